Source: an optimization exercise on an open RTL-to-GDS flow (aim: small area and a short achievable clock period). Production flows keep margins and buffers that such runs may drop. Only simulation tests tie the RTL to the original design; equivalence was not proved. The runs stand in the order in which they began. Some may have run side by side, so a run need not build on the results above it, and the first need not be the original design. Not every run is shown, and edits may drop behaviour that the tests do not exercise. Power figures rest on the tool's default switching activity, not on a simulated workload.

[design/flow/config.mk]
export PLATFORM = sky130hd
export DESIGN_NAME = dsp
export DESIGN_NICKNAME = dsp
export VERILOG_FILES = /design/flow/design.v
export SDC_FILE = /design/flow/constraint.sdc
export NUM_CORES = 4
export LEC_CHECK = 0
export CAP_MARGIN = 20
export CORE_MARGIN = 2
export CORE_UTILIZATION = 40
export SLEW_MARGIN = 20
[design/flow/design.v]
module two_multipliers_one_adder(
A0,
A1,
B0,
B1,
clk,
reset,
mode_0,
mode_1,
P
);
input [17:0] A0;
input [17:0] A1;
input [17:0] B0;
input [17:0] B1;
input clk;
input reset;
input mode_0;
input mode_1;
output [71:0] P;
reg [17:0] A0_registered;
reg [17:0] B0_registered;
reg [17:0] A1_registered;
reg [17:0] B1_registered;
wire [35:0] A0xB0;
wire [35:0] A1xB1;
wire [36:0] tempsum;
reg [71:0] moutput;
always @(posedge clk)
if (reset) begin
    A0_registered <= 18'b0;
    A1_registered <= 18'b0;
    B0_registered <= 18'b0;
    B1_registered <= 18'b0;
	moutput <= 72'b0;
    end else begin
    A0_registered <= A0;
    A1_registered <= A1;
    B0_registered <= B0;
    B1_registered <= B1;
	if (mode_0 == 1'b0 && mode_1 ==1'b0) begin
	moutput <= {35'd0, tempsum};
	end else if (mode_0 == 1'b1 && mode_1 ==1'b0) begin
	moutput <= {A0xB0, A1xB1};
	end else begin
	moutput <= {36'd0, A0xB0};
	end
end
assign A0xB0 = A0_registered * B0_registered;
assign A1xB1 = A1_registered * B1_registered;
assign P = moutput;
assign tempsum = A0xB0 + A1xB1;
endmodule
module accumulate(
A0,
B0,
C0,
clk,
add_previous,
reset,
mode_0,
S
);
input [71:0] A0;
input [71:0] B0;
input [43:0] C0;
input clk;
input reset;
input add_previous;
input mode_0;
output [143:0] S;
wire [37:0] A0pB0;
wire [43:0] accumulated;
reg [37:0] A0pB0_reg;
reg [143:0] S_temp;
always @(posedge clk)
if (reset) begin
    A0pB0_reg <= 38'b0;
	S_temp <= 144'b0;
    end else begin
    A0pB0_reg <= A0pB0;
	if (mode_0) begin
	S_temp <= {A0[71:0],B0[71:0]};
	end else if (add_previous) begin
    S_temp <= { accumulated , 100'd0};
    end else begin
    S_temp <= {A0pB0_reg, 100'd0};
    end
end
assign A0pB0 = A0[35:0] + B0[35:0];
assign accumulated = A0pB0_reg + C0;
assign S = S_temp;
endmodule
module half_dsp (
A0,
A1,
B0,
B1,
C0,
C1,
D0,
D1,
mode_0,
mode_1,
from_previous,
add_previous,
clk,
reset,
result
);
input [17:0] A0;
input [17:0] A1;
input [17:0] B0;
input [17:0] B1;
input [17:0] C0;
input [17:0] C1;
input [17:0] D0;
input [17:0] D1;
input [43:0] from_previous;
input clk;
input reset;
input mode_0;
input mode_1;
input add_previous;
output [143:0] result;
wire [71:0] partial_0;
wire [71:0] partial_1;
wire [143:0] the_output;
two_multipliers_one_adder m0(
.A0 (A0),
.A1 (A1),
.B0 (B0),
.B1 (B1),
.clk (clk),
.mode_0 (mode_0),
.mode_1 (mode_1),
.reset (reset),
.P (partial_0)
);
two_multipliers_one_adder m1(
.A0 (C0),
.A1 (C1),
.B0 (D0),
.B1 (D1),
.clk (clk),
.mode_0 (mode_0),
.mode_1 (mode_1),
.reset (reset),
.P (partial_1)
);
accumulate m2(
.A0 (partial_0),
.B0 (partial_1),
.C0 (from_previous),
.add_previous (add_previous),
.S (the_output),
.clk (clk),
.mode_0 (mode_0),
.reset (reset)
);
assign result = the_output;
endmodule
module dsp (
A0,
A1,
B0,
B1,
C0,
C1,
D0,
D1,
E0,
E1,
F0,
F1,
G0,
G1,
H0,
H1,
from_previous,
add_previous,
clk,
mode_0,
mode_1,
reset,
result0,
result1
);
input [17:0] A0;
input [17:0] A1;
input [17:0] B0;
input [17:0] B1;
input [17:0] C0;
input [17:0] C1;
input [17:0] D0;
input [17:0] D1;
input [17:0] E0;
input [17:0] E1;
input [17:0] F0;
input [17:0] F1;
input [17:0] G0;
input [17:0] G1;
input [17:0] H0;
input [17:0] H1;
input [43:0] from_previous;
input clk;
input reset;
input mode_0;
input mode_1;
input add_previous;
output [143:0] result0;
output [143:0] result1;
wire [143:0] the_output0;
wire [143:0] the_output1;
half_dsp m0(
.A0 (A0),
.A1 (A1),
.B0 (B0),
.B1 (B1),
.C0 (C0),
.C1 (C1),
.D0 (D0),
.D1 (D1),
.mode_0 (mode_0),
.mode_1 (mode_1),
.from_previous (from_previous),
.add_previous (add_previous),
.clk (clk),
.reset (reset),
.result (the_output0)
);
half_dsp m1(
.A0 (E0),
.A1 (E1),
.B0 (F0),
.B1 (F1),
.C0 (G0),
.C1 (G1),
.D0 (H0),
.D1 (H1),
.mode_0 (mode_0),
.mode_1 (mode_1),
.from_previous (the_output0[71:28]),
.add_previous (add_previous),
.clk (clk),
.reset (reset),
.result (the_output1)
);
assign result0 = the_output0;
assign result1 = the_output1;
endmodule
[design/flow/constraint.sdc]
create_clock -name core_clock -period 8.5 [get_ports {clk}]
set_input_delay 1.7000 -clock core_clock [delete_from_list [all_inputs] [get_ports {clk}]]
set_output_delay 1.7000 -clock core_clock [all_outputs]
set_load 0.01 [all_outputs]
[design/flow/run.sh]
#!/bin/bash
# synth_recipe.tcl (not shown) runs the flow's synth.tcl, then flattens the netlist and writes it again
# the make line also repeats each setting of config.mk as NAME=value (left out here)
make -C /OpenROAD-flow-scripts/flow DESIGN_CONFIG=/design/flow/config.mk WORK_HOME=/design/flow/orfs CLKGATE_MAP_FILE= SYNTH_SCRIPT=/design/flow/synth_recipe.tcl finish
==> flow_metrics.env, run 1 <==
export IMPL_status="finished clean"
export IMPL_yosys_warnings=2
export IMPL_fp_row_count=206
export IMPL_relSlewSlack=0.148
export IMPL_critPathMostFrequentCell="fa_1"
export IMPL_max_cap_violations=0
export IMPL_grt_antenna_before_repair=52
export IMPL_async_flop_share=0
export IMPL_start_util=0.403
export IMPL_dr_max_layer_used="met5"
export IMPL_grt_max_degree=215
export IMPL_final_hold_viol_count=0
export IMPL_antenna_violating_nets_post_route=0
export IMPL_finalWirelength_um=422000
export IMPL_gr_total_overflow=0
export IMPL_fin_util=0.472
export IMPL_grt_usage=0.261
export IMPL_hold_slack_ns=0.450
export IMPL_via_count=102000
export IMPL_met2_length_um=183000
export IMPL_ys_flop_type="dfxtp_1"
export IMPL_ff_latch_area_mm2=0.0190
export IMPL_cp_start_kind="flop"
export IMPL_cts_buffers=122
export IMPL_routedWlPerCell_um=21.3
export IMPL_syn_num_nets=18100
export IMPL_report_final_slew_viol_count=0
export IMPL_synth_area_mm2=0.127
export IMPL_cp_buffers_inverters=7
export IMPL_htree_levels=3
export IMPL_rsz0062_at_grt="true"
export IMPL_io_buffers=624
export IMPL_synth_cells=14500
export IMPL_criticalPathCategory="reg2reg"
export IMPL_area_growth_pct=17.2
export IMPL_clock_root_buffer="clkbuf_16"
export IMPL_place_hpwl_um=355000
export IMPL_cellPowerDensity_mw_per_mm2=229
export IMPL_die_area_mm2=0.322
export IMPL_min_period_ns=8.31
export IMPL_tightest_slew_ns=1.28
export IMPL_power_leakage_nw=73.9
export IMPL_ctsHoldBuffers=0
export IMPL_via_per_inst=5.12
export IMPL_final_cell_mix="inv_1, fa_1, nand2_1, and2_1, ha_1"
export IMPL_setup_viol=0
export IMPL_ys_seq_area_frac=0.148
export IMPL_crit_path_max_fanout=4
export IMPL_reg_largest_list="m0.m2.S_temp x144, m1.m2.S_temp x144"
export IMPL_ys_ff_latch=938
export IMPL_clock_skew_ns=0.105
export IMPL_fp_coreArea_mm2=0.315
export IMPL_worstSkewPairLatency_ns=0.95
export IMPL_n_fill_cell=30700
export IMPL_crit_family="adder cells"
export IMPL_multi_input_area_mm2=0.0964
export IMPL_route_met3_wl_um=33900
export IMPL_drc=0
export IMPL_ir_drop_mv=0.276
export IMPL_die_w_um=568
export IMPL_final_common_cell="inv_1"
export IMPL_clock_sinks=938
export IMPL_drtPass1Iterations=6
export IMPL_ys_types=112
export IMPL_max_freq_mhz=120
export IMPL_drive_gt1_frac=0.0968
export IMPL_critPathArrivalTime_ns=9.03
export IMPL_required_ns=9.22
export IMPL_ios=625
export IMPL_synth_edf_count=0
export IMPL_clkTransAtPathRegs_ns=0.06
export IMPL_cts_tree="yes"
export IMPL_clockBufferDepth=4
export IMPL_cp_slowest_stage_delay_ns=0.59
export IMPL_worst_path_max_delay_cell="fa_1"
export IMPL_post_route_period_util=0.978
export IMPL_drt_initial_drc_count=7805
export IMPL_die_h_um=568
export IMPL_gp_congestion=0.958
export IMPL_endpoint_kind="flop"
export IMPL_m1WireLength_um=182000
export IMPL_grt_pass1_vias=103000
export IMPL_grt_pass1_wl_um=641000
export IMPL_holdCritPathClass="reg2reg"
export IMPL_fin_nets=19100
export IMPL_syn_avg_cell_area_um2=8.74
## stage by stage
stage	total power [mW]	setup TNS, ns	instances	area [µm²]	worst slack [ns]
floorplan	19.0	0	14500	127000	0.141
global placement	27.1	-0.0472	19600	143000	-0.0472
detailed placement	27.1	-0.287	19600	143000	-0.0761
CTS	33.1	0	19800	147000	0.000560
global route	36.7	-0.612	19800	149000	-0.122
finish	34.2	0	19800	149000	0.189
## final cells by class
class / instances / share of cell area
multi-input cells: 10200 / 0.647
flip-flops and latches: 938 / 0.128
repair buffers: 1507 / 0.0888
inverters: 2837 / 0.0716
well taps: 4160 / 0.0350
clock buffers: 142 / 0.0220
clock inverters: 81 / 0.00720
diodes: 22 / 0.000370
## cells in the mapped netlist, drive strengths merged, types with 10 or more instances
cell	n	area, µm²
inv	2835	10600
fa	2056	41200
nand2	1742	6540
and2	1214	7600
ha	1164	14600
dfxtp	938	18800
nor2	576	2170
clkbuf	574	2150
a21oi	563	2830
nor2b	349	2180
o21ai	318	1600
xnor2	275	2470
and3	253	1580
a21o	246	1850
a211oi	202	1540
xor2	177	1570
nand3	94	470
nor3	81	405
nand2b	74	463
o21a	66	495
o21bai	60	450
nand4	54	338
a31oi	53	359
mux2i	46	460
a221oi	43	408
o211ai	41	313
buf	36	161
or3	35	219
o31ai	27	236
o22ai	25	156
or2	20	125
a21boi	19	143
o211a	18	180
a211o	17	150
a2111oi	15	213
a311oi	13	126
a31o	13	114
a41oi	13	121
nor4	13	81.3
o31a	13	114
a22oi	12	95.1
and4	11	96.3
nor3b	11	82.6
nand3b	10	75.1
## cell families after synthesis
family / after synthesis / synth area share
xor+xnor: 453 / 0.0319
mux: 52 / 0.00415
compound gates: 1858 / 0.0966
fa+ha+maj: 3228 / 0.439
simple gates: 4564 / 0.178
buf+inv: 3447 / 0.102
flops: 938 / 0.148
## metal layers
metal | global-route usage | vias up
met5 | 0 | -
met3 | 0.0496 | 578
met4 | 0.125 | 6
li1 | - | 47100
met1 | 0.357 | 50600
met2 | 0.397 | 3372
## timing repair
item / in CTS / in global routing
buffers inserted: 1 / 38
pin swaps: 2 / 143
gates resized for setup: 39 / 373
endpoints found under the setup margin: 14 / 41
## where the power goes
part           internal, mW  total (mW)  switching (mW)
clock                  3.33        5.72            2.39
combinational          9.99        22.7            12.7
sequential             4.96        5.74           0.775
## worst paths after layout
kind | from | to | slack, ns | cells after the start
max reg2reg | m1.m1.A0_registered[7] | m1.m1.moutput[34] | 0.19 | 36
min reg2reg | m1.m1.moutput[36] | m1.m2.S_temp[36] | 0.45 | 1
min | m1.m1.moutput[36] | m1.m2.S_temp[36] | 0.45 | 1
max | m1.m1.A0_registered[7] | m1.m1.moutput[34] | 0.19 | 36
==> run 2, diff against run 1 <==
==> design/flow/design.v (replaced) <==
module two_multipliers_one_adder(
A0,
A1,
B0,
B1,
clk,
sel_sum,
sel_pair,
sel_x,
P
);
input [17:0] A0;
input [17:0] A1;
input [17:0] B0;
input [17:0] B1;
input clk;
input sel_sum;
input sel_pair;
input sel_x;
output [71:0] P;
reg [17:0] A0_registered;
reg [17:0] B0_registered;
reg [17:0] A1_registered;
reg [17:0] B1_registered;
wire [35:0] xs_w, xc_w, ys_w, yc_w;
reg [35:0] xs, xc, ys, yc;
mul18cs mx(.a(A0_registered), .b(B0_registered), .s(xs_w), .c(xc_w));
mul18cs my(.a(A1_registered), .b(B1_registered), .s(ys_w), .c(yc_w));
always @(posedge clk) begin
    A0_registered <= A0;
    A1_registered <= A1;
    B0_registered <= B0;
    B1_registered <= B1;
    xs <= xs_w;
    xc <= xc_w;
    ys <= ys_w;
    yc <= yc_w;
end
wire [35:0] A0xB0 = xs + xc;
wire [35:0] A1xB1 = ys + yc;
wire [36:0] tempsum = A0xB0 + A1xB1;
assign P[71:37] = {35{sel_pair}} & A0xB0[35:1];
assign P[36]    = (sel_pair & A0xB0[0]) | (sel_sum & tempsum[36]);
assign P[35:0]  = ({36{sel_pair}} & A1xB1) | ({36{sel_sum}} & tempsum[35:0])
                | ({36{sel_x}} & A0xB0);
endmodule
module mul18cs(a, b, s, c);
  input [17:0] a;
  input [17:0] b;
  output [35:0] s;
  output [35:0] c;
  wire pp0_0 = a[0] & b[0];
  wire pp0_1 = a[0] & b[1];
  wire pp0_2 = a[0] & b[2];
  wire pp0_3 = a[0] & b[3];
  wire pp0_4 = a[0] & b[4];
  wire pp0_5 = a[0] & b[5];
  wire pp0_6 = a[0] & b[6];
  wire pp0_7 = a[0] & b[7];
  wire pp0_8 = a[0] & b[8];
  wire pp0_9 = a[0] & b[9];
  wire pp0_10 = a[0] & b[10];
  wire pp0_11 = a[0] & b[11];
  wire pp0_12 = a[0] & b[12];
  wire pp0_13 = a[0] & b[13];
  wire pp0_14 = a[0] & b[14];
  wire pp0_15 = a[0] & b[15];
  wire pp0_16 = a[0] & b[16];
  wire pp0_17 = a[0] & b[17];
  wire pp1_0 = a[1] & b[0];
  wire pp1_1 = a[1] & b[1];
  wire pp1_2 = a[1] & b[2];
  wire pp1_3 = a[1] & b[3];
  wire pp1_4 = a[1] & b[4];
  wire pp1_5 = a[1] & b[5];
  wire pp1_6 = a[1] & b[6];
  wire pp1_7 = a[1] & b[7];
  wire pp1_8 = a[1] & b[8];
  wire pp1_9 = a[1] & b[9];
  wire pp1_10 = a[1] & b[10];
  wire pp1_11 = a[1] & b[11];
  wire pp1_12 = a[1] & b[12];
  wire pp1_13 = a[1] & b[13];
  wire pp1_14 = a[1] & b[14];
  wire pp1_15 = a[1] & b[15];
  wire pp1_16 = a[1] & b[16];
  wire pp1_17 = a[1] & b[17];
  wire pp2_0 = a[2] & b[0];
  wire pp2_1 = a[2] & b[1];
  wire pp2_2 = a[2] & b[2];
  wire pp2_3 = a[2] & b[3];
  wire pp2_4 = a[2] & b[4];
  wire pp2_5 = a[2] & b[5];
  wire pp2_6 = a[2] & b[6];
  wire pp2_7 = a[2] & b[7];
  wire pp2_8 = a[2] & b[8];
  wire pp2_9 = a[2] & b[9];
  wire pp2_10 = a[2] & b[10];
  wire pp2_11 = a[2] & b[11];
  wire pp2_12 = a[2] & b[12];
  wire pp2_13 = a[2] & b[13];
  wire pp2_14 = a[2] & b[14];
  wire pp2_15 = a[2] & b[15];
  wire pp2_16 = a[2] & b[16];
  wire pp2_17 = a[2] & b[17];
  wire pp3_0 = a[3] & b[0];
  wire pp3_1 = a[3] & b[1];
  wire pp3_2 = a[3] & b[2];
  wire pp3_3 = a[3] & b[3];
  wire pp3_4 = a[3] & b[4];
  wire pp3_5 = a[3] & b[5];
  wire pp3_6 = a[3] & b[6];
  wire pp3_7 = a[3] & b[7];
  wire pp3_8 = a[3] & b[8];
  wire pp3_9 = a[3] & b[9];
  wire pp3_10 = a[3] & b[10];
  wire pp3_11 = a[3] & b[11];
  wire pp3_12 = a[3] & b[12];
  wire pp3_13 = a[3] & b[13];
  wire pp3_14 = a[3] & b[14];
  wire pp3_15 = a[3] & b[15];
  wire pp3_16 = a[3] & b[16];
  wire pp3_17 = a[3] & b[17];
  wire pp4_0 = a[4] & b[0];
  wire pp4_1 = a[4] & b[1];
  wire pp4_2 = a[4] & b[2];
  wire pp4_3 = a[4] & b[3];
  wire pp4_4 = a[4] & b[4];
  wire pp4_5 = a[4] & b[5];
  wire pp4_6 = a[4] & b[6];
  wire pp4_7 = a[4] & b[7];
  wire pp4_8 = a[4] & b[8];
  wire pp4_9 = a[4] & b[9];
  wire pp4_10 = a[4] & b[10];
  wire pp4_11 = a[4] & b[11];
  wire pp4_12 = a[4] & b[12];
  wire pp4_13 = a[4] & b[13];
  wire pp4_14 = a[4] & b[14];
  wire pp4_15 = a[4] & b[15];
  wire pp4_16 = a[4] & b[16];
  wire pp4_17 = a[4] & b[17];
  wire pp5_0 = a[5] & b[0];
  wire pp5_1 = a[5] & b[1];
  wire pp5_2 = a[5] & b[2];
  wire pp5_3 = a[5] & b[3];
  wire pp5_4 = a[5] & b[4];
  wire pp5_5 = a[5] & b[5];
  wire pp5_6 = a[5] & b[6];
  wire pp5_7 = a[5] & b[7];
  wire pp5_8 = a[5] & b[8];
  wire pp5_9 = a[5] & b[9];
  wire pp5_10 = a[5] & b[10];
  wire pp5_11 = a[5] & b[11];
  wire pp5_12 = a[5] & b[12];
  wire pp5_13 = a[5] & b[13];
  wire pp5_14 = a[5] & b[14];
  wire pp5_15 = a[5] & b[15];
  wire pp5_16 = a[5] & b[16];
  wire pp5_17 = a[5] & b[17];
  wire pp6_0 = a[6] & b[0];
  wire pp6_1 = a[6] & b[1];
  wire pp6_2 = a[6] & b[2];
  wire pp6_3 = a[6] & b[3];
  wire pp6_4 = a[6] & b[4];
  wire pp6_5 = a[6] & b[5];
  wire pp6_6 = a[6] & b[6];
  wire pp6_7 = a[6] & b[7];
  wire pp6_8 = a[6] & b[8];
  wire pp6_9 = a[6] & b[9];
  wire pp6_10 = a[6] & b[10];
  wire pp6_11 = a[6] & b[11];
  wire pp6_12 = a[6] & b[12];
  wire pp6_13 = a[6] & b[13];
  wire pp6_14 = a[6] & b[14];
  wire pp6_15 = a[6] & b[15];
  wire pp6_16 = a[6] & b[16];
  wire pp6_17 = a[6] & b[17];
  wire pp7_0 = a[7] & b[0];
  wire pp7_1 = a[7] & b[1];
  wire pp7_2 = a[7] & b[2];
  wire pp7_3 = a[7] & b[3];
  wire pp7_4 = a[7] & b[4];
  wire pp7_5 = a[7] & b[5];
  wire pp7_6 = a[7] & b[6];
  wire pp7_7 = a[7] & b[7];
  wire pp7_8 = a[7] & b[8];
  wire pp7_9 = a[7] & b[9];
  wire pp7_10 = a[7] & b[10];
  wire pp7_11 = a[7] & b[11];
  wire pp7_12 = a[7] & b[12];
  wire pp7_13 = a[7] & b[13];
  wire pp7_14 = a[7] & b[14];
  wire pp7_15 = a[7] & b[15];
  wire pp7_16 = a[7] & b[16];
  wire pp7_17 = a[7] & b[17];
  wire pp8_0 = a[8] & b[0];
  wire pp8_1 = a[8] & b[1];
  wire pp8_2 = a[8] & b[2];
  wire pp8_3 = a[8] & b[3];
  wire pp8_4 = a[8] & b[4];
  wire pp8_5 = a[8] & b[5];
  wire pp8_6 = a[8] & b[6];
  wire pp8_7 = a[8] & b[7];
  wire pp8_8 = a[8] & b[8];
  wire pp8_9 = a[8] & b[9];
  wire pp8_10 = a[8] & b[10];
  wire pp8_11 = a[8] & b[11];
  wire pp8_12 = a[8] & b[12];
  wire pp8_13 = a[8] & b[13];
  wire pp8_14 = a[8] & b[14];
  wire pp8_15 = a[8] & b[15];
  wire pp8_16 = a[8] & b[16];
  wire pp8_17 = a[8] & b[17];
  wire pp9_0 = a[9] & b[0];
  wire pp9_1 = a[9] & b[1];
  wire pp9_2 = a[9] & b[2];
  wire pp9_3 = a[9] & b[3];
  wire pp9_4 = a[9] & b[4];
  wire pp9_5 = a[9] & b[5];
  wire pp9_6 = a[9] & b[6];
  wire pp9_7 = a[9] & b[7];
  wire pp9_8 = a[9] & b[8];
  wire pp9_9 = a[9] & b[9];
  wire pp9_10 = a[9] & b[10];
  wire pp9_11 = a[9] & b[11];
  wire pp9_12 = a[9] & b[12];
  wire pp9_13 = a[9] & b[13];
  wire pp9_14 = a[9] & b[14];
  wire pp9_15 = a[9] & b[15];
  wire pp9_16 = a[9] & b[16];
  wire pp9_17 = a[9] & b[17];
  wire pp10_0 = a[10] & b[0];
  wire pp10_1 = a[10] & b[1];
  wire pp10_2 = a[10] & b[2];
  wire pp10_3 = a[10] & b[3];
  wire pp10_4 = a[10] & b[4];
  wire pp10_5 = a[10] & b[5];
  wire pp10_6 = a[10] & b[6];
  wire pp10_7 = a[10] & b[7];
  wire pp10_8 = a[10] & b[8];
  wire pp10_9 = a[10] & b[9];
  wire pp10_10 = a[10] & b[10];
  wire pp10_11 = a[10] & b[11];
  wire pp10_12 = a[10] & b[12];
  wire pp10_13 = a[10] & b[13];
  wire pp10_14 = a[10] & b[14];
  wire pp10_15 = a[10] & b[15];
  wire pp10_16 = a[10] & b[16];
  wire pp10_17 = a[10] & b[17];
  wire pp11_0 = a[11] & b[0];
  wire pp11_1 = a[11] & b[1];
  wire pp11_2 = a[11] & b[2];
  wire pp11_3 = a[11] & b[3];
  wire pp11_4 = a[11] & b[4];
  wire pp11_5 = a[11] & b[5];
  wire pp11_6 = a[11] & b[6];
  wire pp11_7 = a[11] & b[7];
  wire pp11_8 = a[11] & b[8];
  wire pp11_9 = a[11] & b[9];
  wire pp11_10 = a[11] & b[10];
  wire pp11_11 = a[11] & b[11];
  wire pp11_12 = a[11] & b[12];
  wire pp11_13 = a[11] & b[13];
  wire pp11_14 = a[11] & b[14];
  wire pp11_15 = a[11] & b[15];
  wire pp11_16 = a[11] & b[16];
  wire pp11_17 = a[11] & b[17];
  wire pp12_0 = a[12] & b[0];
  wire pp12_1 = a[12] & b[1];
  wire pp12_2 = a[12] & b[2];
  wire pp12_3 = a[12] & b[3];
  wire pp12_4 = a[12] & b[4];
  wire pp12_5 = a[12] & b[5];
  wire pp12_6 = a[12] & b[6];
  wire pp12_7 = a[12] & b[7];
  wire pp12_8 = a[12] & b[8];
  wire pp12_9 = a[12] & b[9];
  wire pp12_10 = a[12] & b[10];
  wire pp12_11 = a[12] & b[11];
  wire pp12_12 = a[12] & b[12];
  wire pp12_13 = a[12] & b[13];
  wire pp12_14 = a[12] & b[14];
  wire pp12_15 = a[12] & b[15];
  wire pp12_16 = a[12] & b[16];
  wire pp12_17 = a[12] & b[17];
  wire pp13_0 = a[13] & b[0];
  wire pp13_1 = a[13] & b[1];
  wire pp13_2 = a[13] & b[2];
  wire pp13_3 = a[13] & b[3];
  wire pp13_4 = a[13] & b[4];
  wire pp13_5 = a[13] & b[5];
  wire pp13_6 = a[13] & b[6];
  wire pp13_7 = a[13] & b[7];
  wire pp13_8 = a[13] & b[8];
  wire pp13_9 = a[13] & b[9];
  wire pp13_10 = a[13] & b[10];
  wire pp13_11 = a[13] & b[11];
  wire pp13_12 = a[13] & b[12];
  wire pp13_13 = a[13] & b[13];
  wire pp13_14 = a[13] & b[14];
  wire pp13_15 = a[13] & b[15];
  wire pp13_16 = a[13] & b[16];
  wire pp13_17 = a[13] & b[17];
  wire pp14_0 = a[14] & b[0];
  wire pp14_1 = a[14] & b[1];
  wire pp14_2 = a[14] & b[2];
  wire pp14_3 = a[14] & b[3];
  wire pp14_4 = a[14] & b[4];
  wire pp14_5 = a[14] & b[5];
  wire pp14_6 = a[14] & b[6];
  wire pp14_7 = a[14] & b[7];
  wire pp14_8 = a[14] & b[8];
  wire pp14_9 = a[14] & b[9];
  wire pp14_10 = a[14] & b[10];
  wire pp14_11 = a[14] & b[11];
  wire pp14_12 = a[14] & b[12];
  wire pp14_13 = a[14] & b[13];
  wire pp14_14 = a[14] & b[14];
  wire pp14_15 = a[14] & b[15];
  wire pp14_16 = a[14] & b[16];
  wire pp14_17 = a[14] & b[17];
  wire pp15_0 = a[15] & b[0];
  wire pp15_1 = a[15] & b[1];
  wire pp15_2 = a[15] & b[2];
  wire pp15_3 = a[15] & b[3];
  wire pp15_4 = a[15] & b[4];
  wire pp15_5 = a[15] & b[5];
  wire pp15_6 = a[15] & b[6];
  wire pp15_7 = a[15] & b[7];
  wire pp15_8 = a[15] & b[8];
  wire pp15_9 = a[15] & b[9];
  wire pp15_10 = a[15] & b[10];
  wire pp15_11 = a[15] & b[11];
  wire pp15_12 = a[15] & b[12];
  wire pp15_13 = a[15] & b[13];
  wire pp15_14 = a[15] & b[14];
  wire pp15_15 = a[15] & b[15];
  wire pp15_16 = a[15] & b[16];
  wire pp15_17 = a[15] & b[17];
  wire pp16_0 = a[16] & b[0];
  wire pp16_1 = a[16] & b[1];
  wire pp16_2 = a[16] & b[2];
  wire pp16_3 = a[16] & b[3];
  wire pp16_4 = a[16] & b[4];
  wire pp16_5 = a[16] & b[5];
  wire pp16_6 = a[16] & b[6];
  wire pp16_7 = a[16] & b[7];
  wire pp16_8 = a[16] & b[8];
  wire pp16_9 = a[16] & b[9];
  wire pp16_10 = a[16] & b[10];
  wire pp16_11 = a[16] & b[11];
  wire pp16_12 = a[16] & b[12];
  wire pp16_13 = a[16] & b[13];
  wire pp16_14 = a[16] & b[14];
  wire pp16_15 = a[16] & b[15];
  wire pp16_16 = a[16] & b[16];
  wire pp16_17 = a[16] & b[17];
  wire pp17_0 = a[17] & b[0];
  wire pp17_1 = a[17] & b[1];
  wire pp17_2 = a[17] & b[2];
  wire pp17_3 = a[17] & b[3];
  wire pp17_4 = a[17] & b[4];
  wire pp17_5 = a[17] & b[5];
  wire pp17_6 = a[17] & b[6];
  wire pp17_7 = a[17] & b[7];
  wire pp17_8 = a[17] & b[8];
  wire pp17_9 = a[17] & b[9];
  wire pp17_10 = a[17] & b[10];
  wire pp17_11 = a[17] & b[11];
  wire pp17_12 = a[17] & b[12];
  wire pp17_13 = a[17] & b[13];
  wire pp17_14 = a[17] & b[14];
  wire pp17_15 = a[17] & b[15];
  wire pp17_16 = a[17] & b[16];
  wire pp17_17 = a[17] & b[17];
  wire hs0 = pp0_13 ^ pp1_12;
  wire hc0 = pp0_13 & pp1_12;
  wire fs0 = pp0_14 ^ pp1_13 ^ pp2_12;
  wire fc0 = (pp0_14 & pp1_13) | (pp0_14 & pp2_12) | (pp1_13 & pp2_12);
  wire hs1 = pp3_11 ^ pp4_10;
  wire hc1 = pp3_11 & pp4_10;
  wire fs1 = pp0_15 ^ pp1_14 ^ pp2_13;
  wire fc1 = (pp0_15 & pp1_14) | (pp0_15 & pp2_13) | (pp1_14 & pp2_13);
  wire fs2 = pp3_12 ^ pp4_11 ^ pp5_10;
  wire fc2 = (pp3_12 & pp4_11) | (pp3_12 & pp5_10) | (pp4_11 & pp5_10);
  wire hs2 = pp6_9 ^ pp7_8;
  wire hc2 = pp6_9 & pp7_8;
  wire fs3 = pp0_16 ^ pp1_15 ^ pp2_14;
  wire fc3 = (pp0_16 & pp1_15) | (pp0_16 & pp2_14) | (pp1_15 & pp2_14);
  wire fs4 = pp3_13 ^ pp4_12 ^ pp5_11;
  wire fc4 = (pp3_13 & pp4_12) | (pp3_13 & pp5_11) | (pp4_12 & pp5_11);
  wire fs5 = pp6_10 ^ pp7_9 ^ pp8_8;
  wire fc5 = (pp6_10 & pp7_9) | (pp6_10 & pp8_8) | (pp7_9 & pp8_8);
  wire hs3 = pp9_7 ^ pp10_6;
  wire hc3 = pp9_7 & pp10_6;
  wire fs6 = pp0_17 ^ pp1_16 ^ pp2_15;
  wire fc6 = (pp0_17 & pp1_16) | (pp0_17 & pp2_15) | (pp1_16 & pp2_15);
  wire fs7 = pp3_14 ^ pp4_13 ^ pp5_12;
  wire fc7 = (pp3_14 & pp4_13) | (pp3_14 & pp5_12) | (pp4_13 & pp5_12);
  wire fs8 = pp6_11 ^ pp7_10 ^ pp8_9;
  wire fc8 = (pp6_11 & pp7_10) | (pp6_11 & pp8_9) | (pp7_10 & pp8_9);
  wire fs9 = pp9_8 ^ pp10_7 ^ pp11_6;
  wire fc9 = (pp9_8 & pp10_7) | (pp9_8 & pp11_6) | (pp10_7 & pp11_6);
  wire hs4 = pp12_5 ^ pp13_4;
  wire hc4 = pp12_5 & pp13_4;
  wire fs10 = pp1_17 ^ pp2_16 ^ pp3_15;
  wire fc10 = (pp1_17 & pp2_16) | (pp1_17 & pp3_15) | (pp2_16 & pp3_15);
  wire fs11 = pp4_14 ^ pp5_13 ^ pp6_12;
  wire fc11 = (pp4_14 & pp5_13) | (pp4_14 & pp6_12) | (pp5_13 & pp6_12);
  wire fs12 = pp7_11 ^ pp8_10 ^ pp9_9;
  wire fc12 = (pp7_11 & pp8_10) | (pp7_11 & pp9_9) | (pp8_10 & pp9_9);
  wire fs13 = pp10_8 ^ pp11_7 ^ pp12_6;
  wire fc13 = (pp10_8 & pp11_7) | (pp10_8 & pp12_6) | (pp11_7 & pp12_6);
  wire hs5 = pp13_5 ^ pp14_4;
  wire hc5 = pp13_5 & pp14_4;
  wire fs14 = pp2_17 ^ pp3_16 ^ pp4_15;
  wire fc14 = (pp2_17 & pp3_16) | (pp2_17 & pp4_15) | (pp3_16 & pp4_15);
  wire fs15 = pp5_14 ^ pp6_13 ^ pp7_12;
  wire fc15 = (pp5_14 & pp6_13) | (pp5_14 & pp7_12) | (pp6_13 & pp7_12);
  wire fs16 = pp8_11 ^ pp9_10 ^ pp10_9;
  wire fc16 = (pp8_11 & pp9_10) | (pp8_11 & pp10_9) | (pp9_10 & pp10_9);
  wire fs17 = pp11_8 ^ pp12_7 ^ pp13_6;
  wire fc17 = (pp11_8 & pp12_7) | (pp11_8 & pp13_6) | (pp12_7 & pp13_6);
  wire fs18 = pp3_17 ^ pp4_16 ^ pp5_15;
  wire fc18 = (pp3_17 & pp4_16) | (pp3_17 & pp5_15) | (pp4_16 & pp5_15);
  wire fs19 = pp6_14 ^ pp7_13 ^ pp8_12;
  wire fc19 = (pp6_14 & pp7_13) | (pp6_14 & pp8_12) | (pp7_13 & pp8_12);
  wire fs20 = pp9_11 ^ pp10_10 ^ pp11_9;
  wire fc20 = (pp9_11 & pp10_10) | (pp9_11 & pp11_9) | (pp10_10 & pp11_9);
  wire fs21 = pp4_17 ^ pp5_16 ^ pp6_15;
  wire fc21 = (pp4_17 & pp5_16) | (pp4_17 & pp6_15) | (pp5_16 & pp6_15);
  wire fs22 = pp7_14 ^ pp8_13 ^ pp9_12;
  wire fc22 = (pp7_14 & pp8_13) | (pp7_14 & pp9_12) | (pp8_13 & pp9_12);
  wire fs23 = pp5_17 ^ pp6_16 ^ pp7_15;
  wire fc23 = (pp5_17 & pp6_16) | (pp5_17 & pp7_15) | (pp6_16 & pp7_15);
  wire hs6 = pp0_9 ^ pp1_8;
  wire hc6 = pp0_9 & pp1_8;
  wire fs24 = pp0_10 ^ pp1_9 ^ pp2_8;
  wire fc24 = (pp0_10 & pp1_9) | (pp0_10 & pp2_8) | (pp1_9 & pp2_8);
  wire hs7 = pp3_7 ^ pp4_6;
  wire hc7 = pp3_7 & pp4_6;
  wire fs25 = pp0_11 ^ pp1_10 ^ pp2_9;
  wire fc25 = (pp0_11 & pp1_10) | (pp0_11 & pp2_9) | (pp1_10 & pp2_9);
  wire fs26 = pp3_8 ^ pp4_7 ^ pp5_6;
  wire fc26 = (pp3_8 & pp4_7) | (pp3_8 & pp5_6) | (pp4_7 & pp5_6);
  wire hs8 = pp6_5 ^ pp7_4;
  wire hc8 = pp6_5 & pp7_4;
  wire fs27 = pp0_12 ^ pp1_11 ^ pp2_10;
  wire fc27 = (pp0_12 & pp1_11) | (pp0_12 & pp2_10) | (pp1_11 & pp2_10);
  wire fs28 = pp3_9 ^ pp4_8 ^ pp5_7;
  wire fc28 = (pp3_9 & pp4_8) | (pp3_9 & pp5_7) | (pp4_8 & pp5_7);
  wire fs29 = pp6_6 ^ pp7_5 ^ pp8_4;
  wire fc29 = (pp6_6 & pp7_5) | (pp6_6 & pp8_4) | (pp7_5 & pp8_4);
  wire hs9 = pp9_3 ^ pp10_2;
  wire hc9 = pp9_3 & pp10_2;
  wire fs30 = pp2_11 ^ pp3_10 ^ pp4_9;
  wire fc30 = (pp2_11 & pp3_10) | (pp2_11 & pp4_9) | (pp3_10 & pp4_9);
  wire fs31 = pp5_8 ^ pp6_7 ^ pp7_6;
  wire fc31 = (pp5_8 & pp6_7) | (pp5_8 & pp7_6) | (pp6_7 & pp7_6);
  wire fs32 = pp8_5 ^ pp9_4 ^ pp10_3;
  wire fc32 = (pp8_5 & pp9_4) | (pp8_5 & pp10_3) | (pp9_4 & pp10_3);
  wire fs33 = pp11_2 ^ pp12_1 ^ pp13_0;
  wire fc33 = (pp11_2 & pp12_1) | (pp11_2 & pp13_0) | (pp12_1 & pp13_0);
  wire fs34 = pp5_9 ^ pp6_8 ^ pp7_7;
  wire fc34 = (pp5_9 & pp6_8) | (pp5_9 & pp7_7) | (pp6_8 & pp7_7);
  wire fs35 = pp8_6 ^ pp9_5 ^ pp10_4;
  wire fc35 = (pp8_6 & pp9_5) | (pp8_6 & pp10_4) | (pp9_5 & pp10_4);
  wire fs36 = pp11_3 ^ pp12_2 ^ pp13_1;
  wire fc36 = (pp11_3 & pp12_2) | (pp11_3 & pp13_1) | (pp12_2 & pp13_1);
  wire fs37 = pp14_0 ^ hc0 ^ fs0;
  wire fc37 = (pp14_0 & hc0) | (pp14_0 & fs0) | (hc0 & fs0);
  wire fs38 = pp8_7 ^ pp9_6 ^ pp10_5;
  wire fc38 = (pp8_7 & pp9_6) | (pp8_7 & pp10_5) | (pp9_6 & pp10_5);
  wire fs39 = pp11_4 ^ pp12_3 ^ pp13_2;
  wire fc39 = (pp11_4 & pp12_3) | (pp11_4 & pp13_2) | (pp12_3 & pp13_2);
  wire fs40 = pp14_1 ^ pp15_0 ^ fc0;
  wire fc40 = (pp14_1 & pp15_0) | (pp14_1 & fc0) | (pp15_0 & fc0);
  wire fs41 = hc1 ^ fs1 ^ fs2;
  wire fc41 = (hc1 & fs1) | (hc1 & fs2) | (fs1 & fs2);
  wire fs42 = pp11_5 ^ pp12_4 ^ pp13_3;
  wire fc42 = (pp11_5 & pp12_4) | (pp11_5 & pp13_3) | (pp12_4 & pp13_3);
  wire fs43 = pp14_2 ^ pp15_1 ^ pp16_0;
  wire fc43 = (pp14_2 & pp15_1) | (pp14_2 & pp16_0) | (pp15_1 & pp16_0);
  wire fs44 = fc1 ^ fc2 ^ hc2;
  wire fc44 = (fc1 & fc2) | (fc1 & hc2) | (fc2 & hc2);
  wire fs45 = fs3 ^ fs4 ^ fs5;
  wire fc45 = (fs3 & fs4) | (fs3 & fs5) | (fs4 & fs5);
  wire fs46 = pp14_3 ^ pp15_2 ^ pp16_1;
  wire fc46 = (pp14_3 & pp15_2) | (pp14_3 & pp16_1) | (pp15_2 & pp16_1);
  wire fs47 = pp17_0 ^ fc3 ^ fc4;
  wire fc47 = (pp17_0 & fc3) | (pp17_0 & fc4) | (fc3 & fc4);
  wire fs48 = fc5 ^ hc3 ^ fs6;
  wire fc48 = (fc5 & hc3) | (fc5 & fs6) | (hc3 & fs6);
  wire fs49 = fs7 ^ fs8 ^ fs9;
  wire fc49 = (fs7 & fs8) | (fs7 & fs9) | (fs8 & fs9);
  wire fs50 = pp15_3 ^ pp16_2 ^ pp17_1;
  wire fc50 = (pp15_3 & pp16_2) | (pp15_3 & pp17_1) | (pp16_2 & pp17_1);
  wire fs51 = fc6 ^ fc7 ^ fc8;
  wire fc51 = (fc6 & fc7) | (fc6 & fc8) | (fc7 & fc8);
  wire fs52 = fc9 ^ hc4 ^ fs10;
  wire fc52 = (fc9 & hc4) | (fc9 & fs10) | (hc4 & fs10);
  wire fs53 = fs11 ^ fs12 ^ fs13;
  wire fc53 = (fs11 & fs12) | (fs11 & fs13) | (fs12 & fs13);
  wire fs54 = pp14_5 ^ pp15_4 ^ pp16_3;
  wire fc54 = (pp14_5 & pp15_4) | (pp14_5 & pp16_3) | (pp15_4 & pp16_3);
  wire fs55 = pp17_2 ^ fc10 ^ fc11;
  wire fc55 = (pp17_2 & fc10) | (pp17_2 & fc11) | (fc10 & fc11);
  wire fs56 = fc12 ^ fc13 ^ hc5;
  wire fc56 = (fc12 & fc13) | (fc12 & hc5) | (fc13 & hc5);
  wire fs57 = fs14 ^ fs15 ^ fs16;
  wire fc57 = (fs14 & fs15) | (fs14 & fs16) | (fs15 & fs16);
  wire fs58 = pp12_8 ^ pp13_7 ^ pp14_6;
  wire fc58 = (pp12_8 & pp13_7) | (pp12_8 & pp14_6) | (pp13_7 & pp14_6);
  wire fs59 = pp15_5 ^ pp16_4 ^ pp17_3;
  wire fc59 = (pp15_5 & pp16_4) | (pp15_5 & pp17_3) | (pp16_4 & pp17_3);
  wire fs60 = fc14 ^ fc15 ^ fc16;
  wire fc60 = (fc14 & fc15) | (fc14 & fc16) | (fc15 & fc16);
  wire fs61 = fc17 ^ fs18 ^ fs19;
  wire fc61 = (fc17 & fs18) | (fc17 & fs19) | (fs18 & fs19);
  wire fs62 = pp10_11 ^ pp11_10 ^ pp12_9;
  wire fc62 = (pp10_11 & pp11_10) | (pp10_11 & pp12_9) | (pp11_10 & pp12_9);
  wire fs63 = pp13_8 ^ pp14_7 ^ pp15_6;
  wire fc63 = (pp13_8 & pp14_7) | (pp13_8 & pp15_6) | (pp14_7 & pp15_6);
  wire fs64 = pp16_5 ^ pp17_4 ^ fc18;
  wire fc64 = (pp16_5 & pp17_4) | (pp16_5 & fc18) | (pp17_4 & fc18);
  wire fs65 = fc19 ^ fc20 ^ fs21;
  wire fc65 = (fc19 & fc20) | (fc19 & fs21) | (fc20 & fs21);
  wire fs66 = pp8_14 ^ pp9_13 ^ pp10_12;
  wire fc66 = (pp8_14 & pp9_13) | (pp8_14 & pp10_12) | (pp9_13 & pp10_12);
  wire fs67 = pp11_11 ^ pp12_10 ^ pp13_9;
  wire fc67 = (pp11_11 & pp12_10) | (pp11_11 & pp13_9) | (pp12_10 & pp13_9);
  wire fs68 = pp14_8 ^ pp15_7 ^ pp16_6;
  wire fc68 = (pp14_8 & pp15_7) | (pp14_8 & pp16_6) | (pp15_7 & pp16_6);
  wire fs69 = pp17_5 ^ fc21 ^ fc22;
  wire fc69 = (pp17_5 & fc21) | (pp17_5 & fc22) | (fc21 & fc22);
  wire fs70 = pp6_17 ^ pp7_16 ^ pp8_15;
  wire fc70 = (pp6_17 & pp7_16) | (pp6_17 & pp8_15) | (pp7_16 & pp8_15);
  wire fs71 = pp9_14 ^ pp10_13 ^ pp11_12;
  wire fc71 = (pp9_14 & pp10_13) | (pp9_14 & pp11_12) | (pp10_13 & pp11_12);
  wire fs72 = pp12_11 ^ pp13_10 ^ pp14_9;
  wire fc72 = (pp12_11 & pp13_10) | (pp12_11 & pp14_9) | (pp13_10 & pp14_9);
  wire fs73 = pp15_8 ^ pp16_7 ^ pp17_6;
  wire fc73 = (pp15_8 & pp16_7) | (pp15_8 & pp17_6) | (pp16_7 & pp17_6);
  wire fs74 = pp7_17 ^ pp8_16 ^ pp9_15;
  wire fc74 = (pp7_17 & pp8_16) | (pp7_17 & pp9_15) | (pp8_16 & pp9_15);
  wire fs75 = pp10_14 ^ pp11_13 ^ pp12_12;
  wire fc75 = (pp10_14 & pp11_13) | (pp10_14 & pp12_12) | (pp11_13 & pp12_12);
  wire fs76 = pp13_11 ^ pp14_10 ^ pp15_9;
  wire fc76 = (pp13_11 & pp14_10) | (pp13_11 & pp15_9) | (pp14_10 & pp15_9);
  wire fs77 = pp8_17 ^ pp9_16 ^ pp10_15;
  wire fc77 = (pp8_17 & pp9_16) | (pp8_17 & pp10_15) | (pp9_16 & pp10_15);
  wire fs78 = pp11_14 ^ pp12_13 ^ pp13_12;
  wire fc78 = (pp11_14 & pp12_13) | (pp11_14 & pp13_12) | (pp12_13 & pp13_12);
  wire fs79 = pp9_17 ^ pp10_16 ^ pp11_15;
  wire fc79 = (pp9_17 & pp10_16) | (pp9_17 & pp11_15) | (pp10_16 & pp11_15);
  wire hs10 = pp0_6 ^ pp1_5;
  wire hc10 = pp0_6 & pp1_5;
  wire fs80 = pp0_7 ^ pp1_6 ^ pp2_5;
  wire fc80 = (pp0_7 & pp1_6) | (pp0_7 & pp2_5) | (pp1_6 & pp2_5);
  wire hs11 = pp3_4 ^ pp4_3;
  wire hc11 = pp3_4 & pp4_3;
  wire fs81 = pp0_8 ^ pp1_7 ^ pp2_6;
  wire fc81 = (pp0_8 & pp1_7) | (pp0_8 & pp2_6) | (pp1_7 & pp2_6);
  wire fs82 = pp3_5 ^ pp4_4 ^ pp5_3;
  wire fc82 = (pp3_5 & pp4_4) | (pp3_5 & pp5_3) | (pp4_4 & pp5_3);
  wire hs12 = pp6_2 ^ pp7_1;
  wire hc12 = pp6_2 & pp7_1;
  wire fs83 = pp2_7 ^ pp3_6 ^ pp4_5;
  wire fc83 = (pp2_7 & pp3_6) | (pp2_7 & pp4_5) | (pp3_6 & pp4_5);
  wire fs84 = pp5_4 ^ pp6_3 ^ pp7_2;
  wire fc84 = (pp5_4 & pp6_3) | (pp5_4 & pp7_2) | (pp6_3 & pp7_2);
  wire fs85 = pp8_1 ^ pp9_0 ^ hs6;
  wire fc85 = (pp8_1 & pp9_0) | (pp8_1 & hs6) | (pp9_0 & hs6);
  wire fs86 = pp5_5 ^ pp6_4 ^ pp7_3;
  wire fc86 = (pp5_5 & pp6_4) | (pp5_5 & pp7_3) | (pp6_4 & pp7_3);
  wire fs87 = pp8_2 ^ pp9_1 ^ pp10_0;
  wire fc87 = (pp8_2 & pp9_1) | (pp8_2 & pp10_0) | (pp9_1 & pp10_0);
  wire fs88 = hc6 ^ fs24 ^ hs7;
  wire fc88 = (hc6 & fs24) | (hc6 & hs7) | (fs24 & hs7);
  wire fs89 = pp8_3 ^ pp9_2 ^ pp10_1;
  wire fc89 = (pp8_3 & pp9_2) | (pp8_3 & pp10_1) | (pp9_2 & pp10_1);
  wire fs90 = pp11_0 ^ fc24 ^ hc7;
  wire fc90 = (pp11_0 & fc24) | (pp11_0 & hc7) | (fc24 & hc7);
  wire fs91 = fs25 ^ fs26 ^ hs8;
  wire fc91 = (fs25 & fs26) | (fs25 & hs8) | (fs26 & hs8);
  wire fs92 = pp11_1 ^ pp12_0 ^ fc25;
  wire fc92 = (pp11_1 & pp12_0) | (pp11_1 & fc25) | (pp12_0 & fc25);
  wire fs93 = fc26 ^ hc8 ^ fs27;
  wire fc93 = (fc26 & hc8) | (fc26 & fs27) | (hc8 & fs27);
  wire fs94 = fs28 ^ fs29 ^ hs9;
  wire fc94 = (fs28 & fs29) | (fs28 & hs9) | (fs29 & hs9);
  wire fs95 = hs0 ^ fc27 ^ fc28;
  wire fc95 = (hs0 & fc27) | (hs0 & fc28) | (fc27 & fc28);
  wire fs96 = fc29 ^ hc9 ^ fs30;
  wire fc96 = (fc29 & hc9) | (fc29 & fs30) | (hc9 & fs30);
  wire fs97 = fs31 ^ fs32 ^ fs33;
  wire fc97 = (fs31 & fs32) | (fs31 & fs33) | (fs32 & fs33);
  wire fs98 = hs1 ^ fc30 ^ fc31;
  wire fc98 = (hs1 & fc30) | (hs1 & fc31) | (fc30 & fc31);
  wire fs99 = fc32 ^ fc33 ^ fs34;
  wire fc99 = (fc32 & fc33) | (fc32 & fs34) | (fc33 & fs34);
  wire fs100 = fs35 ^ fs36 ^ fs37;
  wire fc100 = (fs35 & fs36) | (fs35 & fs37) | (fs36 & fs37);
  wire fs101 = hs2 ^ fc34 ^ fc35;
  wire fc101 = (hs2 & fc34) | (hs2 & fc35) | (fc34 & fc35);
  wire fs102 = fc36 ^ fc37 ^ fs38;
  wire fc102 = (fc36 & fc37) | (fc36 & fs38) | (fc37 & fs38);
  wire fs103 = fs39 ^ fs40 ^ fs41;
  wire fc103 = (fs39 & fs40) | (fs39 & fs41) | (fs40 & fs41);
  wire fs104 = hs3 ^ fc38 ^ fc39;
  wire fc104 = (hs3 & fc38) | (hs3 & fc39) | (fc38 & fc39);
  wire fs105 = fc40 ^ fc41 ^ fs42;
  wire fc105 = (fc40 & fc41) | (fc40 & fs42) | (fc41 & fs42);
  wire fs106 = fs43 ^ fs44 ^ fs45;
  wire fc106 = (fs43 & fs44) | (fs43 & fs45) | (fs44 & fs45);
  wire fs107 = hs4 ^ fc42 ^ fc43;
  wire fc107 = (hs4 & fc42) | (hs4 & fc43) | (fc42 & fc43);
  wire fs108 = fc44 ^ fc45 ^ fs46;
  wire fc108 = (fc44 & fc45) | (fc44 & fs46) | (fc45 & fs46);
  wire fs109 = fs47 ^ fs48 ^ fs49;
  wire fc109 = (fs47 & fs48) | (fs47 & fs49) | (fs48 & fs49);
  wire fs110 = hs5 ^ fc46 ^ fc47;
  wire fc110 = (hs5 & fc46) | (hs5 & fc47) | (fc46 & fc47);
  wire fs111 = fc48 ^ fc49 ^ fs50;
  wire fc111 = (fc48 & fc49) | (fc48 & fs50) | (fc49 & fs50);
  wire fs112 = fs51 ^ fs52 ^ fs53;
  wire fc112 = (fs51 & fs52) | (fs51 & fs53) | (fs52 & fs53);
  wire fs113 = fs17 ^ fc50 ^ fc51;
  wire fc113 = (fs17 & fc50) | (fs17 & fc51) | (fc50 & fc51);
  wire fs114 = fc52 ^ fc53 ^ fs54;
  wire fc114 = (fc52 & fc53) | (fc52 & fs54) | (fc53 & fs54);
  wire fs115 = fs55 ^ fs56 ^ fs57;
  wire fc115 = (fs55 & fs56) | (fs55 & fs57) | (fs56 & fs57);
  wire fs116 = fs20 ^ fc54 ^ fc55;
  wire fc116 = (fs20 & fc54) | (fs20 & fc55) | (fc54 & fc55);
  wire fs117 = fc56 ^ fc57 ^ fs58;
  wire fc117 = (fc56 & fc57) | (fc56 & fs58) | (fc57 & fs58);
  wire fs118 = fs59 ^ fs60 ^ fs61;
  wire fc118 = (fs59 & fs60) | (fs59 & fs61) | (fs60 & fs61);
  wire fs119 = fs22 ^ fc58 ^ fc59;
  wire fc119 = (fs22 & fc58) | (fs22 & fc59) | (fc58 & fc59);
  wire fs120 = fc60 ^ fc61 ^ fs62;
  wire fc120 = (fc60 & fc61) | (fc60 & fs62) | (fc61 & fs62);
  wire fs121 = fs63 ^ fs64 ^ fs65;
  wire fc121 = (fs63 & fs64) | (fs63 & fs65) | (fs64 & fs65);
  wire fs122 = fs23 ^ fc62 ^ fc63;
  wire fc122 = (fs23 & fc62) | (fs23 & fc63) | (fc62 & fc63);
  wire fs123 = fc64 ^ fc65 ^ fs66;
  wire fc123 = (fc64 & fc65) | (fc64 & fs66) | (fc65 & fs66);
  wire fs124 = fs67 ^ fs68 ^ fs69;
  wire fc124 = (fs67 & fs68) | (fs67 & fs69) | (fs68 & fs69);
  wire fs125 = fc23 ^ fc66 ^ fc67;
  wire fc125 = (fc23 & fc66) | (fc23 & fc67) | (fc66 & fc67);
  wire fs126 = fc68 ^ fc69 ^ fs70;
  wire fc126 = (fc68 & fc69) | (fc68 & fs70) | (fc69 & fs70);
  wire fs127 = fs71 ^ fs72 ^ fs73;
  wire fc127 = (fs71 & fs72) | (fs71 & fs73) | (fs72 & fs73);
  wire fs128 = pp16_8 ^ pp17_7 ^ fc70;
  wire fc128 = (pp16_8 & pp17_7) | (pp16_8 & fc70) | (pp17_7 & fc70);
  wire fs129 = fc71 ^ fc72 ^ fc73;
  wire fc129 = (fc71 & fc72) | (fc71 & fc73) | (fc72 & fc73);
  wire fs130 = fs74 ^ fs75 ^ fs76;
  wire fc130 = (fs74 & fs75) | (fs74 & fs76) | (fs75 & fs76);
  wire fs131 = pp14_11 ^ pp15_10 ^ pp16_9;
  wire fc131 = (pp14_11 & pp15_10) | (pp14_11 & pp16_9) | (pp15_10 & pp16_9);
  wire fs132 = pp17_8 ^ fc74 ^ fc75;
  wire fc132 = (pp17_8 & fc74) | (pp17_8 & fc75) | (fc74 & fc75);
  wire fs133 = fc76 ^ fs77 ^ fs78;
  wire fc133 = (fc76 & fs77) | (fc76 & fs78) | (fs77 & fs78);
  wire fs134 = pp12_14 ^ pp13_13 ^ pp14_12;
  wire fc134 = (pp12_14 & pp13_13) | (pp12_14 & pp14_12) | (pp13_13 & pp14_12);
  wire fs135 = pp15_11 ^ pp16_10 ^ pp17_9;
  wire fc135 = (pp15_11 & pp16_10) | (pp15_11 & pp17_9) | (pp16_10 & pp17_9);
  wire fs136 = fc77 ^ fc78 ^ fs79;
  wire fc136 = (fc77 & fc78) | (fc77 & fs79) | (fc78 & fs79);
  wire fs137 = pp10_17 ^ pp11_16 ^ pp12_15;
  wire fc137 = (pp10_17 & pp11_16) | (pp10_17 & pp12_15) | (pp11_16 & pp12_15);
  wire fs138 = pp13_14 ^ pp14_13 ^ pp15_12;
  wire fc138 = (pp13_14 & pp14_13) | (pp13_14 & pp15_12) | (pp14_13 & pp15_12);
  wire fs139 = pp16_11 ^ pp17_10 ^ fc79;
  wire fc139 = (pp16_11 & pp17_10) | (pp16_11 & fc79) | (pp17_10 & fc79);
  wire fs140 = pp11_17 ^ pp12_16 ^ pp13_15;
  wire fc140 = (pp11_17 & pp12_16) | (pp11_17 & pp13_15) | (pp12_16 & pp13_15);
  wire fs141 = pp14_14 ^ pp15_13 ^ pp16_12;
  wire fc141 = (pp14_14 & pp15_13) | (pp14_14 & pp16_12) | (pp15_13 & pp16_12);
  wire fs142 = pp12_17 ^ pp13_16 ^ pp14_15;
  wire fc142 = (pp12_17 & pp13_16) | (pp12_17 & pp14_15) | (pp13_16 & pp14_15);
  wire hs13 = pp0_4 ^ pp1_3;
  wire hc13 = pp0_4 & pp1_3;
  wire fs143 = pp0_5 ^ pp1_4 ^ pp2_3;
  wire fc143 = (pp0_5 & pp1_4) | (pp0_5 & pp2_3) | (pp1_4 & pp2_3);
  wire hs14 = pp3_2 ^ pp4_1;
  wire hc14 = pp3_2 & pp4_1;
  wire fs144 = pp2_4 ^ pp3_3 ^ pp4_2;
  wire fc144 = (pp2_4 & pp3_3) | (pp2_4 & pp4_2) | (pp3_3 & pp4_2);
  wire fs145 = pp5_1 ^ pp6_0 ^ hs10;
  wire fc145 = (pp5_1 & pp6_0) | (pp5_1 & hs10) | (pp6_0 & hs10);
  wire fs146 = pp5_2 ^ pp6_1 ^ pp7_0;
  wire fc146 = (pp5_2 & pp6_1) | (pp5_2 & pp7_0) | (pp6_1 & pp7_0);
  wire fs147 = hc10 ^ fs80 ^ hs11;
  wire fc147 = (hc10 & fs80) | (hc10 & hs11) | (fs80 & hs11);
  wire fs148 = pp8_0 ^ fc80 ^ hc11;
  wire fc148 = (pp8_0 & fc80) | (pp8_0 & hc11) | (fc80 & hc11);
  wire fs149 = fs81 ^ fs82 ^ hs12;
  wire fc149 = (fs81 & fs82) | (fs81 & hs12) | (fs82 & hs12);
  wire fs150 = fc81 ^ fc82 ^ hc12;
  wire fc150 = (fc81 & fc82) | (fc81 & hc12) | (fc82 & hc12);
  wire fs151 = fs83 ^ fs84 ^ fs85;
  wire fc151 = (fs83 & fs84) | (fs83 & fs85) | (fs84 & fs85);
  wire fs152 = fc83 ^ fc84 ^ fc85;
  wire fc152 = (fc83 & fc84) | (fc83 & fc85) | (fc84 & fc85);
  wire fs153 = fs86 ^ fs87 ^ fs88;
  wire fc153 = (fs86 & fs87) | (fs86 & fs88) | (fs87 & fs88);
  wire fs154 = fc86 ^ fc87 ^ fc88;
  wire fc154 = (fc86 & fc87) | (fc86 & fc88) | (fc87 & fc88);
  wire fs155 = fs89 ^ fs90 ^ fs91;
  wire fc155 = (fs89 & fs90) | (fs89 & fs91) | (fs90 & fs91);
  wire fs156 = fc89 ^ fc90 ^ fc91;
  wire fc156 = (fc89 & fc90) | (fc89 & fc91) | (fc90 & fc91);
  wire fs157 = fs92 ^ fs93 ^ fs94;
  wire fc157 = (fs92 & fs93) | (fs92 & fs94) | (fs93 & fs94);
  wire fs158 = fc92 ^ fc93 ^ fc94;
  wire fc158 = (fc92 & fc93) | (fc92 & fc94) | (fc93 & fc94);
  wire fs159 = fs95 ^ fs96 ^ fs97;
  wire fc159 = (fs95 & fs96) | (fs95 & fs97) | (fs96 & fs97);
  wire fs160 = fc95 ^ fc96 ^ fc97;
  wire fc160 = (fc95 & fc96) | (fc95 & fc97) | (fc96 & fc97);
  wire fs161 = fs98 ^ fs99 ^ fs100;
  wire fc161 = (fs98 & fs99) | (fs98 & fs100) | (fs99 & fs100);
  wire fs162 = fc98 ^ fc99 ^ fc100;
  wire fc162 = (fc98 & fc99) | (fc98 & fc100) | (fc99 & fc100);
  wire fs163 = fs101 ^ fs102 ^ fs103;
  wire fc163 = (fs101 & fs102) | (fs101 & fs103) | (fs102 & fs103);
  wire fs164 = fc101 ^ fc102 ^ fc103;
  wire fc164 = (fc101 & fc102) | (fc101 & fc103) | (fc102 & fc103);
  wire fs165 = fs104 ^ fs105 ^ fs106;
  wire fc165 = (fs104 & fs105) | (fs104 & fs106) | (fs105 & fs106);
  wire fs166 = fc104 ^ fc105 ^ fc106;
  wire fc166 = (fc104 & fc105) | (fc104 & fc106) | (fc105 & fc106);
  wire fs167 = fs107 ^ fs108 ^ fs109;
  wire fc167 = (fs107 & fs108) | (fs107 & fs109) | (fs108 & fs109);
  wire fs168 = fc107 ^ fc108 ^ fc109;
  wire fc168 = (fc107 & fc108) | (fc107 & fc109) | (fc108 & fc109);
  wire fs169 = fs110 ^ fs111 ^ fs112;
  wire fc169 = (fs110 & fs111) | (fs110 & fs112) | (fs111 & fs112);
  wire fs170 = fc110 ^ fc111 ^ fc112;
  wire fc170 = (fc110 & fc111) | (fc110 & fc112) | (fc111 & fc112);
  wire fs171 = fs113 ^ fs114 ^ fs115;
  wire fc171 = (fs113 & fs114) | (fs113 & fs115) | (fs114 & fs115);
  wire fs172 = fc113 ^ fc114 ^ fc115;
  wire fc172 = (fc113 & fc114) | (fc113 & fc115) | (fc114 & fc115);
  wire fs173 = fs116 ^ fs117 ^ fs118;
  wire fc173 = (fs116 & fs117) | (fs116 & fs118) | (fs117 & fs118);
  wire fs174 = fc116 ^ fc117 ^ fc118;
  wire fc174 = (fc116 & fc117) | (fc116 & fc118) | (fc117 & fc118);
  wire fs175 = fs119 ^ fs120 ^ fs121;
  wire fc175 = (fs119 & fs120) | (fs119 & fs121) | (fs120 & fs121);
  wire fs176 = fc119 ^ fc120 ^ fc121;
  wire fc176 = (fc119 & fc120) | (fc119 & fc121) | (fc120 & fc121);
  wire fs177 = fs122 ^ fs123 ^ fs124;
  wire fc177 = (fs122 & fs123) | (fs122 & fs124) | (fs123 & fs124);
  wire fs178 = fc122 ^ fc123 ^ fc124;
  wire fc178 = (fc122 & fc123) | (fc122 & fc124) | (fc123 & fc124);
  wire fs179 = fs125 ^ fs126 ^ fs127;
  wire fc179 = (fs125 & fs126) | (fs125 & fs127) | (fs126 & fs127);
  wire fs180 = fc125 ^ fc126 ^ fc127;
  wire fc180 = (fc125 & fc126) | (fc125 & fc127) | (fc126 & fc127);
  wire fs181 = fs128 ^ fs129 ^ fs130;
  wire fc181 = (fs128 & fs129) | (fs128 & fs130) | (fs129 & fs130);
  wire fs182 = fc128 ^ fc129 ^ fc130;
  wire fc182 = (fc128 & fc129) | (fc128 & fc130) | (fc129 & fc130);
  wire fs183 = fs131 ^ fs132 ^ fs133;
  wire fc183 = (fs131 & fs132) | (fs131 & fs133) | (fs132 & fs133);
  wire fs184 = fc131 ^ fc132 ^ fc133;
  wire fc184 = (fc131 & fc132) | (fc131 & fc133) | (fc132 & fc133);
  wire fs185 = fs134 ^ fs135 ^ fs136;
  wire fc185 = (fs134 & fs135) | (fs134 & fs136) | (fs135 & fs136);
  wire fs186 = fc134 ^ fc135 ^ fc136;
  wire fc186 = (fc134 & fc135) | (fc134 & fc136) | (fc135 & fc136);
  wire fs187 = fs137 ^ fs138 ^ fs139;
  wire fc187 = (fs137 & fs138) | (fs137 & fs139) | (fs138 & fs139);
  wire fs188 = pp17_11 ^ fc137 ^ fc138;
  wire fc188 = (pp17_11 & fc137) | (pp17_11 & fc138) | (fc137 & fc138);
  wire fs189 = fc139 ^ fs140 ^ fs141;
  wire fc189 = (fc139 & fs140) | (fc139 & fs141) | (fs140 & fs141);
  wire fs190 = pp15_14 ^ pp16_13 ^ pp17_12;
  wire fc190 = (pp15_14 & pp16_13) | (pp15_14 & pp17_12) | (pp16_13 & pp17_12);
  wire fs191 = fc140 ^ fc141 ^ fs142;
  wire fc191 = (fc140 & fc141) | (fc140 & fs142) | (fc141 & fs142);
  wire fs192 = pp13_17 ^ pp14_16 ^ pp15_15;
  wire fc192 = (pp13_17 & pp14_16) | (pp13_17 & pp15_15) | (pp14_16 & pp15_15);
  wire fs193 = pp16_14 ^ pp17_13 ^ fc142;
  wire fc193 = (pp16_14 & pp17_13) | (pp16_14 & fc142) | (pp17_13 & fc142);
  wire fs194 = pp14_17 ^ pp15_16 ^ pp16_15;
  wire fc194 = (pp14_17 & pp15_16) | (pp14_17 & pp16_15) | (pp15_16 & pp16_15);
  wire hs15 = pp0_3 ^ pp1_2;
  wire hc15 = pp0_3 & pp1_2;
  wire fs195 = pp2_2 ^ pp3_1 ^ pp4_0;
  wire fc195 = (pp2_2 & pp3_1) | (pp2_2 & pp4_0) | (pp3_1 & pp4_0);
  wire fs196 = pp5_0 ^ hc13 ^ fs143;
  wire fc196 = (pp5_0 & hc13) | (pp5_0 & fs143) | (hc13 & fs143);
  wire fs197 = fc143 ^ hc14 ^ fs144;
  wire fc197 = (fc143 & hc14) | (fc143 & fs144) | (hc14 & fs144);
  wire fs198 = fc144 ^ fc145 ^ fs146;
  wire fc198 = (fc144 & fc145) | (fc144 & fs146) | (fc145 & fs146);
  wire fs199 = fc146 ^ fc147 ^ fs148;
  wire fc199 = (fc146 & fc147) | (fc146 & fs148) | (fc147 & fs148);
  wire fs200 = fc148 ^ fc149 ^ fs150;
  wire fc200 = (fc148 & fc149) | (fc148 & fs150) | (fc149 & fs150);
  wire fs201 = fc150 ^ fc151 ^ fs152;
  wire fc201 = (fc150 & fc151) | (fc150 & fs152) | (fc151 & fs152);
  wire fs202 = fc152 ^ fc153 ^ fs154;
  wire fc202 = (fc152 & fc153) | (fc152 & fs154) | (fc153 & fs154);
  wire fs203 = fc154 ^ fc155 ^ fs156;
  wire fc203 = (fc154 & fc155) | (fc154 & fs156) | (fc155 & fs156);
  wire fs204 = fc156 ^ fc157 ^ fs158;
  wire fc204 = (fc156 & fc157) | (fc156 & fs158) | (fc157 & fs158);
  wire fs205 = fc158 ^ fc159 ^ fs160;
  wire fc205 = (fc158 & fc159) | (fc158 & fs160) | (fc159 & fs160);
  wire fs206 = fc160 ^ fc161 ^ fs162;
  wire fc206 = (fc160 & fc161) | (fc160 & fs162) | (fc161 & fs162);
  wire fs207 = fc162 ^ fc163 ^ fs164;
  wire fc207 = (fc162 & fc163) | (fc162 & fs164) | (fc163 & fs164);
  wire fs208 = fc164 ^ fc165 ^ fs166;
  wire fc208 = (fc164 & fc165) | (fc164 & fs166) | (fc165 & fs166);
  wire fs209 = fc166 ^ fc167 ^ fs168;
  wire fc209 = (fc166 & fc167) | (fc166 & fs168) | (fc167 & fs168);
  wire fs210 = fc168 ^ fc169 ^ fs170;
  wire fc210 = (fc168 & fc169) | (fc168 & fs170) | (fc169 & fs170);
  wire fs211 = fc170 ^ fc171 ^ fs172;
  wire fc211 = (fc170 & fc171) | (fc170 & fs172) | (fc171 & fs172);
  wire fs212 = fc172 ^ fc173 ^ fs174;
  wire fc212 = (fc172 & fc173) | (fc172 & fs174) | (fc173 & fs174);
  wire fs213 = fc174 ^ fc175 ^ fs176;
  wire fc213 = (fc174 & fc175) | (fc174 & fs176) | (fc175 & fs176);
  wire fs214 = fc176 ^ fc177 ^ fs178;
  wire fc214 = (fc176 & fc177) | (fc176 & fs178) | (fc177 & fs178);
  wire fs215 = fc178 ^ fc179 ^ fs180;
  wire fc215 = (fc178 & fc179) | (fc178 & fs180) | (fc179 & fs180);
  wire fs216 = fc180 ^ fc181 ^ fs182;
  wire fc216 = (fc180 & fc181) | (fc180 & fs182) | (fc181 & fs182);
  wire fs217 = fc182 ^ fc183 ^ fs184;
  wire fc217 = (fc182 & fc183) | (fc182 & fs184) | (fc183 & fs184);
  wire fs218 = fc184 ^ fc185 ^ fs186;
  wire fc218 = (fc184 & fc185) | (fc184 & fs186) | (fc185 & fs186);
  wire fs219 = fc186 ^ fc187 ^ fs188;
  wire fc219 = (fc186 & fc187) | (fc186 & fs188) | (fc187 & fs188);
  wire fs220 = fc188 ^ fc189 ^ fs190;
  wire fc220 = (fc188 & fc189) | (fc188 & fs190) | (fc189 & fs190);
  wire fs221 = fc190 ^ fc191 ^ fs192;
  wire fc221 = (fc190 & fc191) | (fc190 & fs192) | (fc191 & fs192);
  wire fs222 = pp17_14 ^ fc192 ^ fc193;
  wire fc222 = (pp17_14 & fc192) | (pp17_14 & fc193) | (fc192 & fc193);
  wire fs223 = pp15_17 ^ pp16_16 ^ pp17_15;
  wire fc223 = (pp15_17 & pp16_16) | (pp15_17 & pp17_15) | (pp16_16 & pp17_15);
  wire hs16 = pp0_2 ^ pp1_1;
  wire hc16 = pp0_2 & pp1_1;
  wire fs224 = pp2_1 ^ pp3_0 ^ hs15;
  wire fc224 = (pp2_1 & pp3_0) | (pp2_1 & hs15) | (pp3_0 & hs15);
  wire fs225 = hs13 ^ hc15 ^ fs195;
  wire fc225 = (hs13 & hc15) | (hs13 & fs195) | (hc15 & fs195);
  wire fs226 = hs14 ^ fc195 ^ fs196;
  wire fc226 = (hs14 & fc195) | (hs14 & fs196) | (fc195 & fs196);
  wire fs227 = fs145 ^ fc196 ^ fs197;
  wire fc227 = (fs145 & fc196) | (fs145 & fs197) | (fc196 & fs197);
  wire fs228 = fs147 ^ fc197 ^ fs198;
  wire fc228 = (fs147 & fc197) | (fs147 & fs198) | (fc197 & fs198);
  wire fs229 = fs149 ^ fc198 ^ fs199;
  wire fc229 = (fs149 & fc198) | (fs149 & fs199) | (fc198 & fs199);
  wire fs230 = fs151 ^ fc199 ^ fs200;
  wire fc230 = (fs151 & fc199) | (fs151 & fs200) | (fc199 & fs200);
  wire fs231 = fs153 ^ fc200 ^ fs201;
  wire fc231 = (fs153 & fc200) | (fs153 & fs201) | (fc200 & fs201);
  wire fs232 = fs155 ^ fc201 ^ fs202;
  wire fc232 = (fs155 & fc201) | (fs155 & fs202) | (fc201 & fs202);
  wire fs233 = fs157 ^ fc202 ^ fs203;
  wire fc233 = (fs157 & fc202) | (fs157 & fs203) | (fc202 & fs203);
  wire fs234 = fs159 ^ fc203 ^ fs204;
  wire fc234 = (fs159 & fc203) | (fs159 & fs204) | (fc203 & fs204);
  wire fs235 = fs161 ^ fc204 ^ fs205;
  wire fc235 = (fs161 & fc204) | (fs161 & fs205) | (fc204 & fs205);
  wire fs236 = fs163 ^ fc205 ^ fs206;
  wire fc236 = (fs163 & fc205) | (fs163 & fs206) | (fc205 & fs206);
  wire fs237 = fs165 ^ fc206 ^ fs207;
  wire fc237 = (fs165 & fc206) | (fs165 & fs207) | (fc206 & fs207);
  wire fs238 = fs167 ^ fc207 ^ fs208;
  wire fc238 = (fs167 & fc207) | (fs167 & fs208) | (fc207 & fs208);
  wire fs239 = fs169 ^ fc208 ^ fs209;
  wire fc239 = (fs169 & fc208) | (fs169 & fs209) | (fc208 & fs209);
  wire fs240 = fs171 ^ fc209 ^ fs210;
  wire fc240 = (fs171 & fc209) | (fs171 & fs210) | (fc209 & fs210);
  wire fs241 = fs173 ^ fc210 ^ fs211;
  wire fc241 = (fs173 & fc210) | (fs173 & fs211) | (fc210 & fs211);
  wire fs242 = fs175 ^ fc211 ^ fs212;
  wire fc242 = (fs175 & fc211) | (fs175 & fs212) | (fc211 & fs212);
  wire fs243 = fs177 ^ fc212 ^ fs213;
  wire fc243 = (fs177 & fc212) | (fs177 & fs213) | (fc212 & fs213);
  wire fs244 = fs179 ^ fc213 ^ fs214;
  wire fc244 = (fs179 & fc213) | (fs179 & fs214) | (fc213 & fs214);
  wire fs245 = fs181 ^ fc214 ^ fs215;
  wire fc245 = (fs181 & fc214) | (fs181 & fs215) | (fc214 & fs215);
  wire fs246 = fs183 ^ fc215 ^ fs216;
  wire fc246 = (fs183 & fc215) | (fs183 & fs216) | (fc215 & fs216);
  wire fs247 = fs185 ^ fc216 ^ fs217;
  wire fc247 = (fs185 & fc216) | (fs185 & fs217) | (fc216 & fs217);
  wire fs248 = fs187 ^ fc217 ^ fs218;
  wire fc248 = (fs187 & fc217) | (fs187 & fs218) | (fc217 & fs218);
  wire fs249 = fs189 ^ fc218 ^ fs219;
  wire fc249 = (fs189 & fc218) | (fs189 & fs219) | (fc218 & fs219);
  wire fs250 = fs191 ^ fc219 ^ fs220;
  wire fc250 = (fs191 & fc219) | (fs191 & fs220) | (fc219 & fs220);
  wire fs251 = fs193 ^ fc220 ^ fs221;
  wire fc251 = (fs193 & fc220) | (fs193 & fs221) | (fc220 & fs221);
  wire fs252 = fs194 ^ fc221 ^ fs222;
  wire fc252 = (fs194 & fc221) | (fs194 & fs222) | (fc221 & fs222);
  wire fs253 = fc194 ^ fc222 ^ fs223;
  wire fc253 = (fc194 & fc222) | (fc194 & fs223) | (fc222 & fs223);
  wire fs254 = pp16_17 ^ pp17_16 ^ fc223;
  wire fc254 = (pp16_17 & pp17_16) | (pp16_17 & fc223) | (pp17_16 & fc223);
  assign s[0] = pp0_0;
  assign c[0] = 1'b0;
  assign s[1] = pp0_1;
  assign c[1] = pp1_0;
  assign s[2] = pp2_0;
  assign c[2] = hs16;
  assign s[3] = hc16;
  assign c[3] = fs224;
  assign s[4] = fc224;
  assign c[4] = fs225;
  assign s[5] = fc225;
  assign c[5] = fs226;
  assign s[6] = fc226;
  assign c[6] = fs227;
  assign s[7] = fc227;
  assign c[7] = fs228;
  assign s[8] = fc228;
  assign c[8] = fs229;
  assign s[9] = fc229;
  assign c[9] = fs230;
  assign s[10] = fc230;
  assign c[10] = fs231;
  assign s[11] = fc231;
  assign c[11] = fs232;
  assign s[12] = fc232;
  assign c[12] = fs233;
  assign s[13] = fc233;
  assign c[13] = fs234;
  assign s[14] = fc234;
  assign c[14] = fs235;
  assign s[15] = fc235;
  assign c[15] = fs236;
  assign s[16] = fc236;
  assign c[16] = fs237;
  assign s[17] = fc237;
  assign c[17] = fs238;
  assign s[18] = fc238;
  assign c[18] = fs239;
  assign s[19] = fc239;
  assign c[19] = fs240;
  assign s[20] = fc240;
  assign c[20] = fs241;
  assign s[21] = fc241;
  assign c[21] = fs242;
  assign s[22] = fc242;
  assign c[22] = fs243;
  assign s[23] = fc243;
  assign c[23] = fs244;
  assign s[24] = fc244;
  assign c[24] = fs245;
  assign s[25] = fc245;
  assign c[25] = fs246;
  assign s[26] = fc246;
  assign c[26] = fs247;
  assign s[27] = fc247;
  assign c[27] = fs248;
  assign s[28] = fc248;
  assign c[28] = fs249;
  assign s[29] = fc249;
  assign c[29] = fs250;
  assign s[30] = fc250;
  assign c[30] = fs251;
  assign s[31] = fc251;
  assign c[31] = fs252;
  assign s[32] = fc252;
  assign c[32] = fs253;
  assign s[33] = fc253;
  assign c[33] = fs254;
  assign s[34] = pp17_17;
  assign c[34] = fc254;
  assign s[35] = 1'b0;
  assign c[35] = 1'b0;
endmodule
module accumulate(
A0,
B0,
C0,
clk,
add_previous,
reset,
mode_0,
S
);
input [71:0] A0;
input [71:0] B0;
input [43:0] C0;
input clk;
input reset;
input add_previous;
input mode_0;
output [143:0] S;
reg [35:0] A0_reg;
reg [35:0] B0_reg;
reg [143:0] S_temp;
wire pass = mode_0 & ~reset;
wire acc  = ~mode_0 & ~reset;
wire [43:0] c_in = add_previous ? C0 : 44'd0;
wire [43:0] x = {8'd0, A0_reg};
wire [43:0] y = {8'd0, B0_reg};
wire [43:0] cs_s = x ^ y ^ c_in;
wire [43:0] cs_c = (x & y) | (x & c_in) | (y & c_in);
wire [43:0] accumulated = cs_s + {cs_c[42:0], 1'b0};
always @(posedge clk) begin
    A0_reg <= A0[35:0];
    B0_reg <= B0[35:0];
    S_temp[143:100] <= ({44{pass}} & {A0[71:28]}) | ({44{acc}} & accumulated);
    S_temp[99:72]   <= {28{pass}} & A0[27:0];
    S_temp[71:0]    <= {72{pass}} & B0;
end
assign S = S_temp;
endmodule
module half_dsp (
A0, A1, B0, B1, C0, C1, D0, D1,
sel_sum, sel_pair, sel_x, mode_0,
from_previous, add_previous, clk, reset,
result
);
input [17:0] A0;
input [17:0] A1;
input [17:0] B0;
input [17:0] B1;
input [17:0] C0;
input [17:0] C1;
input [17:0] D0;
input [17:0] D1;
input sel_sum;
input sel_pair;
input sel_x;
input mode_0;
input [43:0] from_previous;
input add_previous;
input clk;
input reset;
output [143:0] result;
wire [71:0] p0;
wire [71:0] p1;
two_multipliers_one_adder m0(
.A0 (A0), .A1 (A1), .B0 (B0), .B1 (B1),
.clk (clk),
.sel_sum (sel_sum), .sel_pair (sel_pair), .sel_x (sel_x),
.P (p0)
);
two_multipliers_one_adder m1(
.A0 (C0), .A1 (C1), .B0 (D0), .B1 (D1),
.clk (clk),
.sel_sum (sel_sum), .sel_pair (sel_pair), .sel_x (sel_x),
.P (p1)
);
accumulate m2(
.A0 (p0),
.B0 (p1),
.C0 (from_previous),
.add_previous (add_previous),
.S (result),
.clk (clk),
.mode_0 (mode_0),
.reset (reset)
);
endmodule
module dsp (
A0, A1, B0, B1, C0, C1, D0, D1,
E0, E1, F0, F1, G0, G1, H0, H1,
from_previous, add_previous, clk, mode_0, mode_1, reset,
result0, result1
);
input [17:0] A0;
input [17:0] A1;
input [17:0] B0;
input [17:0] B1;
input [17:0] C0;
input [17:0] C1;
input [17:0] D0;
input [17:0] D1;
input [17:0] E0;
input [17:0] E1;
input [17:0] F0;
input [17:0] F1;
input [17:0] G0;
input [17:0] G1;
input [17:0] H0;
input [17:0] H1;
input [43:0] from_previous;
input clk;
input reset;
input mode_0;
input mode_1;
input add_previous;
output [143:0] result0;
output [143:0] result1;
reg reset_d;
reg sel_sum;    
reg sel_pair;   
reg sel_x;      
always @(posedge clk) begin
    reset_d  <= reset;
    sel_sum  <= ~reset & ~reset_d & ~mode_0 & ~mode_1;
    sel_pair <= ~reset & ~reset_d &  mode_0 & ~mode_1;
    sel_x    <= ~reset & ~reset_d &  mode_1;
end
wire sel_sum_e  = sel_sum & ~reset;
wire sel_pair_e = sel_pair & ~reset;
wire sel_x_e    = sel_x & ~reset;
wire [143:0] the_output0;
wire [143:0] the_output1;
half_dsp m0(
.A0 (A0), .A1 (A1), .B0 (B0), .B1 (B1),
.C0 (C0), .C1 (C1), .D0 (D0), .D1 (D1),
.sel_sum (sel_sum_e), .sel_pair (sel_pair_e), .sel_x (sel_x_e),
.mode_0 (mode_0),
.from_previous (from_previous),
.add_previous (add_previous),
.clk (clk),
.reset (reset),
.result (the_output0)
);
half_dsp m1(
.A0 (E0), .A1 (E1), .B0 (F0), .B1 (F1),
.C0 (G0), .C1 (G1), .D0 (H0), .D1 (H1),
.sel_sum (sel_sum_e), .sel_pair (sel_pair_e), .sel_x (sel_x_e),
.mode_0 (mode_0),
.from_previous (the_output0[71:28]),
.add_previous (add_previous),
.clk (clk),
.reset (reset),
.result (the_output1)
);
assign result0 = the_output0;
assign result1 = the_output1;
endmodule
==> run 2 against run 1 <==
  * Clock skew shrank 0.048 ns
  * Flip-flop and latch count grew 338
  * Fmax rose by 30%
  * Still clean on timing, DRC and antenna
  * Synthesized area decreased by 4.7%
  * Synthesized cell count is 14% lower
  * Via count shrank 13%
  * Core utilization down 1.7 points
  * Sequential share of layout area grew 5.8 points
  * Non-clock buffer count decreased by 767
  * First-iteration DRC count fell by 16%
  * Worst setup slack improved by 1.9 ns
  * Cell area fell by 7.8%
==> flow_metrics.env, run 2 <==
export IMPL_synth_area_leader_cell="fa_1"
export IMPL_criticalPathCategory="reg2reg"
export IMPL_antenna_violating_nets_post_route=0
export IMPL_yosys_top_cells_area="fa_1, dfxtp_1, and2_1"
export IMPL_ys_types=88
export IMPL_final_cell_mix="and2_1, fa_1, inv_1, dfxtp_1, nand2_1"
export IMPL_clock_sinks=1276
export IMPL_relSlewSlack=0.121
export IMPL_min_period_ns=6.41
export IMPL_reg2reg_depth=25
export IMPL_htree_levels=4
export IMPL_ff2ff_setup_slack_ns=2.09
export IMPL_rsz0062_at_grt="false"
export IMPL_tightest_slew_ns=1.31
export IMPL_crit_path_max_fanout=5
export IMPL_die_h_um=554
export IMPL_ys_seq_area_frac=0.211
export IMPL_finalWirelength_um=423000
export IMPL_async_flop_share=0
export IMPL_cts_tree="yes"
export IMPL_via_count=88400
export IMPL_status="finished clean"
export IMPL_syn_avg_cell_area_um2=9.72
export IMPL_drt_initial_drc_count=6562
export IMPL_synthMostInstantiatedCell="and2_1"
export IMPL_fp_coreArea_mm2=0.302
export IMPL_worstSkewPairLatency_ns=0.89
export IMPL_report_final_slew_viol_count=0
export IMPL_routedWlPerCell_um=24.8
export IMPL_max_cap_violations=0
export IMPL_final_hold_viol_count=0
export IMPL_endpoint_kind="flop"
export IMPL_die_w_um=554
export IMPL_place_hpwl_um=328000
export IMPL_cts_setup_buffers=0
export IMPL_setup_tns_ns=0
export IMPL_post_route_period_util=0.754
export IMPL_r2r_start="m0.m0.ys[1]"
export IMPL_gp_congestion=0.958
export IMPL_drc=0
export IMPL_holdCritPathClass="reg2reg"
export IMPL_grt_usage=0.278
export IMPL_critPathArrivalTime_ns=7.16
export IMPL_critPathCapture="m0.m2.S_temp[102]"
export IMPL_cts_buffers=160
export IMPL_clock_root_buffer="clkbuf_16"
export IMPL_synth_edf_count=0
export IMPL_synth_area_mm2=0.121
export IMPL_min_path_cells=1
export IMPL_required_ns=9.24
export IMPL_fin_nets=16000
export IMPL_final_common_cell="and2_1"
export IMPL_area_growth_pct=13.4
export IMPL_drive_gt1_frac=0.0338
export IMPL_via_per_inst=5.18
export IMPL_io_buffers=624
export IMPL_cts_resized=0
export IMPL_clock_skew_ns=0.0568
export IMPL_cp_start_kind="flop"
export IMPL_syn_num_nets=15500
export IMPL_grt_pass1_wl_um=628000
export IMPL_clkTransAtPathRegs_ns=0.06
export IMPL_synth_cells=12500
export IMPL_clockBufferDepth=4
export IMPL_r2r_end="m0.m2.S_temp[102]"
export IMPL_fp_row_count=202
export IMPL_grt_antenna_before_repair=42
export IMPL_grt_pass1_vias=93400
export IMPL_ys_flop_type="dfxtp_1"
export IMPL_gr_total_overflow=0
export IMPL_start_util=0.401
export IMPL_ios=625
export IMPL_yosys_area_top_type_share=0.352
export IMPL_ctsHoldBuffers=0
export IMPL_synth_common_cells="and2_1, fa_1, inv_1"
export IMPL_yosys_warnings=3
export IMPL_ys_ff_latch=1276
export IMPL_worstSetupStartpoint="m0.m0.ys[1]"
export IMPL_drtPass1Iterations=6
export IMPL_reg_largest_list="m0.m2.S_temp x144, m1.m2.S_temp x144"
export IMPL_grt_max_degree=93
export IMPL_die_area_mm2=0.307
export IMPL_n_fill_cell=28900
export IMPL_max_freq_mhz=156
export IMPL_setup_viol=0
==> run 2: stage by stage <==
stage	instance area [µm²]	std cells	setup slack, ns	hold WS [ns]	util
global route	137000	17100	1.63	0.474	0.455
finish	137000	17100	2.09	0.471	0.455
global placement	132000	16800	1.32	0.438	0.436
floorplan	121000	12500	2.41	0.421	-
CTS	137000	17000	2.12	0.456	0.454
detailed placement	132000	16800	1.31	0.437	0.436
==> run 2: worst min path at each step <==
stage               startpoint       end  slack (ns)
finish                 reset_d     sel_x        0.47
global route           reset_d     sel_x        0.47
CTS                    reset_d     sel_x        0.46
detailed placement     reset_d     sel_x        0.44
global placement       reset_d     sel_x        0.44
floorplan              reset_d  sel_pair        0.42
==> run 2: layout make-up <==
type                       instances  area [µm²]  area share
multi-input combinational       8654       86100       0.627
sequential                      1276       25500       0.186
inverter                        2105        7900      0.0575
timing repair buffer             740        7150      0.0521
tap                             3978        4980      0.0362
clock buffer                     206        4470      0.0325
clock inverter                    81        1120     0.00813
antenna                           28        70.1    0.000510
==> run 2: kinds of logic after synthesis <==
kind of cell             Yosys count  share of synthesized area
AND/OR/NAND/NOR                 3861                      0.175
adder cells (fa/ha/maj)         2750                      0.416
buffers and inverters           2526                     0.0784
AO/OA/AOI/OAI                   1596                     0.0873
flip-flops                      1276                      0.211
XOR/XNOR                         437                     0.0317
multiplexers                      10                   0.000878
==> run 2: routing by layer <==
| layer | vias up | track usage | share of wire |
|---|---|---|---|
| met4 | 14 | 0.193 | 0.081 |
| met1 | 44900 | 0.340 | 0.39 |
| met3 | 877 | 0.0533 | 0.069 |
| li1 | 39500 | - | - |
| met5 | - | 0 | 0.00021 |
| met2 | 3177 | 0.441 | 0.46 |
==> run 2: critical path, cell delays in order (launching register included) <==
cell      delay, ns
dfxtp_1        0.30
ha_1           0.22
fa_1           0.41
a21o_1         0.17
a21oi_1        0.31
o31ai_1        0.18
a211oi_1       0.38
or2_2          0.20
nand2_1        0.05
a21oi_1        0.21
o21bai_1       0.09
a21oi_1        0.17
xnor2_1        0.30
ha_1           0.38
a21o_1         0.18
a21o_1         0.17
a21oi_1        0.17
o21ai_0        0.13
a221o_1        0.37
a221oi_1       0.39
o21ai_0        0.18
a211oi_1       0.54
xor2_1         0.19
nor2_1         0.05
a221o_1        0.35
a22o_1         0.20
Power of run 2 is not shown: the default activity estimate is doubtful for this run.
==> run 3, diff against run 2 <==
==> design/flow/design.v (replaced) <==
module two_multipliers_one_adder(
A0,
A1,
B0,
B1,
clk,
sel_sum,
sel_pair,
sel_x,
P
);
input [17:0] A0;
input [17:0] A1;
input [17:0] B0;
input [17:0] B1;
input clk;
input sel_sum;
input sel_pair;
input sel_x;
output [71:0] P;
reg [17:0] A0_registered;
reg [17:0] A1_registered;
reg [8:0] B0_one, B0_two, B0_neg, B1_one, B1_two, B1_neg;
reg B0_b17, B1_b17;
wire [8:0] b0_one, b0_two, b0_neg, b1_one, b1_two, b1_neg;
wire b0_b17, b1_b17;
booth18 e0(.b(B0), .one(b0_one), .two(b0_two), .neg(b0_neg), .b17(b0_b17));
booth18 e1(.b(B1), .one(b1_one), .two(b1_two), .neg(b1_neg), .b17(b1_b17));
wire [36:0] xs_w, xc_w, ys_w, yc_w;
reg [36:0] xs, xc, ys, yc;
mul18cs mx(.a(A0_registered), .one(B0_one), .two(B0_two), .neg(B0_neg), .b17(B0_b17),
           .s(xs_w), .c(xc_w));
mul18cs my(.a(A1_registered), .one(B1_one), .two(B1_two), .neg(B1_neg), .b17(B1_b17),
           .s(ys_w), .c(yc_w));
always @(posedge clk) begin
    A0_registered <= A0;
    A1_registered <= A1;
    B0_one <= b0_one; B0_two <= b0_two; B0_neg <= b0_neg; B0_b17 <= b0_b17;
    B1_one <= b1_one; B1_two <= b1_two; B1_neg <= b1_neg; B1_b17 <= b1_b17;
    xs <= xs_w;
    xc <= xc_w;
    ys <= ys_w;
    yc <= yc_w;
end
wire [35:0] A0xB0 = xs[35:0] + xc[35:0];
wire [35:0] A1xB1 = ys[35:0] + yc[35:0];
wire [36:0] t1s = xs ^ xc ^ ys;
wire [36:0] t1c = (xs & xc) | (xs & ys) | (xc & ys);
wire [36:0] t1cs = {t1c[35:0], 1'b0};
wire [36:0] t2s = t1s ^ t1cs ^ yc;
wire [36:0] t2c = (t1s & t1cs) | (t1s & yc) | (t1cs & yc);
wire [36:0] tempsum = t2s + {t2c[35:0], 1'b0};
assign P[71:37] = {35{sel_pair}} & A0xB0[35:1];
assign P[36]    = (sel_pair & A0xB0[0]) | (sel_sum & tempsum[36]);
assign P[35:0]  = ({36{sel_pair}} & A1xB1) | ({36{sel_sum}} & tempsum[35:0])
                | ({36{sel_x}} & A0xB0);
endmodule
module booth18(b, one, two, neg, b17);
  input [17:0] b;
  output [8:0] one;
  output [8:0] two;
  output [8:0] neg;
  output b17;
  wire [18:0] bx = {b, 1'b0};
  genvar k;
  generate for (k = 0; k < 9; k = k + 1) begin : dig
    wire b2 = bx[2*k+2], b1 = bx[2*k+1], b0 = bx[2*k];
    assign one[k] = b1 ^ b0;
    assign two[k] = (b2 & ~b1 & ~b0) | (~b2 & b1 & b0);
    assign neg[k] = b2;
  end endgenerate
  assign b17 = b[17];
endmodule
module mul18cs(a, one, two, neg, b17, s, c);
  input [17:0] a;
  input [8:0] one;
  input [8:0] two;
  input [8:0] neg;
  input b17;
  output [36:0] s;
  output [36:0] c;
  wire v0_0 = ((one[0] & a[0])) ^ neg[0];
  wire v0_1 = ((one[0] & a[1]) | (two[0] & a[0])) ^ neg[0];
  wire v0_2 = ((one[0] & a[2]) | (two[0] & a[1])) ^ neg[0];
  wire v0_3 = ((one[0] & a[3]) | (two[0] & a[2])) ^ neg[0];
  wire v0_4 = ((one[0] & a[4]) | (two[0] & a[3])) ^ neg[0];
  wire v0_5 = ((one[0] & a[5]) | (two[0] & a[4])) ^ neg[0];
  wire v0_6 = ((one[0] & a[6]) | (two[0] & a[5])) ^ neg[0];
  wire v0_7 = ((one[0] & a[7]) | (two[0] & a[6])) ^ neg[0];
  wire v0_8 = ((one[0] & a[8]) | (two[0] & a[7])) ^ neg[0];
  wire v0_9 = ((one[0] & a[9]) | (two[0] & a[8])) ^ neg[0];
  wire v0_10 = ((one[0] & a[10]) | (two[0] & a[9])) ^ neg[0];
  wire v0_11 = ((one[0] & a[11]) | (two[0] & a[10])) ^ neg[0];
  wire v0_12 = ((one[0] & a[12]) | (two[0] & a[11])) ^ neg[0];
  wire v0_13 = ((one[0] & a[13]) | (two[0] & a[12])) ^ neg[0];
  wire v0_14 = ((one[0] & a[14]) | (two[0] & a[13])) ^ neg[0];
  wire v0_15 = ((one[0] & a[15]) | (two[0] & a[14])) ^ neg[0];
  wire v0_16 = ((one[0] & a[16]) | (two[0] & a[15])) ^ neg[0];
  wire v0_17 = ((one[0] & a[17]) | (two[0] & a[16])) ^ neg[0];
  wire v0_18 = ((two[0] & a[17])) ^ neg[0];
  wire ns0 = ~neg[0];
  wire v1_0 = ((one[1] & a[0])) ^ neg[1];
  wire v1_1 = ((one[1] & a[1]) | (two[1] & a[0])) ^ neg[1];
  wire v1_2 = ((one[1] & a[2]) | (two[1] & a[1])) ^ neg[1];
  wire v1_3 = ((one[1] & a[3]) | (two[1] & a[2])) ^ neg[1];
  wire v1_4 = ((one[1] & a[4]) | (two[1] & a[3])) ^ neg[1];
  wire v1_5 = ((one[1] & a[5]) | (two[1] & a[4])) ^ neg[1];
  wire v1_6 = ((one[1] & a[6]) | (two[1] & a[5])) ^ neg[1];
  wire v1_7 = ((one[1] & a[7]) | (two[1] & a[6])) ^ neg[1];
  wire v1_8 = ((one[1] & a[8]) | (two[1] & a[7])) ^ neg[1];
  wire v1_9 = ((one[1] & a[9]) | (two[1] & a[8])) ^ neg[1];
  wire v1_10 = ((one[1] & a[10]) | (two[1] & a[9])) ^ neg[1];
  wire v1_11 = ((one[1] & a[11]) | (two[1] & a[10])) ^ neg[1];
  wire v1_12 = ((one[1] & a[12]) | (two[1] & a[11])) ^ neg[1];
  wire v1_13 = ((one[1] & a[13]) | (two[1] & a[12])) ^ neg[1];
  wire v1_14 = ((one[1] & a[14]) | (two[1] & a[13])) ^ neg[1];
  wire v1_15 = ((one[1] & a[15]) | (two[1] & a[14])) ^ neg[1];
  wire v1_16 = ((one[1] & a[16]) | (two[1] & a[15])) ^ neg[1];
  wire v1_17 = ((one[1] & a[17]) | (two[1] & a[16])) ^ neg[1];
  wire v1_18 = ((two[1] & a[17])) ^ neg[1];
  wire ns1 = ~neg[1];
  wire v2_0 = ((one[2] & a[0])) ^ neg[2];
  wire v2_1 = ((one[2] & a[1]) | (two[2] & a[0])) ^ neg[2];
  wire v2_2 = ((one[2] & a[2]) | (two[2] & a[1])) ^ neg[2];
  wire v2_3 = ((one[2] & a[3]) | (two[2] & a[2])) ^ neg[2];
  wire v2_4 = ((one[2] & a[4]) | (two[2] & a[3])) ^ neg[2];
  wire v2_5 = ((one[2] & a[5]) | (two[2] & a[4])) ^ neg[2];
  wire v2_6 = ((one[2] & a[6]) | (two[2] & a[5])) ^ neg[2];
  wire v2_7 = ((one[2] & a[7]) | (two[2] & a[6])) ^ neg[2];
  wire v2_8 = ((one[2] & a[8]) | (two[2] & a[7])) ^ neg[2];
  wire v2_9 = ((one[2] & a[9]) | (two[2] & a[8])) ^ neg[2];
  wire v2_10 = ((one[2] & a[10]) | (two[2] & a[9])) ^ neg[2];
  wire v2_11 = ((one[2] & a[11]) | (two[2] & a[10])) ^ neg[2];
  wire v2_12 = ((one[2] & a[12]) | (two[2] & a[11])) ^ neg[2];
  wire v2_13 = ((one[2] & a[13]) | (two[2] & a[12])) ^ neg[2];
  wire v2_14 = ((one[2] & a[14]) | (two[2] & a[13])) ^ neg[2];
  wire v2_15 = ((one[2] & a[15]) | (two[2] & a[14])) ^ neg[2];
  wire v2_16 = ((one[2] & a[16]) | (two[2] & a[15])) ^ neg[2];
  wire v2_17 = ((one[2] & a[17]) | (two[2] & a[16])) ^ neg[2];
  wire v2_18 = ((two[2] & a[17])) ^ neg[2];
  wire ns2 = ~neg[2];
  wire v3_0 = ((one[3] & a[0])) ^ neg[3];
  wire v3_1 = ((one[3] & a[1]) | (two[3] & a[0])) ^ neg[3];
  wire v3_2 = ((one[3] & a[2]) | (two[3] & a[1])) ^ neg[3];
  wire v3_3 = ((one[3] & a[3]) | (two[3] & a[2])) ^ neg[3];
  wire v3_4 = ((one[3] & a[4]) | (two[3] & a[3])) ^ neg[3];
  wire v3_5 = ((one[3] & a[5]) | (two[3] & a[4])) ^ neg[3];
  wire v3_6 = ((one[3] & a[6]) | (two[3] & a[5])) ^ neg[3];
  wire v3_7 = ((one[3] & a[7]) | (two[3] & a[6])) ^ neg[3];
  wire v3_8 = ((one[3] & a[8]) | (two[3] & a[7])) ^ neg[3];
  wire v3_9 = ((one[3] & a[9]) | (two[3] & a[8])) ^ neg[3];
  wire v3_10 = ((one[3] & a[10]) | (two[3] & a[9])) ^ neg[3];
  wire v3_11 = ((one[3] & a[11]) | (two[3] & a[10])) ^ neg[3];
  wire v3_12 = ((one[3] & a[12]) | (two[3] & a[11])) ^ neg[3];
  wire v3_13 = ((one[3] & a[13]) | (two[3] & a[12])) ^ neg[3];
  wire v3_14 = ((one[3] & a[14]) | (two[3] & a[13])) ^ neg[3];
  wire v3_15 = ((one[3] & a[15]) | (two[3] & a[14])) ^ neg[3];
  wire v3_16 = ((one[3] & a[16]) | (two[3] & a[15])) ^ neg[3];
  wire v3_17 = ((one[3] & a[17]) | (two[3] & a[16])) ^ neg[3];
  wire v3_18 = ((two[3] & a[17])) ^ neg[3];
  wire ns3 = ~neg[3];
  wire v4_0 = ((one[4] & a[0])) ^ neg[4];
  wire v4_1 = ((one[4] & a[1]) | (two[4] & a[0])) ^ neg[4];
  wire v4_2 = ((one[4] & a[2]) | (two[4] & a[1])) ^ neg[4];
  wire v4_3 = ((one[4] & a[3]) | (two[4] & a[2])) ^ neg[4];
  wire v4_4 = ((one[4] & a[4]) | (two[4] & a[3])) ^ neg[4];
  wire v4_5 = ((one[4] & a[5]) | (two[4] & a[4])) ^ neg[4];
  wire v4_6 = ((one[4] & a[6]) | (two[4] & a[5])) ^ neg[4];
  wire v4_7 = ((one[4] & a[7]) | (two[4] & a[6])) ^ neg[4];
  wire v4_8 = ((one[4] & a[8]) | (two[4] & a[7])) ^ neg[4];
  wire v4_9 = ((one[4] & a[9]) | (two[4] & a[8])) ^ neg[4];
  wire v4_10 = ((one[4] & a[10]) | (two[4] & a[9])) ^ neg[4];
  wire v4_11 = ((one[4] & a[11]) | (two[4] & a[10])) ^ neg[4];
  wire v4_12 = ((one[4] & a[12]) | (two[4] & a[11])) ^ neg[4];
  wire v4_13 = ((one[4] & a[13]) | (two[4] & a[12])) ^ neg[4];
  wire v4_14 = ((one[4] & a[14]) | (two[4] & a[13])) ^ neg[4];
  wire v4_15 = ((one[4] & a[15]) | (two[4] & a[14])) ^ neg[4];
  wire v4_16 = ((one[4] & a[16]) | (two[4] & a[15])) ^ neg[4];
  wire v4_17 = ((one[4] & a[17]) | (two[4] & a[16])) ^ neg[4];
  wire v4_18 = ((two[4] & a[17])) ^ neg[4];
  wire ns4 = ~neg[4];
  wire v5_0 = ((one[5] & a[0])) ^ neg[5];
  wire v5_1 = ((one[5] & a[1]) | (two[5] & a[0])) ^ neg[5];
  wire v5_2 = ((one[5] & a[2]) | (two[5] & a[1])) ^ neg[5];
  wire v5_3 = ((one[5] & a[3]) | (two[5] & a[2])) ^ neg[5];
  wire v5_4 = ((one[5] & a[4]) | (two[5] & a[3])) ^ neg[5];
  wire v5_5 = ((one[5] & a[5]) | (two[5] & a[4])) ^ neg[5];
  wire v5_6 = ((one[5] & a[6]) | (two[5] & a[5])) ^ neg[5];
  wire v5_7 = ((one[5] & a[7]) | (two[5] & a[6])) ^ neg[5];
  wire v5_8 = ((one[5] & a[8]) | (two[5] & a[7])) ^ neg[5];
  wire v5_9 = ((one[5] & a[9]) | (two[5] & a[8])) ^ neg[5];
  wire v5_10 = ((one[5] & a[10]) | (two[5] & a[9])) ^ neg[5];
  wire v5_11 = ((one[5] & a[11]) | (two[5] & a[10])) ^ neg[5];
  wire v5_12 = ((one[5] & a[12]) | (two[5] & a[11])) ^ neg[5];
  wire v5_13 = ((one[5] & a[13]) | (two[5] & a[12])) ^ neg[5];
  wire v5_14 = ((one[5] & a[14]) | (two[5] & a[13])) ^ neg[5];
  wire v5_15 = ((one[5] & a[15]) | (two[5] & a[14])) ^ neg[5];
  wire v5_16 = ((one[5] & a[16]) | (two[5] & a[15])) ^ neg[5];
  wire v5_17 = ((one[5] & a[17]) | (two[5] & a[16])) ^ neg[5];
  wire v5_18 = ((two[5] & a[17])) ^ neg[5];
  wire ns5 = ~neg[5];
  wire v6_0 = ((one[6] & a[0])) ^ neg[6];
  wire v6_1 = ((one[6] & a[1]) | (two[6] & a[0])) ^ neg[6];
  wire v6_2 = ((one[6] & a[2]) | (two[6] & a[1])) ^ neg[6];
  wire v6_3 = ((one[6] & a[3]) | (two[6] & a[2])) ^ neg[6];
  wire v6_4 = ((one[6] & a[4]) | (two[6] & a[3])) ^ neg[6];
  wire v6_5 = ((one[6] & a[5]) | (two[6] & a[4])) ^ neg[6];
  wire v6_6 = ((one[6] & a[6]) | (two[6] & a[5])) ^ neg[6];
  wire v6_7 = ((one[6] & a[7]) | (two[6] & a[6])) ^ neg[6];
  wire v6_8 = ((one[6] & a[8]) | (two[6] & a[7])) ^ neg[6];
  wire v6_9 = ((one[6] & a[9]) | (two[6] & a[8])) ^ neg[6];
  wire v6_10 = ((one[6] & a[10]) | (two[6] & a[9])) ^ neg[6];
  wire v6_11 = ((one[6] & a[11]) | (two[6] & a[10])) ^ neg[6];
  wire v6_12 = ((one[6] & a[12]) | (two[6] & a[11])) ^ neg[6];
  wire v6_13 = ((one[6] & a[13]) | (two[6] & a[12])) ^ neg[6];
  wire v6_14 = ((one[6] & a[14]) | (two[6] & a[13])) ^ neg[6];
  wire v6_15 = ((one[6] & a[15]) | (two[6] & a[14])) ^ neg[6];
  wire v6_16 = ((one[6] & a[16]) | (two[6] & a[15])) ^ neg[6];
  wire v6_17 = ((one[6] & a[17]) | (two[6] & a[16])) ^ neg[6];
  wire v6_18 = ((two[6] & a[17])) ^ neg[6];
  wire ns6 = ~neg[6];
  wire v7_0 = ((one[7] & a[0])) ^ neg[7];
  wire v7_1 = ((one[7] & a[1]) | (two[7] & a[0])) ^ neg[7];
  wire v7_2 = ((one[7] & a[2]) | (two[7] & a[1])) ^ neg[7];
  wire v7_3 = ((one[7] & a[3]) | (two[7] & a[2])) ^ neg[7];
  wire v7_4 = ((one[7] & a[4]) | (two[7] & a[3])) ^ neg[7];
  wire v7_5 = ((one[7] & a[5]) | (two[7] & a[4])) ^ neg[7];
  wire v7_6 = ((one[7] & a[6]) | (two[7] & a[5])) ^ neg[7];
  wire v7_7 = ((one[7] & a[7]) | (two[7] & a[6])) ^ neg[7];
  wire v7_8 = ((one[7] & a[8]) | (two[7] & a[7])) ^ neg[7];
  wire v7_9 = ((one[7] & a[9]) | (two[7] & a[8])) ^ neg[7];
  wire v7_10 = ((one[7] & a[10]) | (two[7] & a[9])) ^ neg[7];
  wire v7_11 = ((one[7] & a[11]) | (two[7] & a[10])) ^ neg[7];
  wire v7_12 = ((one[7] & a[12]) | (two[7] & a[11])) ^ neg[7];
  wire v7_13 = ((one[7] & a[13]) | (two[7] & a[12])) ^ neg[7];
  wire v7_14 = ((one[7] & a[14]) | (two[7] & a[13])) ^ neg[7];
  wire v7_15 = ((one[7] & a[15]) | (two[7] & a[14])) ^ neg[7];
  wire v7_16 = ((one[7] & a[16]) | (two[7] & a[15])) ^ neg[7];
  wire v7_17 = ((one[7] & a[17]) | (two[7] & a[16])) ^ neg[7];
  wire v7_18 = ((two[7] & a[17])) ^ neg[7];
  wire ns7 = ~neg[7];
  wire v8_0 = ((one[8] & a[0])) ^ neg[8];
  wire v8_1 = ((one[8] & a[1]) | (two[8] & a[0])) ^ neg[8];
  wire v8_2 = ((one[8] & a[2]) | (two[8] & a[1])) ^ neg[8];
  wire v8_3 = ((one[8] & a[3]) | (two[8] & a[2])) ^ neg[8];
  wire v8_4 = ((one[8] & a[4]) | (two[8] & a[3])) ^ neg[8];
  wire v8_5 = ((one[8] & a[5]) | (two[8] & a[4])) ^ neg[8];
  wire v8_6 = ((one[8] & a[6]) | (two[8] & a[5])) ^ neg[8];
  wire v8_7 = ((one[8] & a[7]) | (two[8] & a[6])) ^ neg[8];
  wire v8_8 = ((one[8] & a[8]) | (two[8] & a[7])) ^ neg[8];
  wire v8_9 = ((one[8] & a[9]) | (two[8] & a[8])) ^ neg[8];
  wire v8_10 = ((one[8] & a[10]) | (two[8] & a[9])) ^ neg[8];
  wire v8_11 = ((one[8] & a[11]) | (two[8] & a[10])) ^ neg[8];
  wire v8_12 = ((one[8] & a[12]) | (two[8] & a[11])) ^ neg[8];
  wire v8_13 = ((one[8] & a[13]) | (two[8] & a[12])) ^ neg[8];
  wire v8_14 = ((one[8] & a[14]) | (two[8] & a[13])) ^ neg[8];
  wire v8_15 = ((one[8] & a[15]) | (two[8] & a[14])) ^ neg[8];
  wire v8_16 = ((one[8] & a[16]) | (two[8] & a[15])) ^ neg[8];
  wire v8_17 = ((one[8] & a[17]) | (two[8] & a[16])) ^ neg[8];
  wire v8_18 = ((two[8] & a[17])) ^ neg[8];
  wire ns8 = ~neg[8];
  wire r9_0 = b17 & a[0];
  wire r9_1 = b17 & a[1];
  wire r9_2 = b17 & a[2];
  wire r9_3 = b17 & a[3];
  wire r9_4 = b17 & a[4];
  wire r9_5 = b17 & a[5];
  wire r9_6 = b17 & a[6];
  wire r9_7 = b17 & a[7];
  wire r9_8 = b17 & a[8];
  wire r9_9 = b17 & a[9];
  wire r9_10 = b17 & a[10];
  wire r9_11 = b17 & a[11];
  wire r9_12 = b17 & a[12];
  wire r9_13 = b17 & a[13];
  wire r9_14 = b17 & a[14];
  wire r9_15 = b17 & a[15];
  wire r9_16 = b17 & a[16];
  wire r9_17 = b17 & a[17];
  wire hs0 = v0_16 ^ v1_14;
  wire hc0 = v0_16 & v1_14;
  wire hs1 = v0_17 ^ v1_15;
  wire hc1 = v0_17 & v1_15;
  wire fs0 = v0_18 ^ v1_16 ^ v2_14;
  wire fc0 = (v0_18 & v1_16) | (v0_18 & v2_14) | (v1_16 & v2_14);
  wire fs1 = ns0 ^ v1_17 ^ v2_15;
  wire fc1 = (ns0 & v1_17) | (ns0 & v2_15) | (v1_17 & v2_15);
  wire hs2 = v3_13 ^ v4_11;
  wire hc2 = v3_13 & v4_11;
  wire fs2 = v1_18 ^ v2_16 ^ v3_14;
  wire fc2 = (v1_18 & v2_16) | (v1_18 & v3_14) | (v2_16 & v3_14);
  wire hs3 = v4_12 ^ v5_10;
  wire hc3 = v4_12 & v5_10;
  wire fs3 = ns1 ^ v2_17 ^ v3_15;
  wire fc3 = (ns1 & v2_17) | (ns1 & v3_15) | (v2_17 & v3_15);
  wire hs4 = v2_18 ^ v3_16;
  wire hc4 = v2_18 & v3_16;
  wire hs5 = v0_10 ^ v1_8;
  wire hc5 = v0_10 & v1_8;
  wire hs6 = v0_11 ^ v1_9;
  wire hc6 = v0_11 & v1_9;
  wire fs4 = v0_12 ^ v1_10 ^ v2_8;
  wire fc4 = (v0_12 & v1_10) | (v0_12 & v2_8) | (v1_10 & v2_8);
  wire hs7 = v3_6 ^ v4_4;
  wire hc7 = v3_6 & v4_4;
  wire fs5 = v0_13 ^ v1_11 ^ v2_9;
  wire fc5 = (v0_13 & v1_11) | (v0_13 & v2_9) | (v1_11 & v2_9);
  wire hs8 = v3_7 ^ v4_5;
  wire hc8 = v3_7 & v4_5;
  wire fs6 = v0_14 ^ v1_12 ^ v2_10;
  wire fc6 = (v0_14 & v1_12) | (v0_14 & v2_10) | (v1_12 & v2_10);
  wire fs7 = v3_8 ^ v4_6 ^ v5_4;
  wire fc7 = (v3_8 & v4_6) | (v3_8 & v5_4) | (v4_6 & v5_4);
  wire hs9 = v6_2 ^ v7_0;
  wire hc9 = v6_2 & v7_0;
  wire fs8 = v0_15 ^ v1_13 ^ v2_11;
  wire fc8 = (v0_15 & v1_13) | (v0_15 & v2_11) | (v1_13 & v2_11);
  wire fs9 = v3_9 ^ v4_7 ^ v5_5;
  wire fc9 = (v3_9 & v4_7) | (v3_9 & v5_5) | (v4_7 & v5_5);
  wire hs10 = v6_3 ^ v7_1;
  wire hc10 = v6_3 & v7_1;
  wire fs10 = v2_12 ^ v3_10 ^ v4_8;
  wire fc10 = (v2_12 & v3_10) | (v2_12 & v4_8) | (v3_10 & v4_8);
  wire fs11 = v5_6 ^ v6_4 ^ v7_2;
  wire fc11 = (v5_6 & v6_4) | (v5_6 & v7_2) | (v6_4 & v7_2);
  wire fs12 = v8_0 ^ neg[8] ^ hs0;
  wire fc12 = (v8_0 & neg[8]) | (v8_0 & hs0) | (neg[8] & hs0);
  wire fs13 = v2_13 ^ v3_11 ^ v4_9;
  wire fc13 = (v2_13 & v3_11) | (v2_13 & v4_9) | (v3_11 & v4_9);
  wire fs14 = v5_7 ^ v6_5 ^ v7_3;
  wire fc14 = (v5_7 & v6_5) | (v5_7 & v7_3) | (v6_5 & v7_3);
  wire fs15 = v8_1 ^ hc0 ^ hs1;
  wire fc15 = (v8_1 & hc0) | (v8_1 & hs1) | (hc0 & hs1);
  wire fs16 = v3_12 ^ v4_10 ^ v5_8;
  wire fc16 = (v3_12 & v4_10) | (v3_12 & v5_8) | (v4_10 & v5_8);
  wire fs17 = v6_6 ^ v7_4 ^ v8_2;
  wire fc17 = (v6_6 & v7_4) | (v6_6 & v8_2) | (v7_4 & v8_2);
  wire fs18 = r9_0 ^ hc1 ^ fs0;
  wire fc18 = (r9_0 & hc1) | (r9_0 & fs0) | (hc1 & fs0);
  wire fs19 = v5_9 ^ v6_7 ^ v7_5;
  wire fc19 = (v5_9 & v6_7) | (v5_9 & v7_5) | (v6_7 & v7_5);
  wire fs20 = v8_3 ^ r9_1 ^ 1'b1;
  wire fc20 = (v8_3 & r9_1) | (v8_3 & 1'b1) | (r9_1 & 1'b1);
  wire fs21 = fc0 ^ fs1 ^ hs2;
  wire fc21 = (fc0 & fs1) | (fc0 & hs2) | (fs1 & hs2);
  wire fs22 = v6_8 ^ v7_6 ^ v8_4;
  wire fc22 = (v6_8 & v7_6) | (v6_8 & v8_4) | (v7_6 & v8_4);
  wire fs23 = r9_2 ^ 1'b1 ^ fc1;
  wire fc23 = (r9_2 & 1'b1) | (r9_2 & fc1) | (1'b1 & fc1);
  wire fs24 = hc2 ^ fs2 ^ hs3;
  wire fc24 = (hc2 & fs2) | (hc2 & hs3) | (fs2 & hs3);
  wire fs25 = v4_13 ^ v5_11 ^ v6_9;
  wire fc25 = (v4_13 & v5_11) | (v4_13 & v6_9) | (v5_11 & v6_9);
  wire fs26 = v7_7 ^ v8_5 ^ r9_3;
  wire fc26 = (v7_7 & v8_5) | (v7_7 & r9_3) | (v8_5 & r9_3);
  wire fs27 = fc2 ^ hc3 ^ fs3;
  wire fc27 = (fc2 & hc3) | (fc2 & fs3) | (hc3 & fs3);
  wire fs28 = v4_14 ^ v5_12 ^ v6_10;
  wire fc28 = (v4_14 & v5_12) | (v4_14 & v6_10) | (v5_12 & v6_10);
  wire fs29 = v7_8 ^ v8_6 ^ r9_4;
  wire fc29 = (v7_8 & v8_6) | (v7_8 & r9_4) | (v8_6 & r9_4);
  wire fs30 = 1'b1 ^ fc3 ^ hs4;
  wire fc30 = (1'b1 & fc3) | (1'b1 & hs4) | (fc3 & hs4);
  wire fs31 = ns2 ^ v3_17 ^ v4_15;
  wire fc31 = (ns2 & v3_17) | (ns2 & v4_15) | (v3_17 & v4_15);
  wire fs32 = v5_13 ^ v6_11 ^ v7_9;
  wire fc32 = (v5_13 & v6_11) | (v5_13 & v7_9) | (v6_11 & v7_9);
  wire fs33 = v8_7 ^ r9_5 ^ hc4;
  wire fc33 = (v8_7 & r9_5) | (v8_7 & hc4) | (r9_5 & hc4);
  wire fs34 = v3_18 ^ v4_16 ^ v5_14;
  wire fc34 = (v3_18 & v4_16) | (v3_18 & v5_14) | (v4_16 & v5_14);
  wire fs35 = v6_12 ^ v7_10 ^ v8_8;
  wire fc35 = (v6_12 & v7_10) | (v6_12 & v8_8) | (v7_10 & v8_8);
  wire hs11 = r9_6 ^ 1'b1;
  wire hc11 = r9_6 & 1'b1;
  wire fs36 = ns3 ^ v4_17 ^ v5_15;
  wire fc36 = (ns3 & v4_17) | (ns3 & v5_15) | (v4_17 & v5_15);
  wire fs37 = v6_13 ^ v7_11 ^ v8_9;
  wire fc37 = (v6_13 & v7_11) | (v6_13 & v8_9) | (v7_11 & v8_9);
  wire fs38 = v4_18 ^ v5_16 ^ v6_14;
  wire fc38 = (v4_18 & v5_16) | (v4_18 & v6_14) | (v5_16 & v6_14);
  wire hs12 = v7_12 ^ v8_10;
  wire hc12 = v7_12 & v8_10;
  wire fs39 = ns4 ^ v5_17 ^ v6_15;
  wire fc39 = (ns4 & v5_17) | (ns4 & v6_15) | (v5_17 & v6_15);
  wire hs13 = v5_18 ^ v6_16;
  wire hc13 = v5_18 & v6_16;
  wire hs14 = v0_6 ^ v1_4;
  wire hc14 = v0_6 & v1_4;
  wire hs15 = v0_7 ^ v1_5;
  wire hc15 = v0_7 & v1_5;
  wire fs40 = v0_8 ^ v1_6 ^ v2_4;
  wire fc40 = (v0_8 & v1_6) | (v0_8 & v2_4) | (v1_6 & v2_4);
  wire hs16 = v3_2 ^ v4_0;
  wire hc16 = v3_2 & v4_0;
  wire fs41 = v0_9 ^ v1_7 ^ v2_5;
  wire fc41 = (v0_9 & v1_7) | (v0_9 & v2_5) | (v1_7 & v2_5);
  wire hs17 = v3_3 ^ v4_1;
  wire hc17 = v3_3 & v4_1;
  wire fs42 = v2_6 ^ v3_4 ^ v4_2;
  wire fc42 = (v2_6 & v3_4) | (v2_6 & v4_2) | (v3_4 & v4_2);
  wire fs43 = v5_0 ^ neg[5] ^ hs5;
  wire fc43 = (v5_0 & neg[5]) | (v5_0 & hs5) | (neg[5] & hs5);
  wire fs44 = v2_7 ^ v3_5 ^ v4_3;
  wire fc44 = (v2_7 & v3_5) | (v2_7 & v4_3) | (v3_5 & v4_3);
  wire fs45 = v5_1 ^ hc5 ^ hs6;
  wire fc45 = (v5_1 & hc5) | (v5_1 & hs6) | (hc5 & hs6);
  wire fs46 = v5_2 ^ v6_0 ^ neg[6];
  wire fc46 = (v5_2 & v6_0) | (v5_2 & neg[6]) | (v6_0 & neg[6]);
  wire fs47 = hc6 ^ fs4 ^ hs7;
  wire fc47 = (hc6 & fs4) | (hc6 & hs7) | (fs4 & hs7);
  wire fs48 = v5_3 ^ v6_1 ^ fc4;
  wire fc48 = (v5_3 & v6_1) | (v5_3 & fc4) | (v6_1 & fc4);
  wire fs49 = hc7 ^ fs5 ^ hs8;
  wire fc49 = (hc7 & fs5) | (hc7 & hs8) | (fs5 & hs8);
  wire fs50 = neg[7] ^ fc5 ^ hc8;
  wire fc50 = (neg[7] & fc5) | (neg[7] & hc8) | (fc5 & hc8);
  wire fs51 = fs6 ^ fs7 ^ hs9;
  wire fc51 = (fs6 & fs7) | (fs6 & hs9) | (fs7 & hs9);
  wire fs52 = fc6 ^ fc7 ^ hc9;
  wire fc52 = (fc6 & fc7) | (fc6 & hc9) | (fc7 & hc9);
  wire fs53 = fs8 ^ fs9 ^ hs10;
  wire fc53 = (fs8 & fs9) | (fs8 & hs10) | (fs9 & hs10);
  wire fs54 = fc8 ^ fc9 ^ hc10;
  wire fc54 = (fc8 & fc9) | (fc8 & hc10) | (fc9 & hc10);
  wire fs55 = fs10 ^ fs11 ^ fs12;
  wire fc55 = (fs10 & fs11) | (fs10 & fs12) | (fs11 & fs12);
  wire fs56 = fc10 ^ fc11 ^ fc12;
  wire fc56 = (fc10 & fc11) | (fc10 & fc12) | (fc11 & fc12);
  wire fs57 = fs13 ^ fs14 ^ fs15;
  wire fc57 = (fs13 & fs14) | (fs13 & fs15) | (fs14 & fs15);
  wire fs58 = fc13 ^ fc14 ^ fc15;
  wire fc58 = (fc13 & fc14) | (fc13 & fc15) | (fc14 & fc15);
  wire fs59 = fs16 ^ fs17 ^ fs18;
  wire fc59 = (fs16 & fs17) | (fs16 & fs18) | (fs17 & fs18);
  wire fs60 = fc16 ^ fc17 ^ fc18;
  wire fc60 = (fc16 & fc17) | (fc16 & fc18) | (fc17 & fc18);
  wire fs61 = fs19 ^ fs20 ^ fs21;
  wire fc61 = (fs19 & fs20) | (fs19 & fs21) | (fs20 & fs21);
  wire fs62 = fc19 ^ fc20 ^ fc21;
  wire fc62 = (fc19 & fc20) | (fc19 & fc21) | (fc20 & fc21);
  wire fs63 = fs22 ^ fs23 ^ fs24;
  wire fc63 = (fs22 & fs23) | (fs22 & fs24) | (fs23 & fs24);
  wire fs64 = fc22 ^ fc23 ^ fc24;
  wire fc64 = (fc22 & fc23) | (fc22 & fc24) | (fc23 & fc24);
  wire fs65 = fs25 ^ fs26 ^ fs27;
  wire fc65 = (fs25 & fs26) | (fs25 & fs27) | (fs26 & fs27);
  wire fs66 = fc25 ^ fc26 ^ fc27;
  wire fc66 = (fc25 & fc26) | (fc25 & fc27) | (fc26 & fc27);
  wire fs67 = fs28 ^ fs29 ^ fs30;
  wire fc67 = (fs28 & fs29) | (fs28 & fs30) | (fs29 & fs30);
  wire fs68 = fc28 ^ fc29 ^ fc30;
  wire fc68 = (fc28 & fc29) | (fc28 & fc30) | (fc29 & fc30);
  wire fs69 = fs31 ^ fs32 ^ fs33;
  wire fc69 = (fs31 & fs32) | (fs31 & fs33) | (fs32 & fs33);
  wire fs70 = fc31 ^ fc32 ^ fc33;
  wire fc70 = (fc31 & fc32) | (fc31 & fc33) | (fc32 & fc33);
  wire fs71 = fs34 ^ fs35 ^ hs11;
  wire fc71 = (fs34 & fs35) | (fs34 & hs11) | (fs35 & hs11);
  wire fs72 = r9_7 ^ fc34 ^ fc35;
  wire fc72 = (r9_7 & fc34) | (r9_7 & fc35) | (fc34 & fc35);
  wire fs73 = hc11 ^ fs36 ^ fs37;
  wire fc73 = (hc11 & fs36) | (hc11 & fs37) | (fs36 & fs37);
  wire fs74 = r9_8 ^ 1'b1 ^ fc36;
  wire fc74 = (r9_8 & 1'b1) | (r9_8 & fc36) | (1'b1 & fc36);
  wire fs75 = fc37 ^ fs38 ^ hs12;
  wire fc75 = (fc37 & fs38) | (fc37 & hs12) | (fs38 & hs12);
  wire fs76 = v7_13 ^ v8_11 ^ r9_9;
  wire fc76 = (v7_13 & v8_11) | (v7_13 & r9_9) | (v8_11 & r9_9);
  wire fs77 = fc38 ^ hc12 ^ fs39;
  wire fc77 = (fc38 & hc12) | (fc38 & fs39) | (hc12 & fs39);
  wire fs78 = v7_14 ^ v8_12 ^ r9_10;
  wire fc78 = (v7_14 & v8_12) | (v7_14 & r9_10) | (v8_12 & r9_10);
  wire fs79 = 1'b1 ^ fc39 ^ hs13;
  wire fc79 = (1'b1 & fc39) | (1'b1 & hs13) | (fc39 & hs13);
  wire fs80 = ns5 ^ v6_17 ^ v7_15;
  wire fc80 = (ns5 & v6_17) | (ns5 & v7_15) | (v6_17 & v7_15);
  wire fs81 = v8_13 ^ r9_11 ^ hc13;
  wire fc81 = (v8_13 & r9_11) | (v8_13 & hc13) | (r9_11 & hc13);
  wire fs82 = v6_18 ^ v7_16 ^ v8_14;
  wire fc82 = (v6_18 & v7_16) | (v6_18 & v8_14) | (v7_16 & v8_14);
  wire hs18 = r9_12 ^ 1'b1;
  wire hc18 = r9_12 & 1'b1;
  wire fs83 = ns6 ^ v7_17 ^ v8_15;
  wire fc83 = (ns6 & v7_17) | (ns6 & v8_15) | (v7_17 & v8_15);
  wire hs19 = v7_18 ^ v8_16;
  wire hc19 = v7_18 & v8_16;
  wire hs20 = v0_4 ^ v1_2;
  wire hc20 = v0_4 & v1_2;
  wire hs21 = v0_5 ^ v1_3;
  wire hc21 = v0_5 & v1_3;
  wire fs84 = v2_2 ^ v3_0 ^ neg[3];
  wire fc84 = (v2_2 & v3_0) | (v2_2 & neg[3]) | (v3_0 & neg[3]);
  wire fs85 = v2_3 ^ v3_1 ^ hc14;
  wire fc85 = (v2_3 & v3_1) | (v2_3 & hc14) | (v3_1 & hc14);
  wire fs86 = neg[4] ^ hc15 ^ fs40;
  wire fc86 = (neg[4] & hc15) | (neg[4] & fs40) | (hc15 & fs40);
  wire fs87 = fc40 ^ hc16 ^ fs41;
  wire fc87 = (fc40 & hc16) | (fc40 & fs41) | (hc16 & fs41);
  wire fs88 = fc41 ^ hc17 ^ fs42;
  wire fc88 = (fc41 & hc17) | (fc41 & fs42) | (hc17 & fs42);
  wire fs89 = fc42 ^ fc43 ^ fs44;
  wire fc89 = (fc42 & fc43) | (fc42 & fs44) | (fc43 & fs44);
  wire fs90 = fc44 ^ fc45 ^ fs46;
  wire fc90 = (fc44 & fc45) | (fc44 & fs46) | (fc45 & fs46);
  wire fs91 = fc46 ^ fc47 ^ fs48;
  wire fc91 = (fc46 & fc47) | (fc46 & fs48) | (fc47 & fs48);
  wire fs92 = fc48 ^ fc49 ^ fs50;
  wire fc92 = (fc48 & fc49) | (fc48 & fs50) | (fc49 & fs50);
  wire fs93 = fc50 ^ fc51 ^ fs52;
  wire fc93 = (fc50 & fc51) | (fc50 & fs52) | (fc51 & fs52);
  wire fs94 = fc52 ^ fc53 ^ fs54;
  wire fc94 = (fc52 & fc53) | (fc52 & fs54) | (fc53 & fs54);
  wire fs95 = fc54 ^ fc55 ^ fs56;
  wire fc95 = (fc54 & fc55) | (fc54 & fs56) | (fc55 & fs56);
  wire fs96 = fc56 ^ fc57 ^ fs58;
  wire fc96 = (fc56 & fc57) | (fc56 & fs58) | (fc57 & fs58);
  wire fs97 = fc58 ^ fc59 ^ fs60;
  wire fc97 = (fc58 & fc59) | (fc58 & fs60) | (fc59 & fs60);
  wire fs98 = fc60 ^ fc61 ^ fs62;
  wire fc98 = (fc60 & fc61) | (fc60 & fs62) | (fc61 & fs62);
  wire fs99 = fc62 ^ fc63 ^ fs64;
  wire fc99 = (fc62 & fc63) | (fc62 & fs64) | (fc63 & fs64);
  wire fs100 = fc64 ^ fc65 ^ fs66;
  wire fc100 = (fc64 & fc65) | (fc64 & fs66) | (fc65 & fs66);
  wire fs101 = fc66 ^ fc67 ^ fs68;
  wire fc101 = (fc66 & fc67) | (fc66 & fs68) | (fc67 & fs68);
  wire fs102 = fc68 ^ fc69 ^ fs70;
  wire fc102 = (fc68 & fc69) | (fc68 & fs70) | (fc69 & fs70);
  wire fs103 = fc70 ^ fc71 ^ fs72;
  wire fc103 = (fc70 & fc71) | (fc70 & fs72) | (fc71 & fs72);
  wire fs104 = fc72 ^ fc73 ^ fs74;
  wire fc104 = (fc72 & fc73) | (fc72 & fs74) | (fc73 & fs74);
  wire fs105 = fc74 ^ fc75 ^ fs76;
  wire fc105 = (fc74 & fc75) | (fc74 & fs76) | (fc75 & fs76);
  wire fs106 = fc76 ^ fc77 ^ fs78;
  wire fc106 = (fc76 & fc77) | (fc76 & fs78) | (fc77 & fs78);
  wire fs107 = fc78 ^ fc79 ^ fs80;
  wire fc107 = (fc78 & fc79) | (fc78 & fs80) | (fc79 & fs80);
  wire fs108 = fc80 ^ fc81 ^ fs82;
  wire fc108 = (fc80 & fc81) | (fc80 & fs82) | (fc81 & fs82);
  wire fs109 = r9_13 ^ fc82 ^ hc18;
  wire fc109 = (r9_13 & fc82) | (r9_13 & hc18) | (fc82 & hc18);
  wire fs110 = r9_14 ^ 1'b1 ^ fc83;
  wire fc110 = (r9_14 & 1'b1) | (r9_14 & fc83) | (1'b1 & fc83);
  wire fs111 = ns7 ^ v8_17 ^ r9_15;
  wire fc111 = (ns7 & v8_17) | (ns7 & r9_15) | (v8_17 & r9_15);
  wire hs22 = v8_18 ^ r9_16;
  wire hc22 = v8_18 & r9_16;
  wire hs23 = v0_2 ^ v1_0;
  wire hc23 = v0_2 & v1_0;
  wire hs24 = v0_3 ^ v1_1;
  wire hc24 = v0_3 & v1_1;
  wire fs112 = v2_0 ^ neg[2] ^ hs20;
  wire fc112 = (v2_0 & neg[2]) | (v2_0 & hs20) | (neg[2] & hs20);
  wire fs113 = v2_1 ^ hc20 ^ hs21;
  wire fc113 = (v2_1 & hc20) | (v2_1 & hs21) | (hc20 & hs21);
  wire fs114 = hs14 ^ hc21 ^ fs84;
  wire fc114 = (hs14 & hc21) | (hs14 & fs84) | (hc21 & fs84);
  wire fs115 = hs15 ^ fc84 ^ fs85;
  wire fc115 = (hs15 & fc84) | (hs15 & fs85) | (fc84 & fs85);
  wire fs116 = hs16 ^ fc85 ^ fs86;
  wire fc116 = (hs16 & fc85) | (hs16 & fs86) | (fc85 & fs86);
  wire fs117 = hs17 ^ fc86 ^ fs87;
  wire fc117 = (hs17 & fc86) | (hs17 & fs87) | (fc86 & fs87);
  wire fs118 = fs43 ^ fc87 ^ fs88;
  wire fc118 = (fs43 & fc87) | (fs43 & fs88) | (fc87 & fs88);
  wire fs119 = fs45 ^ fc88 ^ fs89;
  wire fc119 = (fs45 & fc88) | (fs45 & fs89) | (fc88 & fs89);
  wire fs120 = fs47 ^ fc89 ^ fs90;
  wire fc120 = (fs47 & fc89) | (fs47 & fs90) | (fc89 & fs90);
  wire fs121 = fs49 ^ fc90 ^ fs91;
  wire fc121 = (fs49 & fc90) | (fs49 & fs91) | (fc90 & fs91);
  wire fs122 = fs51 ^ fc91 ^ fs92;
  wire fc122 = (fs51 & fc91) | (fs51 & fs92) | (fc91 & fs92);
  wire fs123 = fs53 ^ fc92 ^ fs93;
  wire fc123 = (fs53 & fc92) | (fs53 & fs93) | (fc92 & fs93);
  wire fs124 = fs55 ^ fc93 ^ fs94;
  wire fc124 = (fs55 & fc93) | (fs55 & fs94) | (fc93 & fs94);
  wire fs125 = fs57 ^ fc94 ^ fs95;
  wire fc125 = (fs57 & fc94) | (fs57 & fs95) | (fc94 & fs95);
  wire fs126 = fs59 ^ fc95 ^ fs96;
  wire fc126 = (fs59 & fc95) | (fs59 & fs96) | (fc95 & fs96);
  wire fs127 = fs61 ^ fc96 ^ fs97;
  wire fc127 = (fs61 & fc96) | (fs61 & fs97) | (fc96 & fs97);
  wire fs128 = fs63 ^ fc97 ^ fs98;
  wire fc128 = (fs63 & fc97) | (fs63 & fs98) | (fc97 & fs98);
  wire fs129 = fs65 ^ fc98 ^ fs99;
  wire fc129 = (fs65 & fc98) | (fs65 & fs99) | (fc98 & fs99);
  wire fs130 = fs67 ^ fc99 ^ fs100;
  wire fc130 = (fs67 & fc99) | (fs67 & fs100) | (fc99 & fs100);
  wire fs131 = fs69 ^ fc100 ^ fs101;
  wire fc131 = (fs69 & fc100) | (fs69 & fs101) | (fc100 & fs101);
  wire fs132 = fs71 ^ fc101 ^ fs102;
  wire fc132 = (fs71 & fc101) | (fs71 & fs102) | (fc101 & fs102);
  wire fs133 = fs73 ^ fc102 ^ fs103;
  wire fc133 = (fs73 & fc102) | (fs73 & fs103) | (fc102 & fs103);
  wire fs134 = fs75 ^ fc103 ^ fs104;
  wire fc134 = (fs75 & fc103) | (fs75 & fs104) | (fc103 & fs104);
  wire fs135 = fs77 ^ fc104 ^ fs105;
  wire fc135 = (fs77 & fc104) | (fs77 & fs105) | (fc104 & fs105);
  wire fs136 = fs79 ^ fc105 ^ fs106;
  wire fc136 = (fs79 & fc105) | (fs79 & fs106) | (fc105 & fs106);
  wire fs137 = fs81 ^ fc106 ^ fs107;
  wire fc137 = (fs81 & fc106) | (fs81 & fs107) | (fc106 & fs107);
  wire fs138 = hs18 ^ fc107 ^ fs108;
  wire fc138 = (hs18 & fc107) | (hs18 & fs108) | (fc107 & fs108);
  wire fs139 = fs83 ^ fc108 ^ fs109;
  wire fc139 = (fs83 & fc108) | (fs83 & fs109) | (fc108 & fs109);
  wire fs140 = hs19 ^ fc109 ^ fs110;
  wire fc140 = (hs19 & fc109) | (hs19 & fs110) | (fc109 & fs110);
  wire fs141 = hc19 ^ fc110 ^ fs111;
  wire fc141 = (hc19 & fc110) | (hc19 & fs111) | (fc110 & fs111);
  wire fs142 = 1'b1 ^ fc111 ^ hs22;
  wire fc142 = (1'b1 & fc111) | (1'b1 & hs22) | (fc111 & hs22);
  wire fs143 = ns8 ^ r9_17 ^ hc22;
  wire fc143 = (ns8 & r9_17) | (ns8 & hc22) | (r9_17 & hc22);
  assign s[0] = v0_0;
  assign c[0] = neg[0];
  assign s[1] = v0_1;
  assign c[1] = 1'b0;
  assign s[2] = neg[1];
  assign c[2] = hs23;
  assign s[3] = hc23;
  assign c[3] = hs24;
  assign s[4] = hc24;
  assign c[4] = fs112;
  assign s[5] = fc112;
  assign c[5] = fs113;
  assign s[6] = fc113;
  assign c[6] = fs114;
  assign s[7] = fc114;
  assign c[7] = fs115;
  assign s[8] = fc115;
  assign c[8] = fs116;
  assign s[9] = fc116;
  assign c[9] = fs117;
  assign s[10] = fc117;
  assign c[10] = fs118;
  assign s[11] = fc118;
  assign c[11] = fs119;
  assign s[12] = fc119;
  assign c[12] = fs120;
  assign s[13] = fc120;
  assign c[13] = fs121;
  assign s[14] = fc121;
  assign c[14] = fs122;
  assign s[15] = fc122;
  assign c[15] = fs123;
  assign s[16] = fc123;
  assign c[16] = fs124;
  assign s[17] = fc124;
  assign c[17] = fs125;
  assign s[18] = fc125;
  assign c[18] = fs126;
  assign s[19] = fc126;
  assign c[19] = fs127;
  assign s[20] = fc127;
  assign c[20] = fs128;
  assign s[21] = fc128;
  assign c[21] = fs129;
  assign s[22] = fc129;
  assign c[22] = fs130;
  assign s[23] = fc130;
  assign c[23] = fs131;
  assign s[24] = fc131;
  assign c[24] = fs132;
  assign s[25] = fc132;
  assign c[25] = fs133;
  assign s[26] = fc133;
  assign c[26] = fs134;
  assign s[27] = fc134;
  assign c[27] = fs135;
  assign s[28] = fc135;
  assign c[28] = fs136;
  assign s[29] = fc136;
  assign c[29] = fs137;
  assign s[30] = fc137;
  assign c[30] = fs138;
  assign s[31] = fc138;
  assign c[31] = fs139;
  assign s[32] = fc139;
  assign c[32] = fs140;
  assign s[33] = fc140;
  assign c[33] = fs141;
  assign s[34] = fc141;
  assign c[34] = fs142;
  assign s[35] = fc142;
  assign c[35] = fs143;
  assign s[36] = 1'b1;
  assign c[36] = fc143;
endmodule
module accumulate(
A0,
B0,
C0,
clk,
add_previous,
reset,
mode_0,
S
);
input [71:0] A0;
input [71:0] B0;
input [43:0] C0;
input clk;
input reset;
input add_previous;
input mode_0;
output [143:0] S;
reg [35:0] A0_reg;
reg [35:0] B0_reg;
reg [143:0] S_temp;
wire pass = mode_0 & ~reset;
wire acc  = ~mode_0 & ~reset;
wire [43:0] x = {8'd0, A0_reg};
wire [43:0] y = {8'd0, B0_reg};
wire [43:0] cs_s = x ^ y ^ C0;
wire [43:0] cs_c = (x & y) | (x & C0) | (y & C0);
wire [43:0] with_prev = cs_s + {cs_c[42:0], 1'b0};
wire [36:0] no_prev = A0_reg + B0_reg;
wire [43:0] accumulated = add_previous ? with_prev : {7'd0, no_prev};
always @(posedge clk) begin
    A0_reg <= A0[35:0];
    B0_reg <= B0[35:0];
    S_temp[143:100] <= ({44{pass}} & {A0[71:28]}) | ({44{acc}} & accumulated);
    S_temp[99:72]   <= {28{pass}} & A0[27:0];
    S_temp[71:0]    <= {72{pass}} & B0;
end
assign S = S_temp;
endmodule
module half_dsp (
A0, A1, B0, B1, C0, C1, D0, D1,
sel_sum, sel_pair, sel_x, mode_0,
from_previous, add_previous, clk, reset,
result
);
input [17:0] A0;
input [17:0] A1;
input [17:0] B0;
input [17:0] B1;
input [17:0] C0;
input [17:0] C1;
input [17:0] D0;
input [17:0] D1;
input sel_sum;
input sel_pair;
input sel_x;
input mode_0;
input [43:0] from_previous;
input add_previous;
input clk;
input reset;
output [143:0] result;
wire [71:0] p0;
wire [71:0] p1;
two_multipliers_one_adder m0(
.A0 (A0), .A1 (A1), .B0 (B0), .B1 (B1),
.clk (clk),
.sel_sum (sel_sum), .sel_pair (sel_pair), .sel_x (sel_x),
.P (p0)
);
two_multipliers_one_adder m1(
.A0 (C0), .A1 (C1), .B0 (D0), .B1 (D1),
.clk (clk),
.sel_sum (sel_sum), .sel_pair (sel_pair), .sel_x (sel_x),
.P (p1)
);
accumulate m2(
.A0 (p0),
.B0 (p1),
.C0 (from_previous),
.add_previous (add_previous),
.S (result),
.clk (clk),
.mode_0 (mode_0),
.reset (reset)
);
endmodule
module dsp (
A0, A1, B0, B1, C0, C1, D0, D1,
E0, E1, F0, F1, G0, G1, H0, H1,
from_previous, add_previous, clk, mode_0, mode_1, reset,
result0, result1
);
input [17:0] A0;
input [17:0] A1;
input [17:0] B0;
input [17:0] B1;
input [17:0] C0;
input [17:0] C1;
input [17:0] D0;
input [17:0] D1;
input [17:0] E0;
input [17:0] E1;
input [17:0] F0;
input [17:0] F1;
input [17:0] G0;
input [17:0] G1;
input [17:0] H0;
input [17:0] H1;
input [43:0] from_previous;
input clk;
input reset;
input mode_0;
input mode_1;
input add_previous;
output [143:0] result0;
output [143:0] result1;
reg reset_d;
reg sel_sum;    
reg sel_pair;   
reg sel_x;      
always @(posedge clk) begin
    reset_d  <= reset;
    sel_sum  <= ~reset & ~reset_d & ~mode_0 & ~mode_1;
    sel_pair <= ~reset & ~reset_d &  mode_0 & ~mode_1;
    sel_x    <= ~reset & ~reset_d &  mode_1;
end
wire sel_sum_e  = sel_sum & ~reset;
wire sel_pair_e = sel_pair & ~reset;
wire sel_x_e    = sel_x & ~reset;
wire [143:0] the_output0;
wire [143:0] the_output1;
half_dsp m0(
.A0 (A0), .A1 (A1), .B0 (B0), .B1 (B1),
.C0 (C0), .C1 (C1), .D0 (D0), .D1 (D1),
.sel_sum (sel_sum_e), .sel_pair (sel_pair_e), .sel_x (sel_x_e),
.mode_0 (mode_0),
.from_previous (from_previous),
.add_previous (add_previous),
.clk (clk),
.reset (reset),
.result (the_output0)
);
half_dsp m1(
.A0 (E0), .A1 (E1), .B0 (F0), .B1 (F1),
.C0 (G0), .C1 (G1), .D0 (H0), .D1 (H1),
.sel_sum (sel_sum_e), .sel_pair (sel_pair_e), .sel_x (sel_x_e),
.mode_0 (mode_0),
.from_previous (the_output0[71:28]),
.add_previous (add_previous),
.clk (clk),
.reset (reset),
.result (the_output1)
);
assign result0 = the_output0;
assign result1 = the_output1;
endmodule
==> run 3 against run 2 <==
  * Fmax is 21% higher
  * Still clean on timing, DRC and antenna
  * Sequential share of layout area is 1.0 points higher
  * Synthesized cell count is 6.9% higher
  * Worst hold slack worse by 0.019 ns
  * Clock skew is 0.015 ns lower
  * Critical path type is now in2reg
  * Cell count is 3.1% higher
  * Synthesized area is 3.1% higher
  * Via count is 13% higher
  * First-iteration DRC count is 50% higher
==> flow_metrics.env, run 3 <==
export IMPL_yosys_warnings=3
export IMPL_ys_seq_area_frac=0.220
export IMPL_area_growth_pct=12.0
export IMPL_relSlewSlack=0.224
export IMPL_r2r_start="m1.m1.xs[10]"
export IMPL_final_cell_mix="inv_1, fa_1, dfxtp_1, a22oi_1, xnor2_1"
export IMPL_criticalPathCategory="in2reg"
export IMPL_multi_input_area_mm2=0.0881
export IMPL_cts_resized=0
export IMPL_setup_tns_ns=0
export IMPL_syn_num_nets=15900
export IMPL_async_flop_share=0
export IMPL_fp_coreArea_mm2=0.311
export IMPL_clkTransAtPathRegs_ns=0.06
export IMPL_htree_levels=4
export IMPL_status="finished clean"
export IMPL_routedWlPerCell_um=26.7
export IMPL_start_util=0.401
export IMPL_min_path_cells=1
export IMPL_syn_avg_cell_area_um2=9.38
export IMPL_drive_gt1_frac=0.0380
export IMPL_finalWirelength_um=469000
export IMPL_via_per_inst=5.66
export IMPL_synth_cells=13300
export IMPL_synth_area_leader_cell="fa_1"
export IMPL_yosys_top_cells_area="fa_1, dfxtp_1, xnor2_1"
export IMPL_m1WireLength_um=196000
export IMPL_crit_chain="clkdlybuf4s50_1, fa_1, ha_1, fa_1, a211oi_1, o211ai_1, a22o_1, a22o_1, o21ai_0, o2bb2ai_1, o2111ai_1, nand2_1, nand3_1, xor2_1, o22ai_1"
export IMPL_met2_length_um=206000
export IMPL_ff_latch_area_mm2=0.0275
export IMPL_path_depth=15
export IMPL_grt_antenna_before_repair=28
export IMPL_whs_endpoint="sel_sum"
export IMPL_clock_sinks=1372
export IMPL_cp_start_kind="input port"
export IMPL_place_hpwl_um=361000
export IMPL_ys_types=85
export IMPL_clock_skew_ns=0.0415
export IMPL_worstSkewPairLatency_ns=0.92
export IMPL_endpoint_kind="flop"
export IMPL_cts_buffers=174
export IMPL_required_ns=9.25
export IMPL_ctsHoldBuffers=0
export IMPL_cp_buffers_inverters=1
export IMPL_route_met3_wl_um=36100
export IMPL_clock_root_buffer="clkbuf_16"
export IMPL_io_buffers=624
export IMPL_ff2ff_setup_slack_ns=3.41
export IMPL_tightest_slew_ns=1.16
export IMPL_post_route_period_util=0.624
export IMPL_clockBufferDepth=4
export IMPL_worst_path_max_delay_cell="clkdlybuf4s50_1"
export IMPL_min_period_ns=5.31
export IMPL_cp_slowest_stage_delay_ns=0.52
export IMPL_cts_tree="yes"
export IMPL_synth_area_mm2=0.125
export IMPL_antenna_violating_nets_post_route=0
export IMPL_r2r_end="m1.m2.S_temp[36]"
export IMPL_max_cap_violations=0
export IMPL_rsz0062_at_grt="false"
export IMPL_yosys_area_top_type_share=0.225
export IMPL_ys_flop_type="dfxtp_1"
export IMPL_gp_congestion=0.985
export IMPL_grt_pass1_wl_um=684000
export IMPL_fp_row_count=205
export IMPL_crit_family="compound AO/OA/AOI/OAI gates"
export IMPL_critPathArrivalTime_ns=6.05
export IMPL_die_w_um=563
export IMPL_final_common_cell="inv_1"
export IMPL_setup_viol=0
export IMPL_report_final_slew_viol_count=0
export IMPL_synthMostInstantiatedCell="inv_1"
export IMPL_reg_largest_list="m0.m2.S_temp x144, m1.m2.S_temp x144"
export IMPL_hold_start="reset_d"
export IMPL_drc=0
export IMPL_grt_pass1_vias=98700
export IMPL_via_count=99500
export IMPL_holdCritPathClass="reg2reg"
export IMPL_crit_path_max_fanout=4
export IMPL_reg2reg_depth=16
export IMPL_final_hold_viol_count=0
export IMPL_drt_initial_drc_count=9831
export IMPL_n_fill_cell=30100
export IMPL_ys_ff_latch=1372
export IMPL_ios=625
export IMPL_gr_total_overflow=0
export IMPL_grt_usage=0.291
export IMPL_cts_setup_buffers=0
export IMPL_synth_edf_count=0
export IMPL_die_area_mm2=0.317
export IMPL_drtPass1Iterations=6
export IMPL_synth_common_cells="inv_1, fa_1, dfxtp_1"
export IMPL_die_h_um=563
export IMPL_max_freq_mhz=188
export IMPL_dr_max_layer_used="met5"
export IMPL_fin_nets=15900
export IMPL_grt_max_degree=91
[run 3: worst max-delay path by stage]
stage	to	slack [ns]	startpoint
after floorplan	m0.m2.S_temp[133]	3.49	from_previous[1]
after global placement	m0.m2.S_temp[143]	2.30	from_previous[1]
after detailed placement	m0.m2.S_temp[143]	2.26	from_previous[1]
after CTS	m0.m2.S_temp[143]	3.22	from_previous[1]
after global routing	m0.m2.S_temp[143]	2.96	from_previous[1]
final	m0.m2.S_temp[143]	3.19	from_previous[1]
[run 3: area by class of cell]
| cell class | instances | share of cell area |
|---|---|---|
| multi-input cells | 9443 | 0.630 |
| flip-flops and latches | 1372 | 0.196 |
| repair buffers | 746 | 0.0513 |
| inverters | 1560 | 0.0419 |
| well taps | 4140 | 0.0370 |
| clock buffers | 204 | 0.0332 |
| clock inverters | 111 | 0.00998 |
| diodes | 19 | 0.000340 |
[run 3: cell families (layout without fill, tap and decap cells)]
family / Yosys count / in the layout / synth area share
multiplexers: 58 / 58 / 0.00483
flip-flops: 1372 / 1372 / 0.220
AO/OA/AOI/OAI: 3256 / 3256 / 0.180
other: 0 / 19 / 0
XOR/XNOR: 1939 / 1939 / 0.136
adder cells (fa/ha/maj): 2224 / 2224 / 0.307
AND/OR/NAND/NOR: 1966 / 1966 / 0.0766
buffers and inverters: 2500 / 2621 / 0.0752
[run 3: per-stage QoR]
step                hold slack (ns)  area [µm²]  instances  setup WS (ns)  utilization
floorplan                     0.363      125000      13300           3.49            -
global placement              0.434      134000      17300           2.30        0.430
detailed placement            0.439      134000      17300           2.26        0.430
CTS                           0.448      140000      17600           3.22        0.449
global route                  0.471      140000      17600           2.96        0.449
finish                        0.451      140000      17600           3.19        0.449
[run 3: routing by layer]
layer,vias up,GRT usage
met5,-,0
met4,6,0.163
met3,763,0.0477
met2,4467,0.447
met1,49600,0.388
li1,44700,-
Power of run 3 is not shown: the default activity estimate is doubtful for this run.
==> run 4, diff against run 3 <==
--- a/design/flow/config.mk
+++ b/design/flow/config.mk
@@ -8,4 +8,5 @@
 export CAP_MARGIN = 20
 export CORE_MARGIN = 2
 export CORE_UTILIZATION = 40
+export SETUP_SLACK_MARGIN = 4.0
 export SLEW_MARGIN = 20
==> run 4 against run 3 <==
  * Worst setup slack better by 0.74 ns
  * Core utilization increased by 0.46 points
  * Die area stayed put
  * Sequential share of layout area shrank 0.18 points
  * Cell count increased by 0.33%
  * Fmax grew 16%
  * Synthesized cell count unchanged
  * Flip-flop and latch count unchanged
  * Highest routed layer unchanged
  * Synthesized area did not move
  * Critical path depth increased by 1
  * Wire length rose by 0.17%
  * Critical endpoint is now m1.m2.S_temp[33]
  * Still clean on timing, DRC and antenna
==> flow_metrics.env, run 4 <==
export IMPL_status="finished clean"
export IMPL_ff_latch_area_mm2=0.0275
export IMPL_via_count=99900
export IMPL_gr_total_overflow=0
export IMPL_final_hold_viol_count=0
export IMPL_ys_ff_latch=1372
export IMPL_routedWlPerCell_um=26.6
export IMPL_ff2ff_setup_slack_ns=3.93
export IMPL_n_fill_cell=30000
export IMPL_yosys_area_top_type_share=0.225
export IMPL_cts_tree="yes"
export IMPL_via_per_inst=5.66
export IMPL_post_route_period_util=0.538
export IMPL_clock_skew_ns=0.0462
export IMPL_hold_slack_ns=0.456
export IMPL_die_area_mm2=0.317
export IMPL_relSlewSlack=0.192
export IMPL_drt_initial_drc_count=9658
export IMPL_syn_avg_cell_area_um2=9.38
export IMPL_setup_tns_ns=0
export IMPL_reg2reg_depth=16
export IMPL_final_cell_mix="inv_1, fa_1, dfxtp_1, a22oi_1, xnor2_1"
export IMPL_yosys_warnings=3
export IMPL_cp_slowest_stage_delay_ns=0.54
export IMPL_io_buffers=624
export IMPL_preCtsSetupSlack_ns=2.85
export IMPL_drc=0
export IMPL_tightest_slew_ns=1.20
export IMPL_required_ns=9.26
export IMPL_clkTransAtPathRegs_ns=0.06
export IMPL_r2r_end="m1.m2.S_temp[33]"
export IMPL_grt_usage=0.291
export IMPL_multi_input_area_mm2=0.0889
export IMPL_grt_max_degree=67
export IMPL_ios=625
export IMPL_ys_flop_type="dfxtp_1"
export IMPL_worstSetupStartpoint="m1.m1.ys[12]"
export IMPL_grt_pass1_wl_um=686000
export IMPL_fp_coreArea_mm2=0.311
export IMPL_ctsHoldBuffers=0
export IMPL_grt_antenna_before_repair=44
export IMPL_ys_seq_area_frac=0.220
export IMPL_clock_sinks=1372
export IMPL_synth_area_mm2=0.125
export IMPL_htree_levels=4
export IMPL_syn_num_nets=15900
export IMPL_placed_area_mm2=0.134
export IMPL_drive_gt1_frac=0.0527
export IMPL_cp_start_kind="flop"
export IMPL_worst_path_max_delay_cell="fa_1"
export IMPL_clockBufferDepth=4
export IMPL_clock_root_buffer="clkbuf_16"
export IMPL_min_period_ns=4.57
export IMPL_setup_ws_ns=3.93
export IMPL_gp_congestion=0.980
export IMPL_critPathCapture="m1.m2.S_temp[33]"
export IMPL_holdCritPathClass="reg2reg"
export IMPL_criticalPathCategory="reg2reg"
export IMPL_rsz0062_at_grt="true"
export IMPL_fp_row_count=205
export IMPL_die_h_um=563
export IMPL_cts_buffers=173
export IMPL_r2r_start="m1.m1.ys[12]"
export IMPL_max_cap_violations=0
export IMPL_synth_common_cells="inv_1, fa_1, dfxtp_1"
export IMPL_synthMostInstantiatedCell="inv_1"
export IMPL_async_flop_share=0
export IMPL_fin_nets=15900
export IMPL_finalWirelength_um=470000
export IMPL_start_util=0.401
export IMPL_synth_area_leader_cell="fa_1"
export IMPL_final_common_cell="inv_1"
export IMPL_critPathArrivalTime_ns=5.33
export IMPL_die_w_um=563
export IMPL_grt_pass1_vias=99600
export IMPL_antenna_violating_nets_post_route=0
export IMPL_final_cell_area_mm2=0.141
export IMPL_setup_viol=0
export IMPL_worstSkewPairLatency_ns=0.90
export IMPL_max_freq_mhz=219
export IMPL_crit_chain="inv_2, fa_1, fa_1, inv_2, ha_4, a21oi_2, or3b_1, a31oi_1, or4_4, o31a_1, a311o_2, a2111oi_4, o41ai_2, xor2_1, a221o_1, and2_1"
export IMPL_report_final_slew_viol_count=0
export IMPL_synth_edf_count=0
export IMPL_drtPass1Iterations=7
export IMPL_place_hpwl_um=361000
export IMPL_ys_types=85
export IMPL_crit_path_max_fanout=4
export IMPL_yosys_top_cells_area="fa_1, dfxtp_1, xnor2_1"
export IMPL_synth_cells=13300
export IMPL_reg_largest_list="m0.m2.S_temp x144, m1.m2.S_temp x144"
export IMPL_area_growth_pct=13.1
export IMPL_endpoint_kind="flop"
-- run 4: metal layers --
layer	global-route usage	up-vias	part of all wire	routed length [µm]
li1	-	44800	-	-
met1	0.384	49600	0.41	193000
met2	0.443	4509	0.43	204000
met3	0.0535	935	0.081	37900
met4	0.176	4	0.074	34800
met5	0	-	0.000055	26
-- run 4: critical path: cells and delay by family (launching register included) --
kind | cells | cell delay, ns
and+or+nand+nor | 3 | 0.83
buffers and inverters | 2 | 0.09
adders and majority gates | 3 | 1.28
AOI/OAI and AO/OA | 7 | 1.74
DFF | 1 | 0.33
xor gates and xnor gates | 1 | 0.16
-- run 4: cells by family after synthesis --
group           Yosys count  synth area share
flops                  1372             0.220
simple gates           1966            0.0766
compound gates         3256             0.180
xor+xnor               1939             0.136
mux                      58           0.00483
fa+ha+maj              2224             0.307
buf+inv                2500            0.0752
-- run 4: area by class of cell --
cell class	count	area share
Timing Repair Buffer	812	0.0543
Sequential cell	1372	0.195
Clock inverter	92	0.00933
Tap cell	4140	0.0367
Clock buffer	220	0.0338
Multi-Input combinational cell	9443	0.629
Antenna cell	14	0.000248
Inverter	1560	0.0416
-- run 4: how the worst min path moves through the flow --
stage	startpoint	endpoint	slack, ns	cells after the start
after floorplan	m0.m1.B1_neg[0]	m0.m1.yc[0]	0.36	0
after global placement	reset_d	sel_x	0.44	1
after detailed placement	reset_d	sel_x	0.44	1
after CTS	reset_d	sel_x	0.45	1
after global routing	reset_d	sel_x	0.49	1
final	reset_d	sel_x	0.46	1
-- run 4: what timing repair did --
action / 4_1_cts / 5_1_grt
hold endpoints to repair: 0 / 0
gates cloned: 0 / 0
setup endpoints to repair: 66 / 104
gates resized for setup: 81 / 107
buffers inserted: 23 / 23
pin swaps: 41 / 45
-- run 4: per-stage QoR --
| step | instances | util |
|---|---|---|
| global route | 17600 | 0.454 |
| CTS | 17600 | 0.452 |
| detailed placement | 17300 | 0.431 |
| global placement | 17300 | 0.431 |
| floorplan | 13300 | - |
| finish | 17700 | 0.454 |
Power of run 4 is not shown: the default activity estimate is doubtful for this run.
==> run 5, diff against run 4 <==
==> design/flow/flow/run.sh (new file) <==
#!/bin/bash
# Standard layout, with one netlist step between synthesis and floorplan:
# flow/polarity.py rebuilds full adders on complemented signals where that
# removes inverters between them (a full adder is self-dual), and swaps
# xor2/xnor2 cells where that removes an inverter. Registers are untouched.
set -euo pipefail
R=orfs/results/${FLOW_PLATFORM}/dsp/base
bash standard.sh synth > synth.log 2>&1
cp $R/1_2_yosys.v yosys_std.v
python3 flow/polarity.py yosys_std.v polarity.v > polarity.log 2>&1
cp polarity.v $R/1_2_yosys.v
rm -f $R/1_synth.odb $R/1_synth.sdc
bash standard.sh > layout.log 2>&1
==> design/flow/flow/polarity.py (new file) <==
#!/usr/bin/env python3
"""Removes inverters between full-adder cells in a flat sky130hd netlist.

A full adder is self-dual: FA(~a, ~b, ~c) == (~cout, ~sum). Synthesis leaves
many full adders whose inputs or outputs pass through inverters. This picks,
for every fa cell, whether to build it on complemented signals (so that its
outputs carry the complement of what they carried before) to minimise the
number of inverters needed, then rewrites the netlist: every inverter is
removed and one inverter is placed per signal whose complement some pin
needs. The logic function of every register input and output port is
unchanged; register cells and their names are untouched.

usage: polarity.py IN.v OUT.v
"""
import re
import sys
from collections import defaultdict

XSWAP = {"sky130_fd_sc_hd__xor2_1": "sky130_fd_sc_hd__xnor2_1",
         "sky130_fd_sc_hd__xnor2_1": "sky130_fd_sc_hd__xor2_1"}
OUT_PINS = {"X", "Y", "Q", "Q_N", "SUM", "COUT", "HI", "LO"}
CELL_RE = re.compile(r"^(\s*)(sky130_fd_sc_hd__\w+)\s+(\S+)\s*\((.*?)\);", re.S | re.M)
PIN_RE = re.compile(r"\.(\w+)\(\s*((?:\\\S+\s)|[^()]*?)\s*\)")


def norm(e):
    return e.strip()


def main():
    src, dst = sys.argv[1], sys.argv[2]
    text = open(src).read()
    m_mod = re.search(r"^module\s+\w+\s*\((.*?)\);", text, re.S | re.M)
    ports = set(re.findall(r"[\w\\.\[\]$]+", m_mod.group(1)))
    # port base names (outputs/inputs) are never rewritten as drivers
    port_bases = set(p.split("[")[0] for p in ports)
    # nets named in assign statements are treated like ports
    for a in re.findall(r"^\s*assign\s+(.*?);", text, re.S | re.M):
        for n in re.findall(r"\\\S+|[A-Za-z_][\w$]*", a):
            port_bases.add(n.lstrip("\\").split("[")[0])

    cells = []
    for m in CELL_RE.finditer(text):
        typ, name, body = m.group(2), m.group(3), m.group(4)
        pins = [(p, norm(e)) for p, e in PIN_RE.findall(body)]
        cells.append(dict(typ=typ, name=name, pins=pins, span=m.span()))

    def base(net):
        n = net.lstrip("\\").split("[")[0].strip()
        return n

    def is_port(net):
        return base(net) in port_bases

    drv = {}
    for i, c in enumerate(cells):
        for p, e in c["pins"]:
            if p in OUT_PINS:
                drv[e] = (i, p)

    def is_inv(c):
        return re.match(r"sky130_fd_sc_hd__(clk)?inv_\d+$", c["typ"]) is not None

    def is_fa(c):
        return re.match(r"sky130_fd_sc_hd__fa_\d+$", c["typ"]) is not None

    # inverters we may remove: output net internal (not a port)
    removable = set()
    for i, c in enumerate(cells):
        if is_inv(c):
            y = dict(c["pins"])["Y"]
            if not is_port(y):
                removable.add(i)

    lit_cache = {}

    def lit(net):
        if net in lit_cache:
            return lit_cache[net]
        d = drv.get(net)
        if d is not None and d[0] in removable:
            a = dict(cells[d[0]]["pins"])["A"]
            r, p = lit(a)
            res = (r, p ^ 1)
        else:
            res = (net, 0)
        lit_cache[net] = res
        return res

    # load pins: every input pin of every kept cell
    loads = []  # (cell index, pin, root, pol)
    for i, c in enumerate(cells):
        if i in removable:
            continue
        for p, e in c["pins"]:
            if p in OUT_PINS:
                continue
            if not (e.startswith("\\") or re.match(r"[A-Za-z_]", e)):
                continue  # constant
            r, pol = lit(e)
            loads.append([i, p, r, pol])

    def is_x2(c):
        return c["typ"] in ("sky130_fd_sc_hd__xor2_1", "sky130_fd_sc_hd__xnor2_1")

    fa_idx = [i for i, c in enumerate(cells) if is_fa(c) or is_x2(c)]
    root_of_fa_out = {}  # root net -> fa cell index
    for i in fa_idx:
        for p, e in cells[i]["pins"]:
            if p in OUT_PINS:
                if is_port(e):
                    continue
                root_of_fa_out[e] = i
    flippable = set(i for i in fa_idx
                    if all(not (p in OUT_PINS and is_port(e)) for p, e in cells[i]["pins"]))

    flip = defaultdict(int)
    root_loads = defaultdict(list)
    for k, (i, p, r, pol) in enumerate(loads):
        root_loads[r].append(k)
    fa_in_loads = defaultdict(list)
    for k, (i, p, r, pol) in enumerate(loads):
        if i in flippable and is_fa(cells[i]):
            fa_in_loads[i].append(k)

    def eff(k):
        i, p, r, pol = loads[k]
        v = pol
        d = root_of_fa_out.get(r)
        if d is not None:
            v ^= flip[d]
        if i in flippable and is_fa(cells[i]):
            v ^= flip[i]
        return v

    n1 = defaultdict(int)
    for k in range(len(loads)):
        if eff(k):
            n1[loads[k][2]] += 1

    def cost_roots(roots):
        return sum(1 for r in roots if n1[r] > 0)

    def do_flip(i):
        touched = []
        for p, e in cells[i]["pins"]:
            if p in OUT_PINS and e in root_loads:
                touched.extend(root_loads[e])
        touched.extend(fa_in_loads[i])
        touched = list(set(touched))
        for k in touched:
            if eff(k):
                n1[loads[k][2]] -= 1
        flip[i] ^= 1
        for k in touched:
            if eff(k):
                n1[loads[k][2]] += 1

    def affected_roots(i):
        rs = set()
        for p, e in cells[i]["pins"]:
            if p in OUT_PINS:
                rs.add(e)
        for k in fa_in_loads[i]:
            rs.add(loads[k][2])
        return rs

    start = sum(1 for r in n1 if n1[r] > 0)
    improved = True
    rounds = 0
    while improved and rounds < 50:
        improved = False
        rounds += 1
        for i in fa_idx:
            if i not in flippable:
                continue
            rs = affected_roots(i)
            before = cost_roots(rs)
            do_flip(i)
            after = cost_roots(rs)
            if after < before:
                improved = True
            else:
                do_flip(i)
    import random
    rnd = random.Random(1)
    cand = [i for i in fa_idx if i in flippable]
    best = sum(1 for r in n1 if n1[r] > 0)
    best_flip = dict(flip)
    for it in range(30):
        for i in rnd.sample(cand, max(1, len(cand) // 20)):
            do_flip(i)
        improved = True
        while improved:
            improved = False
            for i in cand:
                rs = affected_roots(i)
                before = cost_roots(rs)
                do_flip(i)
                after = cost_roots(rs)
                if after < before:
                    improved = True
                elif after > before:
                    do_flip(i)
                else:
                    do_flip(i)
        cur = sum(1 for r in n1 if n1[r] > 0)
        if cur < best:
            best = cur
            best_flip = dict(flip)
        else:
            for i in cand:
                if flip[i] != best_flip.get(i, 0):
                    do_flip(i)
    end = sum(1 for r in n1 if n1[r] > 0)
    print(f"polarity: {len(fa_idx)} full adders, {sum(flip.values())} flipped, "
          f"inverters {sum(1 for i in removable)} -> {end} (start {start}), {rounds} rounds",
          file=sys.stderr)

    # rewrite
    newnets = []
    invname = {}
    counter = [0]

    def fresh(prefix):
        counter[0] += 1
        return f"_{prefix}{counter[0]}_"

    # flipped FA outputs drive fresh nets carrying the complement
    newroot = {}
    for i in fa_idx:
        if flip[i]:
            for p, e in cells[i]["pins"]:
                if p in OUT_PINS:
                    nn = fresh("polc")
                    newroot[e] = nn
                    newnets.append(nn)

    def root_net(r):
        return newroot.get(r, r)

    new_pin = {}  # (cell index, pin) -> expr
    for k, (i, p, r, pol) in enumerate(loads):
        v = eff(k)
        rn = root_net(r)
        if v:
            if rn not in invname:
                nn = fresh("poln")
                invname[rn] = nn
                newnets.append(nn)
            new_pin[(i, p)] = invname[rn]
        else:
            new_pin[(i, p)] = rn
    for i in fa_idx:
        if flip[i]:
            for p, e in cells[i]["pins"]:
                if p in OUT_PINS:
                    new_pin[(i, p)] = newroot[e]

    out = []
    pos = 0
    for i, c in enumerate(cells):
        s, e = c["span"]
        out.append(text[pos:s])
        pos = e
        if i in removable:
            continue
        indent = re.match(r"\s*", text[s:e]).group(0)
        pins = []
        typ = c["typ"]
        if is_x2(c) and flip[i]:
            typ = XSWAP[typ]
        for p, ex in c["pins"]:
            ex2 = new_pin.get((i, p), ex)
            if ex2.startswith("\\") and not ex2.endswith(" "):
                ex2 = ex2 + " "
            if is_x2(c) and flip[i] and p in OUT_PINS:
                p = "Y" if p == "X" else "X"
            pins.append(f"    .{p}({ex2})")
        out.append(f"{indent}{typ} {c['name']} (\n" + ",\n".join(pins) + "\n  );")
    rest = text[pos:]
    endi = rest.rindex("endmodule")
    extra = []
    for rn, nn in invname.items():
        a = rn if not rn.startswith("\\") or rn.endswith(" ") else rn + " "
        extra.append(f"  sky130_fd_sc_hd__inv_1 {fresh('polinv')} (\n    .A({a}),\n    .Y({nn})\n  );")
    body = "".join(out) + rest[:endi] + "\n".join(extra) + "\n" + rest[endi:]
    # declare new nets after the module header
    hdr_end = m_mod.end()
    decl = "".join(f"\n  wire {n};" for n in newnets)
    body = body[:hdr_end] + decl + body[hdr_end:]
    # drop declarations of scalar internal wires no longer referenced
    used = set(re.findall(r"\.\w+\(\s*(\\\S+|[\w$]+)", body))
    def keep_decl(m):
        n = m.group(1)
        if n in used or is_port(n):
            return m.group(0)
        return ""
    body = re.sub(r"\n  wire (_\w+_);", lambda m: keep_decl(m) and m.group(0), body)
    open(dst, "w").write(body)


if __name__ == "__main__":
    main()
==> design/flow/standard.sh (new file) <==
#!/bin/bash
# synth_recipe.tcl (not shown) runs the flow's synth.tcl, then flattens the netlist and writes it again
# the make line also repeats each setting of config.mk as NAME=value (left out here)
make -C /OpenROAD-flow-scripts/flow DESIGN_CONFIG=/design/flow/config.mk WORK_HOME=/design/flow/orfs CLKGATE_MAP_FILE= SYNTH_SCRIPT=/design/flow/synth_recipe.tcl "${@:-finish}"
removed: design/flow/run.sh
==> run 5 against run 4 <==
  * Synthesized area is 2.6% lower
  * Flip-flop and latch count stayed put
  * Cell area is 2.5% lower
  * Sequential share of layout area is 0.49 points higher
  * Critical endpoint is now m1.m2.S_temp[27]
  * Largest cell class unchanged
  * Highest routed layer unchanged
==> flow_metrics.env, run 5 <==
export IMPL_status="finished clean"
export IMPL_crit_path_max_fanout=4
export IMPL_worstSetupStartpoint="m1.m1.xs[2]"
export IMPL_drt_initial_drc_count=9406
export IMPL_syn_avg_cell_area_um2=9.77
export IMPL_finalWirelength_um=456000
export IMPL_critPathCapture="m1.m2.S_temp[27]"
export IMPL_grt_pass1_wl_um=665000
export IMPL_grt_pass1_vias=96100
export IMPL_die_area_mm2=0.308
export IMPL_setup_viol=0
export IMPL_worstSkewPairLatency_ns=0.86
export IMPL_max_cap_violations=0
export IMPL_ios=625
export IMPL_start_util=0.402
export IMPL_antenna_violating_nets_post_route=0
export IMPL_via_count=96300
export IMPL_clkTransAtPathRegs_ns=0.07
export IMPL_r2r_start="m1.m1.xs[2]"
export IMPL_ctsHoldBuffers=0
export IMPL_yosys_warnings=3
export IMPL_die_w_um=555
export IMPL_syn_num_nets=15000
export IMPL_via_per_inst=5.79
export IMPL_cp_slowest_stage_delay_ns=0.56
export IMPL_cts_buffers=170
export IMPL_drtPass1Iterations=6
export IMPL_fin_nets=15100
export IMPL_holdCritPathClass="reg2reg"
export IMPL_critPathArrivalTime_ns=5.40
export IMPL_max_freq_mhz=214
export IMPL_drive_gt1_frac=0.0554
export IMPL_min_period_ns=4.68
export IMPL_area_growth_pct=13.2
export IMPL_ff2ff_setup_slack_ns=3.82
export IMPL_place_hpwl_um=353000
export IMPL_clock_root_buffer="clkbuf_16"
export IMPL_setup_tns_ns=0
export IMPL_drc=0
export IMPL_n_fill_cell=28900
export IMPL_final_common_cell="fa_1"
export IMPL_path_depth=18
export IMPL_tightest_slew_ns=1.19
export IMPL_post_route_period_util=0.551
export IMPL_rsz0062_at_grt="true"
export IMPL_clockBufferDepth=4
export IMPL_synth_area_mm2=0.122
export IMPL_synth_cells=12400
export IMPL_clock_skew_ns=0.0509
export IMPL_clock_sinks=1372
export IMPL_fp_coreArea_mm2=0.303
export IMPL_gp_congestion=0.986
export IMPL_gr_total_overflow=0
export IMPL_criticalPathCategory="reg2reg"
export IMPL_final_cell_mix="fa_1, dfxtp_1, a22oi_1, xnor2_1, ha_1"
export IMPL_htree_levels=4
export IMPL_final_hold_viol_count=0
export IMPL_report_final_slew_viol_count=0
export IMPL_crit_family="compound AO/OA/AOI/OAI gates"
export IMPL_fp_row_count=202
export IMPL_grt_usage=0.290
export IMPL_grt_antenna_before_repair=33
export IMPL_worst_path_max_delay_cell="fa_1"
export IMPL_reg_largest_list="m0.m2.S_temp x144, m1.m2.S_temp x144"
export IMPL_cp_start_kind="flop"
export IMPL_required_ns=9.22
export IMPL_r2r_end="m1.m2.S_temp[27]"
export IMPL_relSlewSlack=0.202
export IMPL_cp_buffers_inverters=5
export IMPL_io_buffers=624
export IMPL_routedWlPerCell_um=27.4
export IMPL_cts_tree="yes"
export IMPL_reg2reg_depth=18
export IMPL_crit_chain="fa_1, fa_1, fa_2, inv_2, nor2b_4, o31ai_4, a211oi_2, or4_4, o31a_1, a311o_2, buf_6, a31oi_4, buf_4, buf_6, xnor2_1, a222oi_1, buf_4, nor2_1"
export IMPL_grt_max_degree=60
export IMPL_die_h_um=555
export IMPL_endpoint_kind="flop"
-- run 5: routing by layer --
layer	global-route usage	up-vias	wire (µm)
met5	0	-	23
met4	0.167	4	30600
met3	0.0478	820	35600
met2	0.452	4406	205000
met1	0.380	48000	185000
li1	-	43100	-
-- run 5: repair_timing --
| item | in CTS | in global routing |
|---|---|---|
| setup endpoints to repair | 71 | 121 |
| pin swaps | 29 | 51 |
| buffers inserted | 34 | 30 |
| gates resized for setup | 52 | 99 |
-- run 5: worst min path at each step --
| stage | depth (start not counted) | slack [ns] | from | end |
|---|---|---|---|---|
| final | 1 | 0.45 | reset_d | sel_x |
| after global routing | 1 | 0.49 | reset_d | sel_sum |
| after CTS | 1 | 0.45 | reset_d | sel_x |
| after detailed placement | 1 | 0.44 | reset_d | sel_x |
| after global placement | 1 | 0.43 | reset_d | sel_x |
| after floorplan | 0 | 0.35 | m0.m0.B0_neg[1] | m0.m0.xs[2] |
-- run 5: stage by stage --
stage	utilization	setup WS, ns	hold WS (ns)	area [µm²]	std cells
after floorplan	-	3.82	0.349	122000	12400
after global placement	0.431	2.88	0.434	131000	16300
after detailed placement	0.431	2.87	0.437	131000	16300
after CTS	0.453	3.80	0.445	137000	16600
after global routing	0.455	3.72	0.494	138000	16600
final	0.455	3.82	0.448	138000	16600
-- run 5: final cells by class --
| cell class | count | area (µm²) | share of cell area |
|---|---|---|---|
| multi-input combinational | 9443 | 88800 | 0.645 |
| sequential | 1372 | 27500 | 0.200 |
| timing repair buffer | 829 | 7810 | 0.0567 |
| tap | 3978 | 4980 | 0.0362 |
| clock buffer | 217 | 4730 | 0.0344 |
| inverter | 694 | 2620 | 0.0190 |
| clock inverter | 90 | 1230 | 0.00891 |
| antenna | 22 | 55.1 | 0.000400 |
-- run 5: worst reg2reg max path, cell delays in order (launching register included) --
cell	delay, ns
dfxtp_2	0.33
fa_1	0.56
fa_1	0.47
fa_2	0.38
inv_2	0.08
nor2b_4	0.05
o31ai_4	0.26
a211oi_2	0.12
or4_4	0.44
o31a_1	0.28
a311o_2	0.44
buf_6	0.15
a31oi_4	0.20
buf_4	0.15
buf_6	0.08
xnor2_1	0.05
a222oi_1	0.25
buf_4	0.19
nor2_1	0.04
Power of run 5 is not shown: the default activity estimate is doubtful for this run.
==> run 6, diff against run 5 <==
==> design/flow/run.sh (new file) <==
#!/bin/bash
# synth_recipe.tcl (not shown) runs the flow's synth.tcl, then flattens the netlist and writes it again
# the make line also repeats each setting of config.mk as NAME=value (left out here)
make -C /OpenROAD-flow-scripts/flow DESIGN_CONFIG=/design/flow/config.mk WORK_HOME=/design/flow/orfs CLKGATE_MAP_FILE= SYNTH_SCRIPT=/design/flow/synth_recipe.tcl finish
--- a/design/flow/config.mk
+++ b/design/flow/config.mk
@@ -8,5 +8,5 @@
 export CAP_MARGIN = 20
 export CORE_MARGIN = 2
 export CORE_UTILIZATION = 40
-export SETUP_SLACK_MARGIN = 4.0
+export SETUP_SLACK_MARGIN = 4.6
 export SLEW_MARGIN = 20
removed: design/flow/flow/run.sh
removed: design/flow/flow/polarity.py
removed: design/flow/standard.sh
==> run 6 against run 5 <==
  * Core utilization up 0.97 points
  * Global-route usage increased by 0.080 points
  * Non-clock buffer count rose by 134
  * Register-to-register slack better by 0.08 ns
  * Highest routed layer unchanged
  * Via count rose by 4.8%
  * Critical path depth shrank 4
  * Clock skew up 0.053 ns
  * Worst setup slack better by 0.080 ns
  * First-iteration DRC count rose by 11%
  * Still clean
  * Die area rose by 2.7%
==> flow_metrics.env, run 6 <==
export IMPL_status="finished clean"
export IMPL_synthMostInstantiatedCell="inv_1"
export IMPL_post_route_period_util=0.541
export IMPL_synth_area_mm2=0.125
export IMPL_drtPass1Iterations=8
export IMPL_async_flop_share=0
export IMPL_drt_initial_drc_count=10500
export IMPL_required_ns=9.28
export IMPL_max_freq_mhz=217
export IMPL_gp_congestion=1.00
export IMPL_drc=0
export IMPL_area_growth_pct=15.8
export IMPL_finalWirelength_um=471000
export IMPL_multi_input_area_mm2=0.0908
export IMPL_antenna_violating_nets_post_route=0
export IMPL_clock_root_buffer="clkbuf_16"
export IMPL_r2r_start="m1.m1.xs[3]"
export IMPL_cts_buffers=171
export IMPL_drive_gt1_frac=0.100
export IMPL_report_final_slew_viol_count=0
export IMPL_criticalPathCategory="reg2reg"
export IMPL_clock_sinks=1372
export IMPL_synth_area_leader_cell="fa_1"
export IMPL_final_common_cell="inv_1"
export IMPL_die_area_mm2=0.317
export IMPL_setup_viol=0
export IMPL_via_per_inst=5.67
export IMPL_ios=625
export IMPL_ys_ff_latch=1372
export IMPL_clockBufferDepth=4
export IMPL_tightest_slew_ns=1.35
export IMPL_die_h_um=563
export IMPL_cts_tree="yes"
export IMPL_syn_num_nets=15900
export IMPL_rsz0062_at_grt="true"
export IMPL_holdCritPathClass="reg2reg"
export IMPL_yosys_top_cells_area="fa_1, dfxtp_1, xnor2_1"
export IMPL_critPathArrivalTime_ns=5.38
export IMPL_ys_flop_type="dfxtp_1"
export IMPL_clkTransAtPathRegs_ns=0.06
export IMPL_ff_latch_area_mm2=0.0278
export IMPL_setup_tns_ns=0
export IMPL_grt_usage=0.291
export IMPL_ys_seq_area_frac=0.220
export IMPL_start_util=0.401
export IMPL_die_w_um=563
export IMPL_grt_max_degree=96
export IMPL_fp_coreArea_mm2=0.311
export IMPL_worstSetupStartpoint="m1.m1.xs[3]"
export IMPL_fp_row_count=205
export IMPL_synth_cells=13300
export IMPL_grt_pass1_vias=98800
export IMPL_clock_skew_ns=0.104
export IMPL_io_buffers=624
export IMPL_via_count=101000
export IMPL_final_cell_mix="inv_1, fa_1, a22oi_1, xnor2_1, dfxtp_1"
export IMPL_htree_levels=4
export IMPL_hold_start="reset_d"
export IMPL_routedWlPerCell_um=26.5
export IMPL_relSlewSlack=0.0905
export IMPL_r2r_end="m1.m2.S_temp[33]"
export IMPL_yosys_area_top_type_share=0.225
export IMPL_fin_nets=16100
export IMPL_endpoint_kind="flop"
export IMPL_final_hold_viol_count=0
export IMPL_min_path_cells=1
export IMPL_gr_total_overflow=0
export IMPL_ff2ff_setup_slack_ns=3.90
export IMPL_min_period_ns=4.60
export IMPL_ys_types=85
export IMPL_synth_common_cells="inv_1, fa_1, dfxtp_1"
export IMPL_place_hpwl_um=360000
export IMPL_syn_avg_cell_area_um2=9.38
export IMPL_max_cap_violations=0
export IMPL_whs_endpoint="sel_x"
export IMPL_n_fill_cell=29700
export IMPL_synth_edf_count=0
export IMPL_crit_path_max_fanout=4
export IMPL_cp_start_kind="flop"
export IMPL_reg_largest_list="m0.m2.S_temp x144, m1.m2.S_temp x144"
export IMPL_grt_antenna_before_repair=42
export IMPL_reg2reg_depth=14
export IMPL_grt_pass1_wl_um=686000
export IMPL_ctsHoldBuffers=0
export IMPL_worstSkewPairLatency_ns=0.93
export IMPL_yosys_warnings=3
==> run 6: cell families (layout without fill, tap and decap cells) <==
logic type      Yosys count  count (layout)  synth area share
compound gates         3256            3256             0.180
buf+inv                2500            2832            0.0752
fa+ha+maj              2224            2224             0.307
simple gates           1966            1967            0.0766
xor+xnor               1939            1939             0.136
flops                  1372            1372             0.220
mux                      58              58           0.00483
other cells               0              16                 0
==> run 6: critical path: stages (launching register included) <==
cell,delay [ns]
dfxtp_2,0.33
fa_1,0.55
fa_1,0.45
ha_4,0.25
nor2b_4,0.14
o31ai_4,0.30
a211oi_2,0.14
or4_4,0.44
o31a_1,0.28
a311o_2,0.45
a2111oi_4,0.36
o41ai_2,0.14
xor2_1,0.15
a221o_1,0.32
and2_1,0.16
==> run 6: worst max-delay path by stage <==
stage | end | cells after the start | slack [ns]
after global routing | m1.m2.S_temp[33] | 15 | 3.82
final | m1.m2.S_temp[33] | 14 | 3.90
after detailed placement | m0.m2.S_temp[133] | 15 | 2.71
after floorplan | m0.m2.S_temp[133] | 14 | 3.83
after global placement | m0.m2.S_temp[133] | 15 | 2.67
after CTS | m1.m2.S_temp[33] | 14 | 3.93
==> run 6: layout make-up <==
cell class | instances | share of cell area
clock buffers | 217 | 0.0328
multi-input cells | 9444 | 0.628
diodes | 16 | 0.000277
repair buffers | 963 | 0.0620
well taps | 4140 | 0.0358
inverters | 1560 | 0.0409
flip-flops and latches | 1372 | 0.192
clock inverters | 92 | 0.00805
==> run 6: repair_timing <==
action                                  CTS  global route
pin swaps                               155           203
setup buffers                           118            87
gates resized for setup                 527           352
endpoints found under the setup margin  473           238
gates cloned                              1             0
==> run 6: layer usage <==
metal,part of all wire,vias to the layer above,GRT usage
met1,0.42,49900,0.396
met2,0.43,4964,0.438
met3,0.088,902,0.0512
met5,0.00043,-,0
met4,0.065,34,0.156
li1,-,45100,-
==> run 6: per-stage QoR <==
step / instances / worst slack [ns] / hold WS [ns] / utilization / area (µm²)
floorplan: 13300 / 3.83 / 0.363 / - / 125000
global placement: 17300 / 2.67 / 0.434 / 0.431 / 134000
detailed placement: 17300 / 2.71 / 0.436 / 0.431 / 134000
CTS: 17700 / 3.93 / 0.446 / 0.459 / 143000
global route: 17800 / 3.82 / 0.467 / 0.465 / 145000
finish: 17800 / 3.90 / 0.449 / 0.465 / 145000
Power of run 6 is not shown: the default activity estimate is doubtful for this run.
==> run 7, diff against run 6 <==
--- a/design/flow/design.v
+++ b/design/flow/design.v
@@ -4,9 +4,9 @@
 B0,
 B1,
 clk,
-sel_sum,
-sel_pair,
 sel_x,
+sel_y,
+sel_pair,
 P
 );
 input [17:0] A0;
@@ -14,9 +14,9 @@
 input [17:0] B0;
 input [17:0] B1;
 input clk;
-input sel_sum;
-input sel_pair;
 input sel_x;
+input sel_y;
+input sel_pair;
 output [71:0] P;
 reg [17:0] A0_registered;
 reg [17:0] A1_registered;
@@ -42,18 +42,20 @@
     ys <= ys_w;
     yc <= yc_w;
 end
-wire [35:0] A0xB0 = xs[35:0] + xc[35:0];
-wire [35:0] A1xB1 = ys[35:0] + yc[35:0];
-wire [36:0] t1s = xs ^ xc ^ ys;
-wire [36:0] t1c = (xs & xc) | (xs & ys) | (xc & ys);
+wire [36:0] q0 = xs & {37{sel_x}};
+wire [36:0] q1 = xc & {37{sel_x}};
+wire [36:0] q2 = ys & {37{sel_y}};
+wire [36:0] q3 = yc & {37{sel_y}};
+wire [36:0] t1s = q0 ^ q1 ^ q2;
+wire [36:0] t1c = (q0 & q1) | (q0 & q2) | (q1 & q2);
 wire [36:0] t1cs = {t1c[35:0], 1'b0};
-wire [36:0] t2s = t1s ^ t1cs ^ yc;
-wire [36:0] t2c = (t1s & t1cs) | (t1s & yc) | (t1cs & yc);
-wire [36:0] tempsum = t2s + {t2c[35:0], 1'b0};
+wire [36:0] t2s = t1s ^ t1cs ^ q3;
+wire [36:0] t2c = (t1s & t1cs) | (t1s & q3) | (t1cs & q3);
+wire [36:0] lo = t2s + {t2c[35:0], 1'b0};
+wire [35:0] A0xB0 = xs[35:0] + xc[35:0];
 assign P[71:37] = {35{sel_pair}} & A0xB0[35:1];
-assign P[36]    = (sel_pair & A0xB0[0]) | (sel_sum & tempsum[36]);
-assign P[35:0]  = ({36{sel_pair}} & A1xB1) | ({36{sel_sum}} & tempsum[35:0])
-                | ({36{sel_x}} & A0xB0);
+assign P[36]    = (sel_pair & A0xB0[0]) | lo[36];
+assign P[35:0]  = lo[35:0];
 endmodule
 module booth18(b, one, two, neg, b17);
   input [17:0] b;
@@ -698,6 +700,7 @@
 add_previous,
 reset,
 mode_0,
+reset_d,
 S
 );
 input [71:0] A0;
@@ -707,18 +710,21 @@
 input reset;
 input add_previous;
 input mode_0;
+input reset_d;    
 output [143:0] S;
 reg [35:0] A0_reg;
 reg [35:0] B0_reg;
 reg [143:0] S_temp;
 wire pass = mode_0 & ~reset;
 wire acc  = ~mode_0 & ~reset;
-wire [43:0] x = {8'd0, A0_reg};
-wire [43:0] y = {8'd0, B0_reg};
+wire [35:0] a0 = A0_reg & {36{~reset_d}};
+wire [35:0] b0 = B0_reg & {36{~reset_d}};
+wire [43:0] x = {8'd0, a0};
+wire [43:0] y = {8'd0, b0};
 wire [43:0] cs_s = x ^ y ^ C0;
 wire [43:0] cs_c = (x & y) | (x & C0) | (y & C0);
 wire [43:0] with_prev = cs_s + {cs_c[42:0], 1'b0};
-wire [36:0] no_prev = A0_reg + B0_reg;
+wire [36:0] no_prev = a0 + b0;
 wire [43:0] accumulated = add_previous ? with_prev : {7'd0, no_prev};
 always @(posedge clk) begin
     A0_reg <= A0[35:0];
@@ -731,7 +737,7 @@
 endmodule
 module half_dsp (
 A0, A1, B0, B1, C0, C1, D0, D1,
-sel_sum, sel_pair, sel_x, mode_0,
+sel_x, sel_y, sel_pair, reset_d, mode_0,
 from_previous, add_previous, clk, reset,
 result
 );
@@ -743,9 +749,10 @@
 input [17:0] C1;
 input [17:0] D0;
 input [17:0] D1;
-input sel_sum;
-input sel_pair;
 input sel_x;
+input sel_y;
+input sel_pair;
+input reset_d;
 input mode_0;
 input [43:0] from_previous;
 input add_previous;
@@ -757,13 +764,13 @@
 two_multipliers_one_adder m0(
 .A0 (A0), .A1 (A1), .B0 (B0), .B1 (B1),
 .clk (clk),
-.sel_sum (sel_sum), .sel_pair (sel_pair), .sel_x (sel_x),
+.sel_x (sel_x), .sel_y (sel_y), .sel_pair (sel_pair),
 .P (p0)
 );
 two_multipliers_one_adder m1(
 .A0 (C0), .A1 (C1), .B0 (D0), .B1 (D1),
 .clk (clk),
-.sel_sum (sel_sum), .sel_pair (sel_pair), .sel_x (sel_x),
+.sel_x (sel_x), .sel_y (sel_y), .sel_pair (sel_pair),
 .P (p1)
 );
 accumulate m2(
@@ -774,7 +781,8 @@
 .S (result),
 .clk (clk),
 .mode_0 (mode_0),
-.reset (reset)
+.reset (reset),
+.reset_d (reset_d)
 );
 endmodule
 module dsp (
@@ -808,24 +816,21 @@
 output [143:0] result0;
 output [143:0] result1;
 reg reset_d;
-reg sel_sum;    
-reg sel_pair;   
 reg sel_x;      
+reg sel_y;      
+reg sel_pair;   
 always @(posedge clk) begin
     reset_d  <= reset;
-    sel_sum  <= ~reset & ~reset_d & ~mode_0 & ~mode_1;
+    sel_x    <= ~reset & ~reset_d & (mode_1 | ~mode_0);
+    sel_y    <= ~reset & ~reset_d & ~mode_1;
     sel_pair <= ~reset & ~reset_d &  mode_0 & ~mode_1;
-    sel_x    <= ~reset & ~reset_d &  mode_1;
 end
-wire sel_sum_e  = sel_sum & ~reset;
-wire sel_pair_e = sel_pair & ~reset;
-wire sel_x_e    = sel_x & ~reset;
 wire [143:0] the_output0;
 wire [143:0] the_output1;
 half_dsp m0(
 .A0 (A0), .A1 (A1), .B0 (B0), .B1 (B1),
 .C0 (C0), .C1 (C1), .D0 (D0), .D1 (D1),
-.sel_sum (sel_sum_e), .sel_pair (sel_pair_e), .sel_x (sel_x_e),
+.sel_x (sel_x), .sel_y (sel_y), .sel_pair (sel_pair), .reset_d (reset_d),
 .mode_0 (mode_0),
 .from_previous (from_previous),
 .add_previous (add_previous),
@@ -836,7 +841,7 @@
 half_dsp m1(
 .A0 (E0), .A1 (E1), .B0 (F0), .B1 (F1),
 .C0 (G0), .C1 (G1), .D0 (H0), .D1 (H1),
-.sel_sum (sel_sum_e), .sel_pair (sel_pair_e), .sel_x (sel_x_e),
+.sel_x (sel_x), .sel_y (sel_y), .sel_pair (sel_pair), .reset_d (reset_d),
 .mode_0 (mode_0),
 .from_previous (the_output0[71:28]),
 .add_previous (add_previous),
==> design/flow/flow/run.sh (new file) <==
#!/bin/bash
# Standard layout, with one netlist step between synthesis and floorplan:
# flow/polarity.py rebuilds full adders on complemented signals where that
# removes inverters between them (a full adder is self-dual), and swaps
# xor2/xnor2 cells where that removes an inverter. Registers are untouched.
set -euo pipefail
R=orfs/results/${FLOW_PLATFORM}/dsp/base
bash standard.sh synth > synth.log 2>&1
cp $R/1_2_yosys.v yosys_std.v
python3 flow/polarity.py yosys_std.v polarity.v > polarity.log 2>&1
cp polarity.v $R/1_2_yosys.v
rm -f $R/1_synth.odb $R/1_synth.sdc
bash standard.sh > layout.log 2>&1
==> design/flow/flow/polarity.py: back to that of run 5 <==
==> design/flow/standard.sh (new file) <==
#!/bin/bash
# synth_recipe.tcl (not shown) runs the flow's synth.tcl, then flattens the netlist and writes it again
# the make line also repeats each setting of config.mk as NAME=value (left out here)
make -C /OpenROAD-flow-scripts/flow DESIGN_CONFIG=/design/flow/config.mk WORK_HOME=/design/flow/orfs CLKGATE_MAP_FILE= SYNTH_SCRIPT=/design/flow/synth_recipe.tcl "${@:-finish}"
--- a/design/flow/config.mk
+++ b/design/flow/config.mk
@@ -8,5 +8,5 @@
 export CAP_MARGIN = 20
 export CORE_MARGIN = 2
 export CORE_UTILIZATION = 40
-export SETUP_SLACK_MARGIN = 4.6
+export SETUP_SLACK_MARGIN = 4.0
 export SLEW_MARGIN = 20
removed: design/flow/run.sh
==> run 7 against run 6 <==
  * Flip-flop and latch count is the same
  * Worst hold slack gained 0.19 ns
  * Wire length decreased by 2.3%
  * Non-clock buffer count shrank 63
  * Worst setup slack better by 0.052 ns
  * Clock-buffer cell count fell by 5
  * Largest cell class unchanged
  * Highest routed layer unchanged
==> flow_metrics.env, run 7 <==
export IMPL_status="finished clean"
export IMPL_cts_buffers=171
export IMPL_report_final_slew_viol_count=0
export IMPL_start_util=0.402
export IMPL_met2_length_um=204000
export IMPL_synth_area_mm2=0.117
export IMPL_finalWirelength_um=460000
export IMPL_endpoint_kind="flop"
export IMPL_die_area_mm2=0.297
export IMPL_hold_slack_ns=0.634
export IMPL_power_leakage_nw=57.1
export IMPL_rsz0062_at_grt="true"
export IMPL_critPathArrivalTime_ns=5.29
export IMPL_holdCritPathClass="reg2reg"
export IMPL_die_w_um=545
export IMPL_syn_avg_cell_area_um2=9.69
export IMPL_htree_levels=4
export IMPL_drt_initial_drc_count=9739
export IMPL_grt_max_degree=77
export IMPL_min_period_ns=4.55
export IMPL_placed_area_mm2=0.126
export IMPL_grt_pass1_vias=95500
export IMPL_die_h_um=545
export IMPL_via_count=93600
export IMPL_synth_cells=12100
export IMPL_gp_congestion=1.04
export IMPL_ios=625
export IMPL_reg_largest_list="m0.m2.S_temp x144, m1.m2.S_temp x144"
export IMPL_gr_total_overflow=0
export IMPL_clockBufferDepth=4
export IMPL_ir_drop_mv=0.182
export IMPL_cellPowerDensity_mw_per_mm2=315
export IMPL_fin_nets=14600
export IMPL_preCtsSetupSlack_ns=2.25
export IMPL_grt_antenna_before_repair=39
export IMPL_via_per_inst=5.76
export IMPL_dr_max_layer_used="met5"
export IMPL_antenna_violating_nets_post_route=0
export IMPL_crit_path_max_fanout=7
export IMPL_setup_viol=0
export IMPL_drtPass1Iterations=6
export IMPL_final_hold_viol_count=0
export IMPL_required_ns=9.24
export IMPL_worstSkewPairLatency_ns=0.89
export IMPL_routedWlPerCell_um=28.3
export IMPL_clkTransAtPathRegs_ns=0.06
export IMPL_n_fill_cell=27400
export IMPL_criticalPathCategory="reg2reg"
export IMPL_final_common_cell="fa_1"
export IMPL_tightest_slew_ns=1.29
export IMPL_grt_pass1_wl_um=662000
export IMPL_yosys_warnings=3
export IMPL_max_cap_violations=0
export IMPL_fp_coreArea_mm2=0.291
export IMPL_io_buffers=624
export IMPL_clock_root_buffer="clkbuf_16"
export IMPL_grt_usage=0.303
export IMPL_fp_row_count=198
export IMPL_setup_ws_ns=3.95
export IMPL_place_hpwl_um=347000
export IMPL_relSlewSlack=0.136
export IMPL_drive_gt1_frac=0.0793
export IMPL_drc=0
export IMPL_route_met3_wl_um=39000
export IMPL_cts_tree="yes"
export IMPL_clock_sinks=1372
export IMPL_m1WireLength_um=182000
export IMPL_max_freq_mhz=220
export IMPL_setup_tns_ns=0
export IMPL_ctsHoldBuffers=0
export IMPL_area_growth_pct=16.0
export IMPL_post_route_period_util=0.535
export IMPL_final_cell_area_mm2=0.136
export IMPL_syn_num_nets=14500
export IMPL_final_cell_mix="fa_1, dfxtp_1, a22oi_1, xnor2_1, inv_1"
export IMPL_clock_skew_ns=0.0725
export IMPL_cp_start_kind="flop"
==> run 7: path summary, 6_finish.rpt <==
check                           end  cells after the start       startpoint  slack, ns
hold / removal          m0.m1.xs[2]                      1  m0.m1.B0_neg[1]       0.63
hold reg to reg         m0.m1.xs[2]                      1  m0.m1.B0_neg[1]       0.63
setup / recovery  m0.m2.S_temp[107]                     17            sel_x       3.95
setup reg to reg  m0.m2.S_temp[107]                     17            sel_x       3.95
==> run 7: layout make-up <==
cell class              count  area [µm²]  area share
clock inverters            92        1010     0.00748
diodes                     13        32.5    0.000240
multi-input cells        8813       84600       0.624
repair buffers            900        9310      0.0686
inverters                 965        3620      0.0267
well taps                3900        4880      0.0360
clock buffers             212        4690      0.0345
flip-flops and latches   1372       27500       0.203
==> run 7: power breakdown <==
| group | switching [mW] | internal (mW) | total (mW) | leakage [nW] |
|---|---|---|---|---|
| clock network | 3.17 | 4.35 | 7.52 | 2.79 |
| registers | 2.69 | 8.56 | 11.2 | 11.5 |
| logic | 13.8 | 10.2 | 24.0 | 42.9 |
==> run 7: what timing repair did <==
action                                  4_1_cts  5_1_grt
resized for setup                           234      278
pin swaps                                    65      111
endpoints found under the setup margin      266      141
setup buffers                                64       64
gates cloned                                 15       10
hold endpoints to repair                      0        0
==> run 7: routing by layer <==
metal  up-vias  global-route usage
met1     47200               0.390
met4        26               0.187
li1      40600                   -
met5         -                   0
met2      4837               0.472
met3       968              0.0536
==> run 7: worst max-delay path: stages, from the launching register on <==
cell,delay [ns]
dfxtp_4,0.41
buf_12,0.15
clkbuf_16,0.15
nand2_2,0.05
fa_1,0.53
inv_1,0.06
fa_1,0.49
ha_4,0.31
nand2_2,0.07
nor3_4,0.21
nand2_1,0.09
or3_4,0.42
a211oi_4,0.34
o31a_1,0.26
a21oi_4,0.09
o311a_1,0.33
xnor2_2,0.16
a221o_1,0.32
==> run 7: through the flow <==
step / total power [mW] / instances / utilization
final: 42.8 / 16300 / 0.466
after CTS: 42.4 / 16200 / 0.459
after global placement: 34.2 / 15800 / 0.432
after floorplan: 24.9 / 12100 / -
after global routing: 45.7 / 16300 / 0.466
after detailed placement: 34.3 / 15800 / 0.432
==> run 8, diff against run 7 <==
==> design/flow/run.sh (new file) <==
#!/bin/bash
# synth_recipe.tcl (not shown) runs the flow's synth.tcl, then flattens the netlist and writes it again
# the make line also repeats each setting of config.mk as NAME=value (left out here)
make -C /OpenROAD-flow-scripts/flow DESIGN_CONFIG=/design/flow/config.mk WORK_HOME=/design/flow/orfs CLKGATE_MAP_FILE= SYNTH_SCRIPT=/design/flow/synth_recipe.tcl finish
removed: design/flow/flow/run.sh
removed: design/flow/flow/polarity.py
removed: design/flow/standard.sh
==> run 8 against run 7 <==
  * Sequential share of layout area down 0.43 points
  * Flip-flop and latch count unchanged
  * Global-route usage down 1.5 points
  * Fmax down 1.3%
  * Register-to-register slack worse by 0.06 ns
  * First-iteration DRC count down 2.5%
  * Largest power group unchanged
  * Highest routed layer unchanged
==> flow_metrics.env, run 8 <==
export IMPL_clock_sinks=1372
export IMPL_reg2reg_depth=19
export IMPL_synth_mux_area_frac=0.00480
export IMPL_final_cell_area_mm2=0.139
export IMPL_syn_avg_cell_area_um2=9.41
export IMPL_ff2ff_setup_slack_ns=3.89
export IMPL_synth_top_family_by_area="adder cells"
export IMPL_antenna_violating_nets_post_route=0
export IMPL_r2r_start="sel_x"
export IMPL_criticalPathCategory="reg2reg"
export IMPL_synth_compound_gate_area_share=0.157
export IMPL_synth_cells=12700
export IMPL_die_w_um=550
export IMPL_status="finished clean"
export IMPL_final_cell_mix="inv_1, fa_1, dfxtp_1, a22oi_1, xnor2_1"
export IMPL_max_freq_mhz=217
export IMPL_gr_total_overflow=0
export IMPL_min_path_cells=1
export IMPL_routedWlPerCell_um=26.4
export IMPL_clockBufferDepth=4
export IMPL_hold_slack_ns=0.651
export IMPL_ir_drop_mv=0.218
export IMPL_cp_start_kind="flop"
export IMPL_worst_path_max_delay_cell="fa_2"
export IMPL_die_h_um=550
export IMPL_gp_congestion=1.01
export IMPL_combinationalPowerShare=0.557
export IMPL_fin_util=0.467
export IMPL_final_common_cell="inv_1"
export IMPL_yosys_area_top_type_share=0.236
export IMPL_setup_tns_ns=0
export IMPL_cts_tree="yes"
export IMPL_intPower_mw=22.8
export IMPL_via_per_inst=5.56
export IMPL_cp_slowest_stage_delay_ns=0.59
export IMPL_yosys_warnings=3
export IMPL_synth_area_leader_cell="fa_1"
export IMPL_rsz0062_at_grt="true"
export IMPL_grt_pass1_vias=94100
export IMPL_synth_xor_xnor_area_share=0.133
export IMPL_via_count=94400
export IMPL_final_hold_viol_count=0
export IMPL_yosys_top_cells_area="fa_1, dfxtp_1, xnor2_1"
export IMPL_r2r_end="m1.m2.S_temp[108]"
export IMPL_finalWirelength_um=448000
export IMPL_die_area_mm2=0.302
export IMPL_crit_chain="buf_12, buf_6, buf_8, buf_12, and2_4, fa_1, fa_2, ha_4, a211o_1, o211ai_1, buf_4, a21oi_4, a211oi_4, o31ai_4, a211oi_4, o21ai_2, a31o_2, a211o_1, o211a_1"
export IMPL_whs_endpoint="m1.m0.xc[0]"
export IMPL_hold_start="m1.m0.B0_neg[0]"
export IMPL_power_leakage_nw=60.2
export IMPL_async_flop_share=0
export IMPL_clkPwrFrac=0.180
export IMPL_drtPass1Iterations=9
export IMPL_required_ns=9.23
export IMPL_drive_gt1_frac=0.0785
export IMPL_clock_root_buffer="clkbuf_16"
export IMPL_seqPwrFrac=0.263
export IMPL_drt_initial_drc_count=9495
export IMPL_grt_usage=0.288
export IMPL_ff_latch_area_mm2=0.0275
export IMPL_crit_family="compound AO/OA/AOI/OAI gates"
export IMPL_start_util=0.402
export IMPL_drc=0
export IMPL_syn_num_nets=15100
export IMPL_endpoint_kind="flop"
export IMPL_synth_area_mm2=0.119
export IMPL_grt_max_degree=70
export IMPL_ys_ff_latch=1372
export IMPL_ys_seq_area_frac=0.230
export IMPL_synth_edf_count=0
export IMPL_fp_row_count=200
export IMPL_clock_skew_ns=0.0740
export IMPL_path_depth=19
export IMPL_htree_levels=4
export IMPL_min_period_ns=4.61
export IMPL_yosys_area_share_simple=0.0903
export IMPL_clkTransAtPathRegs_ns=0.06
export IMPL_p_sw_frac=0.459
export IMPL_synthMostInstantiatedCell="inv_1"
export IMPL_place_hpwl_um=334000
export IMPL_multi_input_area_mm2=0.0846
export IMPL_ys_types=86
export IMPL_post_route_period_util=0.542
export IMPL_report_final_slew_viol_count=0
export IMPL_synth_common_cells="inv_1, fa_1, dfxtp_1"
export IMPL_setup_viol=0
export IMPL_grt_antenna_before_repair=34
export IMPL_n_fill_cell=28200
export IMPL_reg_largest_list="m0.m2.S_temp x144, m1.m2.S_temp x144"
export IMPL_tightest_slew_ns=1.19
export IMPL_io_buffers=624
export IMPL_fp_coreArea_mm2=0.297
export IMPL_ctsHoldBuffers=0
export IMPL_fin_nets=15300
export IMPL_ys_flop_type="dfxtp_1"
export IMPL_cts_buffers=169
export IMPL_grt_pass1_wl_um=645000
export IMPL_crit_path_max_fanout=6
export IMPL_relSlewSlack=0.206
export IMPL_max_cap_violations=0
export IMPL_worstSkewPairLatency_ns=0.90
export IMPL_power_switching_mw=19.3
export IMPL_placed_area_mm2=0.128
export IMPL_critPathArrivalTime_ns=5.34
export IMPL_ios=625
export IMPL_cellPowerDensity_mw_per_mm2=304
export IMPL_cp_buffers_inverters=5
export IMPL_synth_adder_area_share=0.307
export IMPL_area_growth_pct=16.3
export IMPL_holdCritPathClass="reg2reg"
[run 8: cell types whose count changed in the layout (fill, tap and decap cells not counted), sizes merged]
| cell | change |
|---|---|
| xnor2 | -19 |
| clkbuf | +21 |
| clkdlybuf4s50 | -6 |
| nor2 | -1 |
| bufbuf | -5 |
| inv | +580 |
| xor2 | +19 |
| diode | +8 |
| clkinvlp | +8 |
| buf | +52 |
| bufinv | +3 |
| dlymetal6s2s | +6 |
| clkinv | -2 |
[run 8: worst max path at each step]
stage | endpoint | startpoint | slack [ns]
global route | m1.m2.S_temp[108] | sel_x | 3.76
CTS | m0.m2.S_temp[107] | sel_x | 3.88
detailed placement | m0.m2.S_temp[141] | from_previous[1] | 2.46
floorplan | m0.m2.S_temp[136] | from_previous[2] | 3.84
finish | m1.m2.S_temp[108] | sel_x | 3.89
global placement | m0.m2.S_temp[141] | from_previous[1] | 2.55
[run 8: per-stage QoR]
stage / worst slack (ns) / instances / power (mW)
after CTS: 3.88 / 16800 / 41.6
after floorplan: 3.84 / 12700 / 24.7
after detailed placement: 2.46 / 16500 / 33.6
after global routing: 3.76 / 17000 / 45.2
after global placement: 2.55 / 16500 / 33.6
final: 3.89 / 17000 / 42.1
[run 8: power by group through the flow]
stage,sequential (mW),combinational (mW),clock [mW]
3_3_place_gp,11.1,22.4,0
6_report,11.1,23.4,7.58
5_1_grt,11.1,26.1,7.98
2_1_floorplan,9.21,15.5,0
3_5_place_dp,11.1,22.5,0
4_1_cts,11.0,22.9,7.74
[run 8: area by class of cell]
class,instances,area share
Multi-Input combinational cell,8812,0.610
Clock inverter,85,0.00793
Tap cell,3939,0.0356
Sequential cell,1372,0.198
Antenna cell,21,0.000379
Inverter,1561,0.0424
Timing Repair Buffer,960,0.0714
Clock buffer,220,0.0336
[run 8: worst reg2reg max path, delay by kind of cell (launching register included)]
kind	cells	cell delay (ns)
flip-flops	1	0.36
buffers and inverters	5	0.69
adder cells (fa/ha/maj)	3	1.29
AND/OR/NAND/NOR	1	0.14
AO/OA/AOI/OAI	10	2.00
[run 8: what timing repair did]
item                       CTS  global route
setup endpoints to repair  273           166
cloned                       7            24
pin swaps                   50           170
setup buffers               49           101
gates resized for setup    173           350
[run 8: kinds of logic (layout without fill, tap and decap cells)]
family,after synthesis,count (layout)
AOI/OAI and AO/OA,2674,2674
buffers and inverters,2478,2826
and+or+nand+nor,2192,2192
adders and majority gates,2080,2080
xor gates and xnor gates,1811,1811
DFF,1372,1372
muxes,55,55
other,0,21
[run 8: routing by layer]
metal  wire [µm]  up-vias  GRT usage
li1            -    42000          -
met1      175000    46800      0.365
met2      200000     4649      0.451
met3       39200      945     0.0552
met4       32900       18      0.180
met5         122        -          0
==> run 9, diff against run 8 <==
==> design/flow/flow/run.sh (new file) <==
#!/bin/bash
# Standard layout with two changes:
# 1. One netlist step between synthesis and floorplan: flow/polarity.py
#    rebuilds full adders on complemented signals where that removes
#    inverters between them (a full adder is self-dual), and swaps xor2/xnor2
#    cells where that removes an inverter. Registers are untouched.
# 2. Every input and output port still gets a buffer, but a buf_1 instead of
#    the clkdlybuf4s50_1 that buffer_ports picks by default.
set -euo pipefail
R=orfs/results/${FLOW_PLATFORM}/dsp/base
bash standard.sh synth > synth.log 2>&1
cp $R/1_2_yosys.v yosys_std.v
python3 flow/polarity.py yosys_std.v polarity.v > polarity.log 2>&1
cp polarity.v $R/1_2_yosys.v
rm -f $R/1_synth.odb $R/1_synth.sdc
bash standard.sh "BUFFER_PORTS_ARGS=-buffer_cell sky130_fd_sc_hd__buf_1" finish > layout.log 2>&1
==> design/flow/flow/polarity.py: back to that of run 5 <==
==> design/flow/standard.sh (new file) <==
#!/bin/bash
# synth_recipe.tcl (not shown) runs the flow's synth.tcl, then flattens the netlist and writes it again
# the make line also repeats each setting of config.mk as NAME=value (left out here)
make -C /OpenROAD-flow-scripts/flow DESIGN_CONFIG=/design/flow/config.mk WORK_HOME=/design/flow/orfs CLKGATE_MAP_FILE= SYNTH_SCRIPT=/design/flow/synth_recipe.tcl "${@:-finish}"
--- a/design/flow/config.mk
+++ b/design/flow/config.mk
@@ -7,6 +7,6 @@
 export LEC_CHECK = 0
 export CAP_MARGIN = 20
 export CORE_MARGIN = 2
-export CORE_UTILIZATION = 40
+export CORE_UTILIZATION = 55
 export SETUP_SLACK_MARGIN = 4.0
 export SLEW_MARGIN = 20
removed: design/flow/run.sh
==> run 9 against run 8 <==
  * Worst setup slack lost 0.053 ns
  * Die area shrank 28%
  * Cell area shrank 6.4%
  * Wire length shrank 1.2%
  * Fmax shrank 1.1%
  * Cell count shrank 11%
  * Non-clock buffer count shrank 80
  * Clock power shrank 5.4%
  * Core utilization grew 15 points
  * Combinational power is essentially flat
  * Via count grew 0.50%
  * Critical endpoint unchanged
==> flow_metrics.env, run 9 <==
export IMPL_status="finished clean"
export IMPL_clock_root_buffer="clkbuf_16"
export IMPL_required_ns=9.22
export IMPL_drc=0
export IMPL_finalWirelength_um=442000
export IMPL_drt_initial_drc_count=11100
export IMPL_synth_area_mm2=0.117
export IMPL_drive_gt1_frac=0.0739
export IMPL_placed_area_mm2=0.120
export IMPL_grt_pass1_wl_um=643000
export IMPL_cts_buffers=157
export IMPL_rsz0062_at_grt="true"
export IMPL_place_hpwl_um=334000
export IMPL_cp_start_kind="flop"
export IMPL_antenna_violating_nets_post_route=0
export IMPL_holdCritPathClass="reg2reg"
export IMPL_final_cell_mix="fa_1, dfxtp_1, a22oi_1, xnor2_1, inv_1"
export IMPL_io_buffers=624
export IMPL_clkPwrFrac=0.172
export IMPL_max_freq_mhz=214
export IMPL_grt_usage=0.400
export IMPL_endpoint_kind="flop"
export IMPL_power_leakage_nw=55.2
export IMPL_setup_viol=0
export IMPL_final_cell_area_mm2=0.130
export IMPL_p_sw_frac=0.462
export IMPL_min_period_ns=4.66
export IMPL_worstSkewPairLatency_ns=0.84
export IMPL_syn_avg_cell_area_um2=9.69
export IMPL_die_w_um=465
export IMPL_ctsHoldBuffers=0
export IMPL_max_cap_violations=0
export IMPL_setup_tns_ns=0
export IMPL_drtPass1Iterations=7
export IMPL_n_fill_cell=18100
export IMPL_start_util=0.552
export IMPL_final_common_cell="fa_1"
export IMPL_synth_cells=12100
export IMPL_relSlewSlack=0.161
export IMPL_report_final_slew_viol_count=0
export IMPL_critPathArrivalTime_ns=5.39
export IMPL_criticalPathCategory="reg2reg"
export IMPL_crit_path_max_fanout=6
export IMPL_via_per_inst=6.26
export IMPL_yosys_warnings=3
export IMPL_combinationalPowerShare=0.556
export IMPL_grt_pass1_vias=94700
export IMPL_clock_sinks=1372
export IMPL_cellPowerDensity_mw_per_mm2=322
export IMPL_syn_num_nets=14500
export IMPL_routedWlPerCell_um=29.2
export IMPL_die_h_um=465
export IMPL_fp_coreArea_mm2=0.212
export IMPL_power_switching_mw=19.3
export IMPL_gr_total_overflow=0
export IMPL_fp_row_count=169
export IMPL_die_area_mm2=0.216
export IMPL_tightest_slew_ns=1.25
export IMPL_area_growth_pct=10.9
export IMPL_final_hold_viol_count=0
export IMPL_via_count=94800
export IMPL_grt_max_degree=68
export IMPL_reg_largest_list="m0.m2.S_temp x144, m1.m2.S_temp x144"
export IMPL_post_route_period_util=0.548
export IMPL_clock_skew_ns=0.0333
export IMPL_intPower_mw=22.4
export IMPL_clockBufferDepth=3
export IMPL_seqPwrFrac=0.272
export IMPL_gp_congestion=1.06
export IMPL_ir_drop_mv=0.270
export IMPL_crit_chain="buf_12, buf_6, buf_8, buf_16, nand2_8, fa_1, inv_2, fa_1, ha_4, or4_4, o21ai_4, a21oi_4, a211oi_2, buf_4, o31ai_4, a211oi_4, buf_4, o21ai_2, a31o_4, a211o_1, o211a_1"
export IMPL_cp_slowest_stage_delay_ns=0.52
export IMPL_grt_antenna_before_repair=26
export IMPL_fin_nets=14600
export IMPL_ios=625
export IMPL_worst_path_max_delay_cell="or4_4"
export IMPL_cts_tree="yes"
export IMPL_clkTransAtPathRegs_ns=0.06
export IMPL_htree_levels=4
[run 9: area by class of cell]
type / count / area (µm²) / area share
diodes: 22 / 55.1 / 0.000424
clock buffers: 205 / 4410 / 0.0340
clock inverters: 75 / 976 / 0.00752
inverters: 965 / 3630 / 0.0280
multi-input cells: 8812 / 84500 / 0.651
flip-flops and latches: 1372 / 27500 / 0.212
well taps: 2821 / 3530 / 0.0272
repair buffers: 880 / 5140 / 0.0396
[run 9: through the flow]
step | power [mW] | worst slack [ns] | hold slack (ns) | std cells | util
finish | 41.7 | 3.84 | 0.644 | 15200 | 0.613
global route | 44.4 | 3.76 | 0.665 | 15100 | 0.613
CTS | 41.1 | 3.87 | 0.645 | 15000 | 0.602
detailed placement | 33.5 | 2.77 | 0.596 | 14700 | 0.568
global placement | 33.3 | 2.82 | 0.623 | 14700 | 0.568
floorplan | 24.9 | 3.85 | 0.363 | 12100 | -
[run 9: worst paths after layout]
kind	endpoint	slack (ns)	start	cells past startpoint
setup / recovery	m1.m2.S_temp[108]	3.84	sel_y	21
hold / removal	m0.m2.A0_reg[0]	0.64	m0.m0.yc[0]	2
setup reg to reg	m1.m2.S_temp[108]	3.84	sel_y	21
hold reg to reg	m0.m2.A0_reg[0]	0.64	m0.m0.yc[0]	2
[run 9: power by group through the flow]
| stage | Combinational [mW] | Clock, mW | Sequential (mW) |
|---|---|---|---|
| finish | 23.2 | 7.17 | 11.4 |
| global placement | 21.9 | 0 | 11.4 |
| CTS | 22.6 | 7.27 | 11.2 |
| floorplan | 15.7 | 0 | 9.22 |
| global route | 25.7 | 7.50 | 11.3 |
| detailed placement | 22.2 | 0 | 11.3 |
[run 9: routing by layer]
| layer | vias up | share of wire | GRT usage |
|---|---|---|---|
| li1 | 40500 | - | - |
| met1 | 47500 | 0.39 | 0.529 |
| met2 | 5719 | 0.45 | 0.620 |
| met3 | 1027 | 0.093 | 0.0675 |
| met4 | 12 | 0.072 | 0.232 |
| met5 | - | 0.00048 | 0 |
[run 9: critical path: cells and delay by family (launching register included)]
| family | cells | cell delay, ns |
|---|---|---|
| AO/OA/AOI/OAI | 9 | 1.54 |
| adder cells (fa/ha/maj) | 3 | 1.19 |
| buffers and inverters | 7 | 0.84 |
| AND/OR/NAND/NOR | 2 | 0.57 |
| flip-flops | 1 | 0.39 |
[run 9: repair_timing]
| item | in CTS | in global routing |
|---|---|---|
| setup endpoints to repair | 262 | 156 |
| resized for setup | 185 | 281 |
| pin swaps | 53 | 121 |
| buffers inserted | 51 | 73 |
| gates cloned | 10 | 13 |
==> run 10, diff against run 9 <==
--- a/design/flow/design.v
+++ b/design/flow/design.v
@@ -19,24 +19,24 @@
 input sel_pair;
 output [71:0] P;
 reg [17:0] A0_registered;
+reg [17:0] B0_registered;
 reg [17:0] A1_registered;
-reg [8:0] B0_one, B0_two, B0_neg, B1_one, B1_two, B1_neg;
-reg B0_b17, B1_b17;
+reg [17:0] B1_registered;
 wire [8:0] b0_one, b0_two, b0_neg, b1_one, b1_two, b1_neg;
 wire b0_b17, b1_b17;
-booth18 e0(.b(B0), .one(b0_one), .two(b0_two), .neg(b0_neg), .b17(b0_b17));
-booth18 e1(.b(B1), .one(b1_one), .two(b1_two), .neg(b1_neg), .b17(b1_b17));
+booth18 e0(.b(B0_registered), .one(b0_one), .two(b0_two), .neg(b0_neg), .b17(b0_b17));
+booth18 e1(.b(B1_registered), .one(b1_one), .two(b1_two), .neg(b1_neg), .b17(b1_b17));
 wire [36:0] xs_w, xc_w, ys_w, yc_w;
 reg [36:0] xs, xc, ys, yc;
-mul18cs mx(.a(A0_registered), .one(B0_one), .two(B0_two), .neg(B0_neg), .b17(B0_b17),
+mul18cs mx(.a(A0_registered), .one(b0_one), .two(b0_two), .neg(b0_neg), .b17(b0_b17),
            .s(xs_w), .c(xc_w));
-mul18cs my(.a(A1_registered), .one(B1_one), .two(B1_two), .neg(B1_neg), .b17(B1_b17),
+mul18cs my(.a(A1_registered), .one(b1_one), .two(b1_two), .neg(b1_neg), .b17(b1_b17),
            .s(ys_w), .c(yc_w));
 always @(posedge clk) begin
     A0_registered <= A0;
     A1_registered <= A1;
-    B0_one <= b0_one; B0_two <= b0_two; B0_neg <= b0_neg; B0_b17 <= b0_b17;
-    B1_one <= b1_one; B1_two <= b1_two; B1_neg <= b1_neg; B1_b17 <= b1_b17;
+    B0_registered <= B0;
+    B1_registered <= B1;
     xs <= xs_w;
     xc <= xc_w;
     ys <= ys_w;
==> run 10 against run 9 <==
  * Still clean on timing, DRC and antenna
  * Worst hold slack lost 0.12 ns
  * Synthesized area grew 20%
  * Combinational power shrank 8%
  * Cell area grew 17%
  * Core utilization shrank 1.5 points
==> flow_metrics.env, run 10 <==
export IMPL_critPathArrivalTime_ns=5.32
export IMPL_endpoint_kind="flop"
export IMPL_multi_input_area_mm2=0.105
export IMPL_die_area_mm2=0.260
export IMPL_rsz0062_at_grt="true"
export IMPL_final_cell_area_mm2=0.152
export IMPL_finalWirelength_um=542000
export IMPL_grt_pass1_vias=119000
export IMPL_placed_area_mm2=0.144
export IMPL_grt_usage=0.400
export IMPL_relSlewSlack=0.229
export IMPL_final_hold_viol_count=0
export IMPL_ir_drop_mv=0.269
export IMPL_max_cap_violations=0
export IMPL_htree_levels=4
export IMPL_syn_num_nets=20500
export IMPL_cts_buffers=160
export IMPL_power_leakage_nw=62.5
export IMPL_cts_tree="yes"
export IMPL_syn_avg_cell_area_um2=7.77
export IMPL_crit_family="compound AO/OA/AOI/OAI gates"
export IMPL_area_growth_pct=7.99
export IMPL_drc=0
export IMPL_worst_path_max_delay_cell="fa_1"
export IMPL_fin_nets=20000
export IMPL_status="finished clean"
export IMPL_reg_largest_list="m0.m2.S_temp x144, m1.m2.S_temp x144"
export IMPL_drtPass1Iterations=8
export IMPL_synth_area_mm2=0.141
export IMPL_crit_chain="buf_8, buf_12, nand2_4, fa_1, inv_1, fa_1, ha_4, o21ai_1, o21bai_1, o21ai_2, a41oi_4, nand4_1, a211o_1, a21oi_2, a211oi_2, xnor2_1, a22o_1"
export IMPL_ios=625
export IMPL_fp_coreArea_mm2=0.254
export IMPL_cellPowerDensity_mw_per_mm2=254
export IMPL_clock_sinks=1300
export IMPL_ff_latch_area_mm2=0.0262
export IMPL_n_fill_cell=23700
export IMPL_start_util=0.554
export IMPL_fp_row_count=185
export IMPL_via_per_inst=6.27
export IMPL_synth_cells=18100
export IMPL_crit_path_max_fanout=7
export IMPL_min_period_ns=4.57
export IMPL_grt_pass1_wl_um=787000
export IMPL_final_cell_mix="nand2_1, nor2_1, a21oi_1, o21ai_0, fa_1"
export IMPL_post_route_period_util=0.537
export IMPL_antenna_violating_nets_post_route=0
export IMPL_drive_gt1_frac=0.0611
export IMPL_drt_initial_drc_count=16200
export IMPL_die_w_um=510
export IMPL_routedWlPerCell_um=25.7
export IMPL_clkTransAtPathRegs_ns=0.06
export IMPL_ctsHoldBuffers=0
export IMPL_gr_total_overflow=0
export IMPL_tightest_slew_ns=1.16
export IMPL_holdCritPathClass="reg2reg"
export IMPL_cp_slowest_stage_delay_ns=0.53
export IMPL_place_hpwl_um=401000
export IMPL_grt_max_degree=109
export IMPL_yosys_warnings=3
export IMPL_io_buffers=624
export IMPL_via_count=132000
export IMPL_setup_tns_ns=0
export IMPL_cp_start_kind="flop"
export IMPL_worstSkewPairLatency_ns=0.90
export IMPL_gp_congestion=1.02
export IMPL_criticalPathCategory="reg2reg"
export IMPL_clock_skew_ns=0.0533
export IMPL_max_freq_mhz=219
export IMPL_cp_buffers_inverters=3
export IMPL_grt_antenna_before_repair=52
export IMPL_die_h_um=510
export IMPL_clock_root_buffer="clkbuf_16"
export IMPL_final_common_cell="nand2_1"
export IMPL_required_ns=9.25
export IMPL_clockBufferDepth=4
export IMPL_critPathMostFrequentCell="fa_1"
export IMPL_setup_viol=0
export IMPL_report_final_slew_viol_count=0
-- run 10: area by class of cell --
cell class                 count  share of cell area
antenna                       19            0.000313
multi-input combinational  13900               0.690
clock buffer                 196              0.0293
tap                         3366              0.0277
timing repair inverter         5            0.000165
inverter                    1110              0.0278
sequential                  1300               0.172
timing repair buffer        1078              0.0438
clock inverter                98             0.00867
-- run 10: worst reg2reg max path, cell delays in order (launching register included) --
cell	delay, ns
dfxtp_4	0.40
buf_8	0.13
buf_12	0.18
nand2_4	0.07
fa_1	0.53
inv_1	0.06
fa_1	0.52
ha_4	0.33
o21ai_1	0.07
o21bai_1	0.24
o21ai_2	0.12
a41oi_4	0.34
nand4_1	0.23
a211o_1	0.41
a21oi_2	0.27
a211oi_2	0.10
xnor2_1	0.18
a22o_1	0.24
-- run 10: report_power, final --
group / internal [mW] / switching (mW)
Sequential: 8.02 / 1.77
Clock: 4.48 / 3.11
Combinational: 8.29 / 13.0
Total: 20.8 / 17.9
-- run 10: worst paths after layout --
check,start,to,slack (ns),cells after the start
worst max-delay path,sel_y,m0.m2.S_temp[106],3.93,17
worst min-delay path,m0.m0.B1_registered[3],m0.m0.ys[2],0.52,0
worst max register to register,sel_y,m0.m2.S_temp[106],3.93,17
worst min register to register,m0.m0.B1_registered[3],m0.m0.ys[2],0.52,0
-- run 10: stage by stage --
stage | utilization | std cells | power, mW | setup WS [ns] | hold slack [ns]
floorplan | - | 18100 | 22.9 | 4.01 | 0.363
global placement | 0.564 | 20700 | 30.4 | 3.14 | 0.509
detailed placement | 0.564 | 20700 | 30.4 | 3.12 | 0.505
CTS | 0.590 | 21000 | 38.2 | 3.99 | 0.519
global route | 0.598 | 21100 | 41.2 | 3.84 | 0.530
finish | 0.598 | 21100 | 38.7 | 3.93 | 0.520
-- run 10: routing by layer --
| layer | share of wire | track usage | up-vias |
|---|---|---|---|
| met5 | 0.00019 | 0 | - |
| met4 | 0.074 | 0.238 | 16 |
| met3 | 0.099 | 0.0780 | 1249 |
| met2 | 0.43 | 0.605 | 6741 |
| met1 | 0.39 | 0.533 | 63200 |
| li1 | - | - | 61200 |
-- run 10: timing repair --
item                                    in CTS  in global routing
endpoints found under the setup margin     307                194
resized for setup                           82                218
pin swaps                                    4                 46
cloned                                      10                 19
buffers inserted                            24                 68
==> run 11, diff against run 10 <==
--- a/design/flow/design.v
+++ b/design/flow/design.v
@@ -19,24 +19,24 @@
 input sel_pair;
 output [71:0] P;
 reg [17:0] A0_registered;
-reg [17:0] B0_registered;
 reg [17:0] A1_registered;
-reg [17:0] B1_registered;
+reg [8:0] B0_one, B0_two, B0_neg, B1_one, B1_two, B1_neg;
+reg B0_b17, B1_b17;
 wire [8:0] b0_one, b0_two, b0_neg, b1_one, b1_two, b1_neg;
 wire b0_b17, b1_b17;
-booth18 e0(.b(B0_registered), .one(b0_one), .two(b0_two), .neg(b0_neg), .b17(b0_b17));
-booth18 e1(.b(B1_registered), .one(b1_one), .two(b1_two), .neg(b1_neg), .b17(b1_b17));
+booth18 e0(.b(B0), .one(b0_one), .two(b0_two), .neg(b0_neg), .b17(b0_b17));
+booth18 e1(.b(B1), .one(b1_one), .two(b1_two), .neg(b1_neg), .b17(b1_b17));
 wire [36:0] xs_w, xc_w, ys_w, yc_w;
 reg [36:0] xs, xc, ys, yc;
-mul18cs mx(.a(A0_registered), .one(b0_one), .two(b0_two), .neg(b0_neg), .b17(b0_b17),
+mul18cs mx(.a(A0_registered), .one(B0_one), .two(B0_two), .neg(B0_neg), .b17(B0_b17),
            .s(xs_w), .c(xc_w));
-mul18cs my(.a(A1_registered), .one(b1_one), .two(b1_two), .neg(b1_neg), .b17(b1_b17),
+mul18cs my(.a(A1_registered), .one(B1_one), .two(B1_two), .neg(B1_neg), .b17(B1_b17),
            .s(ys_w), .c(yc_w));
 always @(posedge clk) begin
     A0_registered <= A0;
     A1_registered <= A1;
-    B0_registered <= B0;
-    B1_registered <= B1;
+    B0_one <= b0_one; B0_two <= b0_two; B0_neg <= b0_neg; B0_b17 <= b0_b17;
+    B1_one <= b1_one; B1_two <= b1_two; B1_neg <= b1_neg; B1_b17 <= b1_b17;
     xs <= xs_w;
     xc <= xc_w;
     ys <= ys_w;
--- a/design/flow/config.mk
+++ b/design/flow/config.mk
@@ -7,6 +7,6 @@
 export LEC_CHECK = 0
 export CAP_MARGIN = 20
 export CORE_MARGIN = 2
-export CORE_UTILIZATION = 55
+export CORE_UTILIZATION = 65
 export SETUP_SLACK_MARGIN = 4.0
 export SLEW_MARGIN = 20
==> run 11 against run 10 <==
  * First-iteration DRC count shrank 23%
  * Fmax decreased by 1.5%
  * Clock-buffer cell count shrank 11
  * Clock power is 3.8% lower
  * Sequential share of layout area up 4.2 points
==> flow_metrics.env, run 11 <==
export IMPL_fp_coreArea_mm2=0.179
export IMPL_critPathArrivalTime_ns=5.36
export IMPL_drtPass1Iterations=9
export IMPL_via_count=96300
export IMPL_tightest_slew_ns=1.19
export IMPL_htree_levels=4
export IMPL_cp_buffers_inverters=3
export IMPL_place_hpwl_um=315000
export IMPL_post_route_period_util=0.546
export IMPL_hold_start="m0.m2.S_temp[70]"
export IMPL_grtUsageMet1=0.549
export IMPL_setup_viol=0
export IMPL_die_w_um=428
export IMPL_yosys_warnings=3
export IMPL_clock_skew_ns=0.0316
export IMPL_gp_congestion=1.08
export IMPL_grt_usage=0.453
export IMPL_synth_cells=12100
export IMPL_status="finished clean"
export IMPL_syn_avg_cell_area_um2=9.69
export IMPL_grt_max_degree=73
export IMPL_holdCritPathClass="reg2reg"
export IMPL_die_h_um=428
export IMPL_drc=0
export IMPL_busiest_layer="met2"
export IMPL_cellPowerDensity_mw_per_mm2=325
export IMPL_die_area_mm2=0.183
export IMPL_r2r_start="sel_x"
export IMPL_met3_usage=0.106
export IMPL_relSlewSlack=0.209
export IMPL_routedWlPerCell_um=28.9
export IMPL_start_util=0.655
export IMPL_drive_gt1_frac=0.0661
export IMPL_criticalPathCategory="reg2reg"
export IMPL_grt_antenna_before_repair=34
export IMPL_final_cell_area_mm2=0.128
export IMPL_required_ns=9.22
export IMPL_clock_sinks=1372
export IMPL_synth_area_mm2=0.117
export IMPL_ctsHoldBuffers=0
export IMPL_final_cell_mix="fa_1, dfxtp_1, a22oi_1, xnor2_1, inv_1"
export IMPL_setup_ws_ns=3.86
export IMPL_hold_slack_ns=0.648
export IMPL_io_buffers=624
export IMPL_rsz0062_at_grt="true"
export IMPL_gr_total_overflow=0
export IMPL_report_final_slew_viol_count=0
export IMPL_ios=625
export IMPL_worst_path_max_delay_cell="fa_1"
export IMPL_grt_util_met2=0.679
export IMPL_fp_row_count=155
export IMPL_final_common_cell="fa_1"
export IMPL_clockBufferDepth=3
export IMPL_cts_tree="yes"
export IMPL_grt_pass1_vias=97100
export IMPL_crit_family="compound AO/OA/AOI/OAI gates"
export IMPL_finalWirelength_um=424000
export IMPL_via_per_inst=6.57
export IMPL_clkTransAtPathRegs_ns=0.07
export IMPL_max_cap_violations=0
export IMPL_placed_area_mm2=0.120
export IMPL_fin_nets=14600
export IMPL_finalPower_mw=41.8
export IMPL_cts_buffers=155
export IMPL_ir_drop_mv=0.333
export IMPL_area_growth_pct=9.84
export IMPL_setup_tns_ns=0
export IMPL_syn_num_nets=14500
export IMPL_worstSkewPairLatency_ns=0.83
export IMPL_antenna_violating_nets_post_route=0
export IMPL_crit_path_max_fanout=10
export IMPL_clock_root_buffer="clkbuf_16"
export IMPL_endpoint_kind="flop"
export IMPL_max_freq_mhz=216
export IMPL_power_leakage_nw=55.0
export IMPL_final_hold_viol_count=0
export IMPL_reg_largest_list="m0.m2.S_temp x144, m1.m2.S_temp x144"
export IMPL_cp_slowest_stage_delay_ns=0.49
export IMPL_crit_chain="buf_8, buf_12, nand2_1, fa_1, fa_1, inv_1, ha_1, a21oi_4, o21a_1, or3_4, a211oi_4, o31a_1, a21oi_4, o311a_1, xnor2_1, a221o_1"
export IMPL_cp_start_kind="flop"
export IMPL_grt_pass1_wl_um=624000
export IMPL_worstSetupStartpoint="sel_x"
export IMPL_drt_initial_drc_count=12500
export IMPL_min_period_ns=4.64
export IMPL_preCtsSetupSlack_ns=2.73
==> run 11: cell count changes in the layout (fill, tap and decap cells not counted), sizes merged, moves of 453 or more <==
cell   delta
a22oi   +947
xnor2   +818
nand2  -1189
nor2   -1325
o22ai   -453
a21oi  -1211
o21ai  -1232
==> run 11: timing repair <==
action | 4_1_cts | 5_1_grt
gates cloned | 11 | 15
resized for setup | 109 | 253
pin swaps | 26 | 90
setup endpoints to repair | 246 | 128
buffers inserted | 38 | 67
==> run 11: worst paths after layout <==
check                                          to  slack, ns  cells past startpoint
worst max-delay path            m0.m2.S_temp[107]       3.86                     16
worst min-delay path            m1.m2.S_temp[142]       0.65                      2
worst max register to register  m0.m2.S_temp[107]       3.86                     16
worst min register to register  m1.m2.S_temp[142]       0.65                      2
==> run 11: cell type report <==
type	instances	area [µm²]
Clock inverter	98	1230
Sequential cell	1372	27500
Inverter	965	3630
Antenna cell	24	60.1
Timing Repair Buffer	843	4810
Tap cell	2355	2950
Multi-Input combinational cell	8812	84000
Fill cell	13300	50200
Clock buffer	185	4280
==> run 11: where the power goes <==
| part | total [mW] | internal, mW | switching (mW) | leakage [nW] |
|---|---|---|---|---|
| clock network | 7.29 | 4.28 | 3.02 | 2.68 |
| logic | 23.1 | 9.73 | 13.4 | 40.8 |
| registers | 11.4 | 8.55 | 2.83 | 11.5 |
==> run 11: stage by stage <==
| step | util | cells |
|---|---|---|
| 4_1_cts | 0.707 | 14500 |
| 5_1_grt | 0.719 | 14600 |
| 2_1_floorplan | - | 12100 |
| 6_report | 0.719 | 14700 |
| 3_3_place_gp | 0.669 | 14200 |
| 3_5_place_dp | 0.669 | 14200 |
==> run 11: tightest hold or removal path, cell delays in order, from the launching register on <==
cell and delay [ns]:
dfxtp_1 0.38, xor2_1 0.09, o22ai_1 0.13
==> run 11: routing by layer <==
layer / vias to the layer above / routed length [µm]
met5: - / 132
met4: 20 / 46300
met3: 1733 / 47300
met2: 6811 / 184000
met1: 47200 / 146000
li1: 40500 / -
==> run 12, diff against run 11 <==
--- a/design/flow/config.mk
+++ b/design/flow/config.mk
@@ -7,6 +7,7 @@
 export LEC_CHECK = 0
 export CAP_MARGIN = 20
 export CORE_MARGIN = 2
-export CORE_UTILIZATION = 65
+export CORE_UTILIZATION = 55
+export CTS_BUF_LIST = sky130_fd_sc_hd__clkbuf_8
 export SETUP_SLACK_MARGIN = 4.0
 export SLEW_MARGIN = 20
==> run 12 against run 11 <==
  * Sequential share of layout area down 0.15 points
  * Worst hold slack worse by 0.034 ns
  * Synthesized cell count unchanged
  * Die area up 18%
  * Power down 0.90%
  * Still clean on timing, DRC and antenna
  * Clock-buffer cell count up 94
  * Largest power group unchanged
==> flow_metrics.env, run 12 <==
export IMPL_status="finished clean"
export IMPL_io_buffers=624
export IMPL_ctsHoldBuffers=0
export IMPL_clock_root_buffer="clkbuf_8"
export IMPL_synth_area_mm2=0.117
export IMPL_power_leakage_nw=55.5
export IMPL_clkPwrFrac=0.167
export IMPL_antenna_violating_nets_post_route=0
export IMPL_seqPwrFrac=0.275
export IMPL_clkTransAtPathRegs_ns=0.06
export IMPL_via_per_inst=6.24
export IMPL_relSlewSlack=0.251
export IMPL_clock_skew_ns=0.0547
export IMPL_gr_total_overflow=0
export IMPL_power_switching_mw=19.3
export IMPL_drc=0
export IMPL_final_cell_area_mm2=0.129
export IMPL_criticalPathCategory="reg2reg"
export IMPL_combinationalPowerShare=0.558
export IMPL_post_route_period_util=0.549
export IMPL_cellPowerDensity_mw_per_mm2=320
export IMPL_htree_levels=4
export IMPL_final_hold_viol_count=0
export IMPL_p_sw_frac=0.466
export IMPL_endpoint_kind="flop"
export IMPL_gp_congestion=1.06
export IMPL_cp_start_kind="flop"
export IMPL_clockBufferDepth=3
export IMPL_hold_start="m0.m0.yc[0]"
export IMPL_fin_nets=14700
export IMPL_ios=625
export IMPL_placed_area_mm2=0.120
export IMPL_final_common_cell="fa_1"
export IMPL_area_growth_pct=10.6
export IMPL_fin_util=0.611
export IMPL_via_count=95400
export IMPL_grt_pass1_vias=95500
export IMPL_tightest_slew_ns=1.12
export IMPL_max_cap_violations=0
export IMPL_synth_cells=12100
export IMPL_setup_viol=0
export IMPL_r2r_start="sel_x"
export IMPL_grt_max_degree=71
export IMPL_die_h_um=465
export IMPL_final_cell_mix="fa_1, dfxtp_1, a22oi_1, xnor2_1, inv_1"
export IMPL_reg_largest_list="m0.m2.S_temp x144, m1.m2.S_temp x144"
export IMPL_finalWirelength_um=444000
export IMPL_holdCritPathClass="reg2reg"
export IMPL_max_freq_mhz=214
export IMPL_rsz0062_at_grt="true"
export IMPL_syn_avg_cell_area_um2=9.69
export IMPL_drt_initial_drc_count=11000
export IMPL_syn_num_nets=14500
export IMPL_yosys_warnings=3
export IMPL_report_final_slew_viol_count=0
export IMPL_intPower_mw=22.1
export IMPL_die_area_mm2=0.216
export IMPL_ir_drop_mv=0.229
export IMPL_die_w_um=465
export IMPL_crit_path_max_fanout=7
export IMPL_grt_pass1_wl_um=645000
export IMPL_worstSkewPairLatency_ns=1.06
export IMPL_worstSetupStartpoint="sel_x"
export IMPL_required_ns=9.41
export IMPL_cts_tree="yes"
export IMPL_min_period_ns=4.66
export IMPL_fp_coreArea_mm2=0.212
export IMPL_critPathArrivalTime_ns=5.57
export IMPL_place_hpwl_um=334000
export IMPL_grt_usage=0.401
export IMPL_grt_antenna_before_repair=22
export IMPL_drtPass1Iterations=9
export IMPL_routedWlPerCell_um=29.1
export IMPL_drive_gt1_frac=0.0773
export IMPL_cts_buffers=231
export IMPL_fp_row_count=169
export IMPL_setup_tns_ns=0
export IMPL_clock_sinks=1372
export IMPL_start_util=0.552
run 12: worst max-delay path, cell delays in order, from the launching register on:
cell and delay, ns:
dfxtp_4 0.41, buf_12 0.16, buf_8 0.12, buf_16 0.13, nand2_1 0.07, fa_1 0.52
inv_1 0.05, fa_1 0.49, ha_4 0.30, inv_2 0.05, nor3_4 0.25, nand2_1 0.09
or3_4 0.43, a211oi_4 0.26, o31a_1 0.26, a21oi_4 0.09, buf_4 0.17, o21ba_2 0.23
xnor2_2 0.14, o221a_2 0.28
run 12: repair_timing:
action / CTS / global route
pin swaps: 28 / 109
cloned: 12 / 13
setup buffers: 48 / 63
resized for setup: 169 / 221
endpoints found under the setup margin: 266 / 140
run 12: path summary, 6_finish.rpt:
kind | cells after the start | to | slack, ns
min | 2 | m0.m2.A0_reg[0] | 0.61
min reg2reg | 2 | m0.m2.A0_reg[0] | 0.61
max | 19 | m0.m2.S_temp[103] | 3.84
max reg2reg | 19 | m0.m2.S_temp[103] | 3.84
run 12: through the flow:
step / total power [mW] / worst slack [ns] / std cells / hold slack (ns)
after floorplan: 24.9 / 3.85 / 12100 / 0.363
after global placement: 33.3 / 2.82 / 14700 / 0.623
after detailed placement: 33.5 / 2.77 / 14700 / 0.596
after CTS: 40.9 / 3.83 / 15200 / 0.616
after global routing: 44.1 / 3.79 / 15300 / 0.651
final: 41.4 / 3.84 / 15300 / 0.614
run 12: layout make-up:
type | count | area (µm²)
timing repair buffer | 869 | 5100
antenna | 19 | 47.5
clock inverter | 152 | 1560
clock buffer | 279 | 3840
multi-input combinational | 8812 | 84100
tap | 2821 | 3530
fill | 18200 | 82300
inverter | 965 | 3630
sequential | 1372 | 27500
run 12: per-layer routing:
metal  up-vias  GRT usage  part of all wire
met5         -          0           0.00013
met4         6      0.240             0.074
met3      1134     0.0697             0.092
met2      5672      0.620              0.45
met1     47900      0.527              0.39
li1      40700          -                 -
run 12: power groups by stage:
stage	logic [mW]	registers (mW)	clock network, mW
2_1_floorplan	15.7	9.22	0
3_3_place_gp	21.9	11.4	0
3_5_place_dp	22.2	11.3	0
4_1_cts	22.6	11.2	7.02
5_1_grt	25.6	11.3	7.30
6_report	23.1	11.4	6.93
==> run 13, diff against run 12 <==
--- a/design/flow/config.mk
+++ b/design/flow/config.mk
@@ -7,7 +7,6 @@
 export LEC_CHECK = 0
 export CAP_MARGIN = 20
 export CORE_MARGIN = 2
-export CORE_UTILIZATION = 55
-export CTS_BUF_LIST = sky130_fd_sc_hd__clkbuf_8
+export CORE_UTILIZATION = 72
 export SETUP_SLACK_MARGIN = 4.0
 export SLEW_MARGIN = 20
==> run 13 against run 12 <==
  * Still clean
  * Cell count shrank 5.5%
  * Synthesized area is the same
  * Clock skew shrank 0.020 ns
  * Die area shrank 23%
  * Sequential power is essentially flat
  * Clock power grew 3.6%
  * Wire length grew 0.27%
  * Worst setup slack lost 0.092 ns
  * Flip-flop and latch count is the same
  * Non-clock buffer count shrank 36
  * Critical endpoint is now m0.m2.S_temp[107]
  * Largest power group unchanged
==> flow_metrics.env, run 13 <==
export IMPL_clock_sinks=1372
export IMPL_final_cell_mix="fa_1, dfxtp_1, a22oi_1, xnor2_1, inv_1"
export IMPL_gr_total_overflow=0
export IMPL_fp_coreArea_mm2=0.161
export IMPL_clkTransAtPathRegs_ns=0.06
export IMPL_clockBufferDepth=3
export IMPL_cts_tree="yes"
export IMPL_start_util=0.727
export IMPL_post_route_period_util=0.559
export IMPL_combinationalPowerShare=0.565
export IMPL_crit_path_max_fanout=8
export IMPL_clock_root_buffer="clkbuf_16"
export IMPL_antenna_violating_nets_post_route=0
export IMPL_via_count=101000
export IMPL_yosys_warnings=3
export IMPL_worstSkewPairLatency_ns=0.85
export IMPL_report_final_slew_viol_count=0
export IMPL_grt_max_degree=71
export IMPL_cp_start_kind="flop"
export IMPL_relSlewSlack=0.190
export IMPL_hold_slack_ns=0.635
export IMPL_grt_usage=0.523
export IMPL_die_area_mm2=0.166
export IMPL_power_leakage_nw=54.9
export IMPL_min_period_ns=4.75
export IMPL_multi_input_area_mm2=0.0839
export IMPL_crit_family="compound AO/OA/AOI/OAI gates"
export IMPL_p_sw_frac=0.469
export IMPL_drive_gt1_frac=0.0646
export IMPL_intPower_mw=22.6
export IMPL_place_hpwl_um=316000
export IMPL_preCtsSetupSlack_ns=2.55
export IMPL_critPathArrivalTime_ns=5.47
export IMPL_ctsHoldBuffers=0
export IMPL_area_growth_pct=9.51
export IMPL_tightest_slew_ns=1.21
export IMPL_synth_cells=12100
export IMPL_n_fill_cell=9575
export IMPL_grt_pass1_wl_um=642000
export IMPL_grt_util_met2=0.767
export IMPL_htree_levels=4
export IMPL_reg_largest_list="m0.m2.S_temp x144, m1.m2.S_temp x144"
export IMPL_final_hold_viol_count=0
export IMPL_max_cap_violations=0
export IMPL_syn_num_nets=14500
export IMPL_final_cell_area_mm2=0.128
export IMPL_power_switching_mw=20.0
export IMPL_synth_area_mm2=0.117
export IMPL_drc=0
export IMPL_seqPwrFrac=0.266
export IMPL_syn_avg_cell_area_um2=9.69
export IMPL_cellPowerDensity_mw_per_mm2=332
export IMPL_fin_util=0.796
export IMPL_fin_nets=14600
export IMPL_fp_row_count=147
export IMPL_drtPass1Iterations=12
export IMPL_grt_antenna_before_repair=49
export IMPL_criticalPathCategory="reg2reg"
export IMPL_finalWirelength_um=446000
export IMPL_placed_area_mm2=0.119
export IMPL_setup_ws_ns=3.75
export IMPL_met3_usage=0.174
export IMPL_ir_drop_mv=0.308
export IMPL_die_w_um=407
export IMPL_grt_pass1_vias=102000
export IMPL_final_common_cell="fa_1"
export IMPL_setup_viol=0
export IMPL_busiest_layer="met2"
export IMPL_setup_tns_ns=0
export IMPL_routedWlPerCell_um=30.8
export IMPL_crit_chain="buf_12, buf_12, nand2_4, fa_1, inv_2, fa_2, ha_4, a21o_1, a21oi_2, o21a_1, or3_4, a211oi_4, o31a_1, a21oi_4, o311a_1, xnor2_2, a221o_1"
export IMPL_worst_path_max_delay_cell="fa_1"
export IMPL_endpoint_kind="flop"
export IMPL_status="finished clean"
export IMPL_via_per_inst=6.97
export IMPL_required_ns=9.21
export IMPL_cp_buffers_inverters=3
export IMPL_cp_slowest_stage_delay_ns=0.55
export IMPL_ff_latch_area_mm2=0.0275
export IMPL_holdCritPathClass="reg2reg"
export IMPL_die_h_um=407
export IMPL_max_freq_mhz=210
export IMPL_grtUsageMet1=0.615
export IMPL_ios=625
export IMPL_gp_congestion=1.08
export IMPL_cts_buffers=150
export IMPL_clock_skew_ns=0.0350
export IMPL_io_buffers=624
export IMPL_drt_initial_drc_count=15900
export IMPL_rsz0062_at_grt="true"
export IMPL_critPathMostFrequentCell="buf_12"
export IMPL_clkPwrFrac=0.169
-- run 13: power groups by stage --
stage / Combinational, mW / Sequential [mW] / Clock, mW
final: 24.0 / 11.3 / 7.18
after global routing: 26.0 / 11.2 / 7.40
after CTS: 22.8 / 11.0 / 7.15
after detailed placement: 22.2 / 11.1 / 0
after global placement: 21.4 / 11.1 / 0
after floorplan: 15.7 / 9.22 / 0
-- run 13: final timing paths --
path                         start  slack, ns           endpoint  cells after the start
setup / recovery             sel_x       3.75  m0.m2.S_temp[107]                     17
hold / removal    m0.m2.S_temp[66]       0.63  m1.m2.S_temp[138]                      2
setup reg to reg             sel_x       3.75  m0.m2.S_temp[107]                     17
hold reg to reg   m0.m2.S_temp[66]       0.63  m1.m2.S_temp[138]                      2
-- run 13: per-layer routing --
metal / wire, µm / vias up
li1: - / 40500
met1: 142000 / 48100
met2: 186000 / 9302
met3: 65600 / 2909
met4: 51500 / 38
met5: 280 / -
-- run 13: through the flow --
stage               std cells  total power [mW]
CTS                     14300              41.0
finish                  14400              42.5
global placement        14000              32.6
floorplan               12100              24.9
detailed placement      14000              33.3
global route            14400              44.5
-- run 13: repair_timing --
item / CTS / global route
buffers inserted: 42 / 57
pin swaps: 50 / 117
gates resized for setup: 131 / 234
gates cloned: 11 / 14
setup endpoints to repair: 241 / 142
-- run 13: final cells by class --
type                            instances  share of cell area
Timing Repair Buffer                  833              0.0379
Clock inverter                         90             0.00963
Inverter                              965              0.0283
Sequential cell                      1372               0.215
Clock buffer                          185              0.0322
Antenna cell                           30            0.000586
Multi-Input combinational cell       8812               0.656
Tap cell                             2160              0.0211
-- run 13: worst register-to-register path: stages, from the launching register on --
cell and delay, ns:
dfxtp_4 0.40, buf_12 0.16, buf_12 0.15, nand2_4 0.07, fa_1 0.55, inv_2 0.06, fa_2 0.47, ha_4 0.31
a21o_1 0.14, a21oi_2 0.06, o21a_1 0.21, or3_4 0.43, a211oi_4 0.32, o31a_1 0.33, a21oi_4 0.11, o311a_1 0.40
xnor2_2 0.16, a221o_1 0.33
==> run 14, diff against run 13 <==
--- a/design/flow/design.v
+++ b/design/flow/design.v
@@ -5,7 +5,7 @@
 B1,
 clk,
 sel_x,
-sel_y,
+gate_y,
 sel_pair,
 P
 );
@@ -15,7 +15,7 @@
 input [17:0] B1;
 input clk;
 input sel_x;
-input sel_y;
+input gate_y;    
 input sel_pair;
 output [71:0] P;
 reg [17:0] A0_registered;
@@ -39,18 +39,15 @@
     B1_one <= b1_one; B1_two <= b1_two; B1_neg <= b1_neg; B1_b17 <= b1_b17;
     xs <= xs_w;
     xc <= xc_w;
-    ys <= ys_w;
-    yc <= yc_w;
+    ys <= ys_w & {37{gate_y}};
+    yc <= yc_w & {37{gate_y}};
 end
-wire [36:0] q0 = xs & {37{sel_x}};
-wire [36:0] q1 = xc & {37{sel_x}};
-wire [36:0] q2 = ys & {37{sel_y}};
-wire [36:0] q3 = yc & {37{sel_y}};
-wire [36:0] t1s = q0 ^ q1 ^ q2;
-wire [36:0] t1c = (q0 & q1) | (q0 & q2) | (q1 & q2);
-wire [36:0] t1cs = {t1c[35:0], 1'b0};
-wire [36:0] t2s = t1s ^ t1cs ^ q3;
-wire [36:0] t2c = (t1s & t1cs) | (t1s & q3) | (t1cs & q3);
+wire [36:0] f1s = xs ^ xc ^ ys;
+wire [36:0] f1c = (xs & xc) | (xs & ys) | (xc & ys);
+wire [36:0] t1s = sel_x ? f1s : ys;
+wire [36:0] t1cs = {f1c[35:0] & {36{sel_x}}, 1'b0};
+wire [36:0] t2s = t1s ^ t1cs ^ yc;
+wire [36:0] t2c = (t1s & t1cs) | (t1s & yc) | (t1cs & yc);
 wire [36:0] lo = t2s + {t2c[35:0], 1'b0};
 wire [35:0] A0xB0 = xs[35:0] + xc[35:0];
 assign P[71:37] = {35{sel_pair}} & A0xB0[35:1];
@@ -737,7 +734,7 @@
 endmodule
 module half_dsp (
 A0, A1, B0, B1, C0, C1, D0, D1,
-sel_x, sel_y, sel_pair, reset_d, mode_0,
+sel_x, gate_y, sel_pair, reset_d, mode_0,
 from_previous, add_previous, clk, reset,
 result
 );
@@ -750,7 +747,7 @@
 input [17:0] D0;
 input [17:0] D1;
 input sel_x;
-input sel_y;
+input gate_y;
 input sel_pair;
 input reset_d;
 input mode_0;
@@ -764,13 +761,13 @@
 two_multipliers_one_adder m0(
 .A0 (A0), .A1 (A1), .B0 (B0), .B1 (B1),
 .clk (clk),
-.sel_x (sel_x), .sel_y (sel_y), .sel_pair (sel_pair),
+.sel_x (sel_x), .gate_y (gate_y), .sel_pair (sel_pair),
 .P (p0)
 );
 two_multipliers_one_adder m1(
 .A0 (C0), .A1 (C1), .B0 (D0), .B1 (D1),
 .clk (clk),
-.sel_x (sel_x), .sel_y (sel_y), .sel_pair (sel_pair),
+.sel_x (sel_x), .gate_y (gate_y), .sel_pair (sel_pair),
 .P (p1)
 );
 accumulate m2(
@@ -817,12 +814,11 @@
 output [143:0] result1;
 reg reset_d;
 reg sel_x;      
-reg sel_y;      
 reg sel_pair;   
+wire gate_y = ~reset & ~reset_d & ~mode_1;
 always @(posedge clk) begin
     reset_d  <= reset;
     sel_x    <= ~reset & ~reset_d & (mode_1 | ~mode_0);
-    sel_y    <= ~reset & ~reset_d & ~mode_1;
     sel_pair <= ~reset & ~reset_d &  mode_0 & ~mode_1;
 end
 wire [143:0] the_output0;
@@ -830,7 +826,7 @@
 half_dsp m0(
 .A0 (A0), .A1 (A1), .B0 (B0), .B1 (B1),
 .C0 (C0), .C1 (C1), .D0 (D0), .D1 (D1),
-.sel_x (sel_x), .sel_y (sel_y), .sel_pair (sel_pair), .reset_d (reset_d),
+.sel_x (sel_x), .gate_y (gate_y), .sel_pair (sel_pair), .reset_d (reset_d),
 .mode_0 (mode_0),
 .from_previous (from_previous),
 .add_previous (add_previous),
@@ -841,7 +837,7 @@
 half_dsp m1(
 .A0 (E0), .A1 (E1), .B0 (F0), .B1 (F1),
 .C0 (G0), .C1 (G1), .D0 (H0), .D1 (H1),
-.sel_x (sel_x), .sel_y (sel_y), .sel_pair (sel_pair), .reset_d (reset_d),
+.sel_x (sel_x), .gate_y (gate_y), .sel_pair (sel_pair), .reset_d (reset_d),
 .mode_0 (mode_0),
 .from_previous (the_output0[71:28]),
 .add_previous (add_previous),
--- a/design/flow/config.mk
+++ b/design/flow/config.mk
@@ -7,6 +7,6 @@
 export LEC_CHECK = 0
 export CAP_MARGIN = 20
 export CORE_MARGIN = 2
-export CORE_UTILIZATION = 72
+export CORE_UTILIZATION = 65
 export SETUP_SLACK_MARGIN = 4.0
 export SLEW_MARGIN = 20
==> run 14 against run 13 <==
  * Still clean on timing, DRC and antenna
  * Combinational power is 6% higher
  * Power is 1.5% higher
  * Worst setup slack gained 0.22 ns
  * Critical path type unchanged
  * Critical endpoint is now m1.m2.S_temp[95]
  * Largest power group unchanged
  * Highest routed layer unchanged
==> flow_metrics.env, run 14 <==
export IMPL_status="finished clean"
export IMPL_clock_sinks=1372
export IMPL_ios=625
export IMPL_yosys_warnings=3
export IMPL_grt_antenna_before_repair=40
export IMPL_clkTransAtPathRegs_ns=0.07
export IMPL_endpoint_kind="flop"
export IMPL_htree_levels=4
export IMPL_crit_path_max_fanout=7
export IMPL_cts_buffers=156
export IMPL_die_w_um=428
export IMPL_rsz0062_at_grt="true"
export IMPL_post_route_period_util=0.533
export IMPL_worst_path_max_delay_cell="xor2_1"
export IMPL_setup_tns_ns=0
export IMPL_grt_max_degree=78
export IMPL_post_place_cells=14000
export IMPL_clkPwrFrac=0.171
export IMPL_max_freq_mhz=221
export IMPL_drtPass1Iterations=7
export IMPL_syn_num_nets=14200
export IMPL_final_cell_area_mm2=0.127
export IMPL_synth_cells=11800
export IMPL_grt_pass1_wl_um=620000
export IMPL_drive_gt1_frac=0.0666
export IMPL_final_common_cell="fa_1"
export IMPL_tightest_slew_ns=1.26
export IMPL_power_switching_mw=20.6
export IMPL_seqPwrFrac=0.241
export IMPL_fin_util=0.710
export IMPL_clock_root_buffer="clkbuf_16"
export IMPL_cts_tree="yes"
export IMPL_synth_area_mm2=0.117
export IMPL_final_cell_mix="fa_1, dfxtp_1, a22oi_1, xnor2_1, inv_1"
export IMPL_finalWirelength_um=419000
export IMPL_intPower_mw=22.5
export IMPL_holdCritPathClass="reg2reg"
export IMPL_combinationalPowerShare=0.588
export IMPL_routedWlPerCell_um=29.2
export IMPL_fp_coreArea_mm2=0.179
export IMPL_clock_skew_ns=0.0538
export IMPL_cp_start_kind="flop"
export IMPL_die_h_um=428
export IMPL_grtUsageMet1=0.572
export IMPL_reg_largest_list="m0.m2.S_temp x144, m1.m2.S_temp x144, m0.m0.ys x37"
export IMPL_antenna_violating_nets_post_route=0
export IMPL_criticalPathCategory="reg2reg"
export IMPL_grt_usage=0.450
export IMPL_hold_slack_ns=0.574
export IMPL_start_util=0.655
export IMPL_die_area_mm2=0.184
export IMPL_drc=0
export IMPL_area_growth_pct=8.45
export IMPL_ir_drop_mv=0.258
export IMPL_n_fill_cell=13400
export IMPL_setup_viol=0
export IMPL_syn_avg_cell_area_um2=9.94
export IMPL_drt_initial_drc_count=12300
export IMPL_min_period_ns=4.53
export IMPL_max_cap_violations=0
export IMPL_cp_slowest_stage_delay_ns=0.78
export IMPL_fin_cells=14300
export IMPL_critPathArrivalTime_ns=5.34
export IMPL_fin_nets=14200
export IMPL_place_hpwl_um=314000
export IMPL_worstSkewPairLatency_ns=0.87
export IMPL_cellPowerDensity_mw_per_mm2=340
export IMPL_gp_congestion=1.06
export IMPL_placed_area_mm2=0.120
export IMPL_power_leakage_nw=54.7
export IMPL_report_final_slew_viol_count=0
export IMPL_grt_util_met2=0.669
export IMPL_via_count=94500
export IMPL_final_hold_viol_count=0
export IMPL_fp_row_count=155
export IMPL_ctsHoldBuffers=0
export IMPL_io_buffers=624
export IMPL_relSlewSlack=0.152
export IMPL_met3_usage=0.111
export IMPL_gr_total_overflow=0
export IMPL_via_per_inst=6.59
export IMPL_busiest_layer="met2"
export IMPL_p_sw_frac=0.478
export IMPL_grt_pass1_vias=95300
export IMPL_crit_chain="buf_4, buf_6, mux2_2, ha_1, ha_1, fa_1, a21o_1, a21oi_2, o21ai_1, nor4b_2, a211oi_2, buf_4, a21oi_2, nand2b_1, xor2_1, and2_1"
export IMPL_clockBufferDepth=3
export IMPL_required_ns=9.31
-- run 14: power groups by stage --
stage / clock network [mW] / logic [mW] / registers (mW)
2_1_floorplan: 0 / 16.3 / 9.00
3_3_place_gp: 0 / 23.8 / 10.4
3_5_place_dp: 0 / 24.2 / 10.4
4_1_cts: 7.41 / 24.7 / 10.3
5_1_grt: 7.65 / 27.7 / 10.5
6_report: 7.37 / 25.4 / 10.4
-- run 14: through the flow --
stage               setup WS, ns  total power, mW
global placement            2.61             34.2
detailed placement          2.58             34.6
CTS                         3.90             42.4
global route                3.85             45.8
finish                      3.97             43.2
floorplan                   3.81             25.3
-- run 14: worst paths after layout --
check / start / endpoint / slack, ns / depth (start not counted)
min reg2reg: m0.m0.yc[0] / m0.m2.A0_reg[0] / 0.57 / 1
max: sel_x / m1.m2.S_temp[95] / 3.97 / 16
min: m0.m0.yc[0] / m0.m2.A0_reg[0] / 0.57 / 1
max reg2reg: sel_x / m1.m2.S_temp[95] / 3.97 / 16
-- run 14: cell type report --
type                       instances  area, µm²  share of cell area
antenna                           22       55.1            0.000434
clock buffer                     205       4360              0.0343
clock inverter                    85       1230             0.00970
inverter                         771       2900              0.0228
multi-input combinational       8742      84100               0.662
sequential                      1372      27500               0.217
tap                             2355       2950              0.0232
timing repair buffer             784       3880              0.0305
-- run 14: layer usage --
metal  routed length [µm]  up-vias
li1                     -    39800
met1               152000    46500
met2               180000     6604
met3                49200     1587
met4                38500       44
met5                  310        -
-- run 14: what timing repair did --
action	CTS	global route
setup endpoints to repair	234	97
gates cloned	3	4
buffers inserted	22	22
pin swaps	12	31
resized for setup	61	116
-- run 14: worst max-delay path: cells and delay by family (launching register included) --
| kind | cells | cell delay (ns) |
|---|---|---|
| AOI/OAI and AO/OA | 5 | 0.76 |
| DFF | 1 | 0.48 |
| muxes | 1 | 0.36 |
| and+or+nand+nor | 3 | 0.59 |
| adders and majority gates | 3 | 0.99 |
| xor gates and xnor gates | 1 | 0.78 |
| buffers and inverters | 3 | 0.52 |
==> run 15, diff against run 14 <==
--- a/design/flow/config.mk
+++ b/design/flow/config.mk
@@ -8,5 +8,6 @@
 export CAP_MARGIN = 20
 export CORE_MARGIN = 2
 export CORE_UTILIZATION = 65
+export CTS_BUF_LIST = sky130_fd_sc_hd__clkbuf_8
 export SETUP_SLACK_MARGIN = 4.0
 export SLEW_MARGIN = 20
==> run 15 against run 14 <==
  * Register-to-register slack lost 0.03 ns
  * Synthesized area is the same
  * Still clean
  * Non-clock buffer count shrank 2
  * Worst setup slack lost 0.035 ns
==> flow_metrics.env, run 15 <==
export IMPL_fp_coreArea_mm2=0.179
export IMPL_ios=625
export IMPL_grtUsageMet1=0.565
export IMPL_grt_pass1_wl_um=619000
export IMPL_grt_pass1_vias=95800
export IMPL_clock_root_buffer="clkbuf_8"
export IMPL_clockBufferDepth=3
export IMPL_syn_num_nets=14200
export IMPL_endpoint_kind="flop"
export IMPL_required_ns=9.45
export IMPL_area_growth_pct=8.27
export IMPL_cellPowerDensity_mw_per_mm2=336
export IMPL_relSlewSlack=0.190
export IMPL_busiest_layer="met2"
export IMPL_crit_path_max_fanout=31
export IMPL_cts_tree="yes"
export IMPL_gr_total_overflow=0
export IMPL_grt_antenna_before_repair=42
export IMPL_clock_skew_ns=0.101
export IMPL_drt_initial_drc_count=12000
export IMPL_drive_gt1_frac=0.0752
export IMPL_via_count=94600
export IMPL_grt_max_degree=78
export IMPL_final_common_cell="fa_1"
export IMPL_worstSkewPairLatency_ns=1.09
export IMPL_status="finished clean"
export IMPL_max_freq_mhz=219
export IMPL_finalWirelength_um=420000
export IMPL_syn_avg_cell_area_um2=9.94
export IMPL_start_util=0.655
export IMPL_power_leakage_nw=54.8
export IMPL_setup_viol=0
export IMPL_grt_util_met2=0.664
export IMPL_post_route_period_util=0.537
export IMPL_die_area_mm2=0.184
export IMPL_io_buffers=624
export IMPL_ir_drop_mv=0.241
export IMPL_routedWlPerCell_um=29.0
export IMPL_criticalPathCategory="reg2reg"
export IMPL_tightest_slew_ns=1.21
export IMPL_die_w_um=428
export IMPL_drc=0
export IMPL_met3_usage=0.125
export IMPL_die_h_um=428
export IMPL_clock_sinks=1372
export IMPL_report_final_slew_viol_count=0
export IMPL_n_fill_cell=13500
export IMPL_min_period_ns=4.56
export IMPL_fin_nets=14300
export IMPL_yosys_warnings=3
export IMPL_synth_area_mm2=0.117
export IMPL_critPathArrivalTime_ns=5.51
export IMPL_place_hpwl_um=314000
export IMPL_final_hold_viol_count=0
export IMPL_drtPass1Iterations=7
export IMPL_antenna_violating_nets_post_route=0
export IMPL_htree_levels=4
export IMPL_max_cap_violations=0
export IMPL_setup_ws_ns=3.94
export IMPL_preCtsSetupSlack_ns=2.58
export IMPL_grt_usage=0.450
export IMPL_cts_buffers=231
export IMPL_fp_row_count=155
export IMPL_final_cell_mix="fa_1, dfxtp_1, a22oi_1, xnor2_1, inv_1"
export IMPL_crit_chain="buf_12, buf_16, mux2_2, fa_1, ha_1, or2_2, a21oi_1, a21oi_2, a221o_1, a21boi_4, nor2_4, o31a_1, o41ai_4, o21a_1, mux2i_1"
export IMPL_via_per_inst=6.53
export IMPL_fin_util=0.709
export IMPL_ctsHoldBuffers=0
export IMPL_reg_largest_list="m0.m2.S_temp x144, m1.m2.S_temp x144, m0.m0.ys x37"
export IMPL_rsz0062_at_grt="true"
export IMPL_cp_start_kind="flop"
export IMPL_finalPower_mw=42.6
export IMPL_post_place_cells=14000
export IMPL_gp_congestion=1.06
export IMPL_cp_slowest_stage_delay_ns=0.45
export IMPL_synth_cells=11800
export IMPL_setup_tns_ns=0
export IMPL_worst_path_max_delay_cell="fa_1"
export IMPL_holdCritPathClass="reg2reg"
export IMPL_clkTransAtPathRegs_ns=0.07
export IMPL_fin_cells=14500
[run 15: critical path, delay by kind of cell (launching register included)]
family                     cells  cell delay, ns
AOI/OAI and AO/OA              7            1.89
adders and majority gates      2            0.80
buffers and inverters          2            0.42
DFF                            1            0.38
muxes                          2            0.58
and+or+nand+nor                2            0.38
[run 15: worst paths after layout]
| kind | slack, ns | endpoint | startpoint | cells past startpoint |
|---|---|---|---|---|
| worst max-delay path | 3.94 | m1.m2.S_temp[35] | sel_x | 15 |
| worst min register to register | 0.55 | m1.m2.A0_reg[0] | m1.m0.yc[0] | 1 |
| worst min-delay path | 0.55 | m1.m2.A0_reg[0] | m1.m0.yc[0] | 1 |
| worst max register to register | 3.94 | m1.m2.S_temp[35] | sel_x | 15 |
[run 15: layout make-up]
| cell class | instances | area (µm²) | share of cell area |
|---|---|---|---|
| Inverter | 771 | 2900 | 0.0229 |
| Clock buffer | 282 | 3880 | 0.0306 |
| Antenna cell | 31 | 77.6 | 0.000612 |
| Multi-Input combinational cell | 8742 | 84200 | 0.664 |
| Clock inverter | 141 | 1400 | 0.0111 |
| Timing Repair Buffer | 782 | 3870 | 0.0305 |
| Sequential cell | 1372 | 27500 | 0.217 |
| Tap cell | 2355 | 2950 | 0.0232 |
[run 15: per-layer routing]
| metal | vias to the layer above | share of wire |
|---|---|---|
| met5 | - | 0.00050 |
| met3 | 1647 | 0.12 |
| met2 | 6722 | 0.43 |
| met1 | 46200 | 0.36 |
| li1 | 40000 | - |
| met4 | 32 | 0.093 |
[run 15: timing repair]
action	4_1_cts	5_1_grt
setup endpoints to repair	233	100
buffers inserted	16	25
gates cloned	3	5
pin swaps	8	44
resized for setup	47	146
[run 15: stage by stage]
step                      area, µm²  hold WS (ns)
after floorplan              117000         0.363
after global placement       120000         0.544
after detailed placement     120000         0.563
after CTS                    126000         0.534
after global routing         127000         0.577
final                        127000         0.551
[run 15: report_power, final]
group	internal, mW	switching (mW)
registers	8.10	2.32
clock network	3.77	3.04
logic	10.2	15.2
total	22.0	20.5
==> run 16, diff against run 15 <==
--- a/design/flow/config.mk
+++ b/design/flow/config.mk
@@ -9,5 +9,5 @@
 export CORE_MARGIN = 2
 export CORE_UTILIZATION = 65
 export CTS_BUF_LIST = sky130_fd_sc_hd__clkbuf_8
-export SETUP_SLACK_MARGIN = 4.0
+export SETUP_SLACK_MARGIN = 4.2
 export SLEW_MARGIN = 20
==> run 16 against run 15 <==
  * Fmax rose by 1.6%
  * Register-to-register slack improved by 0.07 ns
  * Die area did not move
  * Wire length rose by 0.84%
  * Clock-buffer cell count fell by 8
  * Worst setup slack improved by 0.071 ns
  * Via count rose by 0.84%
  * Critical endpoint is now m0.m2.S_temp[30]
  * Highest routed layer unchanged
  * Worst hold slack improved by 0.037 ns
  * Largest power group unchanged
  * Cell area rose by 1.4%
  * Combinational power barely moved
==> flow_metrics.env, run 16 <==
export IMPL_whs_endpoint="m0.m2.A0_reg[0]"
export IMPL_required_ns=9.38
export IMPL_htree_levels=4
export IMPL_syn_num_nets=14200
export IMPL_max_freq_mhz=223
export IMPL_gp_congestion=1.07
export IMPL_drc=0
export IMPL_worst_path_max_delay_cell="fa_1"
export IMPL_clock_root_buffer="clkbuf_8"
export IMPL_endpoint_kind="flop"
export IMPL_cts_tree="yes"
export IMPL_die_area_mm2=0.184
export IMPL_ir_drop_mv=0.238
export IMPL_final_cell_mix="fa_1, dfxtp_1, a22oi_1, xnor2_1, inv_1"
export IMPL_ctsHoldBuffers=0
export IMPL_criticalPathCategory="reg2reg"
export IMPL_fin_cells=14500
export IMPL_setup_ws_ns=4.01
export IMPL_io_buffers=624
export IMPL_min_path_cells=1
export IMPL_r2r_end="m0.m2.S_temp[30]"
export IMPL_ff2ff_setup_slack_ns=4.01
export IMPL_die_w_um=428
export IMPL_drt_initial_drc_count=12400
export IMPL_clockBufferDepth=3
export IMPL_max_cap_violations=0
export IMPL_syn_avg_cell_area_um2=9.94
export IMPL_worstSkewPairLatency_ns=1.03
export IMPL_holdCritPathClass="reg2reg"
export IMPL_report_final_slew_viol_count=0
export IMPL_antenna_violating_nets_post_route=0
export IMPL_final_common_cell="fa_1"
export IMPL_critPathMostFrequentCell="fa_1"
export IMPL_relSlewSlack=0.163
export IMPL_fin_nets=14400
export IMPL_setup_viol=0
export IMPL_status="finished clean"
export IMPL_grt_max_degree=81
export IMPL_via_per_inst=6.57
export IMPL_routedWlPerCell_um=29.2
export IMPL_grt_antenna_before_repair=52
export IMPL_finalWirelength_um=423000
export IMPL_post_place_cells=13900
export IMPL_start_util=0.655
export IMPL_clkTransAtPathRegs_ns=0.07
export IMPL_drtPass1Iterations=9
export IMPL_hold_slack_ns=0.588
export IMPL_yosys_warnings=3
export IMPL_post_route_period_util=0.529
export IMPL_area_growth_pct=9.77
export IMPL_synth_area_mm2=0.117
export IMPL_clock_sinks=1372
export IMPL_critPathArrivalTime_ns=5.37
export IMPL_cellPowerDensity_mw_per_mm2=333
export IMPL_synth_cells=11800
export IMPL_clock_skew_ns=0.0628
export IMPL_crit_path_max_fanout=4
export IMPL_fp_row_count=155
export IMPL_power_leakage_nw=55.2
export IMPL_reg2reg_depth=15
export IMPL_preCtsSetupSlack_ns=2.68
export IMPL_crit_chain="fa_1, mux2_2, fa_1, ha_4, or3_4, or4_4, a21oi_4, nor3_4, o31ai_4, a21oi_2, a2111oi_2, o21bai_1, a31o_1, xor2_2, and2_1"
export IMPL_die_h_um=428
export IMPL_rsz0062_at_grt="true"
export IMPL_hold_start="m0.m0.yc[0]"
export IMPL_grt_usage=0.450
export IMPL_place_hpwl_um=315000
export IMPL_setup_tns_ns=0
export IMPL_cp_start_kind="flop"
export IMPL_gr_total_overflow=0
export IMPL_fp_coreArea_mm2=0.179
export IMPL_cts_buffers=223
export IMPL_ios=625
export IMPL_drive_gt1_frac=0.0947
export IMPL_final_hold_viol_count=0
export IMPL_via_count=95300
export IMPL_grt_pass1_vias=95000
export IMPL_grt_pass1_wl_um=620000
export IMPL_min_period_ns=4.49
export IMPL_tightest_slew_ns=1.26
export IMPL_r2r_start="m0.m1.xs[8]"
export IMPL_reg_largest_list="m0.m2.S_temp x144, m1.m2.S_temp x144, m0.m0.ys x37"
export IMPL_cp_slowest_stage_delay_ns=0.49
## run 16: cell count changes in the layout (fill, tap and decap cells not counted), sizes merged
cell,previous run,this run
clkbuf,294,292
buf,770,809
inv,832,828
bufinv,24,23
bufbuf,0,4
clkinvlp,10,11
diode,31,34
clkinv,46,47
## run 16: worst max path at each step
stage | start | endpoint | slack (ns) | cells past startpoint
after floorplan | from_previous[2] | m0.m2.S_temp[140] | 3.81 | 13
after global placement | from_previous[5] | m0.m2.S_temp[140] | 2.71 | 14
after detailed placement | from_previous[5] | m0.m2.S_temp[140] | 2.68 | 14
after CTS | m0.m1.xs[7] | m0.m2.S_temp[30] | 4.11 | 15
after global routing | m0.m1.xs[7] | m0.m2.S_temp[30] | 3.91 | 15
final | m0.m1.xs[8] | m0.m2.S_temp[30] | 4.01 | 15
## run 16: critical path, delay by kind of cell, from the launching register on
family / cells / cell delay, ns
xor gates and xnor gates: 1 / 0.17
and+or+nand+nor: 4 / 1.07
muxes: 1 / 0.28
adders and majority gates: 3 / 1.17
AOI/OAI and AO/OA: 6 / 1.34
DFF: 1 / 0.34
## run 16: what timing repair did
action,4_1_cts,5_1_grt
setup endpoints to repair,260,131
buffers inserted,49,53
cloned,10,12
pin swaps,52,99
resized for setup,167,287
## run 16: cell type report
type	instances	area [µm²]
multi-input combinational	8742	85200
fill	13400	50300
sequential	1372	27600
timing repair buffer	831	4700
clock buffer	274	3770
tap	2355	2950
inverter	771	2910
clock inverter	138	1310
antenna	34	85.1
## run 16: metrics by stage
stage               total power, mW  utilization  cell area [µm²]
finish                         42.8        0.719           129000
global route                   45.4        0.718           128000
CTS                            41.6        0.707           126000
detailed placement             34.6        0.670           120000
global placement               34.1        0.670           120000
floorplan                      25.3            -           117000
## run 16: report_power, final
| part | total, mW | switching [mW] | internal (mW) | leakage [nW] |
|---|---|---|---|---|
| Sequential | 10.7 | 2.59 | 8.10 | 11.4 |
| Combinational | 25.6 | 15.1 | 10.5 | 41.0 |
| Clock | 6.54 | 2.91 | 3.63 | 2.81 |
| Total | 42.8 | 20.5 | 22.2 | 55.2 |
## run 16: metal layers
layer | up-vias | share of wire | GRT usage
met4 | 40 | 0.094 | 0.338
met1 | 46800 | 0.37 | 0.579
met3 | 1604 | 0.12 | 0.117
met2 | 6862 | 0.42 | 0.654
met5 | - | 0.00067 | 0
li1 | 40100 | - | -

-- port drivers added, routing unchanged --
No port has a modelled driver above. Below, the same layouts with a new extraction and two added sets of constraints. Step 1 assumes that a clkbuf_16 drives the clock port and a buf_2 every other input. Step 2, shift: input delay + t, output delay - t, t = (earliest + latest rising clock arrival at the registers) / 2. This alone moves slack from input paths to output paths. a / b / c = ideal / step 1 / step 2; a / b = the first two.
run | shift t [ns] | setup WS [ns] | hold slack, ns | worst setup path at the end | cell pins on the clock port's net
run 1 | 0.996 | 0.189 / 0.189 / 0.189 | 0.450 / 0.450 / 0.450 | register to register | 1
run 2 | 0.960 | 2.087 / 2.087 / 1.212 | 0.471 / 0.471 / 0.471 | input to register | 1
run 3 | 1.020 | 3.193 / 3.277 / 2.257 | 0.451 / 0.451 / 0.451 | input to register | 1
run 4 | 0.983 | 3.930 / 3.930 / 3.196 | 0.456 / 0.456 / 0.456 | input to register | 1
run 5 | 0.941 | 3.819 / 3.819 / 3.159 | 0.448 / 0.448 / 0.448 | input to register | 1
run 6 | 0.992 | 3.899 / 3.899 / 3.154 | 0.449 / 0.449 / 0.449 | input to register | 1
run 7 | 0.961 | 3.950 / 3.950 / 3.081 | 0.634 / 0.634 / 0.634 | input to register | 1
run 8 | 0.972 | 3.891 / 3.891 / 3.097 | 0.651 / 0.651 / 0.651 | input to register | 1
run 9 | 0.927 | 3.838 / 3.838 / 3.123 | 0.644 / 0.644 / 0.644 | input to register | 1
run 10 | 0.980 | 3.932 / 3.932 / 3.208 | 0.520 / 0.520 / 0.520 | input to register | 1
run 11 | 0.915 | 3.862 / 3.862 / 3.183 | 0.648 / 0.648 / 0.648 | input to register | 1
run 12 | 1.135 | 3.838 / 3.838 / 3.099 | 0.614 / 0.614 / 0.614 | input to register | 1
run 13 | 0.935 | 3.746 / 3.746 / 3.155 | 0.635 / 0.635 / 0.635 | input to register | 1
run 14 | 0.942 | 3.970 / 3.970 / 3.107 | 0.574 / 0.574 / 0.574 | input to register | 1
run 15 | 1.141 | 3.936 / 3.936 / 2.882 | 0.551 / 0.551 / 0.551 | input to register | 1
run 16 | 1.098 | 4.006 / 4.006 / 3.142 | 0.588 / 0.588 / 0.588 | input to register | 1
After both steps every run listed still meets setup and hold. The setup slack of run 15, which loses most, moves by 0.000 ns with the drivers and by -1.054 ns with both steps.
